This design comes from an exercise in tuning for small area, a short achievable clock period and few clock cycles per item on the open sky130 flow, not from production work.
At most, simulation tests tie the RTL to the original design; equivalence was not proved.
Runs are listed by start time; runs that overlapped did not see each other's results, and the first one shown may already differ from the original design.
Not every run is shown, and edits may drop behaviour that the tests do not exercise.
No functional check of the RTL was part of runs 5 to 8 and 11.

==> design.v <==
module PC #(parameter bits=32) (input logic clk, rst,en,
									input logic [bits-1:0] d, 
									output logic [bits-1:0] q);
    always_ff @(posedge clk, posedge rst) 
        if (rst) 		q <= 0;
        else if (!en) q <= d;
endmodule
module sumador #(parameter N=32)(input logic [N-1:0] A,B,
										  output logic [N-1:0] C);
assign C = A + B;
endmodule
module mux_ #(parameter bits=4)(input logic  select, 
									input logic [bits-1:0] A, B,
									output logic [bits-1:0] out);
always_comb 
	begin
		case(select)
			1'b0 :out = A;
			1'b1 :out = B;
			default :out = A;
		endcase 
	end
endmodule
module mux3_1 #(parameter bits=32)(input logic [1:0] select, 
									input logic [bits-1:0] A, B, C,
									output logic [bits-1:0] out);
always_comb 
	begin
		case(select)
			2'b00 :out = A;
			2'b01 :out = B;
			2'b10 :out = C;
			default :out = A;
		endcase 
	end
endmodule
module pipeLine #(parameter bits = 32) 
	(input logic clk, rst, en, flush,
	input [bits-1:0] stateIn, 
	output logic [bits-1:0] stateOut);
logic [bits-1:0] state;
always_ff @ (posedge clk, posedge rst) begin
	if (rst)
		state <= 32'b0;
	else if(flush)
		state <= 32'b0;
	else if(!en)
		state <= stateIn;
end
assign stateOut = state;
endmodule
module Fetch (input logic clk,rst,en,
					input logic [31:0]imemData,
					input logic [31:0]pcNext,
					output logic [31:0]instr, pc, nextPcOut);
	PC #(32) pcflipflop(clk, rst, en, pcNext, pc);
	sumador #(32) add1(pc, 32'h1, nextPcOut);
	assign instr = imemData;
endmodule
module Extend(input logic [16:0] datain,
                output logic [31:0] dataout);
   assign dataout = {{15{datain[16]}}, datain};
endmodule
module ControlUnit(input logic Inmed,
						input logic [1:0] Op,
						input logic [3:0] func,
						output logic FlagW,RegWrite,MemtoReg,MemWrite,
						Branch,ALUSrc,NoWrite,RegSrcA1,RegSrcA2,txt,
						output logic [3:0] ALUControl);
logic [9:0]generalOut;
logic ALUOp;
 always_comb begin
		case(Op)
			2'b00:if(Inmed)begin
						if(func == 4'b1001)
							generalOut = 10'b0011010010; 
						else
							generalOut = 10'b0001010010; 
						end
					else begin
						if(func == 4'b1001)
							generalOut = 10'b0010010010; 
						else
							generalOut = 10'b0000010010; 
						end
			2'b01: if(Inmed)
						generalOut = 10'b0101110000; 
					 else
						generalOut = 10'b0000110000; 
			2'b10: if(func == 4'b1111)
						generalOut = 10'b0101000001; 
					 else
						generalOut = 10'b0101001000; 
			2'b11: generalOut = 10'b1101000100; 
        default:
          generalOut = 10'b0000000000;
		endcase
	end
assign{RegSrcA1,RegSrcA2,NoWrite,ALUSrc,MemtoReg,RegWrite,MemWrite,Branch,ALUOp,txt} = generalOut;
always_comb begin
	if(ALUOp) begin
			case(func)
				4'b0000: ALUControl = 4'b0000; 
				4'b0001: ALUControl = 4'b0001; 
				4'b0010: ALUControl = 4'b0010; 
				4'b0100: ALUControl = 4'b0100; 
				4'b0101: ALUControl = 4'b0101; 
				4'b0110: ALUControl = 4'b0110; 
				4'b0111: ALUControl = 4'b0111; 
				4'b1000: ALUControl = 4'b1000; 
				4'b1001: ALUControl = 4'b0001; 
				default: ALUControl = 4'b0000;
			endcase
		FlagW = (func == 4'b1001);
	end
	else begin
	ALUControl = 4'b0000;
	FlagW = 1'b0;
	end
end
endmodule
module RegFile (input logic clk, rst, WE3,
					input logic [3:0] A1, A2, A3,
					input logic [31:0] WD3,R15,
					output logic [31:0] RD1, RD2);
	logic [31:0] regF [14:0];
	logic [31:0] rf1, rf2;
	int n;
	always_ff @(posedge clk) begin
		if(rst)begin
			for (n = 0; n < 15; n = n + 1) begin
				regF[n] <= 32'b0;
			end
		end
		else begin
			if(WE3 && (A3 != 4'b1111))
				regF[A3] <= WD3;
		end
	end
	always_comb begin
		if (WE3 && (A1 == A3))
			rf1 = WD3;
		else
			rf1 = regF[A1];
		if (WE3 && (A2 == A3))
			rf2 = WD3;
		else
			rf2 = regF[A2];
	end
	always_comb begin
		if (A1 == 4'h0)begin 
            RD1 = 32'h0;
		end
      else begin
			if(A1==4'b1111)
            RD1 = R15;
			else
				RD1 = rf1;
		end
	end
	always_comb begin
		if (A2 == 4'h0)
            RD2 =32'h0;
        else if (A2 == 4'b1111)
            RD2 = 32'h0;
        else    
            RD2 = rf2;     
	end
endmodule
module Decode (input logic clk,rst,WE3,
					input logic [31:0]instr,pc,WD3,
					input logic [3:0] A3,
					output logic [3:0]ALUControl,RA1,RA2,
					output logic [31:0]immExt,RD1,RD2,
					output logic FlagW,RegWrite,MemtoReg,MemWrite,Branch,ALUSrc,NoWrite,txt);
	logic RegSrcA1,RegSrcA2;
	ControlUnit  CU(instr[4],instr[31:30],instr[3:0],
					FlagW,RegWrite,MemtoReg,MemWrite,Branch,
					ALUSrc,NoWrite,RegSrcA1,RegSrcA2,txt,ALUControl);
	mux_ #(4) muxA1(RegSrcA1,instr[25:22],4'b1111,RA1);
	mux_ #(4) muxA2(RegSrcA2,instr[21:18],instr[29:26],RA2);
	RegFile RF(clk,rst,WE3,RA1,RA2,A3,WD3,pc,RD1,RD2);
	Extend EI(instr[21:5],immExt);
endmodule
module pipeDecotoExe #(parameter bits = 32) 
	(input logic clk,rst,flush,
	input logic [bits-1:0] immExtD,RD2D,RD1D,
	input logic [3:0] WA3D,
	output logic [bits-1:0] immExtE, RD2E,RD1E,
	output logic [3:0] WA3E);
logic [bits-1:0] immExt;
logic [bits-1:0] RD2;
logic [bits-1:0] RD1;
logic [3:0] WA3;
always_ff @ (posedge clk, posedge rst) begin
	if (rst) begin
		immExt <= 32'b0;
		RD2 <= 32'b0;
		RD1 <= 32'b0;
		WA3 <= 4'b0;
	end
	else if (flush) begin
		immExt <= 32'b0;
		RD2 <= 32'b0;
		RD1 <= 32'b0;
		WA3 <= 4'b0;
	end
	else begin
		immExt <= immExtD;
		RD2 <= RD2D;
		RD1 <= RD1D;
		WA3 <= WA3D;
	end
end
assign immExtE = immExt;
assign RD2E = RD2;
assign RD1E = RD1;
assign WA3E = WA3;
endmodule
module pipeContUnitDtoE (input logic clk,rst,flush,FlagWD,RegWriteD,MemtoRegD,
										MemWriteD,BranchD,ALUSrcD,NoWriteD, 
								input logic [1:0] CondD,
								input logic [3:0] ALUControlD,
								output logic FlagWE,RegWriteE,MemtoRegE,MemWriteE,
												BranchE,ALUSrcE,NoWriteE,
								output logic [1:0] CondE,
								output logic [3:0] ALUControlE);
logic FlagW,RegWrite,MemtoReg,MemWrite,
		Branch,ALUSrc,NoWrite;
logic [1:0] Cond;
logic [3:0] ALUControl;
always_ff @ (posedge clk, posedge rst) begin
	if (rst) begin
		{FlagW,RegWrite,MemtoReg,MemWrite,
		Branch,ALUSrc,NoWrite,Cond} <= 9'b0;
		ALUControl <= 4'b0;
	end
	else if (flush) begin
		{FlagW,RegWrite,MemtoReg,MemWrite,
		Branch,ALUSrc,NoWrite,Cond} <= 9'b0;
		ALUControl <= 4'b0;
	end
	else begin
		FlagW <= FlagWD;
		RegWrite <= RegWriteD;
		MemtoReg <= MemtoRegD;
		MemWrite <= MemWriteD;
		Branch <= BranchD;
		ALUSrc <= ALUSrcD;
		NoWrite <= NoWriteD;
		Cond <= CondD;
		ALUControl <= ALUControlD;
	end
end
assign FlagWE = FlagW;
assign RegWriteE = RegWrite;
assign MemtoRegE = MemtoReg;
assign MemWriteE = MemWrite;
assign BranchE = Branch;
assign ALUSrcE = ALUSrc;
assign NoWriteE = NoWrite;
assign CondE = Cond;
assign ALUControlE = ALUControl;
endmodule
module sumALU #(parameter bits = 32)( input logic [bits-1:0] a, b,
												output logic [bits-1:0] out,
												output logic cout);
	assign {cout, out} = a + b;
endmodule
module resALU #(parameter bits = 32)( input logic [bits-1:0] a, b,
												output logic [bits-1:0] out);
	assign  out = a - b;
endmodule
module mulALU #(parameter bits = 32)( input logic [bits-1:0] a, b,
													output logic [bits-1:0] out);
	assign out = a * b;
endmodule
module andALU #(parameter bits = 32)
				(input logic [bits-1:0] a,b,
				output logic [bits-1:0] c);
	assign c = a & b;
endmodule
module orALU #(parameter bits = 32)
				(input logic [bits-1:0] a, b,
				output logic [bits-1:0] c);
	assign c = a | b;
endmodule
module flagN #(parameter bits = 32)
				(input logic [3:0] s,
				input logic [bits-1:0] result,
				output logic flag);
	assign flag = result[bits-1];
endmodule 
module flagZ #(parameter bits = 32)
					(input logic [3:0] s,
					input logic [bits-1:0] result,
					output logic flag);
	assign flag = (result == '0) & (s == 4'b0000
												| s == 4'b0001
												| s == 4'b0010
												| s == 4'b0011);
endmodule
module flagO# (parameter bits = 32)
					(input logic [bits-1:0] a, b, result,
					input logic [3:0]s,
					output logic flag);
logic aritmetic, signo, verif;
always_comb begin
		case(s)
			4'b0000 :aritmetic = 1;
			4'b0001 :aritmetic = 1;
			default :aritmetic = 0;
		endcase 
	end
assign signo = a[bits-1] ^ result[bits-1];
always_comb begin
		case(s)
			4'b0000 :verif = a[bits-1] == b[bits-1];
			4'b0001 :verif = a[bits-1] ^ b[bits-1];
			default :verif = 0;
		endcase 
	end
assign flag = aritmetic & signo & verif;	
endmodule 
module shiftL#	(parameter bits=32)(input logic [bits-1:0] num,
											input logic [bits-1:0] corrim,
											output logic [bits-1:0] out);
assign out = num << corrim;
endmodule
module shiftR#	(parameter bits=32)(input logic [bits-1:0] num,
											input logic [bits-1:0] corrim,
											output logic [bits-1:0] out);
assign out = num >> corrim;
endmodule 
module muxflag(input logic [3:0]s, 
					input logic	[3:0]flags,
					output logic [3:0] out);
	always_comb begin
		case(s)
			4'b0000 :out = flags;
			4'b0001 :out = flags;
			4'b0010 :out = {1'b0,flags[2:0]};
			4'b0011 :out = {1'b0,flags[2:0]};
			default :out = 4'b0000;
		endcase 
	end
endmodule
module muxALU #(parameter bits = 32)
				(input logic [3:0] s,
				input [bits-1:0] value0,value1,value2,value3,value4,value5,value6,value7,value8,
				output logic [bits-1:0] out);
	always_comb begin
		case(s)
			4'b0000: out = value0;
			4'b0001: out = value1;
			4'b0010: out = value2;
			4'b0011: out = value3;
			4'b0100: out = value4;
			4'b0101: out = value5;
			4'b0110: out = value6;
			4'b0111: out = value7;
			4'b1000: out = value8;
			default: out = value0;
		endcase
	end
endmodule
module Alu #(parameter bits=32)(input logic [3:0] s,
										input logic [bits-1:0] a,b,
										output logic [bits-1:0] outAlu,
										output logic [3:0] flag);
	logic [bits-1:0] andO, orO, shiftl, shiftr, sumO, resO, multO, divO;
	logic cout, flagN, flagZ, flagO, foaux;
	logic [3:0] flagAux;
	sumALU #(bits) sumAlu(a,b,sumO,cout);
	resALU #(bits) resAlu(a,b,resO);
	mulALU #(bits) mulAlu(a,b,multO);
	assign divO = '0;
	andALU #(bits) andAlu(a,b,andO);
	orALU #(bits) orAlu(a,b,orO);
	flagN #(bits) fN(s,outAlu,flagN);
	flagZ #(bits) fZ(s,outAlu,flagZ);
	flagO #(bits) fO(a,b,outAlu,s,flagO);
	shiftL #(bits) sl(a,b,shiftl);
	shiftR #(bits) sr(a,b,shiftr);
	assign flagAux = {cout, flagN, flagZ, flagO};
	muxflag mf(s,flagAux,flag);
	muxALU #(bits) muxalu(s,
							sumO,
							resO,
							multO,
							divO,
							andO,
							orO,
							shiftl,
							shiftr,
							b,
							outAlu);
endmodule
module flipflop #(parameter bits = 2) 
	(input logic clk,rst,en, 
	input [bits-1:0] stateIn, 
	output logic [bits-1:0] stateOut);
logic [bits-1:0] state;
always_ff @ (posedge clk, posedge rst) begin
	if (rst)
		state <= 2'b0;
	else begin
		if(en)
			state <= stateIn;
	end
end
assign stateOut = state;
endmodule
module CondCheck (input logic [1:0] Cond,
						input logic [3:0] Flags,
						output logic CondEx);
	logic neg, zero, carry_, overflow;
	assign {carry_, neg, zero, overflow} = Flags;
	always_comb case(Cond) 
		2'b00:     CondEx = 1'b1; 				 
		2'b01:     CondEx = zero; 				 
		2'b10:     CondEx = !neg && !zero; 	 
		2'b11:     CondEx = neg; 				 
		default:  CondEx = 1'bx;
	endcase
endmodule
module CondUnit(input logic clk,rst,FlagWE,NoWriteE,
						BranchE,MemWriteE,RegWriteE,
						input logic [1:0] CondE,
						input logic [3:0] AluFlags,
						output logic PCSrcE,RegWE,MemWE);
	logic [3:0] Flags;
	logic CondEx;
	flipflop #(2) ff1(clk,rst,FlagWE,AluFlags[3:2],Flags[3:2]);
	flipflop #(2) ff2(clk,rst,FlagWE,AluFlags[1:0],Flags[1:0]);
	CondCheck cc(CondE,Flags,CondEx);
	assign PCSrcE = CondEx & BranchE;
	assign RegWE = RegWriteE & !NoWriteE;
	assign MemWE = MemWriteE;
endmodule
module Execute (input logic clk,rst,FlagWE,RegWriteE,
						MemWriteE,BranchE,ALUSrcE,NoWriteE,
						input logic [1:0] CondE,
						input logic [3:0] ALUControlE,
						input logic [31:0]immExtE,RD2E,RD1E,
						output logic [31:0] ALUResultE,
						output logic PCSrcE,RegWE,MemWE);
	logic [31:0] SrcBE;
	logic [3:0] AluFlags;
	mux_ #(32) muxRegOrInmExt(ALUSrcE,RD2E,immExtE,SrcBE);
	Alu #(32) ALU(ALUControlE,RD1E,SrcBE,ALUResultE,AluFlags);
	CondUnit unidadCond(clk,rst,FlagWE,NoWriteE,BranchE,
								MemWriteE,RegWriteE,CondE,AluFlags,PCSrcE,
								RegWE,MemWE);
endmodule
module pipeExetoMem #(parameter bits = 32) 
							(input logic clk,rst,
							input logic [3:0] WA3E,
							input logic [bits-1:0]WriteDataE,ALUResultE,
							output logic [3:0] WA3M,
							output logic [bits-1:0] WriteDataM,ALUResultM);
logic [bits-1:0] WriteData;
logic [bits-1:0] ALUResult;
logic [3:0] WA3;
always_ff @ (posedge clk, posedge rst) begin
	if (rst) begin
		WA3 <= 4'b0;
		WriteData <= 32'b0;
		ALUResult <= 32'b0;
	end
	else begin
		WA3 <= WA3E;
		WriteData <= WriteDataE;
		ALUResult <= ALUResultE;
	end
end
assign WA3M = WA3;
assign WriteDataM = WriteData;
assign ALUResultM = ALUResult;
endmodule
module pipeCondUnitEtoM(input logic clk,rst,MemWriteE,MemtoRegE,RegWriteE,PCSrcE,
								output logic MemWriteM,MemtoRegM,RegWriteM,PCSrcM);
logic MemWrite,MemtoReg,RegWrite,PCSrc;
always_ff @ (posedge clk, posedge rst) begin
	if (rst) begin
		{MemWrite,MemtoReg,RegWrite,PCSrc} <= 4'b0;
	end
	else begin
		MemWrite <= MemWriteE;
		MemtoReg <= MemtoRegE;
		RegWrite <= RegWriteE;
		PCSrc <= PCSrcE;
	end
end
assign MemWriteM = MemWrite;
assign MemtoRegM = MemtoReg;
assign RegWriteM = RegWrite;
assign PCSrcM = PCSrc;
endmodule
module pipeMemtoWBack(input logic clk,rst,MemtoRegM,RegWriteM,PCSrcM,
							 input logic [3:0] WA3M,
							 input logic [31:0] ALUResultM,RDataM,
							 output logic MemtoRegW,RegWriteW,PCSrcW,
							 output logic [3:0] WA3W,
							 output logic [31:0] ALUResultW,RDataW);
logic MemtoReg,RegWrite,PCSrc;
logic [3:0] WA3;
logic [31:0] ALUResult;
logic [31:0] RData;
always_ff @ (posedge clk, posedge rst) begin
	if (rst) begin
		{MemtoReg,RegWrite,PCSrc} <= 3'b0;
		WA3 <= 4'b0;
		ALUResult <= 32'b0;
		RData <= 32'b0;
	end
	else begin
		MemtoReg <= MemtoRegM;
		RegWrite <= RegWriteM;
		PCSrc <= PCSrcM;
		WA3 <= WA3M;
		ALUResult <= ALUResultM;
		RData <= RDataM;
	end
end
assign MemtoRegW = MemtoReg;
assign RegWriteW = RegWrite;
assign PCSrcW = PCSrc;
assign WA3W = WA3;
assign ALUResultW = ALUResult;
assign RDataW = RData;
endmodule
module ForwardUnit (input logic RegWriteM,RegWriteW,
						 input logic [3:0] RA1E,RA2E,WA3M,WA3W,
						 output logic [1:0] RD1ESelect,RD2ESelect);
logic [1:0] ForwardRD1E, ForwardRD2E;						 
always_comb begin
	if((RA1E == WA3M) && RegWriteM)begin
		ForwardRD1E = 2'b10;
	end
	else if((RA1E == WA3W) && RegWriteW)begin
		ForwardRD1E = 2'b01;
	end
	else begin
		ForwardRD1E = 2'b00;
	end
end
always_comb begin
	if((RA2E == WA3M) && RegWriteM)begin
		ForwardRD2E = 2'b10;
	end
	else if((RA2E == WA3W) && RegWriteW)begin
		ForwardRD2E = 2'b01;
	end
	else begin
		ForwardRD2E = 2'b00;
	end
end
assign RD1ESelect = ForwardRD1E;
assign RD2ESelect = ForwardRD2E;
endmodule
 module StallUnit(input logic MemtoRegE,
						input logic [1:0] OpE,
						input logic [3:0] RA1D,RA2D,WA3E,
						output logic Stall);
logic LDRStall;
always_comb begin
	if((OpE == 2'b01)&&((RA1D == WA3E)|(RA2D == WA3E))&&MemtoRegE)
		LDRStall = 1'b1;
	else 
		LDRStall = 1'b0;
end
assign Stall = LDRStall;
endmodule
module Procesador(input logic clk,rst,
						input logic [31:0] imem_rdata,
						input logic [6:0] dmem_rdata,
						output logic [31:0] imem_addr,
						output logic [31:0] dmem_addr,
						output logic dmem_we,
						output logic [6:0] dmem_wdata,
						output logic txtE,
						output logic [31:0] SrcBE);
	logic FlagWD,MemtoRegD,ALUSrcD,RegWriteD,BranchD,MemWriteD,NoWriteD,txtD,
			FlagWE,RegWriteE,MemtoRegE,MemWriteE,BranchE,ALUSrcE,NoWriteE,
			PCSrcE,RegWE,MentoRE,MemWE,
			MemWriteM,MemtoRegM,RegWriteM,PCSrcM,
			MemtoRegW,RegWriteW,PCSrcW,
			Stall;
	logic [1:0] RD1ESelect,RD2ESelect,OpE,CondE;
	logic [3:0] ALUControlD,ALUControlE,WA3E,WA3M,WA3W,
					RA1D,RA2D,RA1E,RA2E;
	logic [31:0] pc,pcmas1,pcNext,pcD;  
	logic [31:0] instrF,instrD,RD1D,immExtD,RD2D,
					 immExtE,RD1E,ALUResultE,SrcAE,RD2E, 
					 WriteDataM,ALUResultM,RDataM,RDataM1,RDataM2,
					 ALUResultW,RDataW,ResultW;
	mux_ #(32) muxPC2(PCSrcE,pcmas1,ALUResultE,pcNext);
	Fetch fetch(clk,rst,Stall,imem_rdata,pcNext,instrF,pc,pcmas1);
	assign imem_addr = pc;
	pipeLine #(32) pipeInstrFtoD(clk,rst,Stall,PCSrcE,instrF,instrD);
	pipeLine #(32) pipePCFtoD(clk,rst,Stall,PCSrcE,pc,pcD);
	Decode decode(clk,rst,RegWriteW,instrD,pcD,ResultW,WA3W,ALUControlD,
					  RA1D,RA2D,immExtD,RD1D,RD2D,FlagWD,RegWriteD,MemtoRegD,
					  MemWriteD,BranchD,ALUSrcD,NoWriteD,txtD);
	pipeDecotoExe #(32) pipeDtoE(clk,rst,(Stall|PCSrcE),immExtD,RD2D,RD1D,instrD[29:26],
										  immExtE,RD2E,RD1E,WA3E);
	pipeContUnitDtoE pipeCUDtoE(clk,rst,(Stall|PCSrcE),FlagWD,RegWriteD,MemtoRegD,MemWriteD,
										 BranchD,ALUSrcD,NoWriteD,instrD[4:3],ALUControlD,
										 FlagWE,RegWriteE,MemtoRegE,MemWriteE,BranchE,
										 ALUSrcE,NoWriteE,CondE,ALUControlE); 
	pipeLine #(4) pipeRA1DtoE(clk,rst,1'b0,(Stall|PCSrcE),RA1D,RA1E);
	pipeLine #(4) pipeRA2DtoE(clk,rst,1'b0,(Stall|PCSrcE),RA2D,RA2E);
	pipeLine #(2) pipeOpDtoE(clk,rst,1'b0,(Stall|PCSrcE),instrD[31:30],OpE);
	pipeLine #(1) pipetxtDtoE(clk,rst,1'b0,(Stall|PCSrcE),txtD,txtE);
	mux3_1 #(32) muxRD1E(RD1ESelect,RD1E,ResultW,ALUResultM,SrcAE);
	mux3_1 #(32) muxRD2E(RD2ESelect,RD2E,ResultW,ALUResultM,SrcBE);
	Execute execute(clk,rst,FlagWE,RegWriteE,MemWriteE,BranchE,
						 ALUSrcE,NoWriteE,CondE,ALUControlE,immExtE,
						 SrcBE,SrcAE,ALUResultE,PCSrcE,RegWE,MemWE);
	pipeExetoMem pipeEtoM(clk,rst,WA3E,SrcBE,ALUResultE,
								 WA3M,WriteDataM,ALUResultM);
	pipeCondUnitEtoM pipeCondEtoM(clk,rst,MemWE,MemtoRegE,RegWE,PCSrcE,
											MemWriteM,MemtoRegM,RegWriteM,PCSrcM);
	assign dmem_addr  = ALUResultM;
	assign dmem_we    = MemWriteM;
	assign dmem_wdata = WriteDataM[6:0];
	assign RDataM = {{25{dmem_rdata[6]}}, dmem_rdata};
	pipeMemtoWBack pipeMtoW(clk,rst,MemtoRegM,RegWriteM,PCSrcM,WA3M,ALUResultM,RDataM,
									MemtoRegW,RegWriteW,PCSrcW,WA3W,ALUResultW,RDataW);
	mux_ #(32) muxMemoryOrAlu(MemtoRegW,ALUResultW,RDataW,ResultW);
	ForwardUnit forwardU(RegWriteM,RegWriteW,RA1E,RA2E,WA3M,WA3W,RD1ESelect,RD2ESelect);
	StallUnit ldrHazard(MemtoRegE,OpE,RA1D,RA2D,WA3E,Stall);
endmodule
==> run.sh <==
#!/bin/bash
# synth_recipe.tcl (not shown) runs the flow's synth.tcl, then flattens the netlist and writes it again
# the make line also repeats each setting of config.mk as NAME=value (left out here)
make -C /OpenROAD-flow-scripts/flow DESIGN_CONFIG=/design/flow/config.mk WORK_HOME=/design/flow/orfs CLKGATE_MAP_FILE= SYNTH_SCRIPT=/design/flow/synth_recipe.tcl finish
==> config.mk <==
export PLATFORM = sky130hd
export DESIGN_NAME = Procesador
export DESIGN_NICKNAME = Procesador
export VERILOG_FILES = /design/flow/design.v
export SDC_FILE = /design/flow/constraint.sdc
export NUM_CORES = 4
export LEC_CHECK = 0
export CAP_MARGIN = 20
export CORE_MARGIN = 2
export CORE_UTILIZATION = 40
export SLEW_MARGIN = 20
==> constraint.sdc <==
create_clock -name core_clock -period 12.0 [get_ports {clk}]
set_input_delay 2.4000 -clock core_clock [delete_from_list [all_inputs] [get_ports {clk}]]
set_output_delay 2.4000 -clock core_clock [all_outputs]
set_load 0.01 [all_outputs]
==> results_dict.tcl, run 1 <==
set metrics [dict create \
    cts_tree "done" \
    io_pins 146 \
    initial_utilization_pct 40.2 \
    synth-compound-area-share_pct 17.4 \
    cts_inserted_buffers 90 \
    gp_congestion 1.06 \
    cp_slowest_stage_delay_ns 0.96 \
    core_area_mm2 0.158 \
    ys_warn_count 22 \
    fillers 15368 \
    cp-start-kind "flop" \
    htreeDepth 3 \
    clkTransAtPathRegs_ns 0.06 \
    clock-sinks 809 \
    hold_start "pipeCUDtoE.MemWrite$_DFF_PP0_" \
    async_flop_share_pct 36.7 \
    synth_seq_cells 809 \
    startpoint "pipeMtoW.WA3[0]$_DFF_PP0_" \
    cp_slowest_cell "nor4_1" \
    crit_top_cell "fa_1" \
    synth.area.top_cells "edfxtp_1 (24%), fa_1 (13%), dfrtp_1 (12%)" \
    ys_seq_area_share_pct 35.9 \
    wire_per_inst_um 33.4 \
    status "timing/DRC/antenna clean" \
    tns_ns 0 \
    setup_viol 0 \
    path_max_fanout 14 \
    placementRows 146 \
    worst_pin_slew_ns 1.15 \
    cp_data_arrival_time_ns 11.87 \
    fmax_mhz 88.7 \
    finalClockSkew_ns 0.101 \
    clock_path_buffers 3 \
    syn_avg_cell_area_um2 8.68 \
    cap_violations 0 \
    area_growth_pct 11.4 \
    utilization_pct 44.7 \
    synth_mux_area_share_pct 0.873 \
    crit_family "adder cells" \
    viasPerCell 6.55 \
    synth_area_leader_cell "edfxtp_1" \
    grt_pass1_vias 59114 \
    fin_crit_ns 11.27 \
    final_common_cell "nand2_1" \
    postCtsSetupRepairBufs 0 \
    yosys.area_share.simple_pct 20.6 \
    syn_area_mm2 0.0635 \
    critPathBufInv 7 \
    most-common-layout-cells "nand2_1 (1248), nor2_1 (1049), edfxtp_1 (512)" \
    synthAdderAreaFrac_pct 16.1 \
    ctsHoldBuffers 0 \
    synth_xor_area_share_pct 2.29 \
    synth-edff-count 512 \
    yosysUniqueCellTypes 117 \
    antenna_left 0 \
    hold_class "flop to flop" \
    route.detailed.drc 0 \
    relSlewSlack_pct 22.8 \
    fin_crit_sh_pct 93.9 \
    syn_inst 7315 \
    drtIter0Drc 8967 \
    yosys_most_used_dff "edfxtp_1" \
    rsz0062_at_grt "no" \
    grt_start_max_net_pins 169 \
    firstDrtPassIters 9 \
    drive_above_1_share_pct 8.27 \
    grt_overflow 0 \
    cts_resized 0 \
    required_ns 12.61 \
    grt_pass1_wl_mm 444 \
    antenna_found_initial 13 \
    critPathKind "flop to flop" \
    fin_nets 7864 \
    r2r_start "pipeMtoW.WA3[0]$_DFF_PP0_" \
    wirelength_mm 314 \
    clock_latency_ns 0.77 \
    grt_use_total_pct 38.1 \
    synth_top_family_by_area "simple AND/OR/NAND/NOR gates" \
    io_buffers 145 \
    hold_violations 0 \
    via_count 61681 \
    die_width_um 402 \
    endpoint_kind "flop" \
    die_y_um 402 \
    clock-root-buffer "clkbuf_16" \
    dieArea_mm2 0.162 \
    drv_slew 0 \
    synth_top_area_share_pct 24.2 \
    hpwl_mm 220 \
]
-- state kept, by name (all words and copies together) (netlist names), 32 cells and up --
signal / flops
pipeInstrFtoD.state: 32
decode.RF.regF: 512
pipeDtoE.RD1: 32
pipeEtoM.ALUResult: 32
pipeDtoE.RD2: 32
pipePCFtoD.state: 32
fetch.pcflipflop.q: 32
pipeMtoW.ALUResult: 32
-- kinds of logic (layout without fill, tap and decap cells) --
family / Yosys count / in the layout
AOI/OAI and AO/OA: 1582 / 1582
xor gates and xnor gates: 157 / 157
adders and majority gates: 570 / 570
buffers and inverters: 1086 / 1071
DFF: 809 / 809
muxes: 43 / 43
other: 1 / 40
and+or+nand+nor: 3067 / 3067
-- synth_stat cells, drive strengths merged (105+ instances only) --
library cell and count:
edfxtp 512, a31oi 194, clkbuf 458, fa 409, nand3 267, nand2 1271, o21ai 163, buf 148
a21oi 424, nor3 131, nor2 1053, and3 119, inv 476, ha 158, xnor2 123, dfrtp 297
a221oi 141, a311oi 132, a211oi 105
-- routing by layer --
layer,track usage [%],routed length [µm],vias to the layer above
met5,0,47,-
met4,23.1,23400,6
met3,11.0,41000,1039
met2,55.2,132000,4710
met1,50.4,118000,30588
li1,-,-,25338
-- path summary, 6_finish.rpt --
| kind | slack (ns) | end | depth (start not counted) |
|---|---|---|---|
| setup / recovery | 0.73 | execute.unidadCond.ff2.state[1]$_DFFE_PP0P_ | 34 |
| hold / removal | 0.36 | pipeCondEtoM.MemWrite$_DFF_PP0_ | 0 |
| setup reg to reg | 0.73 | execute.unidadCond.ff2.state[1]$_DFFE_PP0P_ | 34 |
| hold reg to reg | 0.36 | pipeCondEtoM.MemWrite$_DFF_PP0_ | 0 |
| max in group asynchronous | 7.67 | pipeEtoM.ALUResult[3]$_DFF_PP0_ | 4 |
| min in group asynchronous | 2.24 | pipeDtoE.RD2[1]$_DFF_PP0_ | 2 |
-- per-stage QoR --
step | area [µm²] | worst slack, ns | std cells | hold WS, ns
global placement | 67700 | 1.18 | 9236 | 0.340
CTS | 70600 | 1.07 | 9403 | 0.362
global route | 70700 | 0.238 | 9403 | 0.362
floorplan | 63600 | 1.92 | 7346 | 0.331
detailed placement | 67700 | 1.14 | 9236 | 0.346
finish | 70700 | 0.731 | 9411 | 0.359
-- cell type report --
| cell class | count | area (µm²) | area share [%] |
|---|---|---|---|
| Clock buffer | 124 | 2440 | 3.45 |
| Multi-Input combinational cell | 5451 | 36800 | 52.1 |
| Tap cell | 2072 | 2590 | 3.67 |
| Sequential cell | 809 | 22800 | 32.3 |
| Antenna cell | 8 | 20.0 | 0.0283 |
| Inverter | 480 | 1810 | 2.57 |
| Clock inverter | 43 | 507 | 0.717 |
| Timing Repair Buffer | 424 | 3670 | 5.19 |
Testbench counts, summed over its fixed seeds: cycles 418,263, samples 12,800.
Power of run 1 is left out: the tool's default activity adds up to more than one toggle a clock period on the data nets, which glitch-free logic cannot reach.
==> inputs of run 2 (changes only) <==
==> design.v (replaced) <==
module Procesador(input  logic        clk, rst,
                  input  logic [31:0] imem_rdata,
                  input  logic [6:0]  dmem_rdata,
                  output logic [31:0] imem_addr,
                  output logic [31:0] dmem_addr,
                  output logic        dmem_we,
                  output logic [6:0]  dmem_wdata,
                  output logic        txtE,
                  output logic [31:0] SrcBE);
  logic [31:0] pc;
  logic        vD;
  logic [31:0] ir, pcD;
  logic [31:0] opA, opB;
  logic [6:0]  sdE;
  logic [3:0]  rdE;
  logic        wbE, ldE, stE, txE, cmpE, brE, mulE;    
  logic        fSub, fAnd, fOr, fSh, fLeft, fMov;
  logic [1:0]  condE;
  logic        fwdAE, fwdBE, fwdSE;
  logic        mIter;
  logic [31:0] resM;
  logic [6:0]  sdM;
  logic [3:0]  rdM;
  logic        wbM, ldM, stM, txM;
  logic        flagN, flagZ;
  logic [31:0] rf [1:14];
  assign imem_addr  = pc;
  assign dmem_addr  = resM;
  assign dmem_we    = stM;
  assign dmem_wdata = sdM;
  assign txtE       = txM;
  assign SrcBE      = resM;
  wire [31:0] ldata = {{25{dmem_rdata[6]}}, dmem_rdata};
  wire [31:0] wdata = ldM ? ldata : resM;
  always_ff @(posedge clk) begin
    for (int i = 1; i <= 14; i++)
      if (rst) rf[i] <= 32'b0;
      else if (wbM && rdM == 4'(i)) rf[i] <= wdata;
  end
  logic [31:0] rfx [0:15];
  always_comb begin
    rfx[0]  = 32'b0;
    rfx[15] = 32'b0;
    for (int i = 1; i <= 14; i++) rfx[i] = rf[i];
  end
  function automatic logic [31:0] rdreg(input logic [3:0] a);
    rdreg = rfx[a];
    if (wbM && rdM == a) rdreg = wdata;
    if (a == 4'd0) rdreg = 32'b0;
  endfunction
  wire [1:0]  op    = ir[31:30];
  wire [3:0]  rd    = ir[29:26];
  wire [3:0]  rn    = ir[25:22];
  wire [3:0]  rm    = ir[21:18];
  wire [16:0] imm   = ir[21:5];
  wire        iflg  = ir[4];
  wire [3:0]  fn    = ir[3:0];
  wire [1:0]  cond  = ir[4:3];
  wire [31:0] immx  = {{15{imm[16]}}, imm};
  wire isAlu = (op == 2'b00);
  wire isLdr = (op == 2'b01);
  wire isStx = (op == 2'b10) && (fn == 4'hF);
  wire isStr = (op == 2'b10) && (fn != 4'hF);
  wire isBr  = (op == 2'b11);
  wire aMov  = isAlu && fn == 4'h8;
  wire aCmp  = isAlu && fn == 4'h9;
  wire aSub  = isAlu && (fn == 4'h1 || fn == 4'h9);
  wire aMul  = isAlu && fn == 4'h2;
  wire aAnd  = isAlu && fn == 4'h4;
  wire aOr   = isAlu && fn == 4'h5;
  wire aLsl  = isAlu && fn == 4'h6;
  wire aLsr  = isAlu && fn == 4'h7;
  wire [3:0] ra2   = (op == 2'b10) ? rd : rm;
  wire usesA = ((isAlu && !aMov) || isLdr || isStr) && rn != 4'hF;
  wire usesB = ((isAlu || isLdr) && !iflg) || isStx;
  wire usesS = isStr;
  wire useImm = ((isAlu || isLdr) && iflg) || isStr;
  wire [31:0] rv1 = rdreg(rn);
  wire [31:0] rv2 = rdreg(ra2);
  wire [31:0] tgtD = pcD + immx;
  function automatic logic condok(input logic [1:0] c, input logic n, input logic z);
    case (c)
      2'b00: condok = 1'b1;
      2'b01: condok = z;
      2'b10: condok = !n && !z;
      default: condok = n;
    endcase
  endfunction
  logic mulDone, busyE, takenE;
  wire loaduse = ldE && ((usesA && rn == rdE) || (usesB && ra2 == rdE) || (usesS && rd == rdE));
  wire stallD  = busyE || loaduse;
  wire advD    = vD && !stallD && !takenE;
  wire brKnown = (cond == 2'b00) || !cmpE;
  wire takenD  = advD && isBr && brKnown && condok(cond, flagN, flagZ);
  always_ff @(posedge clk, posedge rst) begin
    if (rst) begin
      pc <= 32'b0;
      vD <= 1'b0;
    end else begin
      if (takenE)      pc <= opA;
      else if (takenD) pc <= tgtD;
      else if (!stallD) pc <= pc + 32'd1;
      if (takenE || takenD) vD <= 1'b0;
      else if (!stallD)     vD <= 1'b1;
    end
  end
  always_ff @(posedge clk) begin
    if (!stallD) begin
      ir  <= imem_rdata;
      pcD <= pc;
    end
  end
  wire [31:0] fa = fwdAE ? resM : opA;
  wire [31:0] fb = fwdBE ? resM : opB;
  wire mFirst = mulE && !mIter;
  wire [31:0] pa0 = opA & {32{opB[0]}};
  wire [31:0] pa1 = {opA[30:0], 1'b0} & {32{opB[1]}};
  wire [31:0] cs_s = resM ^ pa0 ^ pa1;
  wire [31:0] cs_c = {((resM & pa0) | (resM & pa1) | (pa0 & pa1)), 1'b0} ;
  wire [31:0] cs_c32 = cs_c[31:0];
  wire [31:0] addX = mIter ? cs_s : (mFirst ? (fa & {32{fb[0]}}) : fa);
  wire [31:0] addY = mIter ? cs_c32 : (mFirst ? ({fa[30:0], 1'b0} & {32{fb[1]}}) : (fb ^ {32{fSub}}));
  wire [31:0] sum  = addX + addY + {31'b0, fSub & !mulE};
  function automatic logic [31:0] rev32(input logic [31:0] x);
    for (int i = 0; i < 32; i++) rev32[i] = x[31-i];
  endfunction
  wire [31:0] shin = fLeft ? rev32(fa) : fa;
  wire [31:0] shr  = shin >> fb[4:0];
  wire [31:0] sho  = (|fb[31:5]) ? 32'b0 : (fLeft ? rev32(shr) : shr);
  wire [31:0] resE = fMov ? fb :
                     fAnd ? (fa & fb) :
                     fOr  ? (fa | fb) :
                     fSh  ? sho : sum;
  assign mulDone = mIter ? (opB[31:2] == 30'b0) : (fb[31:2] == 30'b0);
  assign busyE   = mulE && !mulDone;
  assign takenE  = brE && condok(condE, flagN, flagZ);
  always_ff @(posedge clk, posedge rst) begin
    if (rst) begin
      {wbE, ldE, stE, txE, cmpE, brE, mulE, mIter} <= '0;
      flagN <= 1'b0;
      flagZ <= 1'b0;
    end else begin
      if (cmpE) begin
        flagN <= sum[31];
        flagZ <= (fa == fb);
      end
      mIter <= busyE;
      if (!busyE) begin
        if (advD) begin
          wbE  <= (isAlu && !aCmp) || isLdr;
          ldE  <= isLdr;
          stE  <= isStr;
          txE  <= isStx;
          cmpE <= aCmp;
          brE  <= isBr && !brKnown;
          mulE <= aMul;
        end else begin
          {wbE, ldE, stE, txE, cmpE, brE, mulE} <= '0;
        end
      end
    end
  end
  always_ff @(posedge clk) begin
    if (busyE) begin
      opA <= (mFirst ? fa : opA) << 2;
      opB <= (mFirst ? fb : opB) >> 2;
    end else begin
      opA <= isBr ? tgtD : (rn == 4'hF) ? pcD : rv1;
      opB <= useImm ? immx : rv2;
      sdE <= rv2[6:0];
      rdE <= rd;
      condE <= cond;
      fSub  <= aSub;
      fAnd  <= aAnd;
      fOr   <= aOr;
      fSh   <= aLsl || aLsr;
      fLeft <= aLsl;
      fMov  <= aMov || isStx;
      fwdAE <= wbE && usesA && rn == rdE;
      fwdBE <= wbE && usesB && ra2 == rdE;
      fwdSE <= wbE && usesS && rd == rdE;
    end
  end
  always_ff @(posedge clk, posedge rst) begin
    if (rst) begin
      {wbM, ldM, stM, txM} <= '0;
    end else if (busyE) begin
      {wbM, ldM, stM, txM} <= '0;
    end else begin
      wbM <= wbE;
      ldM <= ldE;
      stM <= stE;
      txM <= txE;
    end
  end
  always_ff @(posedge clk) begin
    resM <= resE;
    sdM  <= fwdSE ? resM[6:0] : sdE;
    rdM  <= rdE;
  end
endmodule
==> results_dict.tcl, run 2 <==
set metrics [dict create \
    status "timing/DRC/antenna clean" \
    r2r_slack_ns 5.58 \
    wire_per_inst_um 31.0 \
    die_width_um 330 \
    htreeDepth 3 \
    setup_viol 0 \
    fin_crit_sh_pct 53.5 \
    ys_warn_count 3 \
    worstPathCellList "buf_4 -> mux2i_4 -> clkinv_2 -> buf_4 -> ha_1 -> nand2_1 -> o21ai_0 -> mux2_2 -> ha_1 -> o21a_1 -> o31a_1 -> o2111ai_1 -> nand3b_1 -> nor4b_1 -> o41ai_1 -> or3_1 -> a31oi_1 -> o21a_1" \
    yosys_most_used_dff "dfxtp_1" \
    drive_above_1_share_pct 9.34 \
    synth_seq_cells 688 \
    area_growth_pct 12.8 \
    gp_congestion 1.01 \
    ys_seq_area_share_pct 34.9 \
    core_area_mm2 0.105 \
    clkTransAtPathRegs_ns 0.06 \
    die_y_um 330 \
    yosysUniqueCellTypes 106 \
    fin_crit_ns 6.42 \
    cp_slowest_cell "o41ai_1" \
    worst_pin_slew_ns 1.21 \
    viasPerCell 6.73 \
    clock-sinks 688 \
    cp_data_arrival_time_ns 6.94 \
    cp_slowest_stage_delay_ns 0.82 \
    path_max_fanout 35 \
    rsz0062_at_grt "no" \
    async_flop_share_pct 6.83 \
    pre_cts_slack_ns 5.70 \
    grt_overflow 0 \
    grt_pass1_wl_mm 283 \
    cts_inserted_buffers 80 \
    grt_start_max_net_pins 162 \
    postCtsSetupRepairBufs 0 \
    synth_area_leader_cell "dfxtp_1" \
    crit_family "compound AO/OA/AOI/OAI gates" \
    drtIter0Drc 6627 \
    antenna_found_initial 10 \
    syn_area_mm2 0.0426 \
    most-common-layout-cells "nor2_1 (725), dfxtp_1 (555), a211oi_1 (536)" \
    grt_pass1_vias 39459 \
    endpoint_kind "flop" \
    relSlewSlack_pct 19.4 \
    yosys-top-cells-count "nor2_1 (738), dfxtp_1 (555), a211oi_1 (536)" \
    cts_tree "done" \
    io_pins 146 \
    route.detailed.drc 0 \
    yosysMostFrequentCell "nor2_1" \
    drv_slew 0 \
    cts_resized 0 \
    fmax_mhz 156 \
    dieArea_mm2 0.109 \
    syn_inst 5045 \
    synth_top_area_share_pct 26.1 \
    synth-edff-count 86 \
    clock-root-buffer "clkbuf_16" \
    cp-start-kind "flop" \
    fin_nets 5131 \
    hold_class "flop to flop" \
    hold_violations 0 \
    largest_reg_flops 448 \
    regMostFlops "rf" \
    hpwl_mm 129 \
    synth.area.top_cells "dfxtp_1 (26%), a211oi_1 (9.5%), nor2_1 (6.5%)" \
    placementRows 119 \
    io_buffers 145 \
    tns_ns 0 \
    finalClockSkew_ns 0.0578 \
    initial_utilization_pct 40.4 \
    fillers 10447 \
    antenna_left 0 \
    worst_slack_ns 5.58 \
    grt_use_total_pct 35.2 \
    syn_avg_cell_area_um2 8.43 \
    via_count 42987 \
    cap_violations 0 \
    critPathBufInv 3 \
    wirelength_mm 198 \
    critPathKind "flop to flop" \
    firstDrtPassIters 29 \
    clock_latency_ns 0.68 \
    required_ns 12.52 \
    final_common_cell "nor2_1" \
    clock_path_buffers 3 \
    ctsHoldBuffers 0 \
]
## run 2: cell families (layout without fill, tap and decap cells)
| group | after synthesis | in the layout | synth area share [%] |
|---|---|---|---|
| flops | 688 | 688 | 34.9 |
| fa+ha+maj | 160 | 160 | 5.29 |
| other cells | 0 | 2 | 0 |
| xor+xnor | 106 | 106 | 2.18 |
| buf+inv | 634 | 587 | 6.24 |
| mux | 194 | 194 | 5.83 |
| compound gates | 1798 | 1798 | 30.3 |
| simple gates | 1465 | 1465 | 15.2 |
## run 2: through the flow
stage	hold slack (ns)	cell area (µm²)	util, %	instances
after global routing	0.511	48000	45.5	6389
after global placement	0.468	45100	42.8	6238
final	0.478	48000	45.5	6391
after detailed placement	0.463	45100	42.8	6239
after CTS	0.475	48000	45.5	6389
after floorplan	0.424	42600	-	5045
## run 2: worst register-to-register path, cell delays in order, from the launching register on
cell	delay, ns
edfxtp_1	0.32
buf_4	0.55
mux2i_4	0.74
clkinv_2	0.65
buf_4	0.48
ha_1	0.27
nand2_1	0.06
o21ai_0	0.07
mux2_2	0.28
ha_1	0.35
o21a_1	0.20
o31a_1	0.15
o2111ai_1	0.34
nand3b_1	0.26
nor4b_1	0.24
o41ai_1	0.82
or3_1	0.20
a31oi_1	0.07
o21a_1	0.21
## run 2: area by class of cell
| type | instances | area [µm²] | share of cell area (%) |
|---|---|---|---|
| clock inverter | 39 | 497 | 1.03 |
| timing repair buffer | 310 | 2700 | 5.62 |
| multi-input combinational | 3723 | 25300 | 52.8 |
| tap | 1391 | 1740 | 3.63 |
| sequential | 688 | 14900 | 31.0 |
| clock buffer | 111 | 2350 | 4.90 |
| inverter | 127 | 485 | 1.01 |
| antenna | 2 | 5.00 | 0.0104 |
## run 2: worst paths after layout
check / startpoint / end / cells after the start
max: fwdBE$_DFFE_PP_ / resM[21]$_DFF_P_ / 18
min: stE$_DFFE_PP0P_ / stE$_DFFE_PP0P_ / 2
max reg2reg: fwdBE$_DFFE_PP_ / resM[21]$_DFF_P_ / 18
min reg2reg: stE$_DFFE_PP0P_ / stE$_DFFE_PP0P_ / 2
max in group asynchronous: rst / mIter$_DFF_PP0_ / 3
min in group asynchronous: rst / wbM$_DFF_PP0_ / 3
## run 2: metal layers
metal	vias to the layer above	track usage, %	share of wire (%)
met4	12	22.9	7.7
met2	2889	52.9	43
met3	727	8.74	11
met1	20514	44.9	38
li1	18845	-	-
met5	-	0	0.041
Testbench counts for the RTL of run 2, summed over its fixed seeds: cycles 442,993, samples 12,800.
Power of run 2 is not shown: the default activity estimate is doubtful for this run.
==> inputs of run 3 (changes only) <==
==> flow/run.sh (new file) <==
#!/bin/bash
bash standard.sh SETUP_SLACK_MARGIN=8 finish > standard.log 2>&1
==> standard.sh (new file) <==
#!/bin/bash
# synth_recipe.tcl (not shown) runs the flow's synth.tcl, then flattens the netlist and writes it again
# the make line also repeats each setting of config.mk as NAME=value (left out here)
make -C /OpenROAD-flow-scripts/flow DESIGN_CONFIG=/design/flow/config.mk WORK_HOME=/design/flow/orfs CLKGATE_MAP_FILE= SYNTH_SCRIPT=/design/flow/synth_recipe.tcl "${@:-finish}"
removed: run.sh
==> results_dict.tcl, run 3 <==
set metrics [dict create \
    fin_crit_ns 4.33 \
    syn_avg_cell_area_um2 8.43 \
    cts_inserted_buffers 82 \
    cap_violations 0 \
    clock_path_buffers 3 \
    worstPathCellList "buf_12 -> mux2i_1 -> inv_1 -> a311oi_1 -> a21oi_1 -> ha_1 -> a211oi_2 -> o21ai_1 -> a31oi_2 -> nor3_2 -> a2111oi_4 -> o21bai_1 -> a21oi_2 -> xnor2_1 -> a221o_1" \
    setup_viol 0 \
    cp_slowest_stage_delay_ns 0.61 \
    clock-root-buffer "clkbuf_16" \
    final_common_cell "nor2_1" \
    fin_nets 5296 \
    wire_per_inst_um 31.9 \
    min_path_cells 2 \
    synth_top_area_share_pct 26.1 \
    most-common-layout-cells "nor2_1 (721), a211oi_1 (532), dfxtp_1 (530)" \
    ys_seq_area_share_pct 34.9 \
    largest_reg_flops 448 \
    tns_ns 0 \
    fmax_mhz 231 \
    die_width_um 330 \
    drive_above_1_share_pct 15.6 \
    grt_use_total_pct 36.9 \
    worst_pin_slew_ns 1.25 \
    die_y_um 330 \
    cp-start-kind "flop" \
    synth_seq_cells 688 \
    synth.area.top_cells "dfxtp_1 (26%), a211oi_1 (9.5%), nor2_1 (6.5%)" \
    hold_start "stE$_DFFE_PP0P_" \
    clock-sinks 688 \
    firstDrtPassIters 26 \
    grt_overflow 0 \
    initial_utilization_pct 40.4 \
    reg2reg_depth 15 \
    placementRows 119 \
    htreeDepth 3 \
    r2r_slack_ns 7.67 \
    yosysMostFrequentCell "nor2_1" \
    regMostFlops "rf" \
    yosys-top-cells-count "nor2_1 (738), dfxtp_1 (555), a211oi_1 (536)" \
    r2r_start "fwdAE$_DFFE_PP_" \
    drv_slew 0 \
    ys_warn_count 3 \
    finalClockSkew_ns 0.0295 \
    gp_congestion 1.01 \
    antenna_found_initial 15 \
    status "timing/DRC/antenna clean" \
    required_ns 12.54 \
    io_buffers 145 \
    relSlewSlack_pct 16.3 \
    hold_end "stE$_DFFE_PP0P_" \
    cp_data_arrival_time_ns 4.87 \
    r2r-end "resM[28]$_DFF_P_" \
    hold_class "flop to flop" \
    path_max_fanout 28 \
    yosys_most_used_dff "dfxtp_1" \
    synth-edff-count 86 \
    grt_pass1_vias 41033 \
    synth_area_leader_cell "dfxtp_1" \
    grt_pass1_wl_mm 295 \
    endpoint_kind "flop" \
    syn_inst 5045 \
    route.detailed.drc 0 \
    fin_crit_sh_pct 36.1 \
    grt_start_max_net_pins 201 \
    cp_slowest_cell "mux2i_1" \
    io_pins 146 \
    area_growth_pct 19.8 \
    hpwl_mm 130 \
    cts_tree "done" \
    viasPerCell 6.80 \
    yosysUniqueCellTypes 106 \
    via_count 44592 \
    hold_violations 0 \
    drtIter0Drc 7619 \
    clock_latency_ns 0.68 \
    critPathKind "flop to flop" \
    rsz0062_at_grt "yes" \
    core_area_mm2 0.105 \
    dieArea_mm2 0.109 \
    syn_area_mm2 0.0426 \
    clkTransAtPathRegs_ns 0.06 \
    async_flop_share_pct 6.83 \
    antenna_left 0 \
    wirelength_mm 209 \
]
run 3: changes by cell type in the layout (fill, tap and decap cells not counted), sizes merged, moves of 7 or more:
cell	before	now
buf	166	318
dlymetal6s2s	0	7
clkdlybuf4s50	144	63
dlygate4sd2	0	72
run 3: cell type report:
| class | instances | area [µm²] |
|---|---|---|
| Clock inverter | 38 | 497 |
| Sequential cell | 688 | 15000 |
| Inverter | 127 | 578 |
| Fill cell | 10158 | 54400 |
| Antenna cell | 6 | 15.0 |
| Timing Repair inverter | 2 | 17.5 |
| Tap cell | 1391 | 1740 |
| Clock buffer | 114 | 2410 |
| Multi-Input combinational cell | 3724 | 26300 |
| Timing Repair Buffer | 470 | 4480 |
run 3: routing by layer:
metal,global-route usage [%],up-vias,share of wire (%)
li1,-,19200,-
met1,45.3,21117,37
met2,55.0,3318,42
met3,10.9,939,12
met4,27.1,18,8.9
met5,0.391,-,0.13
run 3: metrics by stage:
step                      utilization, %  cell area, µm²  hold WS (ns)  std cells  setup WS (ns)
after global placement              42.9           45200         0.458       6236           6.24
after global routing                48.4           51000         0.505       6556           7.55
after detailed placement            42.9           45200         0.462       6237           6.24
after floorplan                        -           42700         0.424       5045           7.91
after CTS                           47.7           50300         0.476       6513           7.77
final                               48.4           51000         0.480       6560           7.67
run 3: how the worst max path moves through the flow:
stage                    start                end  depth (start not counted)
2_1_floorplan  fwdBE$_DFFE_PP_   resM[28]$_DFF_P_                         19
3_3_place_gp   fwdBE$_DFFE_PP_  flagN$_DFFE_PP0P_                         16
3_5_place_dp   fwdBE$_DFFE_PP_  flagN$_DFFE_PP0P_                         16
4_1_cts        fwdBE$_DFFE_PP_   resM[17]$_DFF_P_                         17
5_1_grt        fwdBE$_DFFE_PP_   resM[19]$_DFF_P_                         21
6_report       fwdAE$_DFFE_PP_   resM[28]$_DFF_P_                         15
run 3: logic make-up (layout without fill, tap and decap cells):
group                      after synthesis  count (layout)  synth area share, %
DFF                                    688             688                 34.9
other                                    0               6                    0
buffers and inverters                  634             751                 6.24
adders and majority gates              160             160                 5.29
AOI/OAI and AO/OA                     1798            1798                 30.3
xor gates and xnor gates               106             106                 2.18
muxes                                  194             195                 5.83
and+or+nand+nor                       1465            1465                 15.2
run 3: worst max-delay path, delay by kind of cell, from the launching register on:
| family | cells | cell delay, ns |
|---|---|---|
| DFF | 1 | 0.44 |
| muxes | 1 | 0.61 |
| buffers and inverters | 2 | 0.50 |
| and+or+nand+nor | 1 | 0.11 |
| AOI/OAI and AO/OA | 9 | 2.10 |
| adders and majority gates | 1 | 0.31 |
| xor gates and xnor gates | 1 | 0.09 |
run 3: repair_timing:
item	CTS	global route
hold buffers	0	0
cloned	10	3
pin swaps	42	41
setup endpoints to repair	521	301
resized for setup	366	83
buffers inserted	114	38
Power of run 3 is not shown: the default activity estimate is doubtful for this run.
==> inputs of run 4 (changes only) <==
--- a/design.v
+++ b/design.v
@@ -9,12 +9,12 @@
                   output logic [31:0] SrcBE);
   logic [31:0] pc;
   logic        vD;
-  logic [31:0] ir, pcD;
+  logic [31:0] ir;
   logic [31:0] opA, opB;
   logic [6:0]  sdE;
   logic [3:0]  rdE;
-  logic        wbE, ldE, stE, txE, cmpE, brE, mulE;    
-  logic        fSub, fAnd, fOr, fSh, fLeft, fMov;
+  logic        wbE, ldE, stE, txE, cmpE, brE, mulE, lslE;    
+  logic        fSub, fAnd, fOr, fSh, fMov;
   logic [1:0]  condE;
   logic        fwdAE, fwdBE, fwdSE;
   logic        mIter;
@@ -77,7 +77,8 @@
   wire useImm = ((isAlu || isLdr) && iflg) || isStr;
   wire [31:0] rv1 = rdreg(rn);
   wire [31:0] rv2 = rdreg(ra2);
-  wire [31:0] tgtD = pcD + immx;
+  wire [17:0] immm1 = {imm[16], imm} - 18'd1;
+  wire [31:0] tgtD = pc + (isBr ? {{14{immm1[17]}}, immm1} : 32'hFFFFFFFF);
   function automatic logic condok(input logic [1:0] c, input logic n, input logic z);
     case (c)
       2'b00: condok = 1'b1;
@@ -91,7 +92,7 @@
   wire stallD  = busyE || loaduse;
   wire advD    = vD && !stallD && !takenE;
   wire brKnown = (cond == 2'b00) || !cmpE;
-  wire takenD  = advD && isBr && brKnown && condok(cond, flagN, flagZ);
+  wire takenD  = advD && isBr && brKnown && condok(cond, flagN, flagZ) && imm != 17'd1;
   always_ff @(posedge clk, posedge rst) begin
     if (rst) begin
       pc <= 32'b0;
@@ -107,7 +108,6 @@
   always_ff @(posedge clk) begin
     if (!stallD) begin
       ir  <= imem_rdata;
-      pcD <= pc;
     end
   end
   wire [31:0] fa = fwdAE ? resM : opA;
@@ -118,25 +118,21 @@
   wire [31:0] cs_s = resM ^ pa0 ^ pa1;
   wire [31:0] cs_c = {((resM & pa0) | (resM & pa1) | (pa0 & pa1)), 1'b0} ;
   wire [31:0] cs_c32 = cs_c[31:0];
-  wire [31:0] addX = mIter ? cs_s : (mFirst ? (fa & {32{fb[0]}}) : fa);
-  wire [31:0] addY = mIter ? cs_c32 : (mFirst ? ({fa[30:0], 1'b0} & {32{fb[1]}}) : (fb ^ {32{fSub}}));
+  wire [31:0] addX = mIter ? cs_s : (mFirst ? (fa & {32{fb[0] & !lslE}}) : fa);
+  wire [31:0] addY = mIter ? cs_c32 : (mFirst ? ({fa[30:0], 1'b0} & {32{fb[1] & !lslE}}) : (fb ^ {32{fSub}}));
   wire [31:0] sum  = addX + addY + {31'b0, fSub & !mulE};
-  function automatic logic [31:0] rev32(input logic [31:0] x);
-    for (int i = 0; i < 32; i++) rev32[i] = x[31-i];
-  endfunction
-  wire [31:0] shin = fLeft ? rev32(fa) : fa;
-  wire [31:0] shr  = shin >> fb[4:0];
-  wire [31:0] sho  = (|fb[31:5]) ? 32'b0 : (fLeft ? rev32(shr) : shr);
+  wire [31:0] sho  = (|fb[31:5]) ? 32'b0 : (fa >> fb[4:0]);
+  wire [31:0] pow2 = (|fb[31:5]) ? 32'b0 : (32'b1 << fb[4:0]);
   wire [31:0] resE = fMov ? fb :
                      fAnd ? (fa & fb) :
                      fOr  ? (fa | fb) :
                      fSh  ? sho : sum;
-  assign mulDone = mIter ? (opB[31:2] == 30'b0) : (fb[31:2] == 30'b0);
+  assign mulDone = mIter ? (opB[31:2] == 30'b0) : (!lslE && fb[31:2] == 30'b0);
   assign busyE   = mulE && !mulDone;
   assign takenE  = brE && condok(condE, flagN, flagZ);
   always_ff @(posedge clk, posedge rst) begin
     if (rst) begin
-      {wbE, ldE, stE, txE, cmpE, brE, mulE, mIter} <= '0;
+      {wbE, ldE, stE, txE, cmpE, brE, mulE, lslE, mIter} <= '0;
       flagN <= 1'b0;
       flagZ <= 1'b0;
     end else begin
@@ -153,19 +149,25 @@
           txE  <= isStx;
           cmpE <= aCmp;
           brE  <= isBr && !brKnown;
-          mulE <= aMul;
+          mulE <= aMul || aLsl;
+          lslE <= aLsl;
         end else begin
-          {wbE, ldE, stE, txE, cmpE, brE, mulE} <= '0;
+          {wbE, ldE, stE, txE, cmpE, brE, mulE, lslE} <= '0;
         end
       end
     end
   end
   always_ff @(posedge clk) begin
     if (busyE) begin
-      opA <= (mFirst ? fa : opA) << 2;
-      opB <= (mFirst ? fb : opB) >> 2;
-    end else begin
-      opA <= isBr ? tgtD : (rn == 4'hF) ? pcD : rv1;
+      if (mFirst && lslE) begin
+        opA <= fa;
+        opB <= pow2;
+      end else begin
+        opA <= (mFirst ? fa : opA) << 2;
+        opB <= (mFirst ? fb : opB) >> 2;
+      end
+    end else begin
+      opA <= (isBr || rn == 4'hF) ? tgtD : rv1;
       opB <= useImm ? immx : rv2;
       sdE <= rv2[6:0];
       rdE <= rd;
@@ -173,8 +175,7 @@
       fSub  <= aSub;
       fAnd  <= aAnd;
       fOr   <= aOr;
-      fSh   <= aLsl || aLsr;
-      fLeft <= aLsl;
+      fSh   <= aLsr;
       fMov  <= aMov || isStx;
       fwdAE <= wbE && usesA && rn == rdE;
       fwdBE <= wbE && usesB && ra2 == rdE;
==> results_dict.tcl, run 4 <==
set metrics [dict create \
    yosys-top-cells-count "nor2_1 (696), dfxtp_1 (555), a211oi_1 (520)" \
    fin_nets 5262 \
    r2r_start "fwdBE$_DFFE_PP_" \
    placementRows 116 \
    largest_reg_flops 448 \
    core_area_mm2 0.100 \
    die_width_um 322 \
    hold_class "flop to flop" \
    initial_utilization_pct 40.4 \
    startpoint "fwdBE$_DFFE_PP_" \
    htreeDepth 3 \
    grt_overflow 0 \
    async_flop_share_pct 7.32 \
    cap_violations 0 \
    viasPerCell 6.67 \
    hpwl_mm 122 \
    status "timing/DRC/antenna clean" \
    most-common-layout-cells "nor2_1 (665), dfxtp_1 (526), a211oi_1 (513)" \
    area_growth_pct 21.4 \
    fillers 9577 \
    syn_area_mm2 0.0406 \
    grt_use_total_pct 35.8 \
    grt_pass1_wl_mm 278 \
    io_pins 146 \
    regMostFlops "rf" \
    route.detailed.drc 0 \
    tns_ns 0 \
    drive_above_1_share_pct 16.6 \
    synth_seq_cells 656 \
    cp-start-kind "flop" \
    yosysMostFrequentCell "nor2_1" \
    relSlewSlack_pct 27.2 \
    cp_data_arrival_time_ns 4.83 \
    wire_per_inst_um 30.2 \
    path_max_fanout 12 \
    endpoint_kind "flop" \
    drtIter0Drc 6951 \
    syn_inst 4992 \
    synth_top_area_share_pct 27.4 \
    syn_avg_cell_area_um2 8.12 \
    grt_start_max_net_pins 262 \
    ys_warn_count 3 \
    synth-edff-count 53 \
    finalClockSkew_ns 0.0434 \
    ctsHoldBuffers 0 \
    dieArea_mm2 0.104 \
    hold_violations 0 \
    final_common_cell "nor2_1" \
    critPathKind "flop to flop" \
    fmax_mhz 233 \
    yosys_most_used_dff "dfxtp_1" \
    cts_inserted_buffers 77 \
    via_count 43212 \
    die_y_um 322 \
    required_ns 12.54 \
    synth_area_leader_cell "dfxtp_1" \
    grt_pass1_vias 39905 \
    fin_crit_ns 4.29 \
    io_buffers 145 \
    clock-sinks 656 \
    clock-root-buffer "clkbuf_16" \
    gp_congestion 1.00 \
    antenna_left 0 \
    regArea_mm2 0.0141 \
    rsz0062_at_grt "yes" \
    fin_crit_sh_pct 35.8 \
    clkTransAtPathRegs_ns 0.06 \
    setup_viol 0 \
    clock_path_buffers 3 \
    ys_seq_area_share_pct 34.3 \
    firstDrtPassIters 9 \
    yosysUniqueCellTypes 100 \
    worst_pin_slew_ns 1.09 \
    wirelength_mm 196 \
    antenna_found_initial 11 \
    cts_tree "done" \
    clock_latency_ns 0.70 \
    drv_slew 0 \
    multi_input_area_mm2 0.0260 \
    synth.area.top_cells "dfxtp_1 (27%), a211oi_1 (9.6%), a22oi_1 (7.0%)" \
    hold_start "sdE[5]$_DFFE_PP_" \
]
## run 4: cell count changes in the layout (fill, tap and decap cells not counted), moves of 29 or more
cell / delta
a222oi_1: -69
edfxtp_1: -33
a311oi_1: -29
o22ai_1: +32
a22oi_1: +108
mux4_2: -31
a21oi_1: +72
nor2_1: -56
## run 4: cells by family after synthesis
logic type      after synthesis  synth area share [%]
fa+ha+maj                   164                  5.67
simple gates               1431                  15.6
flops                       656                  34.3
xor+xnor                    126                  2.72
compound gates             1852                  31.6
mux                         150                  3.90
buf+inv                     613                  6.19
## run 4: stage by stage
step	hold slack, ns	cell area (µm²)	worst slack, ns	std cells	utilization, %
after floorplan	0.448	40800	7.61	4992	-
after global placement	0.463	43100	6.69	6146	43.0
after detailed placement	0.466	43200	6.61	6146	43.0
after CTS	0.465	47900	7.72	6421	47.8
after global routing	0.490	49200	7.56	6475	49.1
final	0.458	49200	7.71	6482	49.1
## run 4: path summary, 6_finish.rpt
kind,slack (ns),endpoint,depth (start not counted)
min in group asynchronous,2.80,pc[31]$_DFFE_PP0P_,4
max in group asynchronous,8.59,lslE$_DFFE_PP0P_,4
worst max-delay path,7.71,resM[28]$_DFF_P_,20
worst min-delay path,0.46,sdM[5]$_DFF_P_,1
worst max register to register,7.71,resM[28]$_DFF_P_,20
worst min register to register,0.46,sdM[5]$_DFF_P_,1
## run 4: layout make-up
class	instances	area share (%)
Clock buffer	107	4.62
Sequential cell	656	28.5
Antenna cell	8	0.0407
Timing Repair Buffer	463	8.62
Inverter	133	1.15
Clock inverter	32	0.871
Tap cell	1357	3.45
Multi-Input combinational cell	3726	52.7
## run 4: layer usage
layer | track usage [%] | up-vias | share of wire (%)
li1 | - | 18797 | -
met1 | 45.4 | 20409 | 38
met2 | 54.8 | 3165 | 43
met3 | 9.03 | 831 | 12
met4 | 22.0 | 10 | 7.6
met5 | 0 | - | 0.037
## run 4: critical path, stage by stage, from the launching register on
cell      delay [ns]
edfxtp_1        0.45
buf_12          0.19
mux2i_4         0.19
buf_12          0.16
nor2_4          0.20
nand2_8         0.11
buf_12          0.19
o22ai_1         0.20
nor2_1          0.06
a21oi_1         0.16
ha_1            0.35
a21o_1          0.21
a21o_1          0.19
a211oi_2        0.29
o41ai_4         0.15
a31o_4          0.27
nand4_1         0.17
nand3b_1        0.13
a21oi_2         0.15
xor2_1          0.21
o21ai_1         0.08
## run 4: repair_timing
item                                    CTS  global route
buffers inserted                        130            46
resized for setup                       338           176
pin swaps                                72            90
cloned                                    6             6
hold endpoints to repair                  0             0
endpoints found under the setup margin  275           124
Testbench counts for the RTL of run 4, summed over its fixed seeds: cycles 441,429, samples 12,800.
Power of run 4 is not shown: the default activity estimate is doubtful for this run.
==> inputs of run 5 (changes only) <==
--- a/design.v
+++ b/design.v
@@ -13,11 +13,12 @@
   logic [31:0] opA, opB;
   logic [6:0]  sdE;
   logic [3:0]  rdE;
-  logic        wbE, ldE, stE, txE, cmpE, brE, mulE, lslE;    
+  logic        wbE, ldE, stE, txE, cmpE, brE, mulE, lslE;
+  logic [1:0]  condE;    
   logic        fSub, fAnd, fOr, fSh, fMov;
-  logic [1:0]  condE;
-  logic        fwdAE, fwdBE, fwdSE;
+  logic        fwdLA, fwdLB, fwdLS;    
   logic        mIter;
+  logic        mg0, mg1;               
   logic [31:0] resM;
   logic [6:0]  sdM;
   logic [3:0]  rdM;
@@ -88,7 +89,12 @@
     endcase
   endfunction
   logic mulDone, busyE, takenE;
-  wire loaduse = ldE && ((usesA && rn == rdE) || (usesB && ra2 == rdE) || (usesS && rd == rdE));
+  logic nE, zE;
+  wire logicOp = aAnd || aOr || aMov || isStx;
+  wire ldDepA  = ldE && usesA && rn == rdE;
+  wire ldDepB  = ldE && usesB && ra2 == rdE;
+  wire ldDepS  = ldE && usesS && rd == rdE;
+  wire loaduse = (ldDepA || ldDepB) && !logicOp;
   wire stallD  = busyE || loaduse;
   wire advD    = vD && !stallD && !takenE;
   wire brKnown = (cond == 2'b00) || !cmpE;
@@ -110,26 +116,29 @@
       ir  <= imem_rdata;
     end
   end
-  wire [31:0] fa = fwdAE ? resM : opA;
-  wire [31:0] fb = fwdBE ? resM : opB;
   wire mFirst = mulE && !mIter;
-  wire [31:0] pa0 = opA & {32{opB[0]}};
-  wire [31:0] pa1 = {opA[30:0], 1'b0} & {32{opB[1]}};
-  wire [31:0] cs_s = resM ^ pa0 ^ pa1;
-  wire [31:0] cs_c = {((resM & pa0) | (resM & pa1) | (pa0 & pa1)), 1'b0} ;
-  wire [31:0] cs_c32 = cs_c[31:0];
-  wire [31:0] addX = mIter ? cs_s : (mFirst ? (fa & {32{fb[0] & !lslE}}) : fa);
-  wire [31:0] addY = mIter ? cs_c32 : (mFirst ? ({fa[30:0], 1'b0} & {32{fb[1] & !lslE}}) : (fb ^ {32{fSub}}));
-  wire [31:0] sum  = addX + addY + {31'b0, fSub & !mulE};
-  wire [31:0] sho  = (|fb[31:5]) ? 32'b0 : (fa >> fb[4:0]);
-  wire [31:0] pow2 = (|fb[31:5]) ? 32'b0 : (32'b1 << fb[4:0]);
-  wire [31:0] resE = fMov ? fb :
-                     fAnd ? (fa & fb) :
-                     fOr  ? (fa | fb) :
+  wire lslSet = mFirst && lslE;           
+  wire [31:0] acc = mIter ? resM : 32'b0;
+  wire [31:0] pa0 = opA & {32{mg0}};
+  wire [31:0] pa1 = {opA[30:0], 1'b0} & {32{mg1}};
+  wire [31:0] cs_s = acc ^ pa0 ^ pa1;
+  wire [31:0] cs_c = {((acc & pa0) | (acc & pa1) | (pa0 & pa1)), 1'b0};
+  wire [31:0] addX = mulE ? cs_s : opA;
+  wire [31:0] addY = mulE ? cs_c[31:0] : (opB ^ {32{fSub}});
+  wire [31:0] sum  = addX + addY + {31'b0, fSub};
+  wire [31:0] sho  = (|opB[31:5]) ? 32'b0 : (opA >> opB[4:0]);
+  wire [31:0] pow2 = (|opB[31:5]) ? 32'b0 : (32'b1 << opB[4:0]);
+  wire [31:0] la = fwdLA ? ldata : opA;
+  wire [31:0] lb = fwdLB ? ldata : opB;
+  wire [31:0] resE = fMov ? lb :
+                     fAnd ? (la & lb) :
+                     fOr  ? (la | lb) :
                      fSh  ? sho : sum;
-  assign mulDone = mIter ? (opB[31:2] == 30'b0) : (!lslE && fb[31:2] == 30'b0);
+  assign mulDone = !lslSet && (opB[31:2] == 30'b0);
   assign busyE   = mulE && !mulDone;
   assign takenE  = brE && condok(condE, flagN, flagZ);
+  assign nE = sum[31];
+  assign zE = (opA == opB);
   always_ff @(posedge clk, posedge rst) begin
     if (rst) begin
       {wbE, ldE, stE, txE, cmpE, brE, mulE, lslE, mIter} <= '0;
@@ -137,8 +146,8 @@
       flagZ <= 1'b0;
     end else begin
       if (cmpE) begin
-        flagN <= sum[31];
-        flagZ <= (fa == fb);
+        flagN <= nE;
+        flagZ <= zE;
       end
       mIter <= busyE;
       if (!busyE) begin
@@ -157,19 +166,28 @@
       end
     end
   end
+  wire fwdA = wbE && !ldE && usesA && rn == rdE;
+  wire fwdB = wbE && !ldE && usesB && ra2 == rdE;
+  wire fwdS = wbE && !ldE && usesS && rd == rdE;
+  wire [31:0] opBD = useImm ? immx : fwdB ? resE : rv2;
   always_ff @(posedge clk) begin
     if (busyE) begin
-      if (mFirst && lslE) begin
-        opA <= fa;
+      if (lslSet) begin
         opB <= pow2;
+        mg0 <= pow2[0];
+        mg1 <= pow2[1];
       end else begin
-        opA <= (mFirst ? fa : opA) << 2;
-        opB <= (mFirst ? fb : opB) >> 2;
+        opA <= opA << 2;
+        opB <= opB >> 2;
+        mg0 <= opB[2];
+        mg1 <= opB[3];
       end
     end else begin
-      opA <= (isBr || rn == 4'hF) ? tgtD : rv1;
-      opB <= useImm ? immx : rv2;
-      sdE <= rv2[6:0];
+      mg0 <= aMul && opBD[0];
+      mg1 <= aMul && opBD[1];
+      opA <= fwdA ? resE : (isBr || rn == 4'hF) ? tgtD : rv1;
+      opB <= opBD;
+      sdE <= fwdS ? resE[6:0] : rv2[6:0];
       rdE <= rd;
       condE <= cond;
       fSub  <= aSub;
@@ -177,9 +195,9 @@
       fOr   <= aOr;
       fSh   <= aLsr;
       fMov  <= aMov || isStx;
-      fwdAE <= wbE && usesA && rn == rdE;
-      fwdBE <= wbE && usesB && ra2 == rdE;
-      fwdSE <= wbE && usesS && rd == rdE;
+      fwdLA <= ldDepA;
+      fwdLB <= ldDepB;
+      fwdLS <= ldDepS;
     end
   end
   always_ff @(posedge clk, posedge rst) begin
@@ -196,7 +214,7 @@
   end
   always_ff @(posedge clk) begin
     resM <= resE;
-    sdM  <= fwdSE ? resM[6:0] : sdE;
+    sdM  <= fwdLS ? dmem_rdata : sdE;
     rdM  <= rdE;
   end
 endmodule
==> results_dict.tcl, run 5 <==
set metrics [dict create \
    status "timing/DRC/antenna clean" \
    clock_latency_ns 0.69 \
    hold_start "txE$_DFFE_PP0N_" \
    die_y_um 323 \
    gp_congestion 1.05 \
    grt_pass1_vias 39776 \
    wirelength_mm 200 \
    routed-wl-met2_mm 84.2 \
    clkTransAtPathRegs_ns 0.06 \
    yosysUniqueCellTypes 93 \
    synth_top_area_share_pct 25.8 \
    core_area_mm2 0.101 \
    wire_per_inst_um 31.2 \
    antenna_found_initial 15 \
    rsz0062_at_grt "yes" \
    synth_area_leader_cell "dfxtp_1" \
    grt_overflow 0 \
    async_flop_share_pct 7.29 \
    hold_class "flop to flop" \
    drive_above_1_share_pct 19.8 \
    area_growth_pct 22.7 \
    route.detailed.drc 0 \
    ys_seq_area_share_pct 35.0 \
    synth_seq_cells 658 \
    grt_pass1_wl_mm 284 \
    clock-root-buffer "clkbuf_16" \
    r2r_slack_ns 7.46 \
    r2r-end "opB[30]$_DFF_P_" \
    firstDrtPassIters 7 \
    io_pins 146 \
    worst_pin_slew_ns 1.10 \
    clock-sinks 658 \
    cts_inserted_buffers 75 \
    drv_slew 0 \
    cp_data_arrival_time_ns 5.07 \
    via_count 43170 \
    tns_ns 0 \
    required_ns 12.53 \
    cts_tree "done" \
    wl_met3_mm 24.2 \
    syn_inst 4911 \
    largest_reg_flops 448 \
    clock_path_buffers 3 \
    yosys-top-cells-count "nor2_1 (663), dfxtp_1 (525), a211oi_1 (487)" \
    hold_violations 0 \
    grt_use_total_pct 36.9 \
    fmax_mhz 220 \
    syn_avg_cell_area_um2 8.30 \
    die_width_um 323 \
    yosysMostFrequentCell "nor2_1" \
    cp-start-kind "flop" \
    io_buffers 145 \
    setup_viol 0 \
    fin_nets 5125 \
    synth.area.top_cells "dfxtp_1 (26%), a211oi_1 (9.0%), edfxtp_1 (6.3%)" \
    drt-met1-wl_mm 73.7 \
    ys_warn_count 3 \
    min_path_cells 2 \
    hpwl_mm 128 \
    most-common-layout-cells "nor2_1 (625), dfxtp_1 (490), a211oi_1 (477)" \
    top_layer_used "met5" \
    ctsHoldBuffers 0 \
    syn_area_mm2 0.0407 \
    path_max_fanout 4 \
    htreeDepth 3 \
    final_common_cell "nor2_1" \
    grt_start_max_net_pins 103 \
    hold_end "txE$_DFFE_PP0N_" \
    fin_crit_ns 4.54 \
    finalClockSkew_ns 0.0594 \
    regMostFlops "rf" \
    placementRows 117 \
    viasPerCell 6.72 \
    dieArea_mm2 0.104 \
    fin_crit_sh_pct 37.9 \
    yosys_most_used_dff "dfxtp_1" \
    critPathKind "flop to flop" \
    relSlewSlack_pct 26.0 \
    fin_cells 6421 \
    initial_utilization_pct 40.2 \
    r2r_start "opA[0]$_SDFFCE_PP0P_" \
    dp_cells 6052 \
    endpoint_kind "flop" \
    drtIter0Drc 7192 \
    cap_violations 0 \
    synth-edff-count 85 \
    reg2reg_depth 16 \
    antenna_left 0 \
]
run 5: cell count changes in the layout (fill, tap and decap cells not counted), sizes merged, moves of 37 or more:
cell    previous run  this run
a21oi            395       259
a22o              37        80
a22oi            378       250
and2              28       116
buf              311       365
ha               131        67
inv              131        50
mux2i            106        69
nand2b            19        58
o21ai            143       228
run 5: worst max-delay path, stage by stage (launching register included):
cell and delay (ns):
edfxtp_1 0.53, and2_4 0.23, fa_1 0.44, mux2_4 0.29
fa_2 0.35, a21o_1 0.22, a2111oi_4 0.34, buf_4 0.20
or3_4 0.14, nand3b_1 0.17, a41o_1 0.27, o311a_1 0.34
o211a_1 0.21, nand3b_1 0.27, buf_4 0.22, a21oi_2 0.11
o2bb2ai_1 0.07
run 5: logic make-up (layout without fill, tap and decap cells):
group,count (synthesis),count (layout),synth area share (%)
muxes,147,147,4.71
adders and majority gates,100,100,3.68
xor gates and xnor gates,150,150,3.26
and+or+nand+nor,1533,1533,17.0
buffers and inverters,566,700,5.74
DFF,658,658,35.0
AOI/OAI and AO/OA,1757,1757,30.6
other,0,8,0
run 5: stage by stage:
step                util, %  area, µm²  hold slack [ns]  setup slack (ns)
floorplan                 -      40900            0.440              7.50
global placement       42.6      43300            0.457              6.28
global route           49.3      50000            0.503              7.44
detailed placement     42.6      43300            0.463              6.32
CTS                    47.7      48400            0.476              7.57
finish                 49.3      50000            0.472              7.46
run 5: worst max path at each step:
stage                                    to  cells past startpoint                  from
after floorplan           opA[31]$_DFFE_PP_                     16      ir[14]$_DFFE_PN_
after global placement      opB[23]$_DFF_P_                     11         dmem_rdata[6]
after detailed placement    opB[23]$_DFF_P_                      9         dmem_rdata[6]
after CTS                   opB[30]$_DFF_P_                     16  opA[0]$_SDFFCE_PP0P_
after global routing      opA[16]$_DFFE_PP_                     16  opA[0]$_SDFFCE_PP0P_
final                       opB[30]$_DFF_P_                     16  opA[0]$_SDFFCE_PP0P_
run 5: final cells by class:
type / instances / area, µm²
multi-input combinational: 3687 / 26500
timing repair buffer: 512 / 4540
sequential: 658 / 14400
inverter: 50 / 194
antenna: 8 / 20.0
clock buffer: 105 / 2190
tap: 1368 / 1710
clock inverter: 33 / 399
fill: 9558 / 51500
run 5: what timing repair did:
item | CTS | global route
resized for setup | 422 | 207
pin swaps | 83 | 131
gates cloned | 3 | 2
buffers inserted | 150 | 68
endpoints found under the setup margin | 556 | 298
run 5: metal layers:
| metal | track usage, % | vias to the layer above |
|---|---|---|
| met3 | 10.9 | 887 |
| met2 | 54.0 | 3071 |
| li1 | - | 18567 |
| met1 | 45.3 | 20625 |
| met5 | 0 | - |
| met4 | 28.4 | 20 |
Power of run 5 is not shown: the default activity estimate is doubtful for this run.
==> inputs of run 6 (changes only) <==
--- a/config.mk
+++ b/config.mk
@@ -7,5 +7,5 @@
 export LEC_CHECK = 0
 export CAP_MARGIN = 20
 export CORE_MARGIN = 2
-export CORE_UTILIZATION = 40
+export CORE_UTILIZATION = 60
 export SLEW_MARGIN = 20
==> results_dict.tcl, run 6 <==
set metrics [dict create \
    critPathKind "flop to flop" \
    relSlewSlack_pct 24.9 \
    io_pins 146 \
    critPathBufInv 0 \
    clkTransAtPathRegs_ns 0.06 \
    fin_crit_ns 4.71 \
    fin_nets 5080 \
    route.detailed.drc 0 \
    clock-sinks 658 \
    gr-usage-met3_pct 23.5 \
    syn_inst 4911 \
    cap_violations 0 \
    dieArea_mm2 0.0700 \
    grt_pass1_vias 40728 \
    largest_reg_flops 448 \
    die_y_um 265 \
    drive_above_1_share_pct 18.9 \
    path_max_fanout 4 \
    cp_data_arrival_time_ns 5.09 \
    clock-root-buffer "clkbuf_16" \
    firstDrtPassIters 14 \
    drv_slew 0 \
    antenna_found_initial 26 \
    clock_latency_ns 0.66 \
    ctsHoldBuffers 0 \
    utilization_pct 73.2 \
    finalClockSkew_ns 0.0417 \
    met1_usage_pct 63.9 \
    htreeDepth 3 \
    clock_path_buffers 3 \
    syn_avg_cell_area_um2 8.30 \
    wire_per_inst_um 34.6 \
    ys_seq_area_share_pct 35.0 \
    cp_slowest_stage_delay_ns 0.56 \
    cp-start-kind "flop" \
    synth_top_area_share_pct 25.8 \
    r2r_slack_ns 7.29 \
    viasPerCell 7.75 \
    cp_slowest_cell "edfxtp_1" \
    worst_pin_slew_ns 1.12 \
    met2_usage_pct 76.0 \
    hold_class "flop to flop" \
    drtIter0Drc 8907 \
    hold_violations 0 \
    grt_overflow 0 \
    most-common-layout-cells "nor2_1 (627), dfxtp_1 (491), a211oi_1 (476)" \
    yosysMostFrequentCell "nor2_1" \
    crit_family "compound AO/OA/AOI/OAI gates" \
    cts_inserted_buffers 72 \
    endpoint_kind "flop" \
    wirelength_mm 203 \
    area_growth_pct 20.6 \
    hold_start "txE$_DFFE_PP0N_" \
    startpoint "opA[1]$_SDFFCE_PP0P_" \
    gp_congestion 1.12 \
    synth_seq_cells 658 \
    grt_use_total_pct 54.3 \
    top_usage_layer "met2" \
    fmax_mhz 212 \
    via_count 45551 \
    yosys_most_used_dff "dfxtp_1" \
    grt_start_max_net_pins 250 \
    die_width_um 265 \
    placementRows 95 \
    status "timing/DRC/antenna clean" \
    crit_top_cell "nand3b_1" \
    required_ns 12.38 \
    worstPathCellList "and2_4 -> fa_1 -> mux2_4 -> fa_2 -> a21o_1 -> a2111oi_4 -> or3_4 -> nand3b_1 -> a41o_1 -> o311a_1 -> o211a_1 -> nand3b_1 -> o22ai_1 -> a21oi_1" \
    synth.area.top_cells "dfxtp_1 (26%), a211oi_1 (9.0%), edfxtp_1 (6.3%)" \
    io_buffers 145 \
    cts_tree "done" \
    r2r-end "opA[30]$_DFFE_PP_" \
    grt_pass1_wl_mm 281 \
    async_flop_share_pct 7.29 \
    tns_ns 0 \
    ys_warn_count 3 \
    fillers 5042 \
    synth-edff-count 85 \
    regMostFlops "rf" \
    reg2reg_depth 14 \
    setup_viol 0 \
    yosys-top-cells-count "nor2_1 (663), dfxtp_1 (525), a211oi_1 (487)" \
    yosysUniqueCellTypes 93 \
    final_common_cell "nor2_1" \
    core_area_mm2 0.0672 \
    r2r_start "opA[1]$_SDFFCE_PP0P_" \
    rsz0062_at_grt "yes" \
    antenna_left 0 \
    syn_area_mm2 0.0407 \
    hold_end "txE$_DFFE_PP0N_" \
    initial_utilization_pct 60.7 \
    min_path_cells 2 \
    hpwl_mm 121 \
    fin_crit_sh_pct 39.3 \
    synth_area_leader_cell "dfxtp_1" \
]
-- run 6: changes by cell type in the layout (fill, tap and decap cells not counted), moves of 7 or more --
cell	delta
clkinv_2	-7
clkdlybuf4s50_1	+10
buf_4	-37
buf_6	-8
a221oi_1	-7
dlygate4sd2_1	-10
-- run 6: worst max path at each step --
stage / end / cells after the start / slack, ns
4_1_cts: opA[30]$_DFFE_PP_ / 14 / 7.49
6_report: opA[30]$_DFFE_PP_ / 14 / 7.29
2_1_floorplan: opA[31]$_DFFE_PP_ / 16 / 7.50
3_3_place_gp: opA[23]$_DFFE_PP_ / 9 / 6.33
3_5_place_dp: opB[23]$_DFF_P_ / 9 / 6.32
5_1_grt: opA[25]$_DFFE_PP_ / 17 / 7.32
-- run 6: layer usage --
| metal | wire length [µm] | up-vias |
|---|---|---|
| met5 | 287 | - |
| met4 | 23100 | 36 |
| met3 | 33000 | 1599 |
| met2 | 79800 | 4593 |
| met1 | 67000 | 20832 |
| li1 | - | 18491 |
-- run 6: logic make-up after synthesis --
group | Yosys count | synth area share (%)
buf+inv | 566 | 5.74
fa+ha+maj | 100 | 3.68
compound gates | 1757 | 30.6
xor+xnor | 150 | 3.26
mux | 147 | 4.71
simple gates | 1533 | 17.0
flops | 658 | 35.0
-- run 6: final cells by class --
class / count / area, µm² / area share (%)
flip-flops and latches: 658 / 14400 / 29.4
diodes: 14 / 35.0 / 0.0713
multi-input cells: 3687 / 26700 / 54.3
clock buffers: 103 / 2100 / 4.28
well taps: 873 / 1090 / 2.22
repair buffers: 470 / 4240 / 8.64
inverters: 50 / 191 / 0.390
clock inverters: 25 / 382 / 0.777
-- run 6: stage by stage --
| stage | cells | hold slack [ns] | cell area (µm²) | setup WS, ns |
|---|---|---|---|---|
| 2_1_floorplan | 4911 | 0.440 | 40900 | 7.50 |
| 4_1_cts | 5797 | 0.474 | 47400 | 7.49 |
| 3_5_place_dp | 5549 | 0.463 | 42600 | 6.32 |
| 3_3_place_gp | 5548 | 0.454 | 42600 | 6.33 |
| 5_1_grt | 5872 | 0.491 | 49100 | 7.32 |
| 6_report | 5880 | 0.479 | 49100 | 7.29 |
-- run 6: worst min-delay path, cell delays in order, from the launching register on --
cell and delay (ns):
dfrtp_1 0.34, nand2_1 0.05, o31ai_1 0.06
-- run 6: repair_timing --
action                                  CTS  global route
buffers inserted                        119            66
endpoints found under the setup margin  483           109
gates cloned                              1             1
gates resized for setup                 402           217
pin swaps                                74           122
endpoints found under the hold margin     0             0
Power of run 6 is not shown: the default activity estimate is doubtful for this run.
==> inputs of run 7 (changes only) <==
--- a/design.v
+++ b/design.v
@@ -46,8 +46,27 @@
   end
   function automatic logic [31:0] rdreg(input logic [3:0] a);
     rdreg = rfx[a];
-    if (wbM && rdM == a) rdreg = wdata;
+    if (wbM && !ldM && rdM == a) rdreg = resM;
     if (a == 4'd0) rdreg = 32'b0;
+  endfunction
+  function automatic logic [31:0] add_ks(input logic [31:0] a, input logic [31:0] b, input logic ci);
+    logic [31:0] g, p, gg, pp, gn, pn;
+    g = a & b;
+    p = a ^ b;
+    gg = g;
+    pp = p;
+    gg[0] = g[0] | (p[0] & ci);
+    for (int l = 0; l < 5; l++) begin
+      gn = gg;
+      pn = pp;
+      for (int i = (1 << l); i < 32; i++) begin
+        gn[i] = gg[i] | (pp[i] & gg[i - (1 << l)]);
+        pn[i] = pp[i] & pp[i - (1 << l)];
+      end
+      gg = gn;
+      pp = pn;
+    end
+    add_ks = p ^ {gg[30:0], ci};
   endfunction
   wire [1:0]  op    = ir[31:30];
   wire [3:0]  rd    = ir[29:26];
@@ -78,8 +97,10 @@
   wire useImm = ((isAlu || isLdr) && iflg) || isStr;
   wire [31:0] rv1 = rdreg(rn);
   wire [31:0] rv2 = rdreg(ra2);
+  wire ldb1 = wbM && ldM && rdM == rn && rn != 4'd0;
+  wire ldb2 = wbM && ldM && rdM == ra2 && ra2 != 4'd0;
   wire [17:0] immm1 = {imm[16], imm} - 18'd1;
-  wire [31:0] tgtD = pc + (isBr ? {{14{immm1[17]}}, immm1} : 32'hFFFFFFFF);
+  wire [31:0] tgtD = add_ks(pc, isBr ? {{14{immm1[17]}}, immm1} : 32'hFFFFFFFF, 1'b0);
   function automatic logic condok(input logic [1:0] c, input logic n, input logic z);
     case (c)
       2'b00: condok = 1'b1;
@@ -125,7 +146,7 @@
   wire [31:0] cs_c = {((acc & pa0) | (acc & pa1) | (pa0 & pa1)), 1'b0};
   wire [31:0] addX = mulE ? cs_s : opA;
   wire [31:0] addY = mulE ? cs_c[31:0] : (opB ^ {32{fSub}});
-  wire [31:0] sum  = addX + addY + {31'b0, fSub};
+  wire [31:0] sum  = add_ks(addX, addY, fSub);
   wire [31:0] sho  = (|opB[31:5]) ? 32'b0 : (opA >> opB[4:0]);
   wire [31:0] pow2 = (|opB[31:5]) ? 32'b0 : (32'b1 << opB[4:0]);
   wire [31:0] la = fwdLA ? ldata : opA;
@@ -169,7 +190,20 @@
   wire fwdA = wbE && !ldE && usesA && rn == rdE;
   wire fwdB = wbE && !ldE && usesB && ra2 == rdE;
   wire fwdS = wbE && !ldE && usesS && rd == rdE;
-  wire [31:0] opBD = useImm ? immx : fwdB ? resE : rv2;
+  wire aE = fwdA;
+  wire aT = !fwdA && (isBr || rn == 4'hF);
+  wire aL = !fwdA && !(isBr || rn == 4'hF) && ldb1;
+  wire aR = !fwdA && !(isBr || rn == 4'hF) && !ldb1;
+  wire bI = useImm;
+  wire bE = !useImm && fwdB;
+  wire bL = !useImm && !fwdB && ldb2;
+  wire bR = !useImm && !fwdB && !ldb2;
+  wire sE = fwdS;
+  wire sL = !fwdS && ldb2;
+  wire sR = !fwdS && !ldb2;
+  wire [31:0] opAD = ({32{aE}} & resE) | ({32{aT}} & tgtD) | ({32{aL}} & ldata) | ({32{aR}} & rv1);
+  wire [31:0] opBD = ({32{bE}} & resE) | ({32{bI}} & immx) | ({32{bL}} & ldata) | ({32{bR}} & rv2);
+  wire [6:0]  sdD  = ({7{sE}} & resE[6:0]) | ({7{sL}} & dmem_rdata) | ({7{sR}} & rv2[6:0]);
   always_ff @(posedge clk) begin
     if (busyE) begin
       if (lslSet) begin
@@ -185,9 +219,9 @@
     end else begin
       mg0 <= aMul && opBD[0];
       mg1 <= aMul && opBD[1];
-      opA <= fwdA ? resE : (isBr || rn == 4'hF) ? tgtD : rv1;
+      opA <= opAD;
       opB <= opBD;
-      sdE <= fwdS ? resE[6:0] : rv2[6:0];
+      sdE <= sdD;
       rdE <= rd;
       condE <= cond;
       fSub  <= aSub;
--- a/config.mk
+++ b/config.mk
@@ -7,5 +7,5 @@
 export LEC_CHECK = 0
 export CAP_MARGIN = 20
 export CORE_MARGIN = 2
-export CORE_UTILIZATION = 60
+export CORE_UTILIZATION = 40
 export SLEW_MARGIN = 20
==> results_dict.tcl, run 7 <==
set metrics [dict create \
    placementRows 117 \
    viasPerCell 6.83 \
    hold_start "stE$_DFFE_PP0N_" \
    antenna_found_initial 13 \
    dieArea_mm2 0.105 \
    r2r_start "ir[9]$_DFFE_PP_" \
    largest_reg_flops 448 \
    r2r-end "opA[31]$_DFFE_PP_" \
    worst_pin_slew_ns 1.26 \
    setup_viol 0 \
    required_ns 12.41 \
    die_width_um 324 \
    utilization_pct 49.7 \
    synth_top_area_share_pct 25.7 \
    r2r_slack_ns 7.51 \
    reg2reg_depth 16 \
    async_flop_share_pct 7.29 \
    yosysMostFrequentCell "nor2_1" \
    yosys_most_used_dff "dfxtp_1" \
    grt_pass1_wl_mm 291 \
    synth.area.top_cells "dfxtp_1 (26%), a211oi_1 (8.7%), edfxtp_1 (6.2%)" \
    critPathKind "flop to flop" \
    via_count 43714 \
    hold_violations 0 \
    grt_pass1_vias 40753 \
    syn_area_mm2 0.0409 \
    dp_cells 5999 \
    io_pins 146 \
    drtIter0Drc 6608 \
    initial_utilization_pct 40.3 \
    cts_inserted_buffers 76 \
    gp_congestion 1.01 \
    hold_class "flop to flop" \
    core_area_mm2 0.102 \
    drive_above_1_share_pct 20.8 \
    clock_path_buffers 3 \
    cts_tree "done" \
    fmax_mhz 223 \
    grt_start_max_net_pins 215 \
    worstPathCellList "or4_4 -> nor3_4 -> buf_4 -> nand4_1 -> xor2_1 -> nand2_1 -> ha_4 -> a21oi_1 -> o211ai_1 -> a41o_1 -> nand4_1 -> a21oi_4 -> o21a_4 -> a221o_1 -> o21ai_4 -> a31oi_1" \
    cp_data_arrival_time_ns 4.90 \
    endpoint_kind "flop" \
    cp_slowest_stage_delay_ns 0.58 \
    rsz0062_at_grt "yes" \
    hpwl_mm 123 \
    wire_per_inst_um 32.1 \
    grt_overflow 0 \
    path_max_fanout 6 \
    finalClockSkew_ns 0.0479 \
    grt_use_total_pct 37.8 \
    cp_slowest_cell "or4_4" \
    firstDrtPassIters 10 \
    final_common_cell "nor2_1" \
    relSlewSlack_pct 15.3 \
    yosysUniqueCellTypes 90 \
    crit_top_cell "nand4_1" \
    hold_end "stE$_DFFE_PP0N_" \
    clock-sinks 658 \
    regMostFlops "rf" \
    htreeDepth 3 \
    syn_inst 4894 \
    synth_seq_cells 658 \
    status "timing/DRC/antenna clean" \
    antenna_left 0 \
    startpoint "ir[9]$_DFFE_PP_" \
    cap_violations 0 \
    wirelength_mm 206 \
    synth_area_leader_cell "dfxtp_1" \
    synth-edff-count 85 \
    fin_crit_ns 4.49 \
    route.detailed.drc 0 \
    drv_slew 0 \
    area_growth_pct 23.4 \
    clock_latency_ns 0.69 \
    min_path_cells 2 \
    cp-start-kind "flop" \
    fin_cells 6404 \
    tns_ns 0 \
    clock-root-buffer "clkbuf_16" \
    yosys-top-cells-count "nor2_1 (663), dfxtp_1 (525), a211oi_1 (474)" \
    io_buffers 145 \
    fin_nets 5102 \
    most-common-layout-cells "nor2_1 (645), dfxtp_1 (491), a211oi_1 (462)" \
    syn_avg_cell_area_um2 8.37 \
    fin_crit_sh_pct 37.4 \
    die_y_um 324 \
    clkTransAtPathRegs_ns 0.07 \
    ys_warn_count 3 \
    ys_seq_area_share_pct 34.8 \
]
-- run 7: cell types whose count changed after synthesis, sizes merged, moves of 21 or more --
cell and delta:
nand4 +39, a21oi -28, nand3 -21, mux2i -24, nor3 -43, o21ai -22, clkbuf +46, buf -33
a222oi +23, a221oi +38, a22oi -49
-- run 7: worst max-delay path, delay by kind of cell (launching register included) --
family	cells	cell delay, ns
adders and majority gates	1	0.30
AOI/OAI and AO/OA	8	1.85
buffers and inverters	1	0.19
and+or+nand+nor	5	1.30
xor gates and xnor gates	1	0.18
DFF	1	0.40
-- run 7: cell type report --
type                            instances  area [µm²]
Multi-Input combinational cell       3660       26900
Antenna cell                           12        30.0
Timing Repair Buffer                  518        4670
Fill cell                            9655       51100
Tap cell                             1368        1710
Sequential cell                       658       14400
Clock buffer                          106        2170
Inverter                               47         180
Clock inverter                         35         460
-- run 7: per-stage QoR --
stage	hold WS, ns	area [µm²]	setup slack [ns]
after floorplan	0.421	41000	7.81
after global placement	0.455	43200	6.40
after detailed placement	0.462	43300	6.38
after CTS	0.476	49000	7.72
after global routing	0.499	50500	7.42
final	0.474	50500	7.51
-- run 7: routing by layer --
metal	wire [µm]	global-route usage (%)
met4	18400	28.7
met2	87000	55.8
met3	25200	11.7
met1	74900	46.0
met5	99	0
-- run 7: cell families (layout without fill, tap and decap cells) --
family                   after synthesis  count (layout)  share of synthesized area (%)
buffers and inverters                576             706                           5.67
flip-flops                           658             658                           34.8
multiplexers                         131             131                           4.32
adder cells (fa/ha/maj)              100             100                           3.66
other                                  0              12                              0
AO/OA/AOI/OAI                       1739            1739                           30.7
AND/OR/NAND/NOR                     1537            1537                           17.5
XOR/XNOR                             153             153                           3.27
-- run 7: worst max-delay path by stage --
stage	end
finish	opA[31]$_DFFE_PP_
global route	opA[31]$_DFFE_PP_
CTS	opA[31]$_DFFE_PP_
detailed placement	opA[26]$_DFFE_PP_
global placement	opA[26]$_DFFE_PP_
floorplan	opA[26]$_DFFE_PP_
-- run 7: repair_timing --
action / in CTS / in global routing
setup endpoints to repair: 625 / 133
buffers inserted: 190 / 53
cloned: 4 / 0
hold buffers: 0 / 0
pin swaps: 81 / 135
gates resized for setup: 484 / 204
Power of run 7 is not shown: the default activity estimate is doubtful for this run.
==> inputs of run 8 (changes only) <==
==> flow/run.sh (replaced) <==
#!/bin/bash
bash standard.sh SETUP_SLACK_MARGIN=8 MATCH_CELL_FOOTPRINT=0 \
  "BUFFER_PORTS_ARGS=-buffer_cell sky130_fd_sc_hd__buf_4" finish > standard.log 2>&1
==> results_dict.tcl, run 8 <==
set metrics [dict create \
    cp-start-kind "flop" \
    clock_path_buffers 3 \
    worst_pin_slew_ns 1.21 \
    hold_start "sdE[1]$_DFFE_PN_" \
    grt_use_total_pct 38.5 \
    finalClockSkew_ns 0.0501 \
    synth.area.top_cells "dfxtp_1 (26%), a211oi_1 (8.7%), edfxtp_1 (6.2%)" \
    fin_crit_ns 4.38 \
    reg2reg_depth 15 \
    dieArea_mm2 0.105 \
    drive_above_1_share_pct 21.5 \
    cap_violations 0 \
    synth_area_leader_cell "dfxtp_1" \
    fin_nets 5032 \
    r2r-end "opA[26]$_DFFE_PP_" \
    wire_per_inst_um 33.2 \
    yosysUniqueCellTypes 90 \
    hold_class "flop to flop" \
    ys_seq_area_share_pct 34.8 \
    path_max_fanout 5 \
    grt_pass1_wl_mm 294 \
    ctsHoldBuffers 0 \
    gp_congestion 1.05 \
    syn_inst 4894 \
    required_ns 12.42 \
    min_path_cells 1 \
    firstDrtPassIters 7 \
    yosysMostFrequentCell "nor2_1" \
    grt_pass1_vias 40150 \
    initial_utilization_pct 40.3 \
    antenna_left 0 \
    route.detailed.drc 0 \
    tns_ns 0 \
    cts_tree "done" \
    status "timing/DRC/antenna clean" \
    wirelength_mm 210 \
    r2r_slack_ns 7.62 \
    clock_latency_ns 0.68 \
    syn_avg_cell_area_um2 8.37 \
    synth_seq_cells 658 \
    cts_inserted_buffers 77 \
    relSlewSlack_pct 19.7 \
    area_growth_pct 20.9 \
    via_count 43682 \
    most-common-layout-cells "nor2_1 (640), dfxtp_1 (502), a211oi_1 (460)" \
    fmax_mhz 228 \
    rsz0062_at_grt "yes" \
    clock-root-buffer "clkbuf_16" \
    cp_data_arrival_time_ns 4.80 \
    cp_slowest_stage_delay_ns 0.71 \
    drv_slew 0 \
    syn_area_mm2 0.0409 \
    fillers 9681 \
    clock-sinks 658 \
    yosys_most_used_dff "dfxtp_1" \
    worstPathCellList "nor4_2 -> nand2_1 -> o211ai_1 -> ha_2 -> buf_6 -> a21oi_2 -> o21ai_2 -> a21oi_1 -> nor2b_1 -> a311o_2 -> a21oi_4 -> xor2_4 -> buf_12 -> o221ai_2 -> o22a_1" \
    clkTransAtPathRegs_ns 0.06 \
    die_y_um 324 \
    crit_family "compound AO/OA/AOI/OAI gates" \
    critPathBufInv 2 \
    yosys-top-cells-count "nor2_1 (663), dfxtp_1 (525), a211oi_1 (474)" \
    regMostFlops "rf" \
    ys_warn_count 3 \
    io_pins 146 \
    synth_top_area_share_pct 25.7 \
    critPathKind "flop to flop" \
    final_common_cell "nor2_1" \
    viasPerCell 6.91 \
    core_area_mm2 0.102 \
    grt_start_max_net_pins 218 \
    placementRows 117 \
    async_flop_share_pct 7.29 \
    htreeDepth 3 \
    largest_reg_flops 448 \
    cp_slowest_cell "nor4_2" \
    synth-edff-count 85 \
    die_width_um 324 \
    hpwl_mm 129 \
    io_buffers 145 \
    hold_end "sdM[1]$_DFF_P_" \
    grt_overflow 0 \
    drtIter0Drc 7313 \
    endpoint_kind "flop" \
    r2r_start "ir[15]$_DFFE_PP_" \
    antenna_found_initial 19 \
    hold_violations 0 \
    fin_crit_sh_pct 36.5 \
    setup_viol 0 \
]
-- run 8: through the flow --
stage	worst slack, ns	cell area (µm²)	utilization (%)	std cells	hold slack (ns)
6_report	7.62	49500	48.7	6317	0.472
5_1_grt	7.45	49500	48.7	6313	0.481
4_1_cts	7.74	47700	47.0	6245	0.476
3_5_place_dp	6.85	43000	42.3	6011	0.458
3_3_place_gp	6.78	43000	42.3	6011	0.456
2_1_floorplan	7.82	41000	-	4894	0.421
-- run 8: repair_timing --
action                     in CTS  in global routing
hold endpoints to repair        0                  0
cloned                          1                  2
resized for setup             285                233
pin swaps                      97                120
setup endpoints to repair     197                105
setup buffers                 100                 66
-- run 8: metal layers --
layer / up-vias / wire length, µm / GRT usage (%)
met4: 12 / 18300 / 26.7
met1: 20869 / 76200 / 47.5
li1: 18497 / - / -
met3: 984 / 26400 / 11.5
met2: 3320 / 88800 / 57.5
met5: - / 74 / 0
-- run 8: area by class of cell --
cell class              instances  area [µm²]  share of cell area [%]
well taps                    1368        1710                    3.46
multi-input cells            3660       26900                    54.4
inverters                      47         190                   0.384
diodes                          4        10.0                  0.0202
repair buffers                447        3800                    7.68
flip-flops and latches        658       14300                    28.9
clock inverters                27         357                   0.720
clock buffers                 106        2190                    4.42
-- run 8: how the worst max path moves through the flow --
stage,startpoint,end,slack (ns),cells past startpoint
after floorplan,dmem_rdata[6],opA[26]$_DFFE_PP_,7.82,10
after global placement,mIter$_DFF_PP0_,pc[14]$_DFFE_PP0P_,6.78,13
after detailed placement,ir[9]$_DFFE_PP_,opA[26]$_DFFE_PP_,6.85,15
after CTS,ir[9]$_DFFE_PP_,opA[31]$_DFFE_PP_,7.74,15
after global routing,ir[10]$_DFFE_PP_,opA[31]$_DFFE_PP_,7.45,16
final,ir[15]$_DFFE_PP_,opA[26]$_DFFE_PP_,7.62,15
-- run 8: logic make-up after synthesis --
group,Yosys count,synth area share [%]
AOI/OAI and AO/OA,1739,30.7
adders and majority gates,100,3.66
DFF,658,34.8
muxes,131,4.32
xor gates and xnor gates,153,3.27
buffers and inverters,576,5.67
and+or+nand+nor,1537,17.5
-- run 8: worst reg2reg max path, cell delays in order, from the launching register on --
cell and delay, ns:
edfxtp_1 0.56, nor4_2 0.71, nand2_1 0.25, o211ai_1 0.37, ha_2 0.38, buf_6 0.13
a21oi_2 0.12, o21ai_2 0.09, a21oi_1 0.17, nor2b_1 0.08, a311o_2 0.42, a21oi_4 0.24
xor2_4 0.18, buf_12 0.14, o221ai_2 0.11, o22a_1 0.20
Power of run 8 is not shown: the default activity estimate is doubtful for this run.
==> inputs of run 9 (changes only) <==
--- a/design.v
+++ b/design.v
@@ -18,7 +18,7 @@
   logic        fSub, fAnd, fOr, fSh, fMov;
   logic        fwdLA, fwdLB, fwdLS;    
   logic        mIter;
-  logic        mg0, mg1;               
+  logic        mOne, mTwo, mNeg, mCo;
   logic [31:0] resM;
   logic [6:0]  sdM;
   logic [3:0]  rdM;
@@ -99,8 +99,8 @@
   wire [31:0] rv2 = rdreg(ra2);
   wire ldb1 = wbM && ldM && rdM == rn && rn != 4'd0;
   wire ldb2 = wbM && ldM && rdM == ra2 && ra2 != 4'd0;
-  wire [17:0] immm1 = {imm[16], imm} - 18'd1;
-  wire [31:0] tgtD = add_ks(pc, isBr ? {{14{immm1[17]}}, immm1} : 32'hFFFFFFFF, 1'b0);
+  wire [31:0] tgtK = immx & {32{isBr}};
+  wire [31:0] tgtD = add_ks(~(pc ^ tgtK), {pc[30:0] | tgtK[30:0], 1'b0}, 1'b0);
   function automatic logic condok(input logic [1:0] c, input logic n, input logic z);
     case (c)
       2'b00: condok = 1'b1;
@@ -139,14 +139,22 @@
   end
   wire mFirst = mulE && !mIter;
   wire lslSet = mFirst && lslE;           
-  wire [31:0] acc = mIter ? resM : 32'b0;
-  wire [31:0] pa0 = opA & {32{mg0}};
-  wire [31:0] pa1 = {opA[30:0], 1'b0} & {32{mg1}};
-  wire [31:0] cs_s = acc ^ pa0 ^ pa1;
-  wire [31:0] cs_c = {((acc & pa0) | (acc & pa1) | (pa0 & pa1)), 1'b0};
-  wire [31:0] addX = mulE ? cs_s : opA;
-  wire [31:0] addY = mulE ? cs_c[31:0] : (opB ^ {32{fSub}});
-  wire [31:0] sum  = add_ks(addX, addY, fSub);
+  wire [31:0] addX = mulE ? (resM & {32{mIter}}) : opA;
+  wire [31:0] addY = mulE ? (((opA & {32{mOne}}) | ({opA[30:0], 1'b0} & {32{mTwo}})) ^ {32{mNeg}})
+                          : (opB ^ {32{fSub}});
+  wire [31:0] sum  = add_ks(addX, addY, fSub | mNeg);
+  function automatic logic [3:0] mdigit(input logic [1:0] pr, input logic ci);
+    case ({pr, ci})
+      3'b000: mdigit = 4'b0000;
+      3'b001: mdigit = 4'b1000;    
+      3'b010: mdigit = 4'b1000;    
+      3'b011: mdigit = 4'b0100;    
+      3'b100: mdigit = 4'b0100;    
+      3'b101: mdigit = 4'b1011;    
+      3'b110: mdigit = 4'b1011;    
+      default: mdigit = 4'b0001;   
+    endcase
+  endfunction
   wire [31:0] sho  = (|opB[31:5]) ? 32'b0 : (opA >> opB[4:0]);
   wire [31:0] pow2 = (|opB[31:5]) ? 32'b0 : (32'b1 << opB[4:0]);
   wire [31:0] la = fwdLA ? ldata : opA;
@@ -155,7 +163,7 @@
                      fAnd ? (la & lb) :
                      fOr  ? (la | lb) :
                      fSh  ? sho : sum;
-  assign mulDone = !lslSet && (opB[31:2] == 30'b0);
+  assign mulDone = !lslSet && !mCo && (opB[31:2] == 30'b0);
   assign busyE   = mulE && !mulDone;
   assign takenE  = brE && condok(condE, flagN, flagZ);
   assign nE = sum[31];
@@ -208,17 +216,14 @@
     if (busyE) begin
       if (lslSet) begin
         opB <= pow2;
-        mg0 <= pow2[0];
-        mg1 <= pow2[1];
+        {mOne, mTwo, mNeg, mCo} <= mdigit(pow2[1:0], 1'b0);
       end else begin
         opA <= opA << 2;
         opB <= opB >> 2;
-        mg0 <= opB[2];
-        mg1 <= opB[3];
-      end
-    end else begin
-      mg0 <= aMul && opBD[0];
-      mg1 <= aMul && opBD[1];
+        {mOne, mTwo, mNeg, mCo} <= mdigit(opB[3:2], mCo);
+      end
+    end else begin
+      {mOne, mTwo, mNeg, mCo} <= aMul ? mdigit(opBD[1:0], 1'b0) : 4'b0000;
       opA <= opAD;
       opB <= opBD;
       sdE <= sdD;
--- a/config.mk
+++ b/config.mk
@@ -8,4 +8,5 @@
 export CAP_MARGIN = 20
 export CORE_MARGIN = 2
 export CORE_UTILIZATION = 40
+export CTS_BUF_LIST = sky130_fd_sc_hd__clkbuf_4 sky130_fd_sc_hd__clkbuf_8
 export SLEW_MARGIN = 20
==> results_dict.tcl, run 9 <==
set metrics [dict create \
    cts_inserted_buffers 112 \
    grt_pass1_wl_mm 283 \
    regArea_mm2 0.0143 \
    async_flop_share_pct 7.27 \
    fmax_mhz 230 \
    core_area_mm2 0.102 \
    fin_crit_sh_pct 36.2 \
    drtIter0Drc 7641 \
    gp_congestion 1.06 \
    cap_violations 0 \
    yosys_most_used_dff "dfxtp_1" \
    ys_seq_area_share_pct 35.0 \
    syn_inst 4939 \
    yosysMostFrequentCell "nor2_1" \
    die_width_um 324 \
    ctsHoldBuffers 0 \
    antenna_found_initial 8 \
    viasPerCell 6.87 \
    cts_tree "done" \
    synth.area.top_cells "dfxtp_1 (26%), a211oi_1 (8.8%), edfxtp_1 (6.2%)" \
    firstDrtPassIters 10 \
    critPathKind "flop to flop" \
    clock-sinks 660 \
    htreeDepth 3 \
    drv_slew 0 \
    r2r-end "opA[3]$_DFFE_PP_" \
    initial_utilization_pct 40.2 \
    reg2reg_depth 7 \
    worst_pin_slew_ns 1.27 \
    route.detailed.drc 0 \
    fin_crit_ns 4.34 \
    io_pins 146 \
    most-common-layout-cells "nor2_1 (638), dfxtp_1 (498), a211oi_1 (471)" \
    hold_class "flop to flop" \
    yosysUniqueCellTypes 98 \
    grt_start_max_net_pins 182 \
    dieArea_mm2 0.105 \
    largest_reg_flops 448 \
    die_y_um 324 \
    synth_top_area_share_pct 25.8 \
    ys_warn_count 3 \
    clock_latency_ns 0.81 \
    cp_data_arrival_time_ns 4.99 \
    clock-root-buffer "clkbuf_8" \
    placementRows 117 \
    grt_overflow 0 \
    fin_nets 5105 \
    final_common_cell "nor2_1" \
    syn_avg_cell_area_um2 8.28 \
    rsz0062_at_grt "yes" \
    required_ns 12.65 \
    r2r_slack_ns 7.66 \
    hold_start "stE$_DFFE_PP0N_" \
    syn_area_mm2 0.0409 \
    min_path_cells 2 \
    tns_ns 0 \
    wirelength_mm 202 \
    multi_input_area_mm2 0.0252 \
    grt_pass1_vias 39401 \
    hold_end "stE$_DFFE_PP0N_" \
    synth-edff-count 85 \
    r2r_start "fAnd$_DFFE_PN_" \
    grt_use_total_pct 36.7 \
    antenna_left 0 \
    finalClockSkew_ns 0.0641 \
    drive_above_1_share_pct 19.8 \
    endpoint_kind "flop" \
    regMostFlops "rf" \
    path_max_fanout 32 \
    whs_ns 0.484 \
    synth_seq_cells 660 \
    io_buffers 145 \
    via_count 44088 \
    setup_viol 0 \
    startpoint "fAnd$_DFFE_PN_" \
    wire_per_inst_um 31.5 \
    yosys-top-cells-count "nor2_1 (655), dfxtp_1 (527), a211oi_1 (479)" \
    area_growth_pct 17.2 \
    cp-start-kind "flop" \
    relSlewSlack_pct 14.6 \
    synth_area_leader_cell "dfxtp_1" \
    fillers 9953 \
    hold_violations 0 \
    hpwl_mm 125 \
    status "timing/DRC/antenna clean" \
    clkTransAtPathRegs_ns 0.06 \
    clock_path_buffers 3 \
]
==> run 9: cell count changes in the layout (fill, tap and decap cells not counted), sizes merged, moves of 28 or more <==
cell,previous run,this run
and2,121,32
mux2,56,20
clkbuf,111,181
a221oi,149,179
a21oi,231,276
a22oi,201,160
a22o,86,124
inv,46,163
nand3,101,73
fa,33,3
xor2,54,98
==> run 9: cell families after synthesis <==
logic type	synth area share [%]
adders and majority gates	2.96
DFF	35.0
xor gates and xnor gates	3.71
and+or+nand+nor	15.3
muxes	3.48
buffers and inverters	6.88
AOI/OAI and AO/OA	32.7
==> run 9: repair_timing <==
action	4_1_cts	5_1_grt
pin swaps	36	85
buffers inserted	56	98
endpoints found under the setup margin	318	168
resized for setup	139	180
cloned	7	5
==> run 9: worst max path at each step <==
| stage | end | slack [ns] | cells after the start |
|---|---|---|---|
| 3_3_place_gp | pc[31]$_DFFE_PP0P_ | 6.46 | 12 |
| 4_1_cts | opA[20]$_DFFE_PP_ | 7.98 | 13 |
| 2_1_floorplan | opA[27]$_DFFE_PP_ | 7.99 | 9 |
| 3_5_place_dp | pc[31]$_DFFE_PP0P_ | 6.34 | 12 |
| 5_1_grt | opA[23]$_DFFE_PP_ | 7.74 | 16 |
| 6_report | opA[3]$_DFFE_PP_ | 7.66 | 7 |
==> run 9: area by class of cell <==
type / count / area share [%]
tap: 1368 / 3.57
multi-input combinational: 3593 / 52.6
inverter: 164 / 1.31
clock inverter: 21 / 0.540
clock buffer: 172 / 4.46
timing repair buffer: 438 / 7.59
antenna: 5 / 0.0261
sequential: 660 / 29.9
==> run 9: critical path: stages, from the launching register on <==
cell	delay (ns)
edfxtp_1	0.33
buf_4	0.50
clkinv_1	0.78
nand3_1	0.86
a221oi_1	0.19
a221oi_1	1.02
a21oi_1	0.29
a21oi_1	0.18
==> run 9: metrics by stage <==
step,cells,util (%),setup WS (ns),cell area [µm²]
detailed placement,6053,42.2,6.34,42900
global route,6417,47.2,7.74,47900
finish,6421,47.2,7.66,47900
CTS,6309,45.6,7.98,46300
floorplan,4939,-,7.99,41000
global placement,6051,42.2,6.46,42900
==> run 9: per-layer routing <==
layer | GRT usage [%] | vias up | wire [µm]
li1 | - | 18788 | -
met1 | 46.5 | 20875 | 74200
met2 | 53.8 | 3460 | 83400
met3 | 10.4 | 957 | 26400
met4 | 25.6 | 8 | 18000
met5 | 0 | - | 44
Testbench counts for the RTL of run 9, summed over its fixed seeds: cycles 422,347, samples 12,800.
Power of run 9 is not shown: the default activity estimate is doubtful for this run.
==> inputs of run 10 (changes only) <==
--- a/config.mk
+++ b/config.mk
@@ -8,5 +8,4 @@
 export CAP_MARGIN = 20
 export CORE_MARGIN = 2
 export CORE_UTILIZATION = 40
-export CTS_BUF_LIST = sky130_fd_sc_hd__clkbuf_4 sky130_fd_sc_hd__clkbuf_8
 export SLEW_MARGIN = 20
==> results_dict.tcl, run 10 <==
set metrics [dict create \
    drv_slew 0 \
    relSlewSlack_pct 20.3 \
    setup_viol 0 \
    syn_area_mm2 0.0409 \
    io_pins 146 \
    fin_crit_sh_pct 35.0 \
    fmax_mhz 238 \
    yosysMostFrequentCell "nor2_1" \
    route.detailed.drc 0 \
    grt_pass1_wl_mm 283 \
    synth-edff-count 85 \
    hold_class "flop to flop" \
    antenna_found_initial 9 \
    area_growth_pct 16.8 \
    required_ns 12.48 \
    async_flop_share_pct 7.27 \
    synth_seq_cells 660 \
    synth.area.top_cells "dfxtp_1 (26%), a211oi_1 (8.8%), edfxtp_1 (6.2%)" \
    whs_ns 0.471 \
    synth_mux_area_share_pct 3.48 \
    ys_warn_count 3 \
    worst_slack_ns 7.80 \
    cp-start-kind "flop" \
    synth_area_leader_cell "dfxtp_1" \
    grt_overflow 0 \
    clock_path_buffers 3 \
    io_buffers 145 \
    synth-compound-area-share_pct 32.7 \
    met2_usage_pct 54.2 \
    final_common_cell "nor2_1" \
    synthAdderAreaFrac_pct 2.96 \
    cp_slowest_cell "nor2_1" \
    gr-usage-met3_pct 10.6 \
    utilization_pct 47.0 \
    synth_xor_area_share_pct 3.71 \
    cp_slowest_stage_delay_ns 0.92 \
    rsz0062_at_grt "yes" \
    clock_latency_ns 0.68 \
    drtIter0Drc 7932 \
    met1_usage_pct 46.6 \
    drive_above_1_share_pct 17.4 \
    pre_cts_slack_ns 6.34 \
    cap_violations 0 \
    tns_ns 0 \
    fin_crit_ns 4.20 \
    synth_top_family_by_area "compound AO/OA/AOI/OAI gates" \
    die_width_um 324 \
    clock-sinks 660 \
    finalClockSkew_ns 0.0497 \
    yosys.area_share.simple_pct 15.3 \
    path_max_fanout 30 \
    worst_pin_slew_ns 1.20 \
    initial_utilization_pct 40.2 \
    wirelength_mm 200 \
    largest_reg_flops 448 \
    clkTransAtPathRegs_ns 0.06 \
    viasPerCell 6.85 \
    top_usage_layer "met2" \
    core_area_mm2 0.102 \
    worstPathCellList "buf_4 -> inv_1 -> buf_4 -> nor2_1 -> a21oi_1 -> o31ai_1 -> o211ai_1 -> a22oi_1" \
    hold_violations 0 \
    synth_top_area_share_pct 25.8 \
    status "timing/DRC/antenna clean" \
    yosysUniqueCellTypes 98 \
    wire_per_inst_um 31.6 \
    cts_inserted_buffers 75 \
    crit_top_cell "buf_4" \
    syn_avg_cell_area_um2 8.28 \
    htreeDepth 3 \
    critPathKind "flop to flop" \
    dieArea_mm2 0.105 \
    die_y_um 324 \
    yosys-top-cells-count "nor2_1 (655), dfxtp_1 (527), a211oi_1 (479)" \
    clock-root-buffer "clkbuf_16" \
    critPathBufInv 3 \
    antenna_left 0 \
    regMostFlops "rf" \
    hpwl_mm 125 \
    cts_tree "done" \
    grt_pass1_vias 39310 \
    via_count 43378 \
    crit_family "compound AO/OA/AOI/OAI gates" \
    placementRows 117 \
    cp_data_arrival_time_ns 4.68 \
    fin_nets 5028 \
    endpoint_kind "flop" \
    most-common-layout-cells "nor2_1 (641), dfxtp_1 (515), a211oi_1 (469)" \
    gp_congestion 1.06 \
    ys_seq_area_share_pct 35.0 \
    firstDrtPassIters 7 \
    grt_start_max_net_pins 182 \
    syn_inst 4939 \
    grt_use_total_pct 36.9 \
    yosys_most_used_dff "dfxtp_1" \
]
run 10: metrics by stage:
step                      area (µm²)  instances
after global placement         42900       6051
after detailed placement       42900       6053
after global routing           47700       6322
after floorplan                41000       4939
final                          47700       6329
after CTS                      46600       6259
run 10: worst paths after layout:
path                                   from           endpoint  slack, ns  cells past startpoint
hold / removal             rdE[3]$_DFFE_PN_     rdM[3]$_DFF_P_       0.47                      0
min in group asynchronous               rst      wbM$_DFF_PP0_       2.86                      4
setup / recovery             opB[3]$_DFF_P_  opA[23]$_DFFE_PP_       7.80                      8
max in group asynchronous               rst   mulE$_DFFE_PP0N_       8.62                      4
hold reg to reg            rdE[3]$_DFFE_PN_     rdM[3]$_DFF_P_       0.47                      0
setup reg to reg             opB[3]$_DFF_P_  opA[23]$_DFFE_PP_       7.80                      8
run 10: logic make-up (layout without fill, tap and decap cells):
family / after synthesis / after routing
fa+ha+maj: 95 / 95
compound gates: 1848 / 1848
flops: 660 / 660
mux: 96 / 96
xor+xnor: 173 / 173
buf+inv: 689 / 702
other cells: 0 / 7
simple gates: 1378 / 1380
run 10: metal layers:
metal	routed length, µm	vias to the layer above
met5	66	-
met4	16600	10
met2	83600	3315
met1	74000	20472
li1	-	18652
met3	26000	929
run 10: area by class of cell:
class | count | area (µm²)
Sequential cell | 660 | 14300
Tap cell | 1368 | 1710
Clock buffer | 112 | 2230
Timing Repair Buffer | 399 | 3350
Fill cell | 9897 | 53900
Multi-Input combinational cell | 3592 | 25100
Clock inverter | 27 | 395
Inverter | 164 | 629
Antenna cell | 7 | 17.5
run 10: timing repair:
action | 4_1_cts | 5_1_grt
hold buffers | 0 | 0
cloned | 8 | 2
gates resized for setup | 133 | 140
pin swaps | 32 | 61
setup buffers | 59 | 58
endpoints found under the setup margin | 284 | 176
hold endpoints to repair | 0 | 0
Power of run 10 is not shown: the default activity estimate is doubtful for this run.
==> inputs of run 11 (changes only) <==
--- a/design.v
+++ b/design.v
@@ -19,6 +19,9 @@
   logic        fwdLA, fwdLB, fwdLS;    
   logic        mIter;
   logic        mOne, mTwo, mNeg, mCo;
+  logic        selX, selYp, selYn;
+  logic [3:0]  sh1, sh2;
+  logic        sh3n;
   logic [31:0] resM;
   logic [6:0]  sdM;
   logic [3:0]  rdM;
@@ -139,9 +142,9 @@
   end
   wire mFirst = mulE && !mIter;
   wire lslSet = mFirst && lslE;           
-  wire [31:0] addX = mulE ? (resM & {32{mIter}}) : opA;
-  wire [31:0] addY = mulE ? (((opA & {32{mOne}}) | ({opA[30:0], 1'b0} & {32{mTwo}})) ^ {32{mNeg}})
-                          : (opB ^ {32{fSub}});
+  wire [31:0] mrow = ((opA & {32{mOne}}) | ({opA[30:0], 1'b0} & {32{mTwo}})) ^ {32{mNeg}};
+  wire [31:0] addX = (opA & {32{selX}}) | (resM & {32{mIter}});
+  wire [31:0] addY = (opB & {32{selYp}}) | (~opB & {32{selYn}}) | mrow;
   wire [31:0] sum  = add_ks(addX, addY, fSub | mNeg);
   function automatic logic [3:0] mdigit(input logic [1:0] pr, input logic ci);
     case ({pr, ci})
@@ -155,7 +158,11 @@
       default: mdigit = 4'b0001;   
     endcase
   endfunction
-  wire [31:0] sho  = (|opB[31:5]) ? 32'b0 : (opA >> opB[4:0]);
+  wire [31:0] sht1 = ({32{sh1[0]}} & opA) | ({32{sh1[1]}} & (opA >> 1)) |
+                     ({32{sh1[2]}} & (opA >> 2)) | ({32{sh1[3]}} & (opA >> 3));
+  wire [31:0] sht2 = ({32{sh2[0]}} & sht1) | ({32{sh2[1]}} & (sht1 >> 4)) |
+                     ({32{sh2[2]}} & (sht1 >> 8)) | ({32{sh2[3]}} & (sht1 >> 12));
+  wire [31:0] sho  = (|opB[31:5]) ? 32'b0 : (sh3n ? sht2 : (sht2 >> 16));
   wire [31:0] pow2 = (|opB[31:5]) ? 32'b0 : (32'b1 << opB[4:0]);
   wire [31:0] la = fwdLA ? ldata : opA;
   wire [31:0] lb = fwdLB ? ldata : opB;
@@ -224,6 +231,14 @@
       end
     end else begin
       {mOne, mTwo, mNeg, mCo} <= aMul ? mdigit(opBD[1:0], 1'b0) : 4'b0000;
+      selX  <= !(aMul || aLsl);
+      selYp <= !(aMul || aLsl) && !aSub;
+      selYn <= !(aMul || aLsl) && aSub;
+      for (int i = 0; i < 4; i++) begin
+        sh1[i] <= (opBD[1:0] == 2'(i));
+        sh2[i] <= (opBD[3:2] == 2'(i));
+      end
+      sh3n <= !opBD[4];
       opA <= opAD;
       opB <= opBD;
       sdE <= sdD;
==> results_dict.tcl, run 11 <==
set metrics [dict create \
    post_dp_cell_area_mm2 0.0430 \
    clock-sinks 672 \
    hold_class "flop to flop" \
    tns_ns 0 \
    initial_utilization_pct 40.3 \
    cp_data_arrival_time_ns 4.61 \
    endpoint_kind "flop" \
    placementRows 117 \
    core_area_mm2 0.102 \
    synth_seq_cells 672 \
    cts_inserted_buffers 79 \
    wirelength_mm 206 \
    regMostFlops "rf" \
    yosys-top-cells-count "nor2_1 (629), dfxtp_1 (527), a211oi_1 (482)" \
    clkTransAtPathRegs_ns 0.06 \
    finalClockSkew_ns 0.0389 \
    grt_use_total_pct 37.9 \
    viasPerCell 6.91 \
    most-common-layout-cells "nor2_1 (619), dfxtp_1 (505), a211oi_1 (471)" \
    setup_viol 0 \
    antenna_left 0 \
    yosys_most_used_dff "dfxtp_1" \
    cap_violations 0 \
    fin_nets 5005 \
    gp_congestion 1.04 \
    yosysMostFrequentCell "nor2_1" \
    syn_inst 4953 \
    synth-edff-count 97 \
    cts_tree "done" \
    grt_start_max_net_pins 133 \
    die_width_um 324 \
    htreeDepth 3 \
    io_buffers 145 \
    fillers 9988 \
    grt_pass1_vias 40054 \
    cp-start-kind "flop" \
    io_pins 146 \
    synth_top_area_share_pct 25.7 \
    drtIter0Drc 7326 \
    dieArea_mm2 0.105 \
    largest_reg_flops 448 \
    antenna_found_initial 7 \
    required_ns 12.59 \
    grt_overflow 0 \
    area_growth_pct 15.5 \
    firstDrtPassIters 9 \
    rsz0062_at_grt "yes" \
    yosysUniqueCellTypes 97 \
    fin_crit_ns 4.02 \
    final_cell_area_mm2 0.0474 \
    status "timing/DRC/antenna clean" \
    synth.area.top_cells "dfxtp_1 (26%), a211oi_1 (8.8%), edfxtp_1 (7.1%)" \
    pre_cts_slack_ns 6.59 \
    syn_avg_cell_area_um2 8.28 \
    ys_warn_count 3 \
    wire_per_inst_um 32.6 \
    worst_slack_ns 7.98 \
    clock_latency_ns 0.68 \
    final_common_cell "nor2_1" \
    hold_violations 0 \
    fin_crit_sh_pct 33.5 \
    synth_area_leader_cell "dfxtp_1" \
    met2_usage_pct 56.0 \
    critPathKind "flop to flop" \
    relSlewSlack_pct 22.7 \
    ys_seq_area_share_pct 35.7 \
    path_max_fanout 24 \
    syn_area_mm2 0.0410 \
    clock_path_buffers 3 \
    whs_ns 0.472 \
    worst_pin_slew_ns 1.16 \
    via_count 43597 \
    met1_usage_pct 47.7 \
    drive_above_1_share_pct 15.4 \
    top_usage_layer "met2" \
    drv_slew 0 \
    hpwl_mm 131 \
    fmax_mhz 249 \
    die_y_um 324 \
    gr-usage-met3_pct 10.7 \
    ctsHoldBuffers 0 \
    route.detailed.drc 0 \
    clock-root-buffer "clkbuf_16" \
    async_flop_share_pct 7.14 \
    grt_pass1_wl_mm 292 \
]
run 11: changes by cell type in the layout (fill, tap and decap cells not counted), sizes merged, moves of 20 or more:
cell	delta
a22oi	+187
o21ai	-66
a21oi	-42
nand2	-42
mux4	-34
buf	-31
xor2	-30
a222oi	-28
nand3	+28
mux2i	+26
nor2	-26
a221oi	-21
a21o	-20
run 11: worst paths after layout:
check	from	end	slack, ns	depth (start not counted)
worst min-delay path	sdE[5]$_DFFE_PN_	sdM[5]$_DFF_P_	0.47	1
max in group asynchronous	rst	pc[26]$_DFFE_PP0P_	9.08	3
worst min register to register	sdE[5]$_DFFE_PN_	sdM[5]$_DFF_P_	0.47	1
min in group asynchronous	rst	flagN$_DFFE_PP0P_	2.31	3
worst max register to register	ir[31]$_DFFE_PP_	opB[18]$_DFF_P_	7.98	12
worst max-delay path	ir[31]$_DFFE_PP_	opB[18]$_DFF_P_	7.98	12
run 11: through the flow:
stage               cells  utilization (%)
CTS                  6266             45.8
floorplan            4953                -
detailed placement   6065             42.2
global route         6301             46.6
global placement     6064             42.2
finish               6305             46.6
run 11: layout make-up:
type	instances	area [µm²]	area share (%)
Sequential cell	672	14700	31.0
Inverter	164	628	1.33
Multi-Input combinational cell	3591	24800	52.3
Timing Repair Buffer	361	2880	6.08
Clock inverter	30	332	0.700
Clock buffer	115	2320	4.91
Antenna cell	4	10.0	0.0211
Tap cell	1368	1710	3.61
run 11: critical path: stages (launching register included):
cell and delay (ns):
edfxtp_1 0.50, nor2b_2 0.23, buf_6 0.21, o21ai_1 0.15
buf_4 0.35, and2_1 0.58, buf_4 0.47, a221oi_1 0.15
o21ai_0 0.11, o22ai_1 0.10, o21ai_0 0.75, a21oi_1 0.17
a21oi_1 0.15
run 11: cell families (layout without fill, tap and decap cells):
logic type	Yosys count	in the layout	synth area share, %
mux	85	85	2.16
xor+xnor	144	144	3.07
other cells	0	4	0
fa+ha+maj	95	95	2.95
flops	672	672	35.7
buf+inv	692	670	6.77
simple gates	1365	1366	15.3
compound gates	1900	1901	34.0
run 11: what timing repair did:
action,in CTS,in global routing
gates resized for setup,115,96
pin swaps,22,36
endpoints found under the setup margin,303,158
gates cloned,4,0
setup buffers,52,33
run 11: metal layers:
layer | vias to the layer above | part of all wire (%)
li1 | 18665 | -
met1 | 20680 | 37
met2 | 3340 | 42
met3 | 908 | 12
met4 | 4 | 8.1
met5 | - | 0.012
Power of run 11 is not shown: the default activity estimate is doubtful for this run.
==> inputs of run 12 (changes only) <==
--- a/design.v
+++ b/design.v
@@ -36,10 +36,10 @@
   assign SrcBE      = resM;
   wire [31:0] ldata = {{25{dmem_rdata[6]}}, dmem_rdata};
   wire [31:0] wdata = ldM ? ldata : resM;
+  wire [31:0] wdr = wdata & {32{!rst}};
   always_ff @(posedge clk) begin
     for (int i = 1; i <= 14; i++)
-      if (rst) rf[i] <= 32'b0;
-      else if (wbM && rdM == 4'(i)) rf[i] <= wdata;
+      if (rst || (wbM && rdM == 4'(i))) rf[i] <= wdr;
   end
   logic [31:0] rfx [0:15];
   always_comb begin
==> results_dict.tcl, run 12 <==
set metrics [dict create \
    drv_slew 0 \
    grt_pass1_wl_mm 270 \
    most-common-layout-cells "edfxtp_1 (545), buf_4 (352), nand2_1 (350)" \
    endpoint_kind "primary output" \
    initial_utilization_pct 40.3 \
    min_path_cells 1 \
    r2r_slack_ns 8.02 \
    syn_area_mm2 0.0403 \
    fin_nets 4221 \
    viasPerCell 7.09 \
    fillers 9179 \
    wirelength_mm 193 \
    fmax_mhz 248 \
    critPathBufInv 1 \
    final_common_cell "edfxtp_1" \
    yosysMostFrequentCell "edfxtp_1" \
    cp_data_arrival_time_ns 1.63 \
    rsz0062_at_grt "yes" \
    status "timing/DRC/antenna clean" \
    ctsHoldBuffers 0 \
    placementRows 116 \
    yosys_most_used_dff "edfxtp_1" \
    relSlewSlack_pct 22.3 \
    grt_start_max_net_pins 63 \
    regMostFlops "rf" \
    io_pins 146 \
    cts_tree "done" \
    synth_area_leader_cell "edfxtp_1" \
    synth-edff-count 545 \
    antenna_left 0 \
    synth_top_area_share_pct 40.6 \
    die_width_um 321 \
    grt_overflow 0 \
    ys_warn_count 3 \
    reg2reg_depth 13 \
    yosysUniqueCellTypes 97 \
    syn_inst 4006 \
    crit_family "flip-flops" \
    whs_ns 0.471 \
    fin_crit_ns 4.03 \
    clock_path_buffers 3 \
    async_flop_share_pct 7.14 \
    drtIter0Drc 6729 \
    synth.area.top_cells "edfxtp_1 (41%), a22oi_1 (6.5%), dfxtp_1 (3.9%)" \
    clock-sinks 672 \
    wire_per_inst_um 35.5 \
    hold_class "flop to flop" \
    fin_crit_sh_pct 33.6 \
    die_y_um 321 \
    drive_above_1_share_pct 17.8 \
    via_count 38627 \
    setup_viol 0 \
    worst_pin_slew_ns 1.15 \
    hpwl_mm 126 \
    htreeDepth 3 \
    cp_slowest_stage_delay_ns 0.72 \
    antenna_found_initial 6 \
    worstPathCellList "buf_4" \
    cap_violations 0 \
    worst-path-stages 1 \
    yosys-top-cells-count "edfxtp_1 (545), nand2_1 (360), a22oi_1 (347)" \
    ys_seq_area_share_pct 47.5 \
    firstDrtPassIters 9 \
    dieArea_mm2 0.103 \
    hold_violations 0 \
    r2r-end "sh1[0]$_DFFE_PN_" \
    critPathKind "flop to primary output" \
    grt_pass1_vias 35918 \
    syn_avg_cell_area_um2 10.1 \
    startpoint "resM[4]$_DFF_P_" \
    cts_inserted_buffers 74 \
    core_area_mm2 0.100 \
    synth_seq_cells 672 \
    multi_input_area_mm2 0.0202 \
    path_max_fanout 6 \
    area_growth_pct 17.4 \
    required_ns 9.60 \
    clock_latency_ns 0.70 \
    route.detailed.drc 0 \
    finalClockSkew_ns 0.0635 \
    io_buffers 145 \
    tns_ns 0 \
    largest_reg_flops 448 \
    gp_congestion 1.01 \
    grt_use_total_pct 36.2 \
    r2r_start "ir[31]$_DFFE_PP_" \
    clock-root-buffer "clkbuf_16" \
    crit_end "SrcBE[4]" \
    regArea_mm2 0.0192 \
    cp-start-kind "flop" \
    clkTransAtPathRegs_ns 0.06 \
    cp_slowest_cell "dfxtp_1" \
]
-- run 12: cell families (layout without fill, tap and decap cells) --
| logic type | after synthesis | after routing | share of synthesized area (%) |
|---|---|---|---|
| simple gates | 1011 | 1011 | 12.2 |
| other cells | 0 | 5 | 0 |
| compound gates | 1482 | 1482 | 26.8 |
| buf+inv | 527 | 667 | 5.38 |
| flops | 672 | 672 | 47.5 |
| mux | 82 | 82 | 2.13 |
| fa+ha+maj | 95 | 95 | 3.00 |
| xor+xnor | 137 | 137 | 2.98 |
-- run 12: cell type report --
type | count | area share [%]
multi-input cells | 2807 | 42.7
flip-flops and latches | 672 | 40.5
repair buffers | 382 | 6.53
clock buffers | 80 | 3.96
well taps | 1298 | 3.43
clock inverters | 57 | 1.63
inverters | 148 | 1.18
diodes | 5 | 0.0264
-- run 12: how the worst min path moves through the flow --
stage          slack, ns            endpoint              from
2_1_floorplan       0.42  condE[0]$_DFFE_PN_   ir[3]$_DFFE_PP_
3_3_place_gp        0.45      sdM[3]$_DFF_P_  sdE[3]$_DFFE_PN_
3_5_place_dp        0.46      sdM[2]$_DFF_P_  sdE[2]$_DFFE_PN_
4_1_cts             0.47      sdM[2]$_DFF_P_  sdE[2]$_DFFE_PN_
5_1_grt             0.49      sdM[5]$_DFF_P_  sdE[5]$_DFFE_PN_
6_report            0.47      sdM[5]$_DFF_P_  sdE[5]$_DFFE_PN_
-- run 12: what timing repair did --
item	4_1_cts	5_1_grt
pin swaps	15	27
endpoints found under the setup margin	396	167
buffers inserted	60	34
cloned	2	0
resized for setup	101	111
-- run 12: routing by layer --
layer  wire [µm]  track usage (%)
met1       69300             45.6
met2       83600             54.7
met3       24900             9.51
met4       15500             24.2
met5          50                0
-- run 12: stage by stage --
stage | std cells | instance area (µm²) | setup WS [ns] | utilization (%)
finish | 5449 | 47300 | 7.97 | 47.3
global route | 5444 | 47300 | 7.93 | 47.3
CTS | 5409 | 46400 | 8.00 | 46.4
detailed placement | 5210 | 42800 | 6.86 | 42.8
global placement | 5209 | 42800 | 6.94 | 42.8
floorplan | 4006 | 40400 | 7.88 | -
-- run 12: worst reg2reg max path, stage by stage (launching register included) --
cell and delay, ns:
edfxtp_1 0.40, buf_4 0.18, nand2b_1 0.09, buf_6 0.26
mux2_2 0.39, buf_4 0.27, nand2_2 0.51, buf_4 0.44
nor2_1 0.20, o31ai_2 0.47, a211oi_4 0.11, buf_4 0.19
buf_12 0.13, and2_1 0.12
Testbench counts for the RTL of run 12, summed over its fixed seeds: cycles 422,347, samples 12,800.
Power of run 12 is not shown: the default activity estimate is doubtful for this run.
==> inputs of run 13 (changes only) <==
==> flow/run.sh (replaced) <==
#!/bin/bash
bash standard.sh SETUP_SLACK_MARGIN=8.4 MATCH_CELL_FOOTPRINT=0 \
  "BUFFER_PORTS_ARGS=-buffer_cell sky130_fd_sc_hd__buf_4" finish > standard.log 2>&1
--- a/config.mk
+++ b/config.mk
@@ -8,4 +8,6 @@
 export CAP_MARGIN = 20
 export CORE_MARGIN = 2
 export CORE_UTILIZATION = 40
+export CTS_CLUSTER_DIAMETER = 100
+export CTS_CLUSTER_SIZE = 16
 export SLEW_MARGIN = 20
==> results_dict.tcl, run 13 <==
set metrics [dict create \
    status "timing/DRC/antenna clean" \
    io_pins 146 \
    synth-edff-count 545 \
    fin_crit_sh_pct 33.0 \
    area_growth_pct 24.8 \
    tns_ns 0 \
    syn_area_mm2 0.0403 \
    endpoint_kind "flop" \
    largest_reg_flops 448 \
    setup_viol 0 \
    yosys-top-cells-count "edfxtp_1 (545), nand2_1 (360), a22oi_1 (347)" \
    clock-sinks 672 \
    placementRows 116 \
    dieArea_mm2 0.103 \
    via_count 39667 \
    wirelength_mm 196 \
    yosysMostFrequentCell "edfxtp_1" \
    async_flop_share_pct 7.14 \
    grt_overflow 0 \
    core_area_mm2 0.100 \
    syn_avg_cell_area_um2 10.1 \
    r2r_slack_ns 8.04 \
    synth_top_area_share_pct 40.6 \
    rsz0062_at_grt "yes" \
    gp_congestion 1.04 \
    cp-start-kind "flop" \
    route.detailed.drc 0 \
    syn_inst 4006 \
    crit_end "opA[22]$_DFFE_PP_" \
    htreeDepth 2 \
    r2r_start "opA[0]$_SDFFCE_PP0P_" \
    grt_pass1_wl_mm 272 \
    initial_utilization_pct 40.3 \
    cts_inserted_buffers 48 \
    grt_use_total_pct 36.3 \
    firstDrtPassIters 9 \
    antenna_found_initial 8 \
    final_common_cell "edfxtp_1" \
    io_buffers 145 \
    most-common-layout-cells "edfxtp_1 (545), buf_4 (391), a22oi_1 (337)" \
    clock_latency_ns 0.67 \
    r2r-end "opA[22]$_DFFE_PP_" \
    clock-root-buffer "clkbuf_16" \
    synth_seq_cells 672 \
    die_y_um 321 \
    hpwl_mm 122 \
    relSlewSlack_pct 17.0 \
    cts_tree "done" \
    die_width_um 321 \
    fin_crit_ns 3.96 \
    hold_class "flop to flop" \
    fin_nets 4377 \
    fmax_mhz 252 \
    antenna_left 0 \
    grt_start_max_net_pins 66 \
    worst_pin_slew_ns 1.24 \
    yosysUniqueCellTypes 97 \
    synth.area.top_cells "edfxtp_1 (41%), a22oi_1 (6.5%), dfxtp_1 (3.9%)" \
    cp_data_arrival_time_ns 4.37 \
    yosys_most_used_dff "edfxtp_1" \
    hold_start "sdE[5]$_DFFE_PN_" \
    clkTransAtPathRegs_ns 0.10 \
    required_ns 12.40 \
    wire_per_inst_um 35.2 \
    drv_slew 0 \
    synth_area_leader_cell "edfxtp_1" \
    reg2reg_depth 16 \
    cap_violations 0 \
    drtIter0Drc 7009 \
    grt_pass1_vias 36736 \
    viasPerCell 7.13 \
    ys_seq_area_share_pct 47.5 \
    ys_warn_count 3 \
    critPathKind "flop to flop" \
    hold_violations 0 \
    fillers 8883 \
    path_max_fanout 3 \
    startpoint "opA[0]$_SDFFCE_PP0P_" \
    clock_path_buffers 3 \
    drive_above_1_share_pct 27.0 \
    finalClockSkew_ns 0.0431 \
    regMostFlops "rf" \
]
==> run 13: cell counts after synthesis <==
Identical to the previous run, type by type.
==> run 13: kinds of logic (layout without fill, tap and decap cells) <==
group | after synthesis | in the layout | share of synthesized area [%]
AOI/OAI and AO/OA | 1482 | 1482 | 26.8
xor gates and xnor gates | 137 | 137 | 2.98
adders and majority gates | 95 | 95 | 3.00
buffers and inverters | 527 | 783 | 5.38
DFF | 672 | 672 | 47.5
muxes | 82 | 82 | 2.13
other | 0 | 1 | 0
and+or+nand+nor | 1011 | 1017 | 12.2
==> run 13: per-layer routing <==
layer	wire (µm)	part of all wire, %	vias to the layer above	global-route usage [%]
met5	47	0.024	-	0
met4	16100	8.2	8	24.3
met3	27600	14	836	10.4
met2	83100	42	3443	54.0
met1	69000	35	19285	45.8
li1	-	-	16095	-
==> run 13: what timing repair did <==
action                      CTS  global route
gates resized for setup     572           234
pin swaps                   116           124
hold endpoints to repair      0             0
hold buffers                  0             0
cloned                        7             1
buffers inserted            226            71
setup endpoints to repair  1053           916
==> run 13: how the worst min path moves through the flow <==
stage | slack [ns] | cells after the start | to
6_report | 0.48 | 1 | sdM[5]$_DFF_P_
5_1_grt | 0.49 | 1 | sdM[6]$_DFF_P_
4_1_cts | 0.48 | 1 | sdM[1]$_DFF_P_
3_5_place_dp | 0.46 | 1 | sdM[6]$_DFF_P_
3_3_place_gp | 0.45 | 1 | sdM[2]$_DFF_P_
2_1_floorplan | 0.42 | 0 | condE[0]$_DFFE_PN_
==> run 13: layout make-up <==
type | instances | area, µm² | share of cell area, %
diodes | 1 | 2.50 | 0.00497
clock buffers | 72 | 1300 | 2.59
clock inverters | 5 | 97.6 | 0.194
inverters | 148 | 567 | 1.13
multi-input cells | 2813 | 22300 | 44.3
flip-flops and latches | 672 | 19300 | 38.4
well taps | 1298 | 1620 | 3.23
repair buffers | 558 | 5140 | 10.2
==> run 13: critical path: stages, from the launching register on <==
cell and delay, ns:
edfxtp_1 0.52, buf_6 0.18, nand2_4 0.05, xnor2_2 0.12, a211oi_2 0.07, fa_2 0.42
fa_2 0.36, nand2b_4 0.17, a21oi_4 0.21, o21ai_4 0.11, a211oi_4 0.33, a41o_1 0.28
buf_4 0.14, a2111oi_2 0.06, a211o_1 0.35, and2_1 0.20, a2bb2oi_1 0.13
==> run 13: through the flow <==
stage	cells	hold slack, ns	cell area [µm²]	setup WS [ns]	util, %
2_1_floorplan	4006	0.424	40800	7.88	-
3_3_place_gp	5184	0.452	42900	6.81	42.9
3_5_place_dp	5184	0.461	42900	6.75	42.9
4_1_cts	5494	0.481	48500	8.11	48.5
5_1_grt	5566	0.490	50300	7.96	50.3
6_report	5567	0.476	50300	8.04	50.3
Power of run 13 is not shown: the default activity estimate is doubtful for this run.
==> inputs of run 14 (changes only) <==
--- a/design.v
+++ b/design.v
@@ -234,25 +234,27 @@
       selX  <= !(aMul || aLsl);
       selYp <= !(aMul || aLsl) && !aSub;
       selYn <= !(aMul || aLsl) && aSub;
-      for (int i = 0; i < 4; i++) begin
-        sh1[i] <= (opBD[1:0] == 2'(i));
-        sh2[i] <= (opBD[3:2] == 2'(i));
-      end
-      sh3n <= !opBD[4];
       opA <= opAD;
       opB <= opBD;
-      sdE <= sdD;
       rdE <= rd;
-      condE <= cond;
       fSub  <= aSub;
       fAnd  <= aAnd;
       fOr   <= aOr;
       fSh   <= aLsr;
       fMov  <= aMov || isStx;
-      fwdLA <= ldDepA;
-      fwdLB <= ldDepB;
-      fwdLS <= ldDepS;
-    end
+    end
+  end
+  always_ff @(posedge clk) begin
+    for (int i = 0; i < 4; i++) begin
+      sh1[i] <= (opBD[1:0] == 2'(i));
+      sh2[i] <= (opBD[3:2] == 2'(i));
+    end
+    sh3n  <= !opBD[4];
+    sdE   <= sdD;
+    condE <= cond;
+    fwdLA <= ldDepA;
+    fwdLB <= ldDepB;
+    fwdLS <= ldDepS;
   end
   always_ff @(posedge clk, posedge rst) begin
     if (rst) begin
==> flow/run.sh (replaced) <==
#!/bin/bash
bash standard.sh SETUP_SLACK_MARGIN=8 MATCH_CELL_FOOTPRINT=0 \
  "BUFFER_PORTS_ARGS=-buffer_cell sky130_fd_sc_hd__buf_4" finish > standard.log 2>&1
==> results_dict.tcl, run 14 <==
set metrics [dict create \
    clkTransAtPathRegs_ns 0.08 \
    fmax_mhz 241 \
    finalClockSkew_ns 0.0352 \
    drv_slew 0 \
    yosysUniqueCellTypes 106 \
    final_common_cell "edfxtp_1" \
    grt_start_max_net_pins 59 \
    via_count 37832 \
    cts_tree "done" \
    cp_slowest_cell "a221o_2" \
    syn_avg_cell_area_um2 10.1 \
    critPathKind "flop to flop" \
    synth_top_area_share_pct 39.5 \
    drtIter0Drc 6974 \
    viasPerCell 7.15 \
    yosys-top-cells-count "edfxtp_1 (524), a22oi_1 (378), nand2_1 (305)" \
    area_growth_pct 14.1 \
    fillers 9138 \
    yosysMostFrequentCell "edfxtp_1" \
    drive_above_1_share_pct 17.1 \
    cp-start-kind "flop" \
    multi_input_area_mm2 0.0199 \
    drt-met1-wl_mm 66.9 \
    clock-sinks 672 \
    async_flop_share_pct 7.14 \
    worst_pin_slew_ns 1.17 \
    critPathBufInv 1 \
    hold_violations 0 \
    endpoint_kind "flop" \
    clock-root-buffer "clkbuf_16" \
    grt_overflow 0 \
    relSlewSlack_pct 20.9 \
    final_cell_area_mm2 0.0455 \
    utilization_pct 46.2 \
    setup_viol 0 \
    grt_pass1_vias 35170 \
    cap_violations 0 \
    tns_ns 0 \
    synth.area.top_cells "edfxtp_1 (39%), a22oi_1 (7.1%), dfxtp_1 (5.0%)" \
    grt_use_total_pct 35.8 \
    initial_utilization_pct 40.4 \
    pre_cts_slack_ns 6.67 \
    wl_met3_mm 27.9 \
    rsz0062_at_grt "yes" \
    ys_seq_area_share_pct 47.5 \
    path_max_fanout 32 \
    hold_class "flop to flop" \
    clock_latency_ns 0.69 \
    syn_inst 3927 \
    regMostFlops "rf" \
    synth_area_leader_cell "edfxtp_1" \
    dieArea_mm2 0.102 \
    crit_top_cell "nand2_1" \
    clock_path_buffers 3 \
    syn_area_mm2 0.0399 \
    routed-wl-met2_mm 79.0 \
    grt_pass1_wl_mm 264 \
    cts_inserted_buffers 49 \
    largest_reg_flops 448 \
    worstPathCellList "buf_4 -> mux2i_1 -> nand2_1 -> ha_2 -> and4_1 -> and3_1 -> nand2_1 -> nor3_4 -> o31ai_1 -> nor3b_1 -> o221a_2 -> a221o_2 -> o22a_1" \
    wire_per_inst_um 35.8 \
    post_dp_cell_area_mm2 0.0423 \
    worst_slack_ns 7.85 \
    top_layer_used "met5" \
    htreeDepth 2 \
    io_buffers 145 \
    fin_nets 4118 \
    fin_crit_sh_pct 34.6 \
    antenna_left 0 \
    required_ns 12.44 \
    crit_family "simple AND/OR/NAND/NOR gates" \
    hpwl_mm 121 \
    most-common-layout-cells "edfxtp_1 (524), a22oi_1 (375), buf_4 (344)" \
    status "timing/DRC/antenna clean" \
    io_pins 146 \
    synth_seq_cells 672 \
    yosys_most_used_dff "edfxtp_1" \
    wirelength_mm 189 \
    regArea_mm2 0.0190 \
    route.detailed.drc 0 \
    placementRows 115 \
    fin_crit_ns 4.15 \
    ctsHoldBuffers 0 \
    cp_slowest_stage_delay_ns 0.51 \
    cp_data_arrival_time_ns 4.59 \
    synth-edff-count 524 \
    antenna_found_initial 10 \
    die_width_um 320 \
    core_area_mm2 0.0986 \
    firstDrtPassIters 10 \
    die_y_um 320 \
    ys_warn_count 3 \
    gp_congestion 1.05 \
]
## run 14: kinds of logic after synthesis
kind of cell,count (synthesis),synth area share (%)
muxes,80,2.13
buffers and inverters,525,5.53
xor gates and xnor gates,134,2.96
DFF,672,47.5
adders and majority gates,95,3.04
and+or+nand+nor,934,11.6
AOI/OAI and AO/OA,1487,27.2
## run 14: final timing paths
| check | start | to | slack (ns) | depth (start not counted) |
|---|---|---|---|---|
| setup / recovery | selYp$_DFFE_PN_ | opA[27]$_DFFE_PP_ | 7.85 | 13 |
| hold / removal | sdE[4]$_DFF_P_ | sdM[4]$_DFF_P_ | 0.46 | 1 |
| setup reg to reg | selYp$_DFFE_PN_ | opA[27]$_DFFE_PP_ | 7.85 | 13 |
| hold reg to reg | sdE[4]$_DFF_P_ | sdM[4]$_DFF_P_ | 0.46 | 1 |
| max in group asynchronous | rst | pc[31]$_DFFE_PP0P_ | 9.17 | 3 |
| min in group asynchronous | rst | ldM$_DFF_PP0_ | 2.26 | 3 |
## run 14: layer usage
layer / up-vias / global-route usage (%)
met1: 18188 / 44.0
met4: 12 / 23.0
li1: 15434 / -
met2: 3329 / 52.7
met3: 869 / 13.4
met5: - / 0
## run 14: final cells by class
class,instances,area share [%]
diodes,4,0.0220
multi-input cells,2734,43.7
clock inverters,7,0.248
flip-flops and latches,672,41.7
inverters,155,1.29
well taps,1287,3.54
clock buffers,63,2.88
repair buffers,370,6.65
## run 14: what timing repair did
| action | CTS | global route |
|---|---|---|
| setup buffers | 52 | 36 |
| resized for setup | 98 | 113 |
| endpoints found under the setup margin | 515 | 109 |
| gates cloned | 6 | 2 |
| pin swaps | 20 | 37 |
## run 14: worst reg2reg max path, cell delays in order, from the launching register on
cell and delay [ns]:
edfxtp_1 0.37, buf_4 0.28, mux2i_1 0.42, nand2_1 0.12
ha_2 0.44, and4_1 0.32, and3_1 0.29, nand2_1 0.13
nor3_4 0.18, o31ai_1 0.10, nor3b_1 0.19, o221a_2 0.38
a221o_2 0.51, o22a_1 0.18
## run 14: stage by stage
stage | hold slack [ns] | std cells
6_report | 0.458 | 5292
5_1_grt | 0.470 | 5288
4_1_cts | 0.460 | 5250
3_5_place_dp | 0.442 | 5122
3_3_place_gp | 0.435 | 5122
2_1_floorplan | 0.346 | 3927
Testbench counts for the RTL of run 14, summed over its fixed seeds: cycles 422,347, samples 12,800.
Power of run 14 is not shown: the default activity estimate is doubtful for this run.
==> inputs of run 15 (changes only) <==
--- a/config.mk
+++ b/config.mk
@@ -9,5 +9,5 @@
 export CORE_MARGIN = 2
 export CORE_UTILIZATION = 40
 export CTS_CLUSTER_DIAMETER = 100
-export CTS_CLUSTER_SIZE = 16
+export CTS_CLUSTER_SIZE = 20
 export SLEW_MARGIN = 20
==> results_dict.tcl, run 15 <==
set metrics [dict create \
    status "timing/DRC/antenna clean" \
    drtIter0Drc 7000 \
    ys_seq_area_share_pct 47.5 \
    synth.area.top_cells "edfxtp_1 (39%), a22oi_1 (7.1%), dfxtp_1 (5.0%)" \
    wirelength_mm 190 \
    gp_congestion 1.05 \
    hold_violations 0 \
    most-common-layout-cells "edfxtp_1 (524), a22oi_1 (377), buf_4 (349)" \
    clock_path_buffers 3 \
    largest_reg_flops 448 \
    yosys-top-cells-count "edfxtp_1 (524), a22oi_1 (378), nand2_1 (305)" \
    worstPathCellList "a22oi_1 -> xor2_1 -> nand2_1 -> ha_1 -> and4_1 -> and3_1 -> nand2_1 -> nor3_4 -> o31ai_1 -> nor3b_1 -> o221a_2 -> a221o_2 -> o22a_1" \
    synth_seq_cells 672 \
    dieArea_mm2 0.102 \
    clkTransAtPathRegs_ns 0.10 \
    area_growth_pct 14.4 \
    die_y_um 320 \
    hold_class "flop to flop" \
    clock-sinks 672 \
    worst_pin_slew_ns 1.10 \
    cp-start-kind "flop" \
    yosysMostFrequentCell "edfxtp_1" \
    crit_top_cell "nand2_1" \
    setup_viol 0 \
    post_dp_cell_area_mm2 0.0423 \
    fin_nets 4124 \
    cp_slowest_cell "edfxtp_1" \
    clock_latency_ns 0.69 \
    fin_crit_sh_pct 34.4 \
    drive_above_1_share_pct 17.5 \
    final_common_cell "edfxtp_1" \
    async_flop_share_pct 7.14 \
    synth_top_area_share_pct 39.5 \
    cts_tree "done" \
    critPathBufInv 0 \
    r2r_slack_ns 7.88 \
    grt_overflow 0 \
    cts_inserted_buffers 42 \
    grt_pass1_wl_mm 264 \
    wire_per_inst_um 35.9 \
    grt_pass1_vias 35098 \
    tns_ns 0 \
    synth_area_leader_cell "edfxtp_1" \
    antenna_found_initial 12 \
    endpoint_kind "flop" \
    route.detailed.drc 0 \
    ys_warn_count 3 \
    regMostFlops "rf" \
    hpwl_mm 121 \
    core_area_mm2 0.0986 \
    viasPerCell 7.14 \
    grt_start_max_net_pins 59 \
    drv_slew 0 \
    syn_avg_cell_area_um2 10.1 \
    rsz0062_at_grt "yes" \
    crit_family "compound AO/OA/AOI/OAI gates" \
    clock-root-buffer "clkbuf_16" \
    cap_violations 0 \
    yosysUniqueCellTypes 106 \
    grt_use_total_pct 35.9 \
    path_max_fanout 11 \
    initial_utilization_pct 40.4 \
    relSlewSlack_pct 26.2 \
    fin_crit_ns 4.12 \
    htreeDepth 2 \
    die_width_um 320 \
    syn_inst 3927 \
    cp_data_arrival_time_ns 4.55 \
    required_ns 12.42 \
    syn_area_mm2 0.0399 \
    antenna_left 0 \
    critPathKind "flop to flop" \
    via_count 37878 \
    io_pins 146 \
    firstDrtPassIters 13 \
    yosys_most_used_dff "edfxtp_1" \
    final_cell_area_mm2 0.0456 \
    finalClockSkew_ns 0.0416 \
    cp_slowest_stage_delay_ns 0.72 \
    placementRows 115 \
    synth-edff-count 524 \
    io_buffers 145 \
    fmax_mhz 242 \
]
## run 15: cell count changes in the layout (fill, tap and decap cells not counted), sizes merged
cell    before  now
buf        366  376
inv        154  157
bufinv       0    1
clkinv       7    6
## run 15: area by class of cell
class | count | area [µm²]
fill | 9164 | 53000
multi-input combinational | 2734 | 19900
sequential | 672 | 19000
timing repair buffer | 383 | 3180
tap | 1287 | 1610
clock buffer | 60 | 1150
inverter | 155 | 587
clock inverter | 10 | 164
antenna | 4 | 10.0
## run 15: worst register-to-register path, delay by kind of cell (launching register included)
| kind | cells | cell delay (ns) |
|---|---|---|
| simple gates | 6 | 0.99 |
| flops | 1 | 0.72 |
| compound gates | 5 | 1.53 |
| xor+xnor | 1 | 0.17 |
| fa+ha+maj | 1 | 0.46 |
## run 15: through the flow
stage	utilization [%]	setup slack, ns	hold slack, ns	std cells
floorplan	-	7.88	0.346	3927
global placement	42.9	6.70	0.435	5122
detailed placement	42.9	6.67	0.442	5122
CTS	45.3	7.89	0.463	5259
global route	46.2	7.82	0.472	5301
finish	46.2	7.88	0.462	5305
## run 15: cell families (layout without fill, tap and decap cells)
kind of cell / Yosys count / in the layout / share of synthesized area, %
mux: 80 / 80 / 2.13
other cells: 0 / 4 / 0
simple gates: 934 / 936 / 11.6
fa+ha+maj: 95 / 95 / 3.04
compound gates: 1487 / 1489 / 27.2
flops: 672 / 672 / 47.5
buf+inv: 525 / 608 / 5.53
xor+xnor: 134 / 134 / 2.96
## run 15: repair_timing
action                                  in CTS  in global routing
hold buffers                                 0                  0
buffers inserted                            60                 39
gates resized for setup                    108                123
pin swaps                                   28                 42
gates cloned                                 7                  2
endpoints found under the setup margin     516                188
## run 15: final timing paths
path	from	end	cells after the start
worst max-delay path	opA[14]$_DFFE_PP_	opA[27]$_DFFE_PP_	13
worst min-delay path	sdE[4]$_DFF_P_	sdM[4]$_DFF_P_	1
worst max register to register	opA[14]$_DFFE_PP_	opA[27]$_DFFE_PP_	13
worst min register to register	sdE[4]$_DFF_P_	sdM[4]$_DFF_P_	1
max in group asynchronous	rst	pc[30]$_DFFE_PP0P_	3
min in group asynchronous	rst	ldM$_DFF_PP0_	3
## run 15: layer usage
metal / track usage (%) / share of wire [%]
met1: 44.5 / 36
met2: 53.2 / 42
met4: 21.4 / 7.5
met3: 13.2 / 15
met5: 0.804 / 0.10
Power of run 15 is not shown: the default activity estimate is doubtful for this run.
==> inputs of run 16 (changes only) <==
--- a/design.v
+++ b/design.v
@@ -234,27 +234,25 @@
       selX  <= !(aMul || aLsl);
       selYp <= !(aMul || aLsl) && !aSub;
       selYn <= !(aMul || aLsl) && aSub;
+      for (int i = 0; i < 4; i++) begin
+        sh1[i] <= (opBD[1:0] == 2'(i));
+        sh2[i] <= (opBD[3:2] == 2'(i));
+      end
+      sh3n <= !opBD[4];
       opA <= opAD;
       opB <= opBD;
+      sdE <= sdD;
       rdE <= rd;
+      condE <= cond;
       fSub  <= aSub;
       fAnd  <= aAnd;
       fOr   <= aOr;
       fSh   <= aLsr;
       fMov  <= aMov || isStx;
-    end
-  end
-  always_ff @(posedge clk) begin
-    for (int i = 0; i < 4; i++) begin
-      sh1[i] <= (opBD[1:0] == 2'(i));
-      sh2[i] <= (opBD[3:2] == 2'(i));
-    end
-    sh3n  <= !opBD[4];
-    sdE   <= sdD;
-    condE <= cond;
-    fwdLA <= ldDepA;
-    fwdLB <= ldDepB;
-    fwdLS <= ldDepS;
+      fwdLA <= ldDepA;
+      fwdLB <= ldDepB;
+      fwdLS <= ldDepS;
+    end
   end
   always_ff @(posedge clk, posedge rst) begin
     if (rst) begin
--- a/config.mk
+++ b/config.mk
@@ -9,5 +9,5 @@
 export CORE_MARGIN = 2
 export CORE_UTILIZATION = 40
 export CTS_CLUSTER_DIAMETER = 100
-export CTS_CLUSTER_SIZE = 20
+export CTS_CLUSTER_SIZE = 16
 export SLEW_MARGIN = 20
==> results_dict.tcl, run 16 <==
set metrics [dict create \
    status "timing/DRC/antenna clean" \
    placementRows 116 \
    hpwl_mm 126 \
    clock_latency_ns 0.72 \
    wirelength_mm 193 \
    firstDrtPassIters 9 \
    fin_nets 4202 \
    dieArea_mm2 0.103 \
    regMostFlops "rf" \
    cp-start-kind "flop" \
    required_ns 12.43 \
    final_common_cell "edfxtp_1" \
    clock-sinks 672 \
    route.detailed.drc 0 \
    area_growth_pct 14.3 \
    clock_path_buffers 3 \
    hold_violations 0 \
    syn_area_mm2 0.0403 \
    htreeDepth 2 \
    fmax_mhz 249 \
    yosys-top-cells-count "edfxtp_1 (545), nand2_1 (360), a22oi_1 (347)" \
    setup_viol 0 \
    async_flop_share_pct 7.14 \
    yosysMostFrequentCell "edfxtp_1" \
    via_count 38297 \
    grt_use_total_pct 36.0 \
    drtIter0Drc 6944 \
    worst_pin_slew_ns 1.17 \
    grt_pass1_vias 35623 \
    viasPerCell 7.10 \
    hold_class "flop to flop" \
    antenna_found_initial 5 \
    endpoint_kind "flop" \
    core_area_mm2 0.100 \
    grt_pass1_wl_mm 268 \
    rsz0062_at_grt "yes" \
    drive_above_1_share_pct 16.7 \
    die_width_um 321 \
    cap_violations 0 \
    tns_ns 0 \
    syn_inst 4006 \
    synth_seq_cells 672 \
    yosys_most_used_dff "edfxtp_1" \
    yosysUniqueCellTypes 97 \
    synth-edff-count 545 \
    synth_top_area_share_pct 40.6 \
    antenna_left 0 \
    cts_tree "done" \
    fillers 9297 \
    die_y_um 321 \
    critPathKind "flop to flop" \
    fin_crit_sh_pct 33.5 \
    syn_avg_cell_area_um2 10.1 \
    relSlewSlack_pct 21.1 \
    ys_warn_count 3 \
    fin_crit_ns 4.02 \
    gp_congestion 1.01 \
    clkTransAtPathRegs_ns 0.08 \
    drv_slew 0 \
    grt_overflow 0 \
    path_max_fanout 6 \
    synth.area.top_cells "edfxtp_1 (41%), a22oi_1 (6.5%), dfxtp_1 (3.9%)" \
    largest_reg_flops 448 \
    wire_per_inst_um 35.8 \
    io_pins 146 \
    finalClockSkew_ns 0.0692 \
    cp_data_arrival_time_ns 4.45 \
    synth_area_leader_cell "edfxtp_1" \
    initial_utilization_pct 40.3 \
    multi_input_area_mm2 0.0201 \
    cts_inserted_buffers 50 \
    most-common-layout-cells "edfxtp_1 (545), buf_4 (360), nand2_1 (349)" \
    grt_start_max_net_pins 63 \
    regArea_mm2 0.0192 \
    ys_seq_area_share_pct 47.5 \
    io_buffers 145 \
    clock-root-buffer "clkbuf_16" \
]
==> run 16: changes by cell type in the layout (fill, tap and decap cells not counted), moves of 15 or more <==
cell | before | now
a22oi_1 | 377 | 345
dfxtp_1 | 80 | 61
o22ai_1 | 16 | 31
a31oi_1 | 51 | 28
o21ai_0 | 156 | 138
a21oi_1 | 207 | 232
edfxtp_1 | 524 | 545
nor2_1 | 174 | 191
nand2_1 | 291 | 349
==> run 16: kinds of logic after synthesis <==
logic type	synth area share [%]
buffers and inverters	5.38
adder cells (fa/ha/maj)	3.00
multiplexers	2.13
AO/OA/AOI/OAI	26.8
flip-flops	47.5
XOR/XNOR	2.98
AND/OR/NAND/NOR	12.2
==> run 16: final cells by class <==
class                      count  area share, %
multi-input combinational   2808           43.7
sequential                   672           41.6
timing repair buffer         386           6.73
tap                         1298           3.52
clock buffer                  69           2.87
inverter                     148           1.22
clock inverter                 9          0.334
antenna                        3         0.0163
==> run 16: critical path, cell delays in order (launching register included) <==
cell	delay, ns
edfxtp_1	0.44
buf_4	0.15
and2_2	0.21
buf_4	0.13
nand2_1	0.05
ha_1	0.28
inv_1	0.04
ha_1	0.23
a2111oi_1	0.44
o21ai_2	0.14
a41oi_2	0.34
buf_4	0.18
nand2_1	0.05
xnor2_1	0.63
o22ai_1	0.16
o32a_1	0.30
==> run 16: routing by layer <==
metal | track usage (%) | up-vias | share of wire [%]
met5 | 0 | - | 0.0093
met4 | 22.5 | 2 | 7.5
met3 | 9.63 | 741 | 13
met2 | 54.5 | 3163 | 43
met1 | 45.6 | 18651 | 36
li1 | - | 15740 | -
==> run 16: worst paths after layout <==
path                                            to        startpoint  cells after the start  slack, ns
worst max-delay path             opA[13]$_DFFE_PP_  ir[30]$_DFFE_PP_                     15       7.98
worst min-delay path                sdM[2]$_DFF_P_  sdE[2]$_DFFE_PN_                      1       0.47
worst max register to register   opA[13]$_DFFE_PP_  ir[30]$_DFFE_PP_                     15       7.98
worst min register to register      sdM[2]$_DFF_P_  sdE[2]$_DFFE_PN_                      1       0.47
max in group asynchronous       pc[21]$_DFFE_PP0P_               rst                      3       9.18
min in group asynchronous            ldM$_DFF_PP0_               rst                      3       2.30
==> run 16: timing repair <==
item / 4_1_cts / 5_1_grt
cloned: 0 / 3
setup buffers: 62 / 37
hold buffers: 0 / 0
hold endpoints to repair: 0 / 0
setup endpoints to repair: 397 / 117
gates resized for setup: 86 / 116
pin swaps: 12 / 25
==> run 16: metrics by stage <==
| step | area (µm²) | utilization (%) | cells | setup WS (ns) | hold WS [ns] |
|---|---|---|---|---|---|
| 3_3_place_gp | 42800 | 42.8 | 5209 | 6.94 | 0.454 |
| 2_1_floorplan | 40400 | - | 4006 | 7.88 | 0.424 |
| 4_1_cts | 45200 | 45.2 | 5350 | 7.99 | 0.477 |
| 6_report | 46100 | 46.1 | 5393 | 7.98 | 0.474 |
| 3_5_place_dp | 42800 | 42.8 | 5210 | 6.86 | 0.461 |
| 5_1_grt | 46100 | 46.1 | 5390 | 7.82 | 0.501 |
Testbench counts for the RTL of run 16, summed over its fixed seeds: cycles 422,347, samples 12,800.
Power of run 16 is not shown: the default activity estimate is doubtful for this run.
==> inputs of run 17 (changes only) <==
--- a/design.v
+++ b/design.v
@@ -234,25 +234,27 @@
       selX  <= !(aMul || aLsl);
       selYp <= !(aMul || aLsl) && !aSub;
       selYn <= !(aMul || aLsl) && aSub;
-      for (int i = 0; i < 4; i++) begin
-        sh1[i] <= (opBD[1:0] == 2'(i));
-        sh2[i] <= (opBD[3:2] == 2'(i));
-      end
-      sh3n <= !opBD[4];
       opA <= opAD;
       opB <= opBD;
-      sdE <= sdD;
       rdE <= rd;
-      condE <= cond;
       fSub  <= aSub;
       fAnd  <= aAnd;
       fOr   <= aOr;
       fSh   <= aLsr;
       fMov  <= aMov || isStx;
-      fwdLA <= ldDepA;
-      fwdLB <= ldDepB;
-      fwdLS <= ldDepS;
-    end
+    end
+  end
+  always_ff @(posedge clk) begin
+    for (int i = 0; i < 4; i++) begin
+      sh1[i] <= (opBD[1:0] == 2'(i));
+      sh2[i] <= (opBD[3:2] == 2'(i));
+    end
+    sh3n  <= !opBD[4];
+    sdE   <= sdD;
+    condE <= cond;
+    fwdLA <= ldDepA;
+    fwdLB <= ldDepB;
+    fwdLS <= ldDepS;
   end
   always_ff @(posedge clk, posedge rst) begin
     if (rst) begin
==> flow/run.sh (replaced) <==
#!/bin/bash
bash standard.sh SETUP_SLACK_MARGIN=7.8 MATCH_CELL_FOOTPRINT=0 \
  "BUFFER_PORTS_ARGS=-buffer_cell sky130_fd_sc_hd__buf_4" finish > standard.log 2>&1
==> results_dict.tcl, run 17 <==
set metrics [dict create \
    drv_slew 0 \
    yosys-top-cells-count "edfxtp_1 (524), a22oi_1 (378), nand2_1 (305)" \
    firstDrtPassIters 10 \
    grt_start_max_net_pins 62 \
    via_count 37216 \
    grt_overflow 0 \
    cp_slowest_stage_delay_ns 0.89 \
    regMostFlops "rf" \
    fin_nets 4068 \
    gp_congestion 1.04 \
    fin_crit_ns 4.30 \
    hold_violations 0 \
    ys_seq_area_share_pct 47.5 \
    cts_inserted_buffers 49 \
    status "timing/DRC/antenna clean" \
    async_flop_share_pct 7.14 \
    cp_data_arrival_time_ns 4.81 \
    synth_area_leader_cell "edfxtp_1" \
    cp-start-kind "flop" \
    synth_top_area_share_pct 39.5 \
    core_area_mm2 0.0986 \
    ctsHoldBuffers 0 \
    hpwl_mm 119 \
    yosysUniqueCellTypes 106 \
    io_buffers 145 \
    grt_pass1_vias 34509 \
    setup_viol 0 \
    die_width_um 320 \
    whs_ns 0.462 \
    path_max_fanout 20 \
    relSlewSlack_pct 23.6 \
    clock_latency_ns 0.68 \
    crit_top_cell "a21oi_1" \
    worst_pin_slew_ns 1.15 \
    utilization_pct 45.2 \
    crit_family "simple AND/OR/NAND/NOR gates" \
    area_growth_pct 11.7 \
    yosysMostFrequentCell "edfxtp_1" \
    clock-root-buffer "clkbuf_16" \
    drive_above_1_share_pct 14.1 \
    worst_slack_ns 7.70 \
    viasPerCell 7.09 \
    cp_slowest_cell "nor2_4" \
    hold_start "sdE[4]$_DFF_P_" \
    finalClockSkew_ns 0.0423 \
    yosys_most_used_dff "edfxtp_1" \
    rsz0062_at_grt "yes" \
    fin_crit_sh_pct 35.8 \
    antenna_left 0 \
    r2r_start "ir[31]$_DFFE_PP_" \
    grt_pass1_wl_mm 256 \
    worstPathCellList "buf_4 -> nand2b_2 -> mux2_2 -> nor2_4 -> a22oi_1 -> nand4_1 -> o211ai_1 -> a21oi_1 -> a21oi_1 -> o21ai_0" \
    most-common-layout-cells "edfxtp_1 (524), a22oi_1 (378), buf_4 (311)" \
    critPathBufInv 1 \
    clkTransAtPathRegs_ns 0.08 \
    tns_ns 0 \
    top_usage_layer "met2" \
    drtIter0Drc 7740 \
    placementRows 115 \
    dieArea_mm2 0.102 \
    wirelength_mm 183 \
    critPathKind "flop to flop" \
    io_pins 146 \
    route.detailed.drc 0 \
    endpoint_kind "flop" \
    clock-sinks 672 \
    synth_seq_cells 672 \
    wire_per_inst_um 34.9 \
    cts_tree "done" \
    met1_usage_pct 43.5 \
    largest_reg_flops 448 \
    syn_inst 3927 \
    met2_usage_pct 51.3 \
    syn_area_mm2 0.0399 \
    startpoint "ir[31]$_DFFE_PP_" \
    final_common_cell "edfxtp_1" \
    die_y_um 320 \
    gr-usage-met3_pct 10.7 \
    ys_warn_count 3 \
    cap_violations 0 \
    initial_utilization_pct 40.4 \
    hold_class "flop to flop" \
    synth-edff-count 524 \
    fmax_mhz 233 \
    grt_use_total_pct 34.5 \
    pre_cts_slack_ns 6.77 \
    syn_avg_cell_area_um2 10.1 \
    required_ns 12.51 \
    synth.area.top_cells "edfxtp_1 (39%), a22oi_1 (7.1%), dfxtp_1 (5.0%)" \
    clock_path_buffers 3 \
    htreeDepth 2 \
    antenna_found_initial 9 \
]
run 17: cell count changes in the layout (fill, tap and decap cells not counted), sizes merged, moves of 21 or more:
cell	previous run	this run
nor2	203	181
a31oi	35	60
dfxtp	79	100
a21oi	239	215
edfxtp	545	524
buf	384	319
nand2	361	305
a22oi	347	378
run 17: stage by stage:
stage / cell area (µm²) / instances
final: 44500 / 5251
after detailed placement: 42200 / 5112
after floorplan: 39900 / 3927
after CTS: 44100 / 5230
after global routing: 44500 / 5247
after global placement: 42200 / 5112
run 17: worst paths after layout:
path / to / slack [ns] / depth (start not counted)
max: sdE[6]$_DFF_P_ / 7.70 / 10
min: sdM[4]$_DFF_P_ / 0.46 / 1
max reg2reg: sdE[6]$_DFF_P_ / 7.70 / 10
min reg2reg: sdM[4]$_DFF_P_ / 0.46 / 1
max in group asynchronous: mIter$_DFF_PP0_ / 9.18 / 3
min in group asynchronous: ldM$_DFF_PP0_ / 2.28 / 3
run 17: final cells by class:
class	count	area [µm²]
timing repair buffer	322	2510
fill	9227	54100
clock buffer	73	1350
clock inverter	6	100
sequential	672	19000
tap	1287	1610
multi-input combinational	2732	19400
inverter	155	583
antenna	4	10.0
run 17: cell families (layout without fill, tap and decap cells):
family,after synthesis,in the layout,synth area share (%)
compound gates,1487,1489,27.2
simple gates,934,934,11.6
flops,672,672,47.5
buf+inv,525,556,5.53
xor+xnor,134,134,2.96
fa+ha+maj,95,95,3.04
mux,80,80,2.13
other cells,0,4,0
run 17: what timing repair did:
item / CTS / global route
setup buffers: 38 / 14
gates cloned: 1 / 2
gates resized for setup: 41 / 53
endpoints found under the setup margin: 137 / 62
hold endpoints to repair: 0 / 0
pin swaps: 4 / 14
run 17: per-layer routing:
layer,up-vias,routed length [µm]
met3,766,26300
met4,10,14200
li1,15309,-
met5,-,49
met2,3164,77400
met1,17967,65500
Testbench counts for the RTL of run 17, summed over its fixed seeds: cycles 422,347, samples 12,800.
Power of run 17 is not shown: the default activity estimate is doubtful for this run.

static timing again, ports no longer ideal:
The flow's constraints put no driver on any port. The routed layouts listed below were extracted and timed again, unchanged, in two steps.
Step 1: set_driving_cell puts a clkbuf_16 on clk and a buf_2 on each other input, an assumption about the parent block.
Step 2 also shifts input and output timing later by t, the mid clock arrival at the registers, as if the neighbouring blocks saw the same clock.
Three values: ideal ports, drivers, drivers and shift; two values: the first two.
run	shift t [ns]	setup WS [ns]	clock arrival spread, ns	worst register clock-pin slew, ns
run 1	0.812	0.731 / 0.731 / 0.731	0.102 / 0.102	0.09 / 0.09
run 2	0.726	5.583 / 5.583 / 5.583	0.058 / 0.057	0.07 / 0.07
run 3	0.740	7.671 / 7.671 / 7.340	0.031 / 0.031	0.07 / 0.07
run 4	0.744	7.708 / 7.708 / 7.264	0.048 / 0.049	0.07 / 0.07
run 5	0.731	7.457 / 7.457 / 7.211	0.060 / 0.060	0.09 / 0.09
run 6	0.712	7.287 / 7.287 / 7.284	0.042 / 0.042	0.08 / 0.08
run 7	0.736	7.514 / 7.514 / 7.139	0.053 / 0.053	0.07 / 0.07
run 8	0.727	7.619 / 7.619 / 7.301	0.051 / 0.050	0.08 / 0.08
run 9	0.843	7.659 / 7.659 / 7.138	0.064 / 0.064	0.07 / 0.07
run 10	0.724	7.798 / 7.798 / 7.335	0.053 / 0.053	0.07 / 0.07
run 11	0.729	7.977 / 7.922 / 7.415	0.047 / 0.046	0.07 / 0.07
run 12	0.740	7.972 / 7.894 / 7.326	0.067 / 0.068	0.07 / 0.07
run 13	0.721	8.037 / 8.037 / 7.521	0.043 / 0.044	0.10 / 0.10
run 14	0.743	7.853 / 7.853 / 7.164	0.036 / 0.036	0.09 / 0.09
run 15	0.738	7.876 / 7.876 / 7.275	0.042 / 0.042	0.10 / 0.10
run 16	0.753	7.977 / 7.929 / 7.323	0.085 / 0.086	0.09 / 0.09
run 17	0.729	7.702 / 7.681 / 7.149	0.042 / 0.042	0.09 / 0.09
After both steps every run listed still meets setup and hold. For run 14, which loses most, drivers alone change the setup slack by 0.000 ns; drivers and shift together by -0.689 ns.
